This design comes from an exercise in tuning for small area, a short achievable clock period and few clock cycles per item on the open sky130 flow, not from production work. At most, simulation tests tie the RTL to the original design; equivalence was not proved. The runs stand in the order in which they began. Some may have run side by side, so a run need not build on the results above it, and the first need not be the original design. Not every run is shown, and edits may drop behaviour that the tests do not exercise. The RTL of runs 12 and 13 was laid out without a check of its function. Power and IR drop assume default switching activity.

$ cat flow/config.mk
export PLATFORM = sky130hd
export DESIGN_NAME = DES_ECB
export DESIGN_NICKNAME = DES_ECB
export VERILOG_FILES = /design/flow/design.v
export SDC_FILE = /design/flow/constraint.sdc
export NUM_CORES = 4
export LEC_CHECK = 0
export CAP_MARGIN = 20
export CORE_MARGIN = 2
export CORE_UTILIZATION = 40
export SLEW_MARGIN = 20
$ cat flow/constraint.sdc
create_clock -name core_clock -period 6.0 [get_ports {Clk}]
set_input_delay 1.2000 -clock core_clock [delete_from_list [all_inputs] [get_ports {Clk}]]
set_output_delay 1.2000 -clock core_clock [all_outputs]
set_load 0.01 [all_outputs]
$ cat flow/design.v
module DES_ECB (Clk, Reset, Start, X, KEY, OUT, RDY);
   parameter	 dummy = 1;
   input	 Clk;
   input	 Reset;
   input	 Start;
   input [63:0]	 X, KEY;
   output [63:0] OUT;
   output	 RDY;
   reg [5:0]	 i;
   reg [47:0]	 ikey;
   reg [63:0]	 temp;
   reg [63:0]	 OUT;
   assign RDY = (i==16);
   always @(posedge Clk)
      begin
	 if (Reset)
	    i = 16;
	 else if (Start)
	    begin
	       i = 0;
 	       temp = IP(X);
	    end
	 else if (i != 16)
	    begin
	       ikey = gen_key (KEY,i);
	       temp = DES_ECB_KERN(temp, ikey);
	       i = i + 1;
	    end
	 OUT = IIP({temp[31:0],temp[63:32]});
      end
   function [63:0] IP;
      input [63:0] X;
      reg [31:0]   L, R;
   begin
      L = {X[64-58], X[64-50], X[64-42], X[64-34],
	   X[64-26], X[64-18], X[64-10], X[64-2],
	   X[64-60], X[64-52], X[64-44], X[64-36],
	   X[64-28], X[64-20], X[64-12], X[64-4],
	   X[64-62], X[64-54], X[64-46], X[64-38],
	   X[64-30], X[64-22], X[64-14], X[64-6],
	   X[64-64], X[64-56], X[64-48], X[64-40],
	   X[64-32], X[64-24], X[64-16], X[64-8]};
      R = {X[64-57], X[64-49], X[64-41], X[64-33],
	   X[64-25], X[64-17], X[64-9], X[64-1],
	   X[64-59], X[64-51], X[64-43], X[64-35],
	   X[64-27], X[64-19], X[64-11], X[64-3],
	   X[64-61], X[64-53], X[64-45], X[64-37],
	   X[64-29], X[64-21], X[64-13], X[64-5],
	   X[64-63], X[64-55], X[64-47], X[64-39],
	   X[64-31], X[64-23], X[64-15], X[64-7]};
      IP = {L,R};
   end
   endfunction
   function [63:0] IIP;
      input [63:0] LR;
   begin
      IIP = { LR[64-40],LR[64-8],LR[64-48],LR[64-16],LR[64-56],LR[64-24],LR[64-64],LR[64-32],
	      LR[64-39],LR[64-7],LR[64-47],LR[64-15],LR[64-55],LR[64-23],LR[64-63],LR[64-31],
	      LR[64-38],LR[64-6],LR[64-46],LR[64-14],LR[64-54],LR[64-22],LR[64-62],LR[64-30],
	      LR[64-37],LR[64-5],LR[64-45],LR[64-13],LR[64-53],LR[64-21],LR[64-61],LR[64-29],
	      LR[64-36],LR[64-4],LR[64-44],LR[64-12],LR[64-52],LR[64-20],LR[64-60],LR[64-28],
	      LR[64-35],LR[64-3],LR[64-43],LR[64-11],LR[64-51],LR[64-19],LR[64-59],LR[64-27],
	      LR[64-34],LR[64-2],LR[64-42],LR[64-10],LR[64-50],LR[64-18],LR[64-58],LR[64-26],
	      LR[64-33],LR[64-1],LR[64-41],LR[64-9],LR[64-49],LR[64-17],LR[64-57],LR[64-25] };
   end
   endfunction
   function [63:0] DES_ECB_KERN;
      input [63:0] LR;
      input [47:0] KEY;
      reg [31:0]   L, Li, R, Ri;
      reg [47:0]   e, tau;
      reg [3:0]	   so1, so2, so3, so4, so5, so6, so7, so8;
      reg [31:0]   tp, t;
   begin
      L = LR [63:32];
      R = LR [31:0];
      e = {   R[32-32],R[32-1], R[32-2], R[32-3], R[32-4], R[32-5],
	      R[32-4], R[32-5], R[32-6], R[32-7], R[32-8], R[32-9],
	      R[32-8], R[32-9], R[32-10],R[32-11],R[32-12],R[32-13],
	      R[32-12],R[32-13],R[32-14],R[32-15],R[32-16],R[32-17],
	      R[32-16],R[32-17],R[32-18],R[32-19],R[32-20],R[32-21],
	      R[32-20],R[32-21],R[32-22],R[32-23],R[32-24],R[32-25],
	      R[32-24],R[32-25],R[32-26],R[32-27],R[32-28],R[32-29],
	      R[32-28],R[32-29],R[32-30],R[32-31],R[32-32],R[32-1] };
      tau = e ^ KEY;
      so1 = S1(tau[47:42]);
      so2 = S2(tau[41:36]);
      so3 = S3(tau[35:30]);
      so4 = S4(tau[29:24]);
      so5 = S5(tau[23:18]);
      so6 = S6(tau[17:12]);
      so7 = S7(tau[11:6]);
      so8 = S8(tau[5:0]);
      t = {so1, so2, so3, so4, so5, so6, so7, so8};
      tp = PermP(t);
      Ri = L ^ tp;
      Li = R;
      DES_ECB_KERN = {Li,Ri};
   end
   endfunction
   function [47:0] gen_key;
      input [63:0] KEY;
      input [3:0]  SEQ;
   begin
      case (SEQ)
	0: gen_key = {KEY[64-10], KEY[64-51], KEY[64-34], KEY[64-60], 
		      KEY[64-49], KEY[64-17], KEY[64-33], KEY[64-57], 
		      KEY[64-2], KEY[64-9], KEY[64-19], KEY[64-42],
		      KEY[64-3], KEY[64-35], KEY[64-26], KEY[64-25], 
		      KEY[64-44], KEY[64-58], KEY[64-59], KEY[64-1], 
		      KEY[64-36], KEY[64-27], KEY[64-18], KEY[64-41],
		      KEY[64-22], KEY[64-28], KEY[64-39], KEY[64-54], 
		      KEY[64-37], KEY[64-4], KEY[64-47], KEY[64-30], 
		      KEY[64-5], KEY[64-53], KEY[64-23], KEY[64-29],
		      KEY[64-61], KEY[64-21], KEY[64-38], KEY[64-63], 
		      KEY[64-15], KEY[64-20], KEY[64-45], KEY[64-14], 
		      KEY[64-13], KEY[64-62], KEY[64-55], KEY[64-31]};
	1: gen_key = {KEY[64-2], KEY[64-43], KEY[64-26], KEY[64-52], 
		      KEY[64-41], KEY[64-9], KEY[64-25], KEY[64-49], 
		      KEY[64-59], KEY[64-1], KEY[64-11], KEY[64-34],
		      KEY[64-60], KEY[64-27], KEY[64-18], KEY[64-17],
		      KEY[64-36], KEY[64-50], KEY[64-51], KEY[64-58], 
		      KEY[64-57], KEY[64-19], KEY[64-10], KEY[64-33],
		      KEY[64-14], KEY[64-20], KEY[64-31], KEY[64-46],
		      KEY[64-29], KEY[64-63], KEY[64-39], KEY[64-22], 
		      KEY[64-28], KEY[64-45], KEY[64-15], KEY[64-21],
		      KEY[64-53], KEY[64-13], KEY[64-30], KEY[64-55],
		      KEY[64-7], KEY[64-12], KEY[64-37], KEY[64-6], 
		      KEY[64-5], KEY[64-54], KEY[64-47], KEY[64-23]};
	2: gen_key = {KEY[64-51], KEY[64-27], KEY[64-10], KEY[64-36], 
		      KEY[64-25], KEY[64-58], KEY[64-9], KEY[64-33], 
		      KEY[64-43], KEY[64-50], KEY[64-60], KEY[64-18],
		      KEY[64-44], KEY[64-11], KEY[64-2], KEY[64-1],
		      KEY[64-49], KEY[64-34], KEY[64-35], KEY[64-42], 
		      KEY[64-41], KEY[64-3], KEY[64-59], KEY[64-17],
		      KEY[64-61], KEY[64-4], KEY[64-15], KEY[64-30],
		      KEY[64-13], KEY[64-47], KEY[64-23], KEY[64-6], 
		      KEY[64-12], KEY[64-29], KEY[64-62], KEY[64-5],
		      KEY[64-37], KEY[64-28], KEY[64-14], KEY[64-39],
		      KEY[64-54], KEY[64-63], KEY[64-21], KEY[64-53], 
		      KEY[64-20], KEY[64-38], KEY[64-31], KEY[64-7]};
	3: gen_key = {KEY[64-35], KEY[64-11], KEY[64-59], KEY[64-49], 
		      KEY[64-9], KEY[64-42], KEY[64-58], KEY[64-17], 
		      KEY[64-27], KEY[64-34], KEY[64-44], KEY[64-2],
		      KEY[64-57], KEY[64-60], KEY[64-51], KEY[64-50],
		      KEY[64-33], KEY[64-18], KEY[64-19], KEY[64-26], 
		      KEY[64-25], KEY[64-52], KEY[64-43], KEY[64-1],
		      KEY[64-45], KEY[64-55], KEY[64-62], KEY[64-14],
		      KEY[64-28], KEY[64-31], KEY[64-7], KEY[64-53], 
		      KEY[64-63], KEY[64-13], KEY[64-46], KEY[64-20],
		      KEY[64-21], KEY[64-12], KEY[64-61], KEY[64-23],
		      KEY[64-38], KEY[64-47], KEY[64-5], KEY[64-37], 
		      KEY[64-4], KEY[64-22], KEY[64-15], KEY[64-54]};
	4: gen_key = {KEY[64-19], KEY[64-60], KEY[64-43], KEY[64-33], 
		      KEY[64-58], KEY[64-26], KEY[64-42], KEY[64-1], 
		      KEY[64-11], KEY[64-18], KEY[64-57], KEY[64-51],
		      KEY[64-41], KEY[64-44], KEY[64-35], KEY[64-34],
		      KEY[64-17], KEY[64-2], KEY[64-3], KEY[64-10], 
		      KEY[64-9], KEY[64-36], KEY[64-27], KEY[64-50],
		      KEY[64-29], KEY[64-39], KEY[64-46], KEY[64-61],
		      KEY[64-12], KEY[64-15], KEY[64-54], KEY[64-37], 
		      KEY[64-47], KEY[64-28], KEY[64-30], KEY[64-4],
		      KEY[64-5], KEY[64-63], KEY[64-45], KEY[64-7],
		      KEY[64-22], KEY[64-31], KEY[64-20], KEY[64-21], 
		      KEY[64-55], KEY[64-6], KEY[64-62], KEY[64-38]};
	5: gen_key = {KEY[64-3], KEY[64-44], KEY[64-27], KEY[64-17], 
		      KEY[64-42], KEY[64-10], KEY[64-26], KEY[64-50], 
		      KEY[64-60], KEY[64-2], KEY[64-41], KEY[64-35],
		      KEY[64-25], KEY[64-57], KEY[64-19], KEY[64-18],
		      KEY[64-1], KEY[64-51], KEY[64-52], KEY[64-59], 
		      KEY[64-58], KEY[64-49], KEY[64-11], KEY[64-34],
		      KEY[64-13], KEY[64-23], KEY[64-30], KEY[64-45],
		      KEY[64-63], KEY[64-62], KEY[64-38], KEY[64-21], 
		      KEY[64-31], KEY[64-12], KEY[64-14], KEY[64-55],
		      KEY[64-20], KEY[64-47], KEY[64-29], KEY[64-54],
		      KEY[64-6], KEY[64-15], KEY[64-4], KEY[64-5], 
		      KEY[64-39], KEY[64-53], KEY[64-46], KEY[64-22]};
	6: gen_key = {KEY[64-52], KEY[64-57], KEY[64-11], KEY[64-1], 
		      KEY[64-26], KEY[64-59], KEY[64-10], KEY[64-34], 
		      KEY[64-44], KEY[64-51], KEY[64-25], KEY[64-19],
		      KEY[64-9], KEY[64-41], KEY[64-3], KEY[64-2],
		      KEY[64-50], KEY[64-35], KEY[64-36], KEY[64-43], 
		      KEY[64-42], KEY[64-33], KEY[64-60], KEY[64-18],
		      KEY[64-28], KEY[64-7], KEY[64-14], KEY[64-29],
		      KEY[64-47], KEY[64-46], KEY[64-22], KEY[64-5], 
		      KEY[64-15], KEY[64-63], KEY[64-61], KEY[64-39],
		      KEY[64-4], KEY[64-31], KEY[64-13], KEY[64-38],
		      KEY[64-53], KEY[64-62], KEY[64-55], KEY[64-20], 
		      KEY[64-23], KEY[64-37], KEY[64-30], KEY[64-6]};
	7: gen_key = {KEY[64-36], KEY[64-41], KEY[64-60], KEY[64-50], 
		      KEY[64-10], KEY[64-43], KEY[64-59], KEY[64-18], 
		      KEY[64-57], KEY[64-35], KEY[64-9], KEY[64-3],
		      KEY[64-58], KEY[64-25], KEY[64-52], KEY[64-51],
		      KEY[64-34], KEY[64-19], KEY[64-49], KEY[64-27], 
		      KEY[64-26], KEY[64-17], KEY[64-44], KEY[64-2],
		      KEY[64-12], KEY[64-54], KEY[64-61], KEY[64-13],
		      KEY[64-31], KEY[64-30], KEY[64-6], KEY[64-20], 
		      KEY[64-62], KEY[64-47], KEY[64-45], KEY[64-23],
		      KEY[64-55], KEY[64-15], KEY[64-28], KEY[64-22],
		      KEY[64-37], KEY[64-46], KEY[64-39], KEY[64-4], 
		      KEY[64-7], KEY[64-21], KEY[64-14], KEY[64-53]};
	8: gen_key = {KEY[64-57], KEY[64-33], KEY[64-52], KEY[64-42], 
		      KEY[64-2], KEY[64-35], KEY[64-51], KEY[64-10], 
		      KEY[64-49], KEY[64-27], KEY[64-1], KEY[64-60],
		      KEY[64-50], KEY[64-17], KEY[64-44], KEY[64-43],
		      KEY[64-26], KEY[64-11], KEY[64-41], KEY[64-19], 
		      KEY[64-18], KEY[64-9], KEY[64-36], KEY[64-59],
		      KEY[64-4], KEY[64-46], KEY[64-53], KEY[64-5],
		      KEY[64-23], KEY[64-22], KEY[64-61], KEY[64-12], 
		      KEY[64-54], KEY[64-39], KEY[64-37], KEY[64-15],
		      KEY[64-47], KEY[64-7], KEY[64-20], KEY[64-14],
		      KEY[64-29], KEY[64-38], KEY[64-31], KEY[64-63], 
		      KEY[64-62], KEY[64-13], KEY[64-6], KEY[64-45]};
	9: gen_key = {KEY[64-41], KEY[64-17], KEY[64-36], KEY[64-26], 
		      KEY[64-51], KEY[64-19], KEY[64-35], KEY[64-59], 
		      KEY[64-33], KEY[64-11], KEY[64-50], KEY[64-44],
		      KEY[64-34], KEY[64-1], KEY[64-57], KEY[64-27],
		      KEY[64-10], KEY[64-60], KEY[64-25], KEY[64-3], 
		      KEY[64-2], KEY[64-58], KEY[64-49], KEY[64-43],
		      KEY[64-55], KEY[64-30], KEY[64-37], KEY[64-20],
		      KEY[64-7], KEY[64-6], KEY[64-45], KEY[64-63], 
		      KEY[64-38], KEY[64-23], KEY[64-21], KEY[64-62],
		      KEY[64-31], KEY[64-54], KEY[64-4], KEY[64-61],
		      KEY[64-13], KEY[64-22], KEY[64-15], KEY[64-47], 
		      KEY[64-46], KEY[64-28], KEY[64-53], KEY[64-29]};
	10: gen_key = {KEY[64-25], KEY[64-1], KEY[64-49], KEY[64-10], 
		       KEY[64-35], KEY[64-3], KEY[64-19], KEY[64-43], 
		       KEY[64-17], KEY[64-60], KEY[64-34], KEY[64-57],
		       KEY[64-18], KEY[64-50], KEY[64-41], KEY[64-11],
		       KEY[64-59], KEY[64-44], KEY[64-9], KEY[64-52], 
		       KEY[64-51], KEY[64-42], KEY[64-33], KEY[64-27],
		       KEY[64-39], KEY[64-14], KEY[64-21], KEY[64-4],
		       KEY[64-54], KEY[64-53], KEY[64-29], KEY[64-47], 
		       KEY[64-22], KEY[64-7], KEY[64-5], KEY[64-46],
		       KEY[64-15], KEY[64-38], KEY[64-55], KEY[64-45],
		       KEY[64-28], KEY[64-6], KEY[64-62], KEY[64-31], 
		       KEY[64-30], KEY[64-12], KEY[64-37], KEY[64-13]};
	11: gen_key = {KEY[64-9], KEY[64-50], KEY[64-33], KEY[64-59], 
		       KEY[64-19], KEY[64-52], KEY[64-3], KEY[64-27], 
		       KEY[64-1], KEY[64-44], KEY[64-18], KEY[64-41],
		       KEY[64-2], KEY[64-34], KEY[64-25], KEY[64-60],
		       KEY[64-43], KEY[64-57], KEY[64-58], KEY[64-36], 
		       KEY[64-35], KEY[64-26], KEY[64-17], KEY[64-11],
		       KEY[64-23], KEY[64-61], KEY[64-5], KEY[64-55],
		       KEY[64-38], KEY[64-37], KEY[64-13], KEY[64-31], 
		       KEY[64-6], KEY[64-54], KEY[64-20], KEY[64-30],
		       KEY[64-62], KEY[64-22], KEY[64-39], KEY[64-29],
		       KEY[64-12], KEY[64-53], KEY[64-46], KEY[64-15], 
		       KEY[64-14], KEY[64-63], KEY[64-21], KEY[64-28]};
	12: gen_key = {KEY[64-58], KEY[64-34], KEY[64-17], KEY[64-43], 
		       KEY[64-3], KEY[64-36], KEY[64-52], KEY[64-11], 
		       KEY[64-50], KEY[64-57], KEY[64-2], KEY[64-25],
		       KEY[64-51], KEY[64-18], KEY[64-9], KEY[64-44],
		       KEY[64-27], KEY[64-41], KEY[64-42], KEY[64-49], 
		       KEY[64-19], KEY[64-10], KEY[64-1], KEY[64-60],
		       KEY[64-7], KEY[64-45], KEY[64-20], KEY[64-39],
		       KEY[64-22], KEY[64-21], KEY[64-28], KEY[64-15], 
		       KEY[64-53], KEY[64-38], KEY[64-4], KEY[64-14],
		       KEY[64-46], KEY[64-6], KEY[64-23], KEY[64-13],
		       KEY[64-63], KEY[64-37], KEY[64-30], KEY[64-62], 
		       KEY[64-61], KEY[64-47], KEY[64-5], KEY[64-12]};
	13: gen_key = {KEY[64-42], KEY[64-18], KEY[64-1], KEY[64-27], 
		       KEY[64-52], KEY[64-49], KEY[64-36], KEY[64-60], 
		       KEY[64-34], KEY[64-41], KEY[64-51], KEY[64-9],
		       KEY[64-35], KEY[64-2], KEY[64-58], KEY[64-57],
		       KEY[64-11], KEY[64-25], KEY[64-26], KEY[64-33], 
		       KEY[64-3], KEY[64-59], KEY[64-50], KEY[64-44],
		       KEY[64-54], KEY[64-29], KEY[64-4], KEY[64-23],
		       KEY[64-6], KEY[64-5], KEY[64-12], KEY[64-62], 
		       KEY[64-37], KEY[64-22], KEY[64-55], KEY[64-61],
		       KEY[64-30], KEY[64-53], KEY[64-7], KEY[64-28],
		       KEY[64-47], KEY[64-21], KEY[64-14], KEY[64-46], 
		       KEY[64-45], KEY[64-31], KEY[64-20], KEY[64-63]};
	14: gen_key = {KEY[64-26], KEY[64-2], KEY[64-50], KEY[64-11], 
		       KEY[64-36], KEY[64-33], KEY[64-49], KEY[64-44], 
		       KEY[64-18], KEY[64-25], KEY[64-35], KEY[64-58],
		       KEY[64-19], KEY[64-51], KEY[64-42], KEY[64-41],
		       KEY[64-60], KEY[64-9], KEY[64-10], KEY[64-17], 
		       KEY[64-52], KEY[64-43], KEY[64-34], KEY[64-57],
		       KEY[64-38], KEY[64-13], KEY[64-55], KEY[64-7],
		       KEY[64-53], KEY[64-20], KEY[64-63], KEY[64-46], 
		       KEY[64-21], KEY[64-6], KEY[64-39], KEY[64-45],
		       KEY[64-14], KEY[64-37], KEY[64-54], KEY[64-12],
		       KEY[64-31], KEY[64-5], KEY[64-61], KEY[64-30], 
		       KEY[64-29], KEY[64-15], KEY[64-4], KEY[64-47]};
	15: gen_key = {KEY[64-18], KEY[64-59], KEY[64-42], KEY[64-3], 
		       KEY[64-57], KEY[64-25], KEY[64-41], KEY[64-36], 
		       KEY[64-10], KEY[64-17], KEY[64-27], KEY[64-50],
		       KEY[64-11], KEY[64-43], KEY[64-34], KEY[64-33],
		       KEY[64-52], KEY[64-1], KEY[64-2], KEY[64-9], 
		       KEY[64-44], KEY[64-35], KEY[64-26], KEY[64-49],
		       KEY[64-30], KEY[64-5], KEY[64-47], KEY[64-62],
		       KEY[64-45], KEY[64-12], KEY[64-55], KEY[64-38], 
		       KEY[64-13], KEY[64-61], KEY[64-31], KEY[64-37],
		       KEY[64-6], KEY[64-29], KEY[64-46], KEY[64-4],
		       KEY[64-23], KEY[64-28], KEY[64-53], KEY[64-22], 
		       KEY[64-21], KEY[64-7], KEY[64-63], KEY[64-39]};
      endcase
   end
   endfunction
   function [31:0] PermP;
      input [31:0] IN;
   PermP= { IN[32-16], IN[32-7],  IN[32-20], IN[32-21], 
	    IN[32-29], IN[32-12], IN[32-28], IN[32-17],
	    IN[32-1],  IN[32-15], IN[32-23], IN[32-26], 
	    IN[32-5],  IN[32-18], IN[32-31], IN[32-10],
	    IN[32-2],  IN[32-8],  IN[32-24], IN[32-14], 
	    IN[32-32], IN[32-27], IN[32-3],  IN[32-9],
	    IN[32-19], IN[32-13], IN[32-30], IN[32-6],  
	    IN[32-22], IN[32-11], IN[32-4],  IN[32-25]
	    };
   endfunction
   function [3:0] S1;
      input [5:0] A;
      reg [3:0]	  OUT;
   begin
      case ({A[5], A[0], A[4], A[3], A[2], A[1]})
	6'd0:	OUT = 4'd14;
	6'd1:	OUT = 4'd4;
	6'd2:	OUT = 4'd13;
	6'd3:	OUT = 4'd1;
	6'd4:	OUT = 4'd2;
	6'd5:	OUT = 4'd15;
	6'd6:	OUT = 4'd11;
	6'd7:	OUT = 4'd8;
	6'd8:	OUT = 4'd3;
	6'd9:	OUT = 4'd10;
	6'd10:	OUT = 4'd6;
	6'd11:	OUT = 4'd12;
	6'd12:	OUT = 4'd5;
	6'd13:	OUT = 4'd9;
	6'd14:	OUT = 4'd0;
	6'd15:	OUT = 4'd7;
	6'd16:	OUT = 4'd0;
	6'd17:	OUT = 4'd15;
	6'd18:	OUT = 4'd7;
	6'd19:	OUT = 4'd4;
	6'd20:	OUT = 4'd14;
	6'd21:	OUT = 4'd2;
	6'd22:	OUT = 4'd13;
	6'd23:	OUT = 4'd1;
	6'd24:	OUT = 4'd10;
	6'd25:	OUT = 4'd6;
	6'd26:	OUT = 4'd12;
	6'd27:	OUT = 4'd11;
	6'd28:	OUT = 4'd9;
	6'd29:	OUT = 4'd5;
	6'd30:	OUT = 4'd3;
	6'd31:	OUT = 4'd8;
	6'd32:	OUT = 4'd4;
	6'd33:	OUT = 4'd1;
	6'd34:	OUT = 4'd14;
	6'd35:	OUT = 4'd8;
	6'd36:	OUT = 4'd13;
	6'd37:	OUT = 4'd6;
	6'd38:	OUT = 4'd2;
	6'd39:	OUT = 4'd11;
	6'd40:	OUT = 4'd15;
	6'd41:	OUT = 4'd12;
	6'd42:	OUT = 4'd9;
	6'd43:	OUT = 4'd7;
	6'd44:	OUT = 4'd3;
	6'd45:	OUT = 4'd10;
	6'd46:	OUT = 4'd5;
	6'd47:	OUT = 4'd0;
	6'd48:	OUT = 4'd15;
	6'd49:	OUT = 4'd12;
	6'd50:	OUT = 4'd8;
	6'd51:	OUT = 4'd2;
	6'd52:	OUT = 4'd4;
	6'd53:	OUT = 4'd9;
	6'd54:	OUT = 4'd1;
	6'd55:	OUT = 4'd7;
	6'd56:	OUT = 4'd5;
	6'd57:	OUT = 4'd11;
	6'd58:	OUT = 4'd3;
	6'd59:	OUT = 4'd14;
	6'd60:	OUT = 4'd10;
	6'd61:	OUT = 4'd0;
	6'd62:	OUT = 4'd6;
	6'd63:	OUT = 4'd13;
      endcase
      S1 = OUT;
   end
endfunction
function [3:0] S2;
   input [5:0] A;
   reg [3:0] OUT;
   begin
      case ({A[5], A[0], A[4], A[3], A[2], A[1]})
	6'd0:	OUT = 4'd15;
	6'd1:	OUT = 4'd1;
	6'd2:	OUT = 4'd8;
	6'd3:	OUT = 4'd14;
	6'd4:	OUT = 4'd6;
	6'd5:	OUT = 4'd11;
	6'd6:	OUT = 4'd3;
	6'd7:	OUT = 4'd4;
	6'd8:	OUT = 4'd9;
	6'd9:	OUT = 4'd7;
	6'd10:	OUT = 4'd2;
	6'd11:	OUT = 4'd13;
	6'd12:	OUT = 4'd12;
	6'd13:	OUT = 4'd0;
	6'd14:	OUT = 4'd5;
	6'd15:	OUT = 4'd10;
	6'd16:	OUT = 4'd3;
	6'd17:	OUT = 4'd13;
	6'd18:	OUT = 4'd4;
	6'd19:	OUT = 4'd7;
	6'd20:	OUT = 4'd15;
	6'd21:	OUT = 4'd2;
	6'd22:	OUT = 4'd8;
	6'd23:	OUT = 4'd14;
	6'd24:	OUT = 4'd12;
	6'd25:	OUT = 4'd0;
	6'd26:	OUT = 4'd1;
	6'd27:	OUT = 4'd10;
	6'd28:	OUT = 4'd6;
	6'd29:	OUT = 4'd9;
	6'd30:	OUT = 4'd11;
	6'd31:	OUT = 4'd5;
	6'd32:	OUT = 4'd0;
	6'd33:	OUT = 4'd14;
	6'd34:	OUT = 4'd7;
	6'd35:	OUT = 4'd11;
	6'd36:	OUT = 4'd10;
	6'd37:	OUT = 4'd4;
	6'd38:	OUT = 4'd13;
	6'd39:	OUT = 4'd1;
	6'd40:	OUT = 4'd5;
	6'd41:	OUT = 4'd8;
	6'd42:	OUT = 4'd12;
	6'd43:	OUT = 4'd6;
	6'd44:	OUT = 4'd9;
	6'd45:	OUT = 4'd3;
	6'd46:	OUT = 4'd2;
	6'd47:	OUT = 4'd15;
	6'd48:	OUT = 4'd13;
	6'd49:	OUT = 4'd8;
	6'd50:	OUT = 4'd10;
	6'd51:	OUT = 4'd1;
	6'd52:	OUT = 4'd3;
	6'd53:	OUT = 4'd15;
	6'd54:	OUT = 4'd4;
	6'd55:	OUT = 4'd2;
	6'd56:	OUT = 4'd11;
	6'd57:	OUT = 4'd6;
	6'd58:	OUT = 4'd7;
	6'd59:	OUT = 4'd12;
	6'd60:	OUT = 4'd0;
	6'd61:	OUT = 4'd5;
	6'd62:	OUT = 4'd14;
	6'd63:	OUT = 4'd9;
      endcase
      S2 = OUT;
   end
   endfunction
   function [3:0] S3;
      input [5:0] A;
      reg [3:0]	  OUT;
   begin
      case ({A[5], A[0], A[4], A[3], A[2], A[1]})
	6'd0:	OUT = 4'd10;
	6'd1:	OUT = 4'd0;
	6'd2:	OUT = 4'd9;
	6'd3:	OUT = 4'd14;
	6'd4:	OUT = 4'd6;
	6'd5:	OUT = 4'd3;
	6'd6:	OUT = 4'd15;
	6'd7:	OUT = 4'd5;
	6'd8:	OUT = 4'd1;
	6'd9:	OUT = 4'd13;
	6'd10:	OUT = 4'd12;
	6'd11:	OUT = 4'd7;
	6'd12:	OUT = 4'd11;
	6'd13:	OUT = 4'd4;
	6'd14:	OUT = 4'd2;
	6'd15:	OUT = 4'd8;
	6'd16:	OUT = 4'd13;
	6'd17:	OUT = 4'd7;
	6'd18:	OUT = 4'd0;
	6'd19:	OUT = 4'd9;
	6'd20:	OUT = 4'd3;
	6'd21:	OUT = 4'd4;
	6'd22:	OUT = 4'd6;
	6'd23:	OUT = 4'd10;
	6'd24:	OUT = 4'd2;
	6'd25:	OUT = 4'd8;
	6'd26:	OUT = 4'd5;
	6'd27:	OUT = 4'd14;
	6'd28:	OUT = 4'd12;
	6'd29:	OUT = 4'd11;
	6'd30:	OUT = 4'd15;
	6'd31:	OUT = 4'd1;
	6'd32:	OUT = 4'd13;
	6'd33:	OUT = 4'd6;
	6'd34:	OUT = 4'd4;
	6'd35:	OUT = 4'd9;
	6'd36:	OUT = 4'd8;
	6'd37:	OUT = 4'd15;
	6'd38:	OUT = 4'd3;
	6'd39:	OUT = 4'd0;
	6'd40:	OUT = 4'd11;
	6'd41:	OUT = 4'd1;
	6'd42:	OUT = 4'd2;
	6'd43:	OUT = 4'd12;
	6'd44:	OUT = 4'd5;
	6'd45:	OUT = 4'd10;
	6'd46:	OUT = 4'd14;
	6'd47:	OUT = 4'd7;
	6'd48:	OUT = 4'd1;
	6'd49:	OUT = 4'd10;
	6'd50:	OUT = 4'd13;
	6'd51:	OUT = 4'd0;
	6'd52:	OUT = 4'd6;
	6'd53:	OUT = 4'd9;
	6'd54:	OUT = 4'd8;
	6'd55:	OUT = 4'd7;
	6'd56:	OUT = 4'd4;
	6'd57:	OUT = 4'd15;
	6'd58:	OUT = 4'd14;
	6'd59:	OUT = 4'd3;
	6'd60:	OUT = 4'd11;
	6'd61:	OUT = 4'd5;
	6'd62:	OUT = 4'd2;
	6'd63:	OUT = 4'd12;
      endcase
      S3 = OUT;
   end
   endfunction
   function [3:0] S4;
      input [5:0] A;
      reg [3:0]	  OUT;
   begin
      case ({A[5], A[0], A[4], A[3], A[2], A[1]})
	6'd0:	OUT = 4'd7;
	6'd1:	OUT = 4'd13;
	6'd2:	OUT = 4'd14;
	6'd3:	OUT = 4'd3;
	6'd4:	OUT = 4'd0;
	6'd5:	OUT = 4'd6;
	6'd6:	OUT = 4'd9;
	6'd7:	OUT = 4'd10;
	6'd8:	OUT = 4'd1;
	6'd9:	OUT = 4'd2;
	6'd10:	OUT = 4'd8;
	6'd11:	OUT = 4'd5;
	6'd12:	OUT = 4'd11;
	6'd13:	OUT = 4'd12;
	6'd14:	OUT = 4'd4;
	6'd15:	OUT = 4'd15;
	6'd16:	OUT = 4'd13;
	6'd17:	OUT = 4'd8;
	6'd18:	OUT = 4'd11;
	6'd19:	OUT = 4'd5;
	6'd20:	OUT = 4'd6;
	6'd21:	OUT = 4'd15;
	6'd22:	OUT = 4'd0;
	6'd23:	OUT = 4'd3;
	6'd24:	OUT = 4'd4;
	6'd25:	OUT = 4'd7;
	6'd26:	OUT = 4'd2;
	6'd27:	OUT = 4'd12;
	6'd28:	OUT = 4'd1;
	6'd29:	OUT = 4'd10;
	6'd30:	OUT = 4'd14;
	6'd31:	OUT = 4'd9;
	6'd32:	OUT = 4'd10;
	6'd33:	OUT = 4'd6;
	6'd34:	OUT = 4'd9;
	6'd35:	OUT = 4'd0;
	6'd36:	OUT = 4'd12;
	6'd37:	OUT = 4'd11;
	6'd38:	OUT = 4'd7;
	6'd39:	OUT = 4'd13;
	6'd40:	OUT = 4'd15;
	6'd41:	OUT = 4'd1;
	6'd42:	OUT = 4'd3;
	6'd43:	OUT = 4'd14;
	6'd44:	OUT = 4'd5;
	6'd45:	OUT = 4'd2;
	6'd46:	OUT = 4'd8;
	6'd47:	OUT = 4'd4;
	6'd48:	OUT = 4'd3;
	6'd49:	OUT = 4'd15;
	6'd50:	OUT = 4'd0;
	6'd51:	OUT = 4'd6;
	6'd52:	OUT = 4'd10;
	6'd53:	OUT = 4'd1;
	6'd54:	OUT = 4'd13;
	6'd55:	OUT = 4'd8;
	6'd56:	OUT = 4'd9;
	6'd57:	OUT = 4'd4;
	6'd58:	OUT = 4'd5;
	6'd59:	OUT = 4'd11;
	6'd60:	OUT = 4'd12;
	6'd61:	OUT = 4'd7;
	6'd62:	OUT = 4'd2;
	6'd63:	OUT = 4'd14;
      endcase
      S4 = OUT;
   end
   endfunction
   function [3:0] S5;
      input [5:0] A;
      reg [3:0]	  OUT;
   begin
      case ({A[5], A[0], A[4], A[3], A[2], A[1]})
	6'd0:	OUT = 4'd2;
	6'd1:	OUT = 4'd12;
	6'd2:	OUT = 4'd4;
	6'd3:	OUT = 4'd1;
	6'd4:	OUT = 4'd7;
	6'd5:	OUT = 4'd10;
	6'd6:	OUT = 4'd11;
	6'd7:	OUT = 4'd6;
	6'd8:	OUT = 4'd8;
	6'd9:	OUT = 4'd5;
	6'd10:	OUT = 4'd3;
	6'd11:	OUT = 4'd15;
	6'd12:	OUT = 4'd13;
	6'd13:	OUT = 4'd0;
	6'd14:	OUT = 4'd14;
	6'd15:	OUT = 4'd9;
	6'd16:	OUT = 4'd14;
	6'd17:	OUT = 4'd11;
	6'd18:	OUT = 4'd2;
	6'd19:	OUT = 4'd12;
	6'd20:	OUT = 4'd4;
	6'd21:	OUT = 4'd7;
	6'd22:	OUT = 4'd13;
	6'd23:	OUT = 4'd1;
	6'd24:	OUT = 4'd5;
	6'd25:	OUT = 4'd0;
	6'd26:	OUT = 4'd15;
	6'd27:	OUT = 4'd10;
	6'd28:	OUT = 4'd3;
	6'd29:	OUT = 4'd9;
	6'd30:	OUT = 4'd8;
	6'd31:	OUT = 4'd6;
	6'd32:	OUT = 4'd4;
	6'd33:	OUT = 4'd2;
	6'd34:	OUT = 4'd1;
	6'd35:	OUT = 4'd11;
	6'd36:	OUT = 4'd10;
	6'd37:	OUT = 4'd13;
	6'd38:	OUT = 4'd7;
	6'd39:	OUT = 4'd8;
	6'd40:	OUT = 4'd15;
	6'd41:	OUT = 4'd9;
	6'd42:	OUT = 4'd12;
	6'd43:	OUT = 4'd5;
	6'd44:	OUT = 4'd6;
	6'd45:	OUT = 4'd3;
	6'd46:	OUT = 4'd0;
	6'd47:	OUT = 4'd14;
	6'd48:	OUT = 4'd11;
	6'd49:	OUT = 4'd8;
	6'd50:	OUT = 4'd12;
	6'd51:	OUT = 4'd7;
	6'd52:	OUT = 4'd1;
	6'd53:	OUT = 4'd14;
	6'd54:	OUT = 4'd2;
	6'd55:	OUT = 4'd13;
	6'd56:	OUT = 4'd6;
	6'd57:	OUT = 4'd15;
	6'd58:	OUT = 4'd0;
	6'd59:	OUT = 4'd9;
	6'd60:	OUT = 4'd10;
	6'd61:	OUT = 4'd4;
	6'd62:	OUT = 4'd5;
	6'd63:	OUT = 4'd3;
      endcase
      S5 = OUT;
   end
   endfunction
   function [3:0] S6;
      input [5:0] A;
      reg [3:0]	  OUT;
   begin
      case ({A[5], A[0], A[4], A[3], A[2], A[1]})
	6'd0:	OUT = 4'd12;
	6'd1:	OUT = 4'd1;
	6'd2:	OUT = 4'd10;
	6'd3:	OUT = 4'd15;
	6'd4:	OUT = 4'd9;
	6'd5:	OUT = 4'd2;
	6'd6:	OUT = 4'd6;
	6'd7:	OUT = 4'd8;
	6'd8:	OUT = 4'd0;
	6'd9:	OUT = 4'd13;
	6'd10:	OUT = 4'd3;
	6'd11:	OUT = 4'd4;
	6'd12:	OUT = 4'd14;
	6'd13:	OUT = 4'd7;
	6'd14:	OUT = 4'd5;
	6'd15:	OUT = 4'd11;
	6'd16:	OUT = 4'd10;
	6'd17:	OUT = 4'd15;
	6'd18:	OUT = 4'd4;
	6'd19:	OUT = 4'd2;
	6'd20:	OUT = 4'd7;
	6'd21:	OUT = 4'd12;
	6'd22:	OUT = 4'd9;
	6'd23:	OUT = 4'd5;
	6'd24:	OUT = 4'd6;
	6'd25:	OUT = 4'd1;
	6'd26:	OUT = 4'd13;
	6'd27:	OUT = 4'd14;
	6'd28:	OUT = 4'd0;
	6'd29:	OUT = 4'd11;
	6'd30:	OUT = 4'd3;
	6'd31:	OUT = 4'd8;
	6'd32:	OUT = 4'd9;
	6'd33:	OUT = 4'd14;
	6'd34:	OUT = 4'd15;
	6'd35:	OUT = 4'd5;
	6'd36:	OUT = 4'd2;
	6'd37:	OUT = 4'd8;
	6'd38:	OUT = 4'd12;
	6'd39:	OUT = 4'd3;
	6'd40:	OUT = 4'd7;
	6'd41:	OUT = 4'd0;
	6'd42:	OUT = 4'd4;
	6'd43:	OUT = 4'd10;
	6'd44:	OUT = 4'd1;
	6'd45:	OUT = 4'd13;
	6'd46:	OUT = 4'd11;
	6'd47:	OUT = 4'd6;
	6'd48:	OUT = 4'd4;
	6'd49:	OUT = 4'd3;
	6'd50:	OUT = 4'd2;
	6'd51:	OUT = 4'd12;
	6'd52:	OUT = 4'd9;
	6'd53:	OUT = 4'd5;
	6'd54:	OUT = 4'd15;
	6'd55:	OUT = 4'd10;
	6'd56:	OUT = 4'd11;
	6'd57:	OUT = 4'd14;
	6'd58:	OUT = 4'd1;
	6'd59:	OUT = 4'd7;
	6'd60:	OUT = 4'd6;
	6'd61:	OUT = 4'd0;
	6'd62:	OUT = 4'd8;
	6'd63:	OUT = 4'd13;
      endcase
      S6 = OUT;
   end
   endfunction
   function [3:0] S7;
      input [5:0] A;
      reg [3:0]	  OUT;
   begin
      case ({A[5], A[0], A[4], A[3], A[2], A[1]})
	6'd0:	OUT = 4'd4;
	6'd1:	OUT = 4'd11;
	6'd2:	OUT = 4'd2;
	6'd3:	OUT = 4'd14;
	6'd4:	OUT = 4'd15;
	6'd5:	OUT = 4'd0;
	6'd6:	OUT = 4'd8;
	6'd7:	OUT = 4'd13;
	6'd8:	OUT = 4'd3;
	6'd9:	OUT = 4'd12;
	6'd10:	OUT = 4'd9;
	6'd11:	OUT = 4'd7;
	6'd12:	OUT = 4'd5;
	6'd13:	OUT = 4'd10;
	6'd14:	OUT = 4'd6;
	6'd15:	OUT = 4'd1;
	6'd16:	OUT = 4'd13;
	6'd17:	OUT = 4'd0;
	6'd18:	OUT = 4'd11;
	6'd19:	OUT = 4'd7;
	6'd20:	OUT = 4'd4;
	6'd21:	OUT = 4'd9;
	6'd22:	OUT = 4'd1;
	6'd23:	OUT = 4'd10;
	6'd24:	OUT = 4'd14;
	6'd25:	OUT = 4'd3;
	6'd26:	OUT = 4'd5;
	6'd27:	OUT = 4'd12;
	6'd28:	OUT = 4'd2;
	6'd29:	OUT = 4'd15;
	6'd30:	OUT = 4'd8;
	6'd31:	OUT = 4'd6;
	6'd32:	OUT = 4'd1;
	6'd33:	OUT = 4'd4;
	6'd34:	OUT = 4'd11;
	6'd35:	OUT = 4'd13;
	6'd36:	OUT = 4'd12;
	6'd37:	OUT = 4'd3;
	6'd38:	OUT = 4'd7;
	6'd39:	OUT = 4'd14;
	6'd40:	OUT = 4'd10;
	6'd41:	OUT = 4'd15;
	6'd42:	OUT = 4'd6;
	6'd43:	OUT = 4'd8;
	6'd44:	OUT = 4'd0;
	6'd45:	OUT = 4'd5;
	6'd46:	OUT = 4'd9;
	6'd47:	OUT = 4'd2;
	6'd48:	OUT = 4'd6;
	6'd49:	OUT = 4'd11;
	6'd50:	OUT = 4'd13;
	6'd51:	OUT = 4'd8;
	6'd52:	OUT = 4'd1;
	6'd53:	OUT = 4'd4;
	6'd54:	OUT = 4'd10;
	6'd55:	OUT = 4'd7;
	6'd56:	OUT = 4'd9;
	6'd57:	OUT = 4'd5;
	6'd58:	OUT = 4'd0;
	6'd59:	OUT = 4'd15;
	6'd60:	OUT = 4'd14;
	6'd61:	OUT = 4'd2;
	6'd62:	OUT = 4'd3;
	6'd63:	OUT = 4'd12;
      endcase
      S7 = OUT;
   end
   endfunction
   function [3:0] S8;
      input [5:0] A;
      reg [3:0]	  OUT;
   begin
      case ({A[5], A[0], A[4], A[3], A[2], A[1]})
	6'd0:	OUT = 4'd13;
	6'd1:	OUT = 4'd2;
	6'd2:	OUT = 4'd8;
	6'd3:	OUT = 4'd4;
	6'd4:	OUT = 4'd6;
	6'd5:	OUT = 4'd15;
	6'd6:	OUT = 4'd11;
	6'd7:	OUT = 4'd1;
	6'd8:	OUT = 4'd10;
	6'd9:	OUT = 4'd9;
	6'd10:	OUT = 4'd3;
	6'd11:	OUT = 4'd14;
	6'd12:	OUT = 4'd5;
	6'd13:	OUT = 4'd0;
	6'd14:	OUT = 4'd12;
	6'd15:	OUT = 4'd7;
	6'd16:	OUT = 4'd1;
	6'd17:	OUT = 4'd15;
	6'd18:	OUT = 4'd13;
	6'd19:	OUT = 4'd8;
	6'd20:	OUT = 4'd10;
	6'd21:	OUT = 4'd3;
	6'd22:	OUT = 4'd7;
	6'd23:	OUT = 4'd4;
	6'd24:	OUT = 4'd12;
	6'd25:	OUT = 4'd5;
	6'd26:	OUT = 4'd6;
	6'd27:	OUT = 4'd11;
	6'd28:	OUT = 4'd0;
	6'd29:	OUT = 4'd14;
	6'd30:	OUT = 4'd9;
	6'd31:	OUT = 4'd2;
	6'd32:	OUT = 4'd7;
	6'd33:	OUT = 4'd11;
	6'd34:	OUT = 4'd4;
	6'd35:	OUT = 4'd1;
	6'd36:	OUT = 4'd9;
	6'd37:	OUT = 4'd12;
	6'd38:	OUT = 4'd14;
	6'd39:	OUT = 4'd2;
	6'd40:	OUT = 4'd0;
	6'd41:	OUT = 4'd6;
	6'd42:	OUT = 4'd10;
	6'd43:	OUT = 4'd13;
	6'd44:	OUT = 4'd15;
	6'd45:	OUT = 4'd3;
	6'd46:	OUT = 4'd5;
	6'd47:	OUT = 4'd8;
	6'd48:	OUT = 4'd2;
	6'd49:	OUT = 4'd1;
	6'd50:	OUT = 4'd14;
	6'd51:	OUT = 4'd7;
	6'd52:	OUT = 4'd4;
	6'd53:	OUT = 4'd10;
	6'd54:	OUT = 4'd8;
	6'd55:	OUT = 4'd13;
	6'd56:	OUT = 4'd15;
	6'd57:	OUT = 4'd12;
	6'd58:	OUT = 4'd9;
	6'd59:	OUT = 4'd0;
	6'd60:	OUT = 4'd3;
	6'd61:	OUT = 4'd5;
	6'd62:	OUT = 4'd6;
	6'd63:	OUT = 4'd11;
      endcase
      S8 = OUT;
   end
   endfunction
endmodule
$ cat flow/run.sh
#!/bin/bash
# synth_recipe.tcl (not shown) runs the flow's synth.tcl, then flattens the netlist and writes it again
# the make line also repeats each setting of config.mk as NAME=value (left out here)
make -C /OpenROAD-flow-scripts/flow DESIGN_CONFIG=/design/flow/config.mk WORK_HOME=/design/flow/orfs CLKGATE_MAP_FILE= SYNTH_SCRIPT=/design/flow/synth_recipe.tcl finish
==> metrics.md, run 1 <==
| Metric | Value |
|---|---|
| Outcome | `no timing/DRC/antenna violations` |
| Ys Warns | `1` |
| Req. time, crit path | `6.09 ns` |
| Pre-CTS setup slack | `0.355 ns` |
| Hold WC Path Type | `reg2reg` |
| DR vias/cell | `7.03` |
| CTS H-tree lvls | `3` |
| Synth Area in Compound Gates | `38.6%` |
| Async set-reset flop share out of synthesis | `0%` |
| Cts hold-fix bufs | `0` |
| Top-Level Pins | `196` |
| Fraction of layout cells with a size suffix above 1 | `11.0%` |
| Switching share of power | `48.1%` |
| Largest family of logic cells by synthesized area | `compound AO/OA/AOI/OAI gates` |
| Die W | `201 um` |
| Pins Over Slew Limit | `0` |
| Worst-path clk slew | `0.06 ns` |
| Starting DRT DRC Count | `3,041` |
| Clock Root Buffer | `clkbuf_16` |
| Critical path class | `in2reg` |
| Starting Density | `40.3%` |
| Cts bufs inserted | `9` |
| Post-Synthesis Cells | `2,123` |
| Site Rows | `72` |
| Worst Setup End Kind | `flop` |
| Post-synth cell types | `91` |
| Synth Area per Inst | `7.30 um^2` |
| Worst clock skew | `0.0150 ns` |
| Clk buf depth | `2` |
| Per-cell routed wire length | `26.2 um` |
| Relative slew slack | `23.2%` |
| First-pass GRT wire length | `109 mm` |
| # fillers | `3,853` |
| Most used flip-flop cell after synthesis | `edfxtp_1` |
| Post-Synth Adder-Cell Area | `5.33%` |
| Simple-gate portion of the synthesized area | `20.9%` |
| Setup_tns | `0 ns` |
| Die area | `0.0403 mm^2` |
| Routed WL | `71.8 mm` |
| Net Count, Synth | `2,320` |
| Power Density | `201 mW/mm^2` |
| Vias in the first global route | `17,600` |
| Actual slew at the worst max-slew pin | `1.15 ns` |
| Post-route setup slack | `0.631 ns` |
| Largest net degree at the start of global routing | `126` |
| XOR/XNOR Fraction of Synth Area | `4.63%` |
| P&R area growth vs syn | `18.3%` |
| Remaining routing DRC violations | `0` |
| Seq cells post-synth | `70` |
| Initial antenna violation count | `0` |
| Total global routing overflow | `0` |
| Sequential area share after synthesis | `13.2%` |
| Leak | `6.42 nW` |
| Hold Fails Final Rpt | `0` |
| CTS tree | `done` |
| Worst-skew pair later-pin latency | `0.35 ns` |
| Clock power frac | `14.8%` |
| Worst Path Max Fanout | `12` |
| Final setup viols | `0` |
| RR Startpoint | `i[0]` |
| Net Switching | `1.77 mW` |
| Reg2Reg Setup Slack | `0.63 ns` |
| Worst Setup EP | `temp[4]` |
| Overall Global Routing Usage | `34.2%` |
| Crit start category | `primary input` |
| CTS Sinks | `70` |
| Worst vdd ir | `0.163 mV` |
| Worst R2R End | `temp[4]` |
| Fmax | `186 MHz` |
| CP startpoint | `KEY[30]` |
| Die Span Y | `201 um` |
| Final Net Count | `2,412` |
| Final period util | `89.5%` |
| P_int | `1.91 mW` |
| Fin crit period | `5.37 ns` |
| EDFF count, synth | `64` |
| Mapped Area | `0.0155 mm^2` |
| Initial DRT Pass Iterations | `8` |
| DP HPWL | `51.1 mm` |
| Unrepaired setup endpoints after global routing | `no` |
| Maxcap violations | `0` |
| Post-CTS Resized | `0` |
| WP data arrival | `5.46 ns` |
| Final GP Congestion | `1.00` |
| Register-to-Register Path Depth | `18` |
| Routed via count | `19,300` |
| Post-synthesis mux area share | `8.57%` |
| Core Area | `0.0385 mm^2` |
| Sequential share of power | `18.4%` |
| Postcts setup bufs | `0` |
| Port Buf Inserts | `187` |
| Routed Antenna Nets | `0` |
| Combinational fraction of design power | `66.7%` |
[synthesized netlist by cell type, drive strengths merged, types with 13 or more instances]
library cell / instances / share of area, %
nand3: 80 / 2.6
o22ai: 32 / 1.3
mux2: 15 / 1.1
a222oi: 25 / 1.6
o31ai: 17 / 0.82
edfxtp: 64 / 12
a22o: 13 / 0.73
buf: 115 / 4.3
nand2: 253 / 6.1
ha: 66 / 5.3
a211o: 18 / 1.0
mux2i: 91 / 5.9
xor2: 22 / 1.4
a22oi: 90 / 4.4
xnor2: 53 / 3.2
a221oi: 38 / 2.1
clkbuf: 135 / 3.3
nand3b: 15 / 0.73
inv: 48 / 1.2
o21ai: 110 / 3.6
a21oi: 131 / 4.2
a31oi: 31 / 1.3
a2111oi: 21 / 1.3
nor4: 22 / 0.97
nand4: 17 / 0.69
a32oi: 17 / 0.96
nand2b: 13 / 0.52
o211ai: 45 / 2.2
a211oi: 47 / 2.4
nor2: 110 / 2.7
nor3: 69 / 2.3
or3: 22 / 0.89
a311oi: 24 / 1.4
or4: 15 / 0.75
a21boi: 15 / 0.73
and3: 16 / 0.68
[power groups by stage]
stage                     Clock (mW)  Combinational (mW)  Sequential (mW)
final                          0.547                2.46            0.679
after global routing           0.572                2.66            0.683
after CTS                      0.560                2.40            0.678
after detailed placement           0                2.38            0.688
after global placement             0                2.37            0.686
after floorplan                    0                1.59            0.654
[state kept, by name (all words and copies together), names as in the netlist]
signal and cells:
i 6, OUT 1, temp 63
[placed cells by master (no fill, tap or decap), drive strengths merged, types with 16 or more instances in the layout]
cell / netlist / routed
a221oi: 38 / 38
clkdlybuf4s50: 0 / 186
a2111oi: 21 / 21
a31oi: 31 / 31
xnor2: 53 / 53
o31ai: 17 / 17
or3: 22 / 22
o21ai: 110 / 110
a21oi: 131 / 131
nor4: 22 / 22
mux2i: 91 / 91
buf: 115 / 145
and3: 16 / 16
nand2: 253 / 253
nand3: 80 / 80
a32oi: 17 / 17
nor2: 110 / 110
o211ai: 45 / 45
a311oi: 24 / 24
edfxtp: 64 / 64
ha: 66 / 66
xor2: 22 / 22
nor3: 69 / 69
o22ai: 32 / 32
a211oi: 47 / 47
nand4: 17 / 17
inv: 48 / 49
a22oi: 90 / 90
a211o: 18 / 18
a222oi: 25 / 25
[cells by family (layout without fill, tap and decap cells)]
| family | Yosys count | after routing |
|---|---|---|
| DFF | 70 | 70 |
| muxes | 117 | 117 |
| adders and majority gates | 66 | 66 |
| and+or+nand+nor | 674 | 674 |
| xor gates and xnor gates | 75 | 75 |
| buffers and inverters | 301 | 397 |
| other | 0 | 1 |
| AOI/OAI and AO/OA | 820 | 820 |
[cell type report]
cell class,instances,area [um^2],share of cell area (%)
Clock inverter,5,60.1,0.328
Tap cell,518,648,3.54
Multi-Input combinational cell,1752,12200,66.3
Inverter,51,191,1.04
Timing Repair Buffer,331,2990,16.3
Clock buffer,10,229,1.25
Sequential cell,70,2050,11.2
Antenna cell,1,2.50,0.0137
[worst min path at each step]
stage,from,endpoint,depth (start not counted),slack [ns]
global placement,i[5],i[5],2,0.54
floorplan,i[5],i[5],2,0.52
detailed placement,i[5],i[5],2,0.54
CTS,i[5],i[5],2,0.56
finish,i[5],i[5],2,0.56
global route,i[5],i[5],2,0.60
[stage by stage]
stage                     cells  util, %  total power, mW  area, um^2  hold slack [ns]
after floorplan            2123        -             2.25       15500            0.521
after global placement     2722     46.9             3.05       18000            0.543
after detailed placement   2722     46.9             3.07       18000            0.542
after CTS                  2737     47.6             3.64       18300            0.560
after global routing       2737     47.6             3.91       18300            0.597
final                      2738     47.6             3.68       18300            0.561
[worst max-delay path, stage by stage]
cell and delay (ns):
clkdlybuf4s50_1 0.84, a221oi_1 0.18, or4bb_1 0.53, a41oi_1 0.26, a211o_1 0.19, inv_1 0.08
ha_1 0.40, nand2b_1 0.11, o311ai_0 0.35, nor3_1 0.17, nand2b_1 0.17, o2111a_1 0.15
nor4_2 0.40, buf_4 0.20, xor2_1 0.15, o21ai_1 0.07
[layer usage]
| metal | part of all wire, % | wire (um) | GRT usage, % | vias to the layer above |
|---|---|---|---|---|
| li1 | - | - | - | 8482 |
| met1 | 42 | 29900 | 49.1 | 9146 |
| met2 | 41 | 29600 | 49.5 | 1405 |
| met3 | 13 | 9520 | 8.57 | 222 |
| met4 | 3.8 | 2740 | 11.9 | 0 |
| met5 | 0 | 0 | 0 | - |
Testbench counts, summed over its fixed seeds: cycles 8,704, items 512.
==> run 2: changes to the inputs <==
==> flow/design.v (replaced) <==
module DES_ECB (Clk, Reset, Start, X, KEY, OUT, RDY);
   input         Clk;
   input         Reset;
   input         Start;
   input  [63:0] X, KEY;
   output [63:0] OUT;
   output        RDY;
   reg [31:0] L, R;
   reg [55:0] CD;
   reg [3:0] cnt;
   reg        busy;
   assign RDY = ~busy;
   wire [63:0] LR_out = {R, L};
   assign OUT = {LR_out[24], LR_out[56], LR_out[16], LR_out[48], LR_out[8], LR_out[40], LR_out[0], LR_out[32], LR_out[25], LR_out[57], LR_out[17], LR_out[49], LR_out[9], LR_out[41], LR_out[1], LR_out[33], LR_out[26], LR_out[58], LR_out[18], LR_out[50], LR_out[10], LR_out[42], LR_out[2], LR_out[34], LR_out[27], LR_out[59], LR_out[19], LR_out[51], LR_out[11], LR_out[43], LR_out[3], LR_out[35], LR_out[28], LR_out[60], LR_out[20], LR_out[52], LR_out[12], LR_out[44], LR_out[4], LR_out[36], LR_out[29], LR_out[61], LR_out[21], LR_out[53], LR_out[13], LR_out[45], LR_out[5], LR_out[37], LR_out[30], LR_out[62], LR_out[22], LR_out[54], LR_out[14], LR_out[46], LR_out[6], LR_out[38], LR_out[31], LR_out[63], LR_out[23], LR_out[55], LR_out[15], LR_out[47], LR_out[7], LR_out[39]};
   wire [63:0] ipx = {X[6], X[14], X[22], X[30], X[38], X[46], X[54], X[62], X[4], X[12], X[20], X[28], X[36], X[44], X[52], X[60], X[2], X[10], X[18], X[26], X[34], X[42], X[50], X[58], X[0], X[8], X[16], X[24], X[32], X[40], X[48], X[56], X[7], X[15], X[23], X[31], X[39], X[47], X[55], X[63], X[5], X[13], X[21], X[29], X[37], X[45], X[53], X[61], X[3], X[11], X[19], X[27], X[35], X[43], X[51], X[59], X[1], X[9], X[17], X[25], X[33], X[41], X[49], X[57]};
   wire [55:0] pc1 = {KEY[7], KEY[15], KEY[23], KEY[31], KEY[39], KEY[47], KEY[55], KEY[63], KEY[6], KEY[14], KEY[22], KEY[30], KEY[38], KEY[46], KEY[54], KEY[62], KEY[5], KEY[13], KEY[21], KEY[29], KEY[37], KEY[45], KEY[53], KEY[61], KEY[4], KEY[12], KEY[20], KEY[28], KEY[1], KEY[9], KEY[17], KEY[25], KEY[33], KEY[41], KEY[49], KEY[57], KEY[2], KEY[10], KEY[18], KEY[26], KEY[34], KEY[42], KEY[50], KEY[58], KEY[3], KEY[11], KEY[19], KEY[27], KEY[35], KEY[43], KEY[51], KEY[59], KEY[36], KEY[44], KEY[52], KEY[60]};
   wire [55:0] cd0 = {pc1[54], pc1[53], pc1[52], pc1[51], pc1[50], pc1[49], pc1[48], pc1[47], pc1[46], pc1[45], pc1[44], pc1[43], pc1[42], pc1[41], pc1[40], pc1[39], pc1[38], pc1[37], pc1[36], pc1[35], pc1[34], pc1[33], pc1[32], pc1[31], pc1[30], pc1[29], pc1[28], pc1[55], pc1[26], pc1[25], pc1[24], pc1[23], pc1[22], pc1[21], pc1[20], pc1[19], pc1[18], pc1[17], pc1[16], pc1[15], pc1[14], pc1[13], pc1[12], pc1[11], pc1[10], pc1[9], pc1[8], pc1[7], pc1[6], pc1[5], pc1[4], pc1[3], pc1[2], pc1[1], pc1[0], pc1[27]};
   function [3:0] S1;
      input [5:0] a;
      begin
         case (a)
           6'd0: S1 = 4'd14;
           6'd1: S1 = 4'd0;
           6'd2: S1 = 4'd4;
           6'd3: S1 = 4'd15;
           6'd4: S1 = 4'd13;
           6'd5: S1 = 4'd7;
           6'd6: S1 = 4'd1;
           6'd7: S1 = 4'd4;
           6'd8: S1 = 4'd2;
           6'd9: S1 = 4'd14;
           6'd10: S1 = 4'd15;
           6'd11: S1 = 4'd2;
           6'd12: S1 = 4'd11;
           6'd13: S1 = 4'd13;
           6'd14: S1 = 4'd8;
           6'd15: S1 = 4'd1;
           6'd16: S1 = 4'd3;
           6'd17: S1 = 4'd10;
           6'd18: S1 = 4'd10;
           6'd19: S1 = 4'd6;
           6'd20: S1 = 4'd6;
           6'd21: S1 = 4'd12;
           6'd22: S1 = 4'd12;
           6'd23: S1 = 4'd11;
           6'd24: S1 = 4'd5;
           6'd25: S1 = 4'd9;
           6'd26: S1 = 4'd9;
           6'd27: S1 = 4'd5;
           6'd28: S1 = 4'd0;
           6'd29: S1 = 4'd3;
           6'd30: S1 = 4'd7;
           6'd31: S1 = 4'd8;
           6'd32: S1 = 4'd4;
           6'd33: S1 = 4'd15;
           6'd34: S1 = 4'd1;
           6'd35: S1 = 4'd12;
           6'd36: S1 = 4'd14;
           6'd37: S1 = 4'd8;
           6'd38: S1 = 4'd8;
           6'd39: S1 = 4'd2;
           6'd40: S1 = 4'd13;
           6'd41: S1 = 4'd4;
           6'd42: S1 = 4'd6;
           6'd43: S1 = 4'd9;
           6'd44: S1 = 4'd2;
           6'd45: S1 = 4'd1;
           6'd46: S1 = 4'd11;
           6'd47: S1 = 4'd7;
           6'd48: S1 = 4'd15;
           6'd49: S1 = 4'd5;
           6'd50: S1 = 4'd12;
           6'd51: S1 = 4'd11;
           6'd52: S1 = 4'd9;
           6'd53: S1 = 4'd3;
           6'd54: S1 = 4'd7;
           6'd55: S1 = 4'd14;
           6'd56: S1 = 4'd3;
           6'd57: S1 = 4'd10;
           6'd58: S1 = 4'd10;
           6'd59: S1 = 4'd0;
           6'd60: S1 = 4'd5;
           6'd61: S1 = 4'd6;
           6'd62: S1 = 4'd0;
           6'd63: S1 = 4'd13;
         endcase
      end
   endfunction
   function [3:0] S2;
      input [5:0] a;
      begin
         case (a)
           6'd0: S2 = 4'd15;
           6'd1: S2 = 4'd3;
           6'd2: S2 = 4'd1;
           6'd3: S2 = 4'd13;
           6'd4: S2 = 4'd8;
           6'd5: S2 = 4'd4;
           6'd6: S2 = 4'd14;
           6'd7: S2 = 4'd7;
           6'd8: S2 = 4'd6;
           6'd9: S2 = 4'd15;
           6'd10: S2 = 4'd11;
           6'd11: S2 = 4'd2;
           6'd12: S2 = 4'd3;
           6'd13: S2 = 4'd8;
           6'd14: S2 = 4'd4;
           6'd15: S2 = 4'd14;
           6'd16: S2 = 4'd9;
           6'd17: S2 = 4'd12;
           6'd18: S2 = 4'd7;
           6'd19: S2 = 4'd0;
           6'd20: S2 = 4'd2;
           6'd21: S2 = 4'd1;
           6'd22: S2 = 4'd13;
           6'd23: S2 = 4'd10;
           6'd24: S2 = 4'd12;
           6'd25: S2 = 4'd6;
           6'd26: S2 = 4'd0;
           6'd27: S2 = 4'd9;
           6'd28: S2 = 4'd5;
           6'd29: S2 = 4'd11;
           6'd30: S2 = 4'd10;
           6'd31: S2 = 4'd5;
           6'd32: S2 = 4'd0;
           6'd33: S2 = 4'd13;
           6'd34: S2 = 4'd14;
           6'd35: S2 = 4'd8;
           6'd36: S2 = 4'd7;
           6'd37: S2 = 4'd10;
           6'd38: S2 = 4'd11;
           6'd39: S2 = 4'd1;
           6'd40: S2 = 4'd10;
           6'd41: S2 = 4'd3;
           6'd42: S2 = 4'd4;
           6'd43: S2 = 4'd15;
           6'd44: S2 = 4'd13;
           6'd45: S2 = 4'd4;
           6'd46: S2 = 4'd1;
           6'd47: S2 = 4'd2;
           6'd48: S2 = 4'd5;
           6'd49: S2 = 4'd11;
           6'd50: S2 = 4'd8;
           6'd51: S2 = 4'd6;
           6'd52: S2 = 4'd12;
           6'd53: S2 = 4'd7;
           6'd54: S2 = 4'd6;
           6'd55: S2 = 4'd12;
           6'd56: S2 = 4'd9;
           6'd57: S2 = 4'd0;
           6'd58: S2 = 4'd3;
           6'd59: S2 = 4'd5;
           6'd60: S2 = 4'd2;
           6'd61: S2 = 4'd14;
           6'd62: S2 = 4'd15;
           6'd63: S2 = 4'd9;
         endcase
      end
   endfunction
   function [3:0] S3;
      input [5:0] a;
      begin
         case (a)
           6'd0: S3 = 4'd10;
           6'd1: S3 = 4'd13;
           6'd2: S3 = 4'd0;
           6'd3: S3 = 4'd7;
           6'd4: S3 = 4'd9;
           6'd5: S3 = 4'd0;
           6'd6: S3 = 4'd14;
           6'd7: S3 = 4'd9;
           6'd8: S3 = 4'd6;
           6'd9: S3 = 4'd3;
           6'd10: S3 = 4'd3;
           6'd11: S3 = 4'd4;
           6'd12: S3 = 4'd15;
           6'd13: S3 = 4'd6;
           6'd14: S3 = 4'd5;
           6'd15: S3 = 4'd10;
           6'd16: S3 = 4'd1;
           6'd17: S3 = 4'd2;
           6'd18: S3 = 4'd13;
           6'd19: S3 = 4'd8;
           6'd20: S3 = 4'd12;
           6'd21: S3 = 4'd5;
           6'd22: S3 = 4'd7;
           6'd23: S3 = 4'd14;
           6'd24: S3 = 4'd11;
           6'd25: S3 = 4'd12;
           6'd26: S3 = 4'd4;
           6'd27: S3 = 4'd11;
           6'd28: S3 = 4'd2;
           6'd29: S3 = 4'd15;
           6'd30: S3 = 4'd8;
           6'd31: S3 = 4'd1;
           6'd32: S3 = 4'd13;
           6'd33: S3 = 4'd1;
           6'd34: S3 = 4'd6;
           6'd35: S3 = 4'd10;
           6'd36: S3 = 4'd4;
           6'd37: S3 = 4'd13;
           6'd38: S3 = 4'd9;
           6'd39: S3 = 4'd0;
           6'd40: S3 = 4'd8;
           6'd41: S3 = 4'd6;
           6'd42: S3 = 4'd15;
           6'd43: S3 = 4'd9;
           6'd44: S3 = 4'd3;
           6'd45: S3 = 4'd8;
           6'd46: S3 = 4'd0;
           6'd47: S3 = 4'd7;
           6'd48: S3 = 4'd11;
           6'd49: S3 = 4'd4;
           6'd50: S3 = 4'd1;
           6'd51: S3 = 4'd15;
           6'd52: S3 = 4'd2;
           6'd53: S3 = 4'd14;
           6'd54: S3 = 4'd12;
           6'd55: S3 = 4'd3;
           6'd56: S3 = 4'd5;
           6'd57: S3 = 4'd11;
           6'd58: S3 = 4'd10;
           6'd59: S3 = 4'd5;
           6'd60: S3 = 4'd14;
           6'd61: S3 = 4'd2;
           6'd62: S3 = 4'd7;
           6'd63: S3 = 4'd12;
         endcase
      end
   endfunction
   function [3:0] S4;
      input [5:0] a;
      begin
         case (a)
           6'd0: S4 = 4'd7;
           6'd1: S4 = 4'd13;
           6'd2: S4 = 4'd13;
           6'd3: S4 = 4'd8;
           6'd4: S4 = 4'd14;
           6'd5: S4 = 4'd11;
           6'd6: S4 = 4'd3;
           6'd7: S4 = 4'd5;
           6'd8: S4 = 4'd0;
           6'd9: S4 = 4'd6;
           6'd10: S4 = 4'd6;
           6'd11: S4 = 4'd15;
           6'd12: S4 = 4'd9;
           6'd13: S4 = 4'd0;
           6'd14: S4 = 4'd10;
           6'd15: S4 = 4'd3;
           6'd16: S4 = 4'd1;
           6'd17: S4 = 4'd4;
           6'd18: S4 = 4'd2;
           6'd19: S4 = 4'd7;
           6'd20: S4 = 4'd8;
           6'd21: S4 = 4'd2;
           6'd22: S4 = 4'd5;
           6'd23: S4 = 4'd12;
           6'd24: S4 = 4'd11;
           6'd25: S4 = 4'd1;
           6'd26: S4 = 4'd12;
           6'd27: S4 = 4'd10;
           6'd28: S4 = 4'd4;
           6'd29: S4 = 4'd14;
           6'd30: S4 = 4'd15;
           6'd31: S4 = 4'd9;
           6'd32: S4 = 4'd10;
           6'd33: S4 = 4'd3;
           6'd34: S4 = 4'd6;
           6'd35: S4 = 4'd15;
           6'd36: S4 = 4'd9;
           6'd37: S4 = 4'd0;
           6'd38: S4 = 4'd0;
           6'd39: S4 = 4'd6;
           6'd40: S4 = 4'd12;
           6'd41: S4 = 4'd10;
           6'd42: S4 = 4'd11;
           6'd43: S4 = 4'd1;
           6'd44: S4 = 4'd7;
           6'd45: S4 = 4'd13;
           6'd46: S4 = 4'd13;
           6'd47: S4 = 4'd8;
           6'd48: S4 = 4'd15;
           6'd49: S4 = 4'd9;
           6'd50: S4 = 4'd1;
           6'd51: S4 = 4'd4;
           6'd52: S4 = 4'd3;
           6'd53: S4 = 4'd5;
           6'd54: S4 = 4'd14;
           6'd55: S4 = 4'd11;
           6'd56: S4 = 4'd5;
           6'd57: S4 = 4'd12;
           6'd58: S4 = 4'd2;
           6'd59: S4 = 4'd7;
           6'd60: S4 = 4'd8;
           6'd61: S4 = 4'd2;
           6'd62: S4 = 4'd4;
           6'd63: S4 = 4'd14;
         endcase
      end
   endfunction
   function [3:0] S5;
      input [5:0] a;
      begin
         case (a)
           6'd0: S5 = 4'd2;
           6'd1: S5 = 4'd14;
           6'd2: S5 = 4'd12;
           6'd3: S5 = 4'd11;
           6'd4: S5 = 4'd4;
           6'd5: S5 = 4'd2;
           6'd6: S5 = 4'd1;
           6'd7: S5 = 4'd12;
           6'd8: S5 = 4'd7;
           6'd9: S5 = 4'd4;
           6'd10: S5 = 4'd10;
           6'd11: S5 = 4'd7;
           6'd12: S5 = 4'd11;
           6'd13: S5 = 4'd13;
           6'd14: S5 = 4'd6;
           6'd15: S5 = 4'd1;
           6'd16: S5 = 4'd8;
           6'd17: S5 = 4'd5;
           6'd18: S5 = 4'd5;
           6'd19: S5 = 4'd0;
           6'd20: S5 = 4'd3;
           6'd21: S5 = 4'd15;
           6'd22: S5 = 4'd15;
           6'd23: S5 = 4'd10;
           6'd24: S5 = 4'd13;
           6'd25: S5 = 4'd3;
           6'd26: S5 = 4'd0;
           6'd27: S5 = 4'd9;
           6'd28: S5 = 4'd14;
           6'd29: S5 = 4'd8;
           6'd30: S5 = 4'd9;
           6'd31: S5 = 4'd6;
           6'd32: S5 = 4'd4;
           6'd33: S5 = 4'd11;
           6'd34: S5 = 4'd2;
           6'd35: S5 = 4'd8;
           6'd36: S5 = 4'd1;
           6'd37: S5 = 4'd12;
           6'd38: S5 = 4'd11;
           6'd39: S5 = 4'd7;
           6'd40: S5 = 4'd10;
           6'd41: S5 = 4'd1;
           6'd42: S5 = 4'd13;
           6'd43: S5 = 4'd14;
           6'd44: S5 = 4'd7;
           6'd45: S5 = 4'd2;
           6'd46: S5 = 4'd8;
           6'd47: S5 = 4'd13;
           6'd48: S5 = 4'd15;
           6'd49: S5 = 4'd6;
           6'd50: S5 = 4'd9;
           6'd51: S5 = 4'd15;
           6'd52: S5 = 4'd12;
           6'd53: S5 = 4'd0;
           6'd54: S5 = 4'd5;
           6'd55: S5 = 4'd9;
           6'd56: S5 = 4'd6;
           6'd57: S5 = 4'd10;
           6'd58: S5 = 4'd3;
           6'd59: S5 = 4'd4;
           6'd60: S5 = 4'd0;
           6'd61: S5 = 4'd5;
           6'd62: S5 = 4'd14;
           6'd63: S5 = 4'd3;
         endcase
      end
   endfunction
   function [3:0] S6;
      input [5:0] a;
      begin
         case (a)
           6'd0: S6 = 4'd12;
           6'd1: S6 = 4'd10;
           6'd2: S6 = 4'd1;
           6'd3: S6 = 4'd15;
           6'd4: S6 = 4'd10;
           6'd5: S6 = 4'd4;
           6'd6: S6 = 4'd15;
           6'd7: S6 = 4'd2;
           6'd8: S6 = 4'd9;
           6'd9: S6 = 4'd7;
           6'd10: S6 = 4'd2;
           6'd11: S6 = 4'd12;
           6'd12: S6 = 4'd6;
           6'd13: S6 = 4'd9;
           6'd14: S6 = 4'd8;
           6'd15: S6 = 4'd5;
           6'd16: S6 = 4'd0;
           6'd17: S6 = 4'd6;
           6'd18: S6 = 4'd13;
           6'd19: S6 = 4'd1;
           6'd20: S6 = 4'd3;
           6'd21: S6 = 4'd13;
           6'd22: S6 = 4'd4;
           6'd23: S6 = 4'd14;
           6'd24: S6 = 4'd14;
           6'd25: S6 = 4'd0;
           6'd26: S6 = 4'd7;
           6'd27: S6 = 4'd11;
           6'd28: S6 = 4'd5;
           6'd29: S6 = 4'd3;
           6'd30: S6 = 4'd11;
           6'd31: S6 = 4'd8;
           6'd32: S6 = 4'd9;
           6'd33: S6 = 4'd4;
           6'd34: S6 = 4'd14;
           6'd35: S6 = 4'd3;
           6'd36: S6 = 4'd15;
           6'd37: S6 = 4'd2;
           6'd38: S6 = 4'd5;
           6'd39: S6 = 4'd12;
           6'd40: S6 = 4'd2;
           6'd41: S6 = 4'd9;
           6'd42: S6 = 4'd8;
           6'd43: S6 = 4'd5;
           6'd44: S6 = 4'd12;
           6'd45: S6 = 4'd15;
           6'd46: S6 = 4'd3;
           6'd47: S6 = 4'd10;
           6'd48: S6 = 4'd7;
           6'd49: S6 = 4'd11;
           6'd50: S6 = 4'd0;
           6'd51: S6 = 4'd14;
           6'd52: S6 = 4'd4;
           6'd53: S6 = 4'd1;
           6'd54: S6 = 4'd10;
           6'd55: S6 = 4'd7;
           6'd56: S6 = 4'd1;
           6'd57: S6 = 4'd6;
           6'd58: S6 = 4'd13;
           6'd59: S6 = 4'd0;
           6'd60: S6 = 4'd11;
           6'd61: S6 = 4'd8;
           6'd62: S6 = 4'd6;
           6'd63: S6 = 4'd13;
         endcase
      end
   endfunction
   function [3:0] S7;
      input [5:0] a;
      begin
         case (a)
           6'd0: S7 = 4'd4;
           6'd1: S7 = 4'd13;
           6'd2: S7 = 4'd11;
           6'd3: S7 = 4'd0;
           6'd4: S7 = 4'd2;
           6'd5: S7 = 4'd11;
           6'd6: S7 = 4'd14;
           6'd7: S7 = 4'd7;
           6'd8: S7 = 4'd15;
           6'd9: S7 = 4'd4;
           6'd10: S7 = 4'd0;
           6'd11: S7 = 4'd9;
           6'd12: S7 = 4'd8;
           6'd13: S7 = 4'd1;
           6'd14: S7 = 4'd13;
           6'd15: S7 = 4'd10;
           6'd16: S7 = 4'd3;
           6'd17: S7 = 4'd14;
           6'd18: S7 = 4'd12;
           6'd19: S7 = 4'd3;
           6'd20: S7 = 4'd9;
           6'd21: S7 = 4'd5;
           6'd22: S7 = 4'd7;
           6'd23: S7 = 4'd12;
           6'd24: S7 = 4'd5;
           6'd25: S7 = 4'd2;
           6'd26: S7 = 4'd10;
           6'd27: S7 = 4'd15;
           6'd28: S7 = 4'd6;
           6'd29: S7 = 4'd8;
           6'd30: S7 = 4'd1;
           6'd31: S7 = 4'd6;
           6'd32: S7 = 4'd1;
           6'd33: S7 = 4'd6;
           6'd34: S7 = 4'd4;
           6'd35: S7 = 4'd11;
           6'd36: S7 = 4'd11;
           6'd37: S7 = 4'd13;
           6'd38: S7 = 4'd13;
           6'd39: S7 = 4'd8;
           6'd40: S7 = 4'd12;
           6'd41: S7 = 4'd1;
           6'd42: S7 = 4'd3;
           6'd43: S7 = 4'd4;
           6'd44: S7 = 4'd7;
           6'd45: S7 = 4'd10;
           6'd46: S7 = 4'd14;
           6'd47: S7 = 4'd7;
           6'd48: S7 = 4'd10;
           6'd49: S7 = 4'd9;
           6'd50: S7 = 4'd15;
           6'd51: S7 = 4'd5;
           6'd52: S7 = 4'd6;
           6'd53: S7 = 4'd0;
           6'd54: S7 = 4'd8;
           6'd55: S7 = 4'd15;
           6'd56: S7 = 4'd0;
           6'd57: S7 = 4'd14;
           6'd58: S7 = 4'd5;
           6'd59: S7 = 4'd2;
           6'd60: S7 = 4'd9;
           6'd61: S7 = 4'd3;
           6'd62: S7 = 4'd2;
           6'd63: S7 = 4'd12;
         endcase
      end
   endfunction
   function [3:0] S8;
      input [5:0] a;
      begin
         case (a)
           6'd0: S8 = 4'd13;
           6'd1: S8 = 4'd1;
           6'd2: S8 = 4'd2;
           6'd3: S8 = 4'd15;
           6'd4: S8 = 4'd8;
           6'd5: S8 = 4'd13;
           6'd6: S8 = 4'd4;
           6'd7: S8 = 4'd8;
           6'd8: S8 = 4'd6;
           6'd9: S8 = 4'd10;
           6'd10: S8 = 4'd15;
           6'd11: S8 = 4'd3;
           6'd12: S8 = 4'd11;
           6'd13: S8 = 4'd7;
           6'd14: S8 = 4'd1;
           6'd15: S8 = 4'd4;
           6'd16: S8 = 4'd10;
           6'd17: S8 = 4'd12;
           6'd18: S8 = 4'd9;
           6'd19: S8 = 4'd5;
           6'd20: S8 = 4'd3;
           6'd21: S8 = 4'd6;
           6'd22: S8 = 4'd14;
           6'd23: S8 = 4'd11;
           6'd24: S8 = 4'd5;
           6'd25: S8 = 4'd0;
           6'd26: S8 = 4'd0;
           6'd27: S8 = 4'd14;
           6'd28: S8 = 4'd12;
           6'd29: S8 = 4'd9;
           6'd30: S8 = 4'd7;
           6'd31: S8 = 4'd2;
           6'd32: S8 = 4'd7;
           6'd33: S8 = 4'd2;
           6'd34: S8 = 4'd11;
           6'd35: S8 = 4'd1;
           6'd36: S8 = 4'd4;
           6'd37: S8 = 4'd14;
           6'd38: S8 = 4'd1;
           6'd39: S8 = 4'd7;
           6'd40: S8 = 4'd9;
           6'd41: S8 = 4'd4;
           6'd42: S8 = 4'd12;
           6'd43: S8 = 4'd10;
           6'd44: S8 = 4'd14;
           6'd45: S8 = 4'd8;
           6'd46: S8 = 4'd2;
           6'd47: S8 = 4'd13;
           6'd48: S8 = 4'd0;
           6'd49: S8 = 4'd15;
           6'd50: S8 = 4'd6;
           6'd51: S8 = 4'd12;
           6'd52: S8 = 4'd10;
           6'd53: S8 = 4'd9;
           6'd54: S8 = 4'd13;
           6'd55: S8 = 4'd0;
           6'd56: S8 = 4'd15;
           6'd57: S8 = 4'd3;
           6'd58: S8 = 4'd3;
           6'd59: S8 = 4'd5;
           6'd60: S8 = 4'd5;
           6'd61: S8 = 4'd6;
           6'd62: S8 = 4'd8;
           6'd63: S8 = 4'd11;
         endcase
      end
   endfunction
   function [31:0] F;
      input [31:0] r;
      input [47:0] k;
      reg [47:0] t;
      reg [31:0] s;
      begin
         t = {r[0], r[31], r[30], r[29], r[28], r[27], r[28], r[27], r[26], r[25], r[24], r[23], r[24], r[23], r[22], r[21], r[20], r[19], r[20], r[19], r[18], r[17], r[16], r[15], r[16], r[15], r[14], r[13], r[12], r[11], r[12], r[11], r[10], r[9], r[8], r[7], r[8], r[7], r[6], r[5], r[4], r[3], r[4], r[3], r[2], r[1], r[0], r[31]} ^ k;
         s = {S1(t[47:42]), S2(t[41:36]), S3(t[35:30]), S4(t[29:24]),
              S5(t[23:18]), S6(t[17:12]), S7(t[11:6]), S8(t[5:0])};
         F = {s[16], s[25], s[12], s[11], s[3], s[20], s[4], s[15], s[31], s[17], s[9], s[6], s[27], s[14], s[1], s[22], s[30], s[24], s[8], s[18], s[0], s[5], s[29], s[23], s[13], s[19], s[2], s[26], s[10], s[21], s[28], s[7]};
      end
   endfunction
   wire [31:0] l0 = L, r0 = R;
   reg [55:0] kcd0;
   always @* begin
      kcd0 = {CD[55], CD[54], CD[53], CD[52], CD[51], CD[50], CD[49], CD[48], CD[47], CD[46], CD[45], CD[44], CD[43], CD[42], CD[41], CD[40], CD[39], CD[38], CD[37], CD[36], CD[35], CD[34], CD[33], CD[32], CD[31], CD[30], CD[29], CD[28], CD[27], CD[26], CD[25], CD[24], CD[23], CD[22], CD[21], CD[20], CD[19], CD[18], CD[17], CD[16], CD[15], CD[14], CD[13], CD[12], CD[11], CD[10], CD[9], CD[8], CD[7], CD[6], CD[5], CD[4], CD[3], CD[2], CD[1], CD[0]};
   end
   wire [47:0] k0 = {kcd0[42], kcd0[39], kcd0[45], kcd0[32], kcd0[55], kcd0[51], kcd0[53], kcd0[28], kcd0[41], kcd0[50], kcd0[35], kcd0[46], kcd0[33], kcd0[37], kcd0[44], kcd0[52], kcd0[30], kcd0[48], kcd0[40], kcd0[49], kcd0[29], kcd0[36], kcd0[43], kcd0[54], kcd0[15], kcd0[4], kcd0[25], kcd0[19], kcd0[9], kcd0[1], kcd0[26], kcd0[16], kcd0[5], kcd0[11], kcd0[23], kcd0[8], kcd0[12], kcd0[7], kcd0[17], kcd0[0], kcd0[22], kcd0[3], kcd0[10], kcd0[14], kcd0[6], kcd0[20], kcd0[27], kcd0[24]};
   wire [31:0] l1 = r0;
   wire [31:0] r1 = l0 ^ F(r0, k0);
   reg [55:0] cd_next;
   always @* begin
      case (cnt)
        0: cd_next = {CD[54], CD[53], CD[52], CD[51], CD[50], CD[49], CD[48], CD[47], CD[46], CD[45], CD[44], CD[43], CD[42], CD[41], CD[40], CD[39], CD[38], CD[37], CD[36], CD[35], CD[34], CD[33], CD[32], CD[31], CD[30], CD[29], CD[28], CD[55], CD[26], CD[25], CD[24], CD[23], CD[22], CD[21], CD[20], CD[19], CD[18], CD[17], CD[16], CD[15], CD[14], CD[13], CD[12], CD[11], CD[10], CD[9], CD[8], CD[7], CD[6], CD[5], CD[4], CD[3], CD[2], CD[1], CD[0], CD[27]};
        7: cd_next = {CD[54], CD[53], CD[52], CD[51], CD[50], CD[49], CD[48], CD[47], CD[46], CD[45], CD[44], CD[43], CD[42], CD[41], CD[40], CD[39], CD[38], CD[37], CD[36], CD[35], CD[34], CD[33], CD[32], CD[31], CD[30], CD[29], CD[28], CD[55], CD[26], CD[25], CD[24], CD[23], CD[22], CD[21], CD[20], CD[19], CD[18], CD[17], CD[16], CD[15], CD[14], CD[13], CD[12], CD[11], CD[10], CD[9], CD[8], CD[7], CD[6], CD[5], CD[4], CD[3], CD[2], CD[1], CD[0], CD[27]};
        14: cd_next = {CD[54], CD[53], CD[52], CD[51], CD[50], CD[49], CD[48], CD[47], CD[46], CD[45], CD[44], CD[43], CD[42], CD[41], CD[40], CD[39], CD[38], CD[37], CD[36], CD[35], CD[34], CD[33], CD[32], CD[31], CD[30], CD[29], CD[28], CD[55], CD[26], CD[25], CD[24], CD[23], CD[22], CD[21], CD[20], CD[19], CD[18], CD[17], CD[16], CD[15], CD[14], CD[13], CD[12], CD[11], CD[10], CD[9], CD[8], CD[7], CD[6], CD[5], CD[4], CD[3], CD[2], CD[1], CD[0], CD[27]};
        default: cd_next = {CD[53], CD[52], CD[51], CD[50], CD[49], CD[48], CD[47], CD[46], CD[45], CD[44], CD[43], CD[42], CD[41], CD[40], CD[39], CD[38], CD[37], CD[36], CD[35], CD[34], CD[33], CD[32], CD[31], CD[30], CD[29], CD[28], CD[55], CD[54], CD[25], CD[24], CD[23], CD[22], CD[21], CD[20], CD[19], CD[18], CD[17], CD[16], CD[15], CD[14], CD[13], CD[12], CD[11], CD[10], CD[9], CD[8], CD[7], CD[6], CD[5], CD[4], CD[3], CD[2], CD[1], CD[0], CD[27], CD[26]};
      endcase
   end
   always @(posedge Clk) begin
      if (Reset)
         busy <= 1'b0;
      else if (Start)
         busy <= 1'b1;
      else if (cnt == 4'd15)
         busy <= 1'b0;
      if (Start)
         cnt <= 4'd0;
      else
         cnt <= cnt + 1'b1;
      if (Start)
         CD <= cd0;
      else
         CD <= cd_next;
      if (Start)
         {L, R} <= ipx;
      else if (busy)
         {L, R} <= {l1, r1};
   end
endmodule
==> run 2 against run 1 <==
Net effect: core utilization rose by 2.8 points; fmax grew 53%; cell area decreased by 24%; worst hold slack got worse by 0.096 ns; synthesized cell count decreased by 44%; critical path type is now reg2reg; largest cell class unchanged; highest routed layer unchanged.
==> metrics.md, run 2 <==
| Metric | Value |
|---|---|
| Relative slew slack | `26.9%` |
| Final Util | `50.4%` |
| P_int | `4.67 mW` |
| Largest net degree at the start of global routing | `90` |
| Post-synthesis mux area share | `21.2%` |
| Hold depth | `1` |
| Total global routing overflow | `0` |
| Vias in the first global route | `9,247` |
| Count leader, synth | `nand2_1` |
| Routed via count | `9,910` |
| Post-Synth Adder-Cell Area | `6.87%` |
| Synth top area share | `17.0%` |
| Die W | `172 um` |
| EDFF count, synth | `64` |
| Seq cells post-synth | `125` |
| Port Buf Inserts | `187` |
| Worst-skew pair later-pin latency | `0.44 ns` |
| Worst-path clk slew | `0.06 ns` |
| Net Count, Synth | `1,388` |
| Ys Warns | `1` |
| Net Switching | `4.26 mW` |
| Leak | `5.42 nW` |
| Total power | `8.94 mW` |
| Initial antenna violation count | `0` |
| Worst Setup End Kind | `flop` |
| Hold WC Path Type | `reg2reg` |
| Final Net Count | `1,536` |
| Worst clock skew | `0.0104 ns` |
| First-pass GRT wire length | `52.0 mm` |
| DR vias/cell | `5.72` |
| Clock Root Buffer | `clkbuf_16` |
| Async set-reset flop share out of synthesis | `0%` |
| Mapped Area | `0.0113 mm^2` |
| XOR/XNOR Fraction of Synth Area | `10.3%` |
| Highest Signal Layer | `met4` |
| Crit start category | `flop` |
| Clock power frac | `11.8%` |
| Ant. Diodes | `0` |
| Most frequent cells in the layout | `clkdlybuf4s50_1 (186), nand2_1 (132), mux2i_1 (111)` |
| RR Startpoint | `R[19]` |
| Die area | `0.0296 mm^2` |
| Post-CTS Resized | `0` |
| Initial DRT Pass Iterations | `5` |
| Remaining routing DRC violations | `0` |
| Fraction of layout cells with a size suffix above 1 | `11.8%` |
| Core Area | `0.0278 mm^2` |
| Layout Cells excl Fill | `1,734` |
| Post-Synthesis Cells | `1,195` |
| Most used flip-flop cell after synthesis | `edfxtp_1` |
| Sequential area share after synthesis | `27.8%` |
| Pins Over Slew Limit | `0` |
| Critical path class | `reg2reg` |
| Largest family of logic cells by synthesized area | `multiplexers` |
| Postcts setup bufs | `0` |
| Final period util | `58.5%` |
| Combinational fraction of design power | `69.7%` |
| Worst Path Max Fanout | `14` |
| Worst R2R End | `R[2]` |
| Final GP Congestion | `0.925` |
| Req. time, crit path | `6.17 ns` |
| Simple-gate portion of the synthesized area | `11.9%` |
| Routed Antenna Nets | `0` |
| Outcome | `no timing/DRC/antenna violations` |
| Power Density | `638 mW/mm^2` |
| Worst vdd ir | `0.257 mV` |
| Overall Global Routing Usage | `22.8%` |
| Fmax | `285 MHz` |
| Routed WL | `33.8 mm` |
| Cts bufs inserted | `17` |
| Fin crit period | `3.51 ns` |
| Clk buf depth | `2` |
| Die Span Y | `172 um` |
| Min-Delay Startpoint | `cnt[0]` |
| Actual slew at the worst max-slew pin | `1.09 ns` |
| Starting DRT DRC Count | `926` |
| Cts hold-fix bufs | `0` |
| Wl on met1 | `15.2 mm` |
| CTS Sinks | `125` |
| Routed wl met3 | `2.14 mm` |
| Maxcap violations | `0` |
| Largest area contributor in the synthesized netlist | `edfxtp_1` |
| WP data arrival | `3.69 ns` |
| DP Cell Count | `1,702` |
| Met2 wire len | `16.0 mm` |
| Top-Level Pins | `196` |
| Reg2Reg Setup Slack | `2.49 ns` |
| Hold Fails Final Rpt | `0` |
| Starting Density | `40.6%` |
| Setup_tns | `0 ns` |
| Site Rows | `61` |
| Synth cell count leaders | `nand2_1 (133), mux2i_1 (111), o21ai_0 (91), edfxtp_1 (64), ha_1 (62)` |
| Worst Hold Path EP | `cnt[0]` |
| CTS tree | `done` |
| Sequential share of power | `18.5%` |
| Unrepaired setup endpoints after global routing | `no` |
| CTS H-tree lvls | `4` |
| Per-cell routed wire length | `19.5 um` |
| Area contributors post-synth | `edfxtp_1 (17%), dfxtp_1 (11%), mux2i_1 (9.8%), ha_1 (6.9%), mux4_2 (6.6%)` |
| Final setup viols | `0` |
| Max reg flops | `56` |
| Synth Area in Compound Gates | `16.8%` |
| Register-to-Register Path Depth | `8` |
| Synth Area per Inst | `9.45 um^2` |
| Switching share of power | `47.7%` |
| P&R area growth vs syn | `24.1%` |
| Commonest non-fill, non-tap cell in the layout | `clkdlybuf4s50_1` |
| Post-synth cell types | `75` |
| DP HPWL | `24.4 mm` |
| CP startpoint | `R[19]` |
[run 2: cells by family after synthesis]
logic type      after synthesis
simple gates                301
compound gates              279
mux                         189
buf+inv                     125
flops                       125
xor+xnor                    114
fa+ha+maj                    62
[run 2: power groups by stage]
stage               Combinational (mW)  Clock, mW  Sequential [mW]
global route                      6.81       1.10             1.69
CTS                               6.17       1.07             1.67
detailed placement                6.13          0             1.68
finish                            6.23       1.06             1.65
floorplan                         4.65          0             1.55
global placement                  6.06          0             1.68
[run 2: stage by stage]
stage | hold slack [ns] | setup WS (ns) | instance area (um^2)
after floorplan | 0.414 | 2.20 | 11300
after global placement | 0.431 | 2.50 | 13400
after detailed placement | 0.441 | 2.48 | 13400
after CTS | 0.463 | 2.47 | 14000
after global routing | 0.499 | 2.24 | 14000
final | 0.465 | 2.49 | 14000
[run 2: layout make-up]
type,count,area [um^2]
flip-flops and latches,125,3140
fillers,2597,13800
clock buffers,20,468
inverters,51,199
multi-input cells,945,7620
well taps,378,473
clock inverters,12,106
repair buffers,203,1990
[run 2: critical path, cell delays in order (launching register included)]
cell	delay (ns)
edfxtp_1	0.51
xor2_1	0.71
ha_1	0.45
inv_1	0.36
mux2i_1	0.13
mux4_2	0.48
o32ai_1	0.34
xnor2_1	0.19
o21ai_1	0.07
[run 2: worst max path at each step]
| stage | endpoint | slack (ns) | cells past startpoint |
|---|---|---|---|
| global placement | R[2] | 2.50 | 8 |
| CTS | R[2] | 2.47 | 8 |
| floorplan | L[0] | 2.20 | 5 |
| detailed placement | R[2] | 2.48 | 8 |
| global route | R[2] | 2.24 | 8 |
| finish | R[2] | 2.49 | 8 |
[run 2: layer usage]
metal | vias to the layer above | GRT usage [%]
li1 | 4755 | -
met1 | 4763 | 31.2
met2 | 355 | 37.6
met3 | 37 | 3.62
met4 | 0 | 6.07
met5 | - | 0
Testbench counts for the RTL of run 2, summed over its fixed seeds: cycles 8,704, items 512.
==> run 3: changes to the inputs <==
--- a/flow/config.mk
+++ b/flow/config.mk
@@ -10,2 +10,3 @@
 export CORE_UTILIZATION = 40
+export SETUP_SLACK_MARGIN = 2
 export SLEW_MARGIN = 20
==> run 3 against run 2 <==
Net effect: critical path depth unchanged; area after synthesis unchanged; synthesized cell count unchanged; register-to-register slack about the same; combinational power about the same; global-route usage unchanged; worst hold slack unchanged; clock skew unchanged; clock power about the same; fmax unchanged.
==> metrics.md, run 3 <==
| Metric | Value |
|---|---|
| Commonest non-fill, non-tap cell in the layout | `clkdlybuf4s50_1` |
| Setup_tns | `0 ns` |
| CTS Sinks | `125` |
| Hold slack | `0.465 ns` |
| Core Area | `0.0278 mm^2` |
| Synth cell count leaders | `nand2_1 (133), mux2i_1 (111), o21ai_0 (91), edfxtp_1 (64), ha_1 (62)` |
| Sequential area share after synthesis | `27.8%` |
| WP buf/inv | `1` |
| Req. time, crit path | `6.17 ns` |
| Actual slew at the worst max-slew pin | `1.09 ns` |
| Worst Setup End Kind | `flop` |
| Per-cell routed wire length | `19.5 um` |
| Vias in the first global route | `9,247` |
| Worst clock skew | `0.0104 ns` |
| CTS tree | `done` |
| P&R area growth vs syn | `24.1%` |
| Async set-reset flop share out of synthesis | `0%` |
| Area contributors post-synth | `edfxtp_1 (17%), dfxtp_1 (11%), mux2i_1 (9.8%), ha_1 (6.9%), mux4_2 (6.6%)` |
| Most frequent cells in the layout | `clkdlybuf4s50_1 (186), nand2_1 (132), mux2i_1 (111)` |
| Ant. Diodes | `0` |
| Site Rows | `61` |
| Fraction of layout cells with a size suffix above 1 | `11.8%` |
| DR vias/cell | `5.72` |
| Top delay family on crit path | `XOR/XNOR gates` |
| Most used flip-flop cell after synthesis | `edfxtp_1` |
| Clk buf depth | `2` |
| Unrepaired setup endpoints after global routing | `no` |
| CP max-delay cell | `xor2_1` |
| Outcome | `no timing/DRC/antenna violations` |
| Routed Antenna Nets | `0` |
| Hold Fails Final Rpt | `0` |
| Initial antenna violation count | `0` |
| Fmax | `285 MHz` |
| Largest net degree at the start of global routing | `90` |
| Routed WL | `33.8 mm` |
| Final Net Count | `1,536` |
| Total global routing overflow | `0` |
| Seq cells post-synth | `125` |
| Crit start category | `flop` |
| Slowest stage delay, CP | `0.71 ns` |
| Worst Path Max Fanout | `14` |
| First-pass GRT wire length | `52.0 mm` |
| Max reg flops | `56` |
| Cts bufs inserted | `17` |
| Die area | `0.0296 mm^2` |
| Synth top area share | `17.0%` |
| Relative slew slack | `26.9%` |
| EDFF count, synth | `64` |
| Die W | `172 um` |
| Final setup viols | `0` |
| WP data arrival | `3.69 ns` |
| Remaining routing DRC violations | `0` |
| Final period util | `58.5%` |
| Pins Over Slew Limit | `0` |
| Critical-path cell list | `xor2_1 -> ha_1 -> inv_1 -> mux2i_1 -> mux4_2 -> o32ai_1 -> xnor2_1 -> o21ai_1` |
| Hold WC Path Type | `reg2reg` |
| Routed via count | `9,910` |
| Count leader, synth | `nand2_1` |
| DP HPWL | `24.4 mm` |
| Ys Warns | `1` |
| Largest area contributor in the synthesized netlist | `edfxtp_1` |
| Total power | `8.94 mW` |
| Starting Density | `40.6%` |
| Final GP Congestion | `0.925` |
| Postcts setup bufs | `0` |
| Post-synth cell types | `75` |
| Starting DRT DRC Count | `926` |
| Leak | `5.42 nW` |
| Worst vdd ir | `0.257 mV` |
| Mapped Area | `0.0113 mm^2` |
| Die Span Y | `172 um` |
| Synth Area per Inst | `9.45 um^2` |
| Post-Synthesis Cells | `1,195` |
| Critical path class | `reg2reg` |
| Worst-skew pair later-pin latency | `0.44 ns` |
| Post-CTS Resized | `0` |
| Worst-path clk slew | `0.06 ns` |
| Overall Global Routing Usage | `22.8%` |
| Initial DRT Pass Iterations | `5` |
| Clock Root Buffer | `clkbuf_16` |
| Maxcap violations | `0` |
| # fillers | `2,597` |
| Port Buf Inserts | `187` |
| Net Count, Synth | `1,388` |
| Power Density | `638 mW/mm^2` |
| CTS H-tree lvls | `4` |
| Cts hold-fix bufs | `0` |
| Top-Level Pins | `196` |
| Fin crit period | `3.51 ns` |
run 3: cell counts in the layout (fill, tap and decap cells not counted):
Identical to the previous run, type by type.
run 3: final cells by class:
type	instances	area (um^2)	share of cell area (%)
clock buffer	20	468	3.34
clock inverter	12	106	0.759
inverter	51	199	1.42
multi-input combinational	945	7620	54.4
sequential	125	3140	22.4
tap	378	473	3.38
timing repair buffer	203	1990	14.2
run 3: path summary, 6_finish.rpt:
path	from	slack [ns]	to	depth (start not counted)
max	R[19]	2.49	R[2]	8
min reg2reg	cnt[0]	0.46	cnt[0]	1
min	cnt[0]	0.46	cnt[0]	1
max reg2reg	R[19]	2.49	R[2]	8
run 3: where the power goes:
group	switching [mW]	internal, mW
Sequential	0.446	1.21
Combinational	3.37	2.86
Clock	0.446	0.609
Total	4.26	4.67
run 3: logic make-up (layout without fill, tap and decap cells):
logic type | after synthesis | after routing | share of synthesized area, %
adders and majority gates | 62 | 62 | 6.87
buffers and inverters | 125 | 286 | 5.04
xor gates and xnor gates | 114 | 114 | 10.3
AOI/OAI and AO/OA | 279 | 279 | 16.8
muxes | 189 | 189 | 21.2
and+or+nand+nor | 301 | 301 | 11.9
DFF | 125 | 125 | 27.8
run 3: routing by layer:
| metal | GRT usage, % | share of wire [%] |
|---|---|---|
| met2 | 37.6 | 47 |
| met3 | 3.62 | 6.3 |
| met4 | 6.07 | 1.6 |
| met5 | 0 | 0 |
| met1 | 31.2 | 45 |
run 3: metrics by stage:
stage                     std cells  cell area, um^2  utilization (%)  setup slack, ns
after floorplan                1195            11300                -             2.20
after global placement         1702            13400             48.2             2.50
after detailed placement       1702            13400             48.2             2.48
after CTS                      1734            14000             50.3             2.47
after global routing           1734            14000             50.4             2.24
final                          1734            14000             50.4             2.49
run 3: worst register-to-register path, delay by kind of cell, from the launching register on:
kind	cells	cell delay, ns
flops	1	0.51
mux	2	0.61
buf+inv	1	0.36
compound gates	2	0.41
fa+ha+maj	1	0.45
xor+xnor	2	0.91
==> run 4: changes to the inputs <==
--- a/flow/config.mk
+++ b/flow/config.mk
@@ -10,3 +10,3 @@
 export CORE_UTILIZATION = 40
-export SETUP_SLACK_MARGIN = 2
+export SETUP_SLACK_MARGIN = 3
 export SLEW_MARGIN = 20
==> run 4 against run 3 <==
Net effect: flip-flop and latch count is the same; critical path depth shrank 7; worst hold slack lost 0.011 ns; fmax grew 17%; routed wire length grew 3.2%; global-route usage grew 0.55 points; area after synthesis is the same; count of clock-buffer cells in the layout grew 1; synthesized cell count is the same; register-to-register slack gained 0.60 ns; highest routed layer unchanged.
==> metrics.md, run 4 <==
| Metric | Value |
|---|---|
| First-pass GRT wire length | `53.5 mm` |
| Final GP Congestion | `0.913` |
| Seq cells post-synth | `125` |
| Sequential area share after synthesis | `27.8%` |
| Clock Root Buffer | `clkbuf_16` |
| Worst-path clk slew | `0.06 ns` |
| Routed WL | `34.9 mm` |
| Hold depth | `1` |
| DP HPWL | `24.8 mm` |
| P&R area growth vs syn | `29.0%` |
| CTS tree | `done` |
| WP data arrival | `1.81 ns` |
| EDFF count, synth | `64` |
| Post-route setup slack | `2.99 ns` |
| Critical path class | `reg2out` |
| Power Density | `644 mW/mm^2` |
| XOR/XNOR Fraction of Synth Area | `10.3%` |
| Remaining routing DRC violations | `0` |
| Most frequent cells in the layout | `clkdlybuf4s50_1 (186), nand2_1 (132), mux2i_1 (111)` |
| Most used flip-flop cell after synthesis | `edfxtp_1` |
| Core Area | `0.0278 mm^2` |
| Worst Path Max Fanout | `5` |
| Fmax | `333 MHz` |
| Site Rows | `61` |
| Vias in the first global route | `9,484` |
| CP max-delay cell | `edfxtp_1` |
| Initial antenna violation count | `0` |
| Setup_tns | `0 ns` |
| Worst clock skew | `0.0107 ns` |
| Worst R2R End | `R[0]` |
| Reg2Reg Setup Slack | `3.09 ns` |
| Synth Area in Compound Gates | `16.8%` |
| RR Startpoint | `R[4]` |
| Synth cell count leaders | `nand2_1 (133), mux2i_1 (111), o21ai_0 (91), edfxtp_1 (64), ha_1 (62)` |
| Largest net degree at the start of global routing | `94` |
| Pre-CTS setup slack | `2.63 ns` |
| Hold Fails Final Rpt | `0` |
| Slowest stage delay, CP | `0.69 ns` |
| Ant. Diodes | `0` |
| Synth Area per Inst | `9.45 um^2` |
| Per-cell routed wire length | `19.8 um` |
| Req. time, crit path | `4.80 ns` |
| DR vias/cell | `5.76` |
| Die W | `172 um` |
| Register-to-Register Path Depth | `10` |
| Critical-path cell list | `clkdlybuf4s50_1` |
| Design area | `0.0146 mm^2` |
| Initial DRT Pass Iterations | `5` |
| Leak | `5.62 nW` |
| Die Span Y | `172 um` |
| Fraction of layout cells with a size suffix above 1 | `15.2%` |
| Starting Density | `40.6%` |
| Max reg flops | `56` |
| Total power | `9.37 mW` |
| Net Count, Synth | `1,388` |
| Top delay family on crit path | `flip-flops` |
| Count leader, synth | `nand2_1` |
| Cts bufs inserted | `17` |
| Async set-reset flop share out of synthesis | `0%` |
| Die area | `0.0296 mm^2` |
| Fin crit period | `3.01 ns` |
| Relative slew slack | `29.3%` |
| Post-Synthesis Cells | `1,195` |
| Cts hold-fix bufs | `0` |
| Top-Level Pins | `196` |
| Largest area contributor in the synthesized netlist | `edfxtp_1` |
| WP buf/inv | `1` |
| CTS Sinks | `125` |
| Final period util | `50.1%` |
| Post-synthesis mux area share | `21.2%` |
| Routed via count | `10,100` |
| Actual slew at the worst max-slew pin | `1.06 ns` |
| Clk buf depth | `2` |
| DP Cell Count | `1,703` |
| Simple-gate portion of the synthesized area | `11.9%` |
| Post-DP Area | `0.0134 mm^2` |
| Hold WC Path Type | `reg2reg` |
| Routed Antenna Nets | `0` |
| Min-Delay Startpoint | `cnt[0]` |
| Starting DRT DRC Count | `815` |
| Crit start category | `flop` |
| # fillers | `2,583` |
| CTS H-tree lvls | `4` |
| Overall Global Routing Usage | `23.4%` |
| Post-synth cell types | `75` |
| Unrepaired setup endpoints after global routing | `yes` |
| Worst-skew pair later-pin latency | `0.44 ns` |
| Post-Synth Adder-Cell Area | `6.87%` |
| Outcome | `no timing/DRC/antenna violations` |
| Port Buf Inserts | `187` |
| Mapped Area | `0.0113 mm^2` |
| Maxcap violations | `0` |
| Largest family of logic cells by synthesized area | `multiplexers` |
| Worst vdd ir | `0.206 mV` |
| Ys Warns | `1` |
| Synth top area share | `17.0%` |
| Area contributors post-synth | `edfxtp_1 (17%), dfxtp_1 (11%), mux2i_1 (9.8%), ha_1 (6.9%), mux4_2 (6.6%)` |
| Worst Setup End Kind | `primary output` |
| Layout Cells excl Fill | `1,762` |
| Final setup viols | `0` |
| Commonest non-fill, non-tap cell in the layout | `clkdlybuf4s50_1` |
| Final Net Count | `1,564` |
| Total global routing overflow | `0` |
| Pins Over Slew Limit | `0` |
| Worst Hold Path EP | `cnt[0]` |
-- run 4: cell counts after synthesis --
Identical to the previous run, type by type.
-- run 4: layout make-up --
cell class / count / area, um^2 / area share, %
Sequential cell: 125 / 3140 / 21.6
Tap cell: 378 / 473 / 3.25
Clock buffer: 21 / 504 / 3.46
Timing Repair Buffer: 231 / 2240 / 15.4
Inverter: 51 / 203 / 1.39
Clock inverter: 11 / 75.1 / 0.516
Multi-Input combinational cell: 945 / 7920 / 54.4
-- run 4: stage by stage --
step	hold WS (ns)	utilization, %
detailed placement	0.442	48.3
global placement	0.431	48.3
floorplan	0.414	-
CTS	0.456	51.5
global route	0.490	52.4
finish	0.454	52.4
-- run 4: power by group --
group | switching (mW) | internal, mW | total [mW] | leakage (nW)
registers | 0.433 | 1.21 | 1.64 | 1.16
clock network | 0.449 | 0.605 | 1.05 | 0.294
logic | 3.53 | 3.15 | 6.68 | 4.16
total | 4.41 | 4.96 | 9.37 | 5.62
-- run 4: worst max path at each step --
stage,start,end,cells after the start
6_report,R[12],OUT[26],1
5_1_grt,R[15],R[31],8
4_1_cts,R[19],R[2],8
3_5_place_dp,R[19],R[2],8
3_3_place_gp,R[19],R[2],8
2_1_floorplan,R[3],R[0],9
-- run 4: layer usage --
metal	global-route usage, %	routed length (um)
met1	32.4	16100
met2	38.0	16500
met3	3.62	1830
met4	6.28	538
met5	0	0
-- run 4: cells by family (layout without fill, tap and decap cells) --
family,Yosys count,count (layout)
flops,125,125
xor+xnor,114,114
fa+ha+maj,62,62
simple gates,301,301
mux,189,189
compound gates,279,279
buf+inv,125,314
-- run 4: repair_timing --
| action | in CTS | in global routing |
|---|---|---|
| setup endpoints to repair | 23 | 20 |
| setup buffers | 12 | 15 |
| hold endpoints to repair | 0 | 0 |
| pin swaps | 1 | 3 |
| resized for setup | 24 | 14 |
==> run 5: changes to the inputs <==
--- a/flow/config.mk
+++ b/flow/config.mk
@@ -10,3 +10,3 @@
 export CORE_UTILIZATION = 40
-export SETUP_SLACK_MARGIN = 3
+export SETUP_SLACK_MARGIN = 4
 export SLEW_MARGIN = 20
==> run 5 against run 4 <==
Net effect: fmax is 8.9% higher; non-clock buffer count is 215 higher; flip-flop and latch count stayed put; worst setup slack better by 0.25 ns; clock skew is 0.00073 ns higher; worst hold slack better by 0.0041 ns; largest cell class unchanged; highest routed layer unchanged.
==> metrics.md, run 5 <==
| Metric | Value |
|---|---|
| EDFF count, synth | `64` |
| Async set-reset flop share out of synthesis | `0%` |
| DR vias/cell | `5.68` |
| Relative slew slack | `34.0%` |
| Final setup viols | `0` |
| CTS Sinks | `125` |
| Overall Global Routing Usage | `26.1%` |
| Worst-path clk slew | `0.06 ns` |
| Final period util | `46.0%` |
| CTS H-tree lvls | `4` |
| Most frequent cells in the layout | `buf_4 (174), nand2_1 (130), clkdlybuf4s50_1 (121)` |
| Clock Root Buffer | `clkbuf_16` |
| FF+latch area | `0.00314 mm^2` |
| Final Util | `64.1%` |
| Fraction of layout cells with a size suffix above 1 | `40.3%` |
| Core Area | `0.0278 mm^2` |
| Port Buf Inserts | `187` |
| Pins Over Slew Limit | `0` |
| Count leader, synth | `nand2_1` |
| Starting DRT DRC Count | `952` |
| Hold Fails Final Rpt | `0` |
| Sequential share of power | `12.0%` |
| Slowest stage delay, CP | `0.54 ns` |
| Mapped Area | `0.0113 mm^2` |
| Top-Level Pins | `196` |
| Max reg flops | `56` |
| Maxcap violations | `0` |
| Routed Antenna Nets | `0` |
| Post-Synthesis Cells | `1,195` |
| Most used flip-flop cell after synthesis | `edfxtp_1` |
| Starting Density | `40.6%` |
| Combinational fraction of design power | `79.2%` |
| Actual slew at the worst max-slew pin | `0.983 ns` |
| P_int | `6.67 mW` |
| Final Net Count | `1,784` |
| Critical path class | `reg2reg` |
| Worst clock skew | `0.0114 ns` |
| CP max-delay cell | `mux4_2` |
| Area contributors post-synth | `edfxtp_1 (17%), dfxtp_1 (11%), mux2i_1 (9.8%), ha_1 (6.9%), mux4_2 (6.6%)` |
| Power Density | `682 mW/mm^2` |
| Synth top area share | `17.0%` |
| Commonest non-fill, non-tap cell in the layout | `buf_4` |
| Per-cell routed wire length | `20.6 um` |
| Final GP Congestion | `0.911` |
| Crit start category | `flop` |
| P&R area growth vs syn | `57.7%` |
| Ys Warns | `1` |
| DP HPWL | `25.2 mm` |
| Fin crit period | `2.76 ns` |
| Cts bufs inserted | `17` |
| Initial antenna violation count | `0` |
| Worst vdd ir | `0.293 mV` |
| Die area | `0.0296 mm^2` |
| CTS tree | `done` |
| Clock power frac | `8.8%` |
| First-pass GRT wire length | `59.0 mm` |
| WP buf/inv | `1` |
| Worst Path Max Fanout | `4` |
| Post-synth cell types | `75` |
| Critical-path cell list | `xor2_4 -> inv_4 -> ha_4 -> mux4_2 -> mux4_2 -> xnor2_1 -> mux2_4` |
| Total global routing overflow | `0` |
| Worst-skew pair later-pin latency | `0.43 ns` |
| Seq cells post-synth | `125` |
| Largest net degree at the start of global routing | `69` |
| Clk buf depth | `2` |
| Die W | `172 um` |
| Switching share of power | `45.1%` |
| Net Switching | `5.48 mW` |
| Remaining routing DRC violations | `0` |
| Hold WC Path Type | `reg2reg` |
| Reg2Reg Setup Slack | `3.24 ns` |
| Routed via count | `11,300` |
| Worst Setup End Kind | `flop` |
| Die Span Y | `172 um` |
| Top delay family on crit path | `multiplexers` |
| WP data arrival | `2.94 ns` |
| Leak | `7.06 nW` |
| Largest area contributor in the synthesized netlist | `edfxtp_1` |
| Vias in the first global route | `10,600` |
| Fmax | `362 MHz` |
| Area of the multi-input gates | `0.00922 mm^2` |
| Req. time, crit path | `6.17 ns` |
| Synth Area per Inst | `9.45 um^2` |
| Outcome | `no timing/DRC/antenna violations` |
| Net Count, Synth | `1,388` |
| Routed WL | `40.8 mm` |
| Sequential area share after synthesis | `27.8%` |
| Synth cell count leaders | `nand2_1 (133), mux2i_1 (111), o21ai_0 (91), edfxtp_1 (64), ha_1 (62)` |
| Setup_tns | `0 ns` |
| Crit-path most repeated cell | `mux4_2` |
| Unrepaired setup endpoints after global routing | `yes` |
| Total power | `12.1 mW` |
| # fillers | `2,277` |
| Site Rows | `61` |
| Ant. Diodes | `0` |
| Hold slack | `0.458 ns` |
| Initial DRT Pass Iterations | `6` |
-- run 5: cell counts after synthesis --
Identical to the previous run, type by type.
-- run 5: timing repair --
item                       4_1_cts  5_1_grt
buffers inserted               182       62
pin swaps                       39       64
hold buffers                     0        0
cloned                           4        3
resized for setup              436      139
setup endpoints to repair      247      169
-- run 5: layer usage --
layer	track usage [%]	vias up	wire (um)
met3	5.10	59	2510
li1	-	5261	-
met5	0	-	0
met4	10.1	0	1190
met2	43.8	414	19900
met1	33.0	5521	17200
-- run 5: power by group through the flow --
stage                     registers (mW)  clock network (mW)  logic, mW
after global placement              1.74                   0       6.46
after floorplan                     1.60                   0       5.16
after CTS                           1.44                1.08       8.56
final                               1.46                1.06       9.62
after detailed placement            1.74                   0       6.54
after global routing                1.49                1.11       10.3
-- run 5: worst register-to-register path, delay by kind of cell (launching register included) --
family	cells	cell delay, ns
xor+xnor	2	0.45
fa+ha+maj	1	0.18
buf+inv	1	0.09
flops	1	0.52
mux	3	1.28
-- run 5: worst paths after layout --
| kind | depth (start not counted) | from | to |
|---|---|---|---|
| max | 7 | R[27] | R[1] |
| min | 1 | cnt[0] | cnt[0] |
| max reg2reg | 7 | R[27] | R[1] |
| min reg2reg | 1 | cnt[0] | cnt[0] |
-- run 5: through the flow --
step | instances | worst slack [ns] | cell area (um^2)
final | 1982 | 3.24 | 17800
after global placement | 1699 | 2.72 | 13900
after detailed placement | 1699 | 2.72 | 13900
after floorplan | 1195 | 3.22 | 12200
after global routing | 1982 | 3.18 | 17800
after CTS | 1917 | 3.19 | 16700
-- run 5: logic make-up (layout without fill, tap and decap cells) --
| logic type | Yosys count | count (layout) | synth area share (%) |
|---|---|---|---|
| mux | 189 | 189 | 21.2 |
| buf+inv | 125 | 530 | 5.04 |
| simple gates | 301 | 302 | 11.9 |
| fa+ha+maj | 62 | 62 | 6.87 |
| xor+xnor | 114 | 115 | 10.3 |
| flops | 125 | 125 | 27.8 |
| compound gates | 279 | 281 | 16.8 |
-- run 5: final cells by class --
cell class                 instances  share of cell area (%)
multi-input combinational        949                    51.8
timing repair buffer             446                    23.1
sequential                       125                    17.7
tap                              378                    2.66
clock buffer                      18                    2.41
inverter                          51                    1.55
clock inverter                    14                   0.871
timing repair inverter             1                  0.0351
==> run 6: changes to the inputs <==
--- a/flow/design.v
+++ b/flow/design.v
@@ -7,12 +7,15 @@
    output        RDY;
-   reg [31:0] L, R;
-   reg [55:0] CD;
-   reg [3:0] cnt;
+   reg [31:0] L, R;       
+   reg [55:0] CD;         
+   reg [3:0]  cnt;        
    reg        busy;
    assign RDY = ~busy;
-   wire [63:0] LR_out = {R, L};
-   assign OUT = {LR_out[24], LR_out[56], LR_out[16], LR_out[48], LR_out[8], LR_out[40], LR_out[0], LR_out[32], LR_out[25], LR_out[57], LR_out[17], LR_out[49], LR_out[9], LR_out[41], LR_out[1], LR_out[33], LR_out[26], LR_out[58], LR_out[18], LR_out[50], LR_out[10], LR_out[42], LR_out[2], LR_out[34], LR_out[27], LR_out[59], LR_out[19], LR_out[51], LR_out[11], LR_out[43], LR_out[3], LR_out[35], LR_out[28], LR_out[60], LR_out[20], LR_out[52], LR_out[12], LR_out[44], LR_out[4], LR_out[36], LR_out[29], LR_out[61], LR_out[21], LR_out[53], LR_out[13], LR_out[45], LR_out[5], LR_out[37], LR_out[30], LR_out[62], LR_out[22], LR_out[54], LR_out[14], LR_out[46], LR_out[6], LR_out[38], LR_out[31], LR_out[63], LR_out[23], LR_out[55], LR_out[15], LR_out[47], LR_out[7], LR_out[39]};
+   wire [63:0] RL = {R, L};
+   assign OUT = {RL[24], RL[56], RL[16], RL[48], RL[8], RL[40], RL[0], RL[32], RL[25], RL[57], RL[17], RL[49], RL[9], RL[41], RL[1], RL[33], RL[26], RL[58], RL[18], RL[50], RL[10], RL[42], RL[2], RL[34], RL[27], RL[59], RL[19], RL[51], RL[11], RL[43], RL[3], RL[35], RL[28], RL[60], RL[20], RL[52], RL[12], RL[44], RL[4], RL[36], RL[29], RL[61], RL[21], RL[53], RL[13], RL[45], RL[5], RL[37], RL[30], RL[62], RL[22], RL[54], RL[14], RL[46], RL[6], RL[38], RL[31], RL[63], RL[23], RL[55], RL[15], RL[47], RL[7], RL[39]};
    wire [63:0] ipx = {X[6], X[14], X[22], X[30], X[38], X[46], X[54], X[62], X[4], X[12], X[20], X[28], X[36], X[44], X[52], X[60], X[2], X[10], X[18], X[26], X[34], X[42], X[50], X[58], X[0], X[8], X[16], X[24], X[32], X[40], X[48], X[56], X[7], X[15], X[23], X[31], X[39], X[47], X[55], X[63], X[5], X[13], X[21], X[29], X[37], X[45], X[53], X[61], X[3], X[11], X[19], X[27], X[35], X[43], X[51], X[59], X[1], X[9], X[17], X[25], X[33], X[41], X[49], X[57]};
    wire [55:0] pc1 = {KEY[7], KEY[15], KEY[23], KEY[31], KEY[39], KEY[47], KEY[55], KEY[63], KEY[6], KEY[14], KEY[22], KEY[30], KEY[38], KEY[46], KEY[54], KEY[62], KEY[5], KEY[13], KEY[21], KEY[29], KEY[37], KEY[45], KEY[53], KEY[61], KEY[4], KEY[12], KEY[20], KEY[28], KEY[1], KEY[9], KEY[17], KEY[25], KEY[33], KEY[41], KEY[49], KEY[57], KEY[2], KEY[10], KEY[18], KEY[26], KEY[34], KEY[42], KEY[50], KEY[58], KEY[3], KEY[11], KEY[19], KEY[27], KEY[35], KEY[43], KEY[51], KEY[59], KEY[36], KEY[44], KEY[52], KEY[60]};
-   wire [55:0] cd0 = {pc1[54], pc1[53], pc1[52], pc1[51], pc1[50], pc1[49], pc1[48], pc1[47], pc1[46], pc1[45], pc1[44], pc1[43], pc1[42], pc1[41], pc1[40], pc1[39], pc1[38], pc1[37], pc1[36], pc1[35], pc1[34], pc1[33], pc1[32], pc1[31], pc1[30], pc1[29], pc1[28], pc1[55], pc1[26], pc1[25], pc1[24], pc1[23], pc1[22], pc1[21], pc1[20], pc1[19], pc1[18], pc1[17], pc1[16], pc1[15], pc1[14], pc1[13], pc1[12], pc1[11], pc1[10], pc1[9], pc1[8], pc1[7], pc1[6], pc1[5], pc1[4], pc1[3], pc1[2], pc1[1], pc1[0], pc1[27]};
+   wire [55:0] cd0 = {pc1[54], pc1[53], pc1[52], pc1[51], pc1[50], pc1[49], pc1[48], pc1[47], pc1[46], pc1[45], pc1[44], pc1[43], pc1[42], pc1[41], pc1[40], pc1[39], pc1[38], pc1[37], pc1[36], pc1[35], pc1[34], pc1[33], pc1[32], pc1[31], pc1[30], pc1[29], pc1[28], pc1[55], pc1[26], pc1[25], pc1[24], pc1[23], pc1[22], pc1[21], pc1[20], pc1[19], pc1[18], pc1[17], pc1[16], pc1[15], pc1[14], pc1[13], pc1[12], pc1[11], pc1[10], pc1[9], pc1[8], pc1[7], pc1[6], pc1[5], pc1[4], pc1[3], pc1[2], pc1[1], pc1[0], pc1[27]};   
+   wire [47:0] rk = {CD[42], CD[39], CD[45], CD[32], CD[55], CD[51], CD[53], CD[28], CD[41], CD[50], CD[35], CD[46], CD[33], CD[37], CD[44], CD[52], CD[30], CD[48], CD[40], CD[49], CD[29], CD[36], CD[43], CD[54], CD[15], CD[4], CD[25], CD[19], CD[9], CD[1], CD[26], CD[16], CD[5], CD[11], CD[23], CD[8], CD[12], CD[7], CD[17], CD[0], CD[22], CD[3], CD[10], CD[14], CD[6], CD[20], CD[27], CD[24]};   
+   wire [47:0] t = {R[0], R[31], R[30], R[29], R[28], R[27], R[28], R[27], R[26], R[25], R[24], R[23], R[24], R[23], R[22], R[21], R[20], R[19], R[20], R[19], R[18], R[17], R[16], R[15], R[16], R[15], R[14], R[13], R[12], R[11], R[12], R[11], R[10], R[9], R[8], R[7], R[8], R[7], R[6], R[5], R[4], R[3], R[4], R[3], R[2], R[1], R[0], R[31]} ^ rk;
+   wire [31:0] s;
    function [3:0] S1;
@@ -585,31 +588,8 @@
    endfunction
-   function [31:0] F;
-      input [31:0] r;
-      input [47:0] k;
-      reg [47:0] t;
-      reg [31:0] s;
-      begin
-         t = {r[0], r[31], r[30], r[29], r[28], r[27], r[28], r[27], r[26], r[25], r[24], r[23], r[24], r[23], r[22], r[21], r[20], r[19], r[20], r[19], r[18], r[17], r[16], r[15], r[16], r[15], r[14], r[13], r[12], r[11], r[12], r[11], r[10], r[9], r[8], r[7], r[8], r[7], r[6], r[5], r[4], r[3], r[4], r[3], r[2], r[1], r[0], r[31]} ^ k;
-         s = {S1(t[47:42]), S2(t[41:36]), S3(t[35:30]), S4(t[29:24]),
-              S5(t[23:18]), S6(t[17:12]), S7(t[11:6]), S8(t[5:0])};
-         F = {s[16], s[25], s[12], s[11], s[3], s[20], s[4], s[15], s[31], s[17], s[9], s[6], s[27], s[14], s[1], s[22], s[30], s[24], s[8], s[18], s[0], s[5], s[29], s[23], s[13], s[19], s[2], s[26], s[10], s[21], s[28], s[7]};
-      end
-   endfunction
-   wire [31:0] l0 = L, r0 = R;
-   reg [55:0] kcd0;
-   always @* begin
-      kcd0 = {CD[55], CD[54], CD[53], CD[52], CD[51], CD[50], CD[49], CD[48], CD[47], CD[46], CD[45], CD[44], CD[43], CD[42], CD[41], CD[40], CD[39], CD[38], CD[37], CD[36], CD[35], CD[34], CD[33], CD[32], CD[31], CD[30], CD[29], CD[28], CD[27], CD[26], CD[25], CD[24], CD[23], CD[22], CD[21], CD[20], CD[19], CD[18], CD[17], CD[16], CD[15], CD[14], CD[13], CD[12], CD[11], CD[10], CD[9], CD[8], CD[7], CD[6], CD[5], CD[4], CD[3], CD[2], CD[1], CD[0]};
-   end
-   wire [47:0] k0 = {kcd0[42], kcd0[39], kcd0[45], kcd0[32], kcd0[55], kcd0[51], kcd0[53], kcd0[28], kcd0[41], kcd0[50], kcd0[35], kcd0[46], kcd0[33], kcd0[37], kcd0[44], kcd0[52], kcd0[30], kcd0[48], kcd0[40], kcd0[49], kcd0[29], kcd0[36], kcd0[43], kcd0[54], kcd0[15], kcd0[4], kcd0[25], kcd0[19], kcd0[9], kcd0[1], kcd0[26], kcd0[16], kcd0[5], kcd0[11], kcd0[23], kcd0[8], kcd0[12], kcd0[7], kcd0[17], kcd0[0], kcd0[22], kcd0[3], kcd0[10], kcd0[14], kcd0[6], kcd0[20], kcd0[27], kcd0[24]};
-   wire [31:0] l1 = r0;
-   wire [31:0] r1 = l0 ^ F(r0, k0);
-   reg [55:0] cd_next;
-   always @* begin
-      case (cnt)
-        0: cd_next = {CD[54], CD[53], CD[52], CD[51], CD[50], CD[49], CD[48], CD[47], CD[46], CD[45], CD[44], CD[43], CD[42], CD[41], CD[40], CD[39], CD[38], CD[37], CD[36], CD[35], CD[34], CD[33], CD[32], CD[31], CD[30], CD[29], CD[28], CD[55], CD[26], CD[25], CD[24], CD[23], CD[22], CD[21], CD[20], CD[19], CD[18], CD[17], CD[16], CD[15], CD[14], CD[13], CD[12], CD[11], CD[10], CD[9], CD[8], CD[7], CD[6], CD[5], CD[4], CD[3], CD[2], CD[1], CD[0], CD[27]};
-        7: cd_next = {CD[54], CD[53], CD[52], CD[51], CD[50], CD[49], CD[48], CD[47], CD[46], CD[45], CD[44], CD[43], CD[42], CD[41], CD[40], CD[39], CD[38], CD[37], CD[36], CD[35], CD[34], CD[33], CD[32], CD[31], CD[30], CD[29], CD[28], CD[55], CD[26], CD[25], CD[24], CD[23], CD[22], CD[21], CD[20], CD[19], CD[18], CD[17], CD[16], CD[15], CD[14], CD[13], CD[12], CD[11], CD[10], CD[9], CD[8], CD[7], CD[6], CD[5], CD[4], CD[3], CD[2], CD[1], CD[0], CD[27]};
-        14: cd_next = {CD[54], CD[53], CD[52], CD[51], CD[50], CD[49], CD[48], CD[47], CD[46], CD[45], CD[44], CD[43], CD[42], CD[41], CD[40], CD[39], CD[38], CD[37], CD[36], CD[35], CD[34], CD[33], CD[32], CD[31], CD[30], CD[29], CD[28], CD[55], CD[26], CD[25], CD[24], CD[23], CD[22], CD[21], CD[20], CD[19], CD[18], CD[17], CD[16], CD[15], CD[14], CD[13], CD[12], CD[11], CD[10], CD[9], CD[8], CD[7], CD[6], CD[5], CD[4], CD[3], CD[2], CD[1], CD[0], CD[27]};
-        default: cd_next = {CD[53], CD[52], CD[51], CD[50], CD[49], CD[48], CD[47], CD[46], CD[45], CD[44], CD[43], CD[42], CD[41], CD[40], CD[39], CD[38], CD[37], CD[36], CD[35], CD[34], CD[33], CD[32], CD[31], CD[30], CD[29], CD[28], CD[55], CD[54], CD[25], CD[24], CD[23], CD[22], CD[21], CD[20], CD[19], CD[18], CD[17], CD[16], CD[15], CD[14], CD[13], CD[12], CD[11], CD[10], CD[9], CD[8], CD[7], CD[6], CD[5], CD[4], CD[3], CD[2], CD[1], CD[0], CD[27], CD[26]};
-      endcase
-   end
+   assign s = {S1(t[47:42]), S2(t[41:36]), S3(t[35:30]), S4(t[29:24]),
+               S5(t[23:18]), S6(t[17:12]), S7(t[11:6]), S8(t[5:0])};
+   wire [31:0] f = {s[16], s[25], s[12], s[11], s[3], s[20], s[4], s[15], s[31], s[17], s[9], s[6], s[27], s[14], s[1], s[22], s[30], s[24], s[8], s[18], s[0], s[5], s[29], s[23], s[13], s[19], s[2], s[26], s[10], s[21], s[28], s[7]};   
+   wire rot1 = (cnt == 4'd0) | (cnt == 4'd7) | (cnt == 4'd14);
+   wire [55:0] cd_r1 = {CD[54], CD[53], CD[52], CD[51], CD[50], CD[49], CD[48], CD[47], CD[46], CD[45], CD[44], CD[43], CD[42], CD[41], CD[40], CD[39], CD[38], CD[37], CD[36], CD[35], CD[34], CD[33], CD[32], CD[31], CD[30], CD[29], CD[28], CD[55], CD[26], CD[25], CD[24], CD[23], CD[22], CD[21], CD[20], CD[19], CD[18], CD[17], CD[16], CD[15], CD[14], CD[13], CD[12], CD[11], CD[10], CD[9], CD[8], CD[7], CD[6], CD[5], CD[4], CD[3], CD[2], CD[1], CD[0], CD[27]};
+   wire [55:0] cd_r2 = {CD[53], CD[52], CD[51], CD[50], CD[49], CD[48], CD[47], CD[46], CD[45], CD[44], CD[43], CD[42], CD[41], CD[40], CD[39], CD[38], CD[37], CD[36], CD[35], CD[34], CD[33], CD[32], CD[31], CD[30], CD[29], CD[28], CD[55], CD[54], CD[25], CD[24], CD[23], CD[22], CD[21], CD[20], CD[19], CD[18], CD[17], CD[16], CD[15], CD[14], CD[13], CD[12], CD[11], CD[10], CD[9], CD[8], CD[7], CD[6], CD[5], CD[4], CD[3], CD[2], CD[1], CD[0], CD[27], CD[26]};
    always @(posedge Clk) begin
@@ -624,3 +604,3 @@
       else
-         cnt <= cnt + 1'b1;
+         cnt <= cnt + 4'd1;
       if (Start)
@@ -628,3 +608,3 @@
       else
-         CD <= cd_next;
+         CD <= rot1 ? cd_r1 : cd_r2;
       if (Start)
@@ -632,3 +612,3 @@
       else if (busy)
-         {L, R} <= {l1, r1};
+         {L, R} <= {R, L ^ f};
    end
==> flow/flow/run.sh (new file) <==
#!/bin/bash
# Own layout flow: the standard synthesis, then the combinational logic is
# re-mapped with an area-oriented ABC script (flip-flops and their names are kept),
# then the standard layout from floorplan to finish on the re-mapped netlist.
set -uo pipefail
W=$(pwd)
F=$W/flow
LIB=$FLOW_HOME/platforms/$FLOW_PLATFORM/lib/sky130_fd_sc_hd__tt_025C_1v80.lib
R=$W/orfs/results/$FLOW_PLATFORM/DES_ECB/base

bash standard.sh synth > $W/std_synth.log 2>&1 || { echo "standard synth failed"; exit 1; }
cp $R/1_2_yosys.v $W/netlist_std.v

# functional models of the library's combinational cells, for techmap
yosys -p "read_liberty -ignore_miss_func $LIB; delete sky130_fd_sc_hd__*df* sky130_fd_sc_hd__*dl* sky130_fd_sc_hd__lpflow_inputisolatch_1 sky130_fd_sc_hd__*probe*; write_verilog -noattr $W/combcells.v" > $W/combcells.log 2>&1 || { echo "cell models failed"; exit 1; }

REMAP_CELLS=$W/combcells.v REMAP_LIB=$LIB REMAP_IN=$W/netlist_std.v REMAP_TOP=$FLOW_TOP \
REMAP_DONT_USE="$(cat $F/dont_use.txt)" REMAP_ABC=$F/remap.abc REMAP_OUT=$W/netlist_remap.v \
REMAP_STAT=$W/remap_stat.txt yosys -c $F/remap.tcl > $W/remap.log 2>&1 || { echo "remap failed"; exit 1; }

cp $W/netlist_remap.v $R/1_2_yosys.v
rm -f $R/1_synth.odb
bash standard.sh > $W/std_layout.log 2>&1 || { echo "layout failed"; tail -20 $W/std_layout.log; exit 1; }
==> flow/flow/dont_use.txt (new file) <==
 sky130_fd_sc_hd__probe_p_8 sky130_fd_sc_hd__probec_p_8 sky130_fd_sc_hd__lpflow_bleeder_1 sky130_fd_sc_hd__lpflow_clkbufkapwr_1 sky130_fd_sc_hd__lpflow_clkbufkapwr_16 sky130_fd_sc_hd__lpflow_clkbufkapwr_2 sky130_fd_sc_hd__lpflow_clkbufkapwr_4 sky130_fd_sc_hd__lpflow_clkbufkapwr_8 sky130_fd_sc_hd__lpflow_clkinvkapwr_1 sky130_fd_sc_hd__lpflow_clkinvkapwr_16 sky130_fd_sc_hd__lpflow_clkinvkapwr_2 sky130_fd_sc_hd__lpflow_clkinvkapwr_4 sky130_fd_sc_hd__lpflow_clkinvkapwr_8 sky130_fd_sc_hd__lpflow_decapkapwr_12 sky130_fd_sc_hd__lpflow_decapkapwr_3 sky130_fd_sc_hd__lpflow_decapkapwr_4 sky130_fd_sc_hd__lpflow_decapkapwr_6 sky130_fd_sc_hd__lpflow_decapkapwr_8 sky130_fd_sc_hd__lpflow_inputiso0n_1 sky130_fd_sc_hd__lpflow_inputiso0p_1 sky130_fd_sc_hd__lpflow_inputiso1n_1 sky130_fd_sc_hd__lpflow_inputiso1p_1 sky130_fd_sc_hd__lpflow_inputisolatch_1 sky130_fd_sc_hd__lpflow_isobufsrc_1 sky130_fd_sc_hd__lpflow_isobufsrc_16 sky130_fd_sc_hd__lpflow_isobufsrc_2 sky130_fd_sc_hd__lpflow_isobufsrc_4 sky130_fd_sc_hd__lpflow_isobufsrc_8 sky130_fd_sc_hd__lpflow_isobufsrckapwr_16 sky130_fd_sc_hd__lpflow_lsbuf_lh_hl_isowell_tap_1 sky130_fd_sc_hd__lpflow_lsbuf_lh_hl_isowell_tap_2 sky130_fd_sc_hd__lpflow_lsbuf_lh_hl_isowell_tap_4 sky130_fd_sc_hd__lpflow_lsbuf_lh_isowell_4 sky130_fd_sc_hd__lpflow_lsbuf_lh_isowell_tap_1 sky130_fd_sc_hd__lpflow_lsbuf_lh_isowell_tap_2 sky130_fd_sc_hd__lpflow_lsbuf_lh_isowell_tap_4 # 
==> flow/flow/remap.abc (new file) <==
strash
dch -f
map -a
mfs2 -a
strash
dch -f
map -a
mfs2 -a
strash
dch -f
map -a
mfs2 -a
strash
dch -f
map -a
mfs2 -a
strash
dch -f
map -a
mfs2 -a
strash
dch -f
map -a
topo
stime -c
==> flow/flow/remap.tcl (new file) <==
# Re-map the combinational logic of a mapped netlist with an area-oriented ABC script.
# Flip-flops (and their instance names) are kept as they are.
yosys -import
set lib $::env(REMAP_LIB)
read_liberty -lib $lib
read_verilog $::env(REMAP_IN)
hierarchy -top $::env(REMAP_TOP)
techmap -map $::env(REMAP_CELLS)
techmap
opt -fast
opt_clean -purge
set du {}
foreach c $::env(REMAP_DONT_USE) { lappend du -dont_use $c }
abc -script $::env(REMAP_ABC) -liberty $lib {*}$du
opt_clean -purge
hilomap -singleton -hicell sky130_fd_sc_hd__conb_1 HI -locell sky130_fd_sc_hd__conb_1 LO
insbuf -buf sky130_fd_sc_hd__buf_4 A X
splitnets
opt_clean -purge
tee -o $::env(REMAP_STAT) stat -liberty $lib
check -assert -mapped
write_verilog -noattr -nohex -nodec $::env(REMAP_OUT)
==> flow/standard.sh (new file) <==
#!/bin/bash
# synth_recipe.tcl (not shown) runs the flow's synth.tcl, then flattens the netlist and writes it again
# the make line also repeats each setting of config.mk as NAME=value (left out here)
make -C /OpenROAD-flow-scripts/flow DESIGN_CONFIG=/design/flow/config.mk WORK_HOME=/design/flow/orfs CLKGATE_MAP_FILE= SYNTH_SCRIPT=/design/flow/synth_recipe.tcl "${@:-finish}"
--- a/flow/config.mk
+++ b/flow/config.mk
@@ -10,3 +10,3 @@
 export CORE_UTILIZATION = 40
-export SETUP_SLACK_MARGIN = 4
+export SETUP_SLACK_MARGIN = 3
 export SLEW_MARGIN = 20
removed: flow/run.sh
==> run 6 against run 5 <==
Net effect: still clean on timing, DRC and antenna; count of clock-buffer cells in the layout rose by 2; final cell count is 3.7% lower; flip-flop and latch count is the same; sequential share of layout area is 8.0 points higher; die area shrank 19%; area after synthesis decreased by 20%; routed wire length down 24%; critical path depth is 7 higher; critical path type unchanged; largest cell class unchanged; largest power group unchanged.
==> metrics.md, run 6 <==
| Metric | Value |
|---|---|
| Outcome | `no timing/DRC/antenna violations` |
| Final setup viols | `0` |
| Critical-path cell list | `clkinv_1 -> nand2_1 -> nand2_2 -> clkinv_1 -> nor2_4 -> nor2_4 -> nor3_1 -> a21oi_1 -> nand2_1 -> a22oi_1 -> a2111oi_1 -> a31oi_2 -> xor2_1 -> o21ai_0` |
| Pins Over Slew Limit | `0` |
| Largest net degree at the start of global routing | `138` |
| Hold WC Path Type | `reg2reg` |
| Core Area | `0.0224 mm^2` |
| Total global routing overflow | `0` |
| Die W | `154 um` |
| Crit start category | `flop` |
| Routed Antenna Nets | `0` |
| Final GP Congestion | `0.947` |
| Total power | `5.82 mW` |
| Net Switching | `2.72 mW` |
| Met2 wire len | `14.4 mm` |
| Clk buf depth | `2` |
| CTS tree | `done` |
| Port Buf Inserts | `187` |
| Highest Signal Layer | `met4` |
| Cts bufs inserted | `17` |
| Starting Density | `40.4%` |
| Routed WL | `31.1 mm` |
| Min-Delay Startpoint | `cnt[0]` |
| Fraction of layout cells with a size suffix above 1 | `5.80%` |
| Commonest non-fill, non-tap cell in the layout | `nand2_1` |
| Routed wl met3 | `2.18 mm` |
| CP max-delay cell | `edfxtp_1` |
| Actual slew at the worst max-slew pin | `0.965 ns` |
| Worst Hold Path EP | `cnt[0]` |
| Post-Synthesis Cells | `1,384` |
| Worst-path clk slew | `0.06 ns` |
| Register-to-Register Path Depth | `14` |
| P&R area growth vs syn | `35.1%` |
| Synth Area per Inst | `6.54 um^2` |
| Maxcap violations | `0` |
| Die area | `0.0239 mm^2` |
| Most frequent cells in the layout | `nand2_1 (348), o21ai_0 (245), clkdlybuf4s50_1 (186)` |
| CTS Sinks | `125` |
| DR vias/cell | `5.34` |
| Leak | `4.72 nW` |
| Slowest stage delay, CP | `0.46 ns` |
| Routed via count | `10,200` |
| Worst Path Max Fanout | `6` |
| Final period util | `47.4%` |
| Reg2Reg Setup Slack | `3.16 ns` |
| Setup_tns | `0 ns` |
| Power Density | `476 mW/mm^2` |
| Worst R2R End | `R[18]` |
| P_int | `3.10 mW` |
| Worst Setup End Kind | `flop` |
| Remaining routing DRC violations | `0` |
| Hold Fails Final Rpt | `0` |
| Sequential share of power | `22.7%` |
| Overall Global Routing Usage | `25.5%` |
| Fmax | `352 MHz` |
| Switching share of power | `46.7%` |
| Ys Warns | `1` |
| Die Span Y | `154 um` |
| DP HPWL | `23.1 mm` |
| Worst-skew pair later-pin latency | `0.43 ns` |
| RR Startpoint | `R[12]` |
| WP data arrival | `2.99 ns` |
| Vias in the first global route | `9,246` |
| Site Rows | `55` |
| Top-Level Pins | `196` |
| Initial antenna violation count | `1` |
| Wl on met1 | `14.1 mm` |
| Critical path class | `reg2reg` |
| Worst clock skew | `0.0150 ns` |
| CTS H-tree lvls | `4` |
| First-pass GRT wire length | `48.4 mm` |
| Worst vdd ir | `0.199 mV` |
| Hold depth | `1` |
| Cts hold-fix bufs | `0` |
| Req. time, crit path | `6.15 ns` |
| Initial DRT Pass Iterations | `6` |
| Final Net Count | `1,740` |
| Fin crit period | `2.84 ns` |
| Clock Root Buffer | `clkbuf_16` |
| Starting DRT DRC Count | `978` |
| Net Count, Synth | `1,515` |
| Combinational fraction of design power | `57.8%` |
| # fillers | `2,250` |
| Mapped Area | `0.00905 mm^2` |
| Unrepaired setup endpoints after global routing | `no` |
| Max reg flops | `56` |
| Per-cell routed wire length | `16.3 um` |
| Clock power frac | `19.5%` |
| Relative slew slack | `35.6%` |
==> run 6: power by group through the flow <==
| stage | Clock [mW] | Combinational (mW) | Sequential [mW] |
|---|---|---|---|
| 6_report | 1.14 | 3.36 | 1.32 |
| 5_1_grt | 1.18 | 3.76 | 1.35 |
| 4_1_cts | 1.15 | 3.18 | 1.34 |
| 3_5_place_dp | 0 | 3.15 | 1.35 |
| 3_3_place_gp | 0 | 3.18 | 1.35 |
| 2_1_floorplan | 0 | 2.10 | 1.33 |
==> run 6: layer usage <==
metal	up-vias	global-route usage, %
met3	27	5.10
met5	-	0
met4	0	6.61
met2	382	42.0
met1	4571	34.3
li1	5204	-
==> run 6: worst max-delay path by stage <==
stage | start | to | slack (ns) | depth (start not counted)
CTS | R[12] | R[18] | 3.01 | 15
finish | R[12] | R[18] | 3.16 | 14
global route | R[12] | R[18] | 2.97 | 14
floorplan | cnt[0] | CD[13] | 3.32 | 5
detailed placement | Start | R[14] | 2.82 | 6
global placement | Start | R[14] | 2.85 | 6
==> run 6: what timing repair did <==
item | CTS | global route
resized for setup | 3 | 37
setup endpoints to repair | 2 | 16
pin swaps | 0 | 0
buffers inserted | 0 | 15
==> run 6: worst max-delay path: cells and delay by family (launching register included) <==
family,cells,cell delay (ns)
compound gates,5,0.84
xor+xnor,1,0.15
buf+inv,2,0.34
flops,1,0.46
simple gates,6,0.78
==> run 6: cell type report <==
cell class	instances	area [um^2]	share of cell area, %
antenna	1	2.50	0.0205
clock inverter	12	158	1.29
timing repair buffer	208	2040	16.7
multi-input combinational	1079	5340	43.7
clock buffer	20	489	4.00
sequential	125	3140	25.7
inverter	178	692	5.66
tap	285	357	2.92
==> run 6: stage by stage <==
stage	std cells	utilization, %	setup WS (ns)	hold WS [ns]	area, um^2
after floorplan	1384	-	3.32	0.417	9070
after global routing	1907	54.5	2.97	0.474	12200
after CTS	1892	53.5	3.01	0.445	12000
after global placement	1860	50.6	2.85	0.430	11300
final	1908	54.5	3.16	0.441	12200
after detailed placement	1860	50.6	2.82	0.436	11300
Testbench counts for the RTL of run 6, summed over its fixed seeds: cycles 8,704, items 512.
==> run 7: changes to the inputs <==
--- a/flow/flow/run.sh
+++ b/flow/flow/run.sh
@@ -22,2 +22,3 @@
 rm -f $R/1_synth.odb
+export BUFFER_PORTS_ARGS="-buffer_cell sky130_fd_sc_hd__buf_1"
 bash standard.sh > $W/std_layout.log 2>&1 || { echo "layout failed"; tail -20 $W/std_layout.log; exit 1; }
--- a/flow/config.mk
+++ b/flow/config.mk
@@ -10,3 +10,2 @@
 export CORE_UTILIZATION = 40
-export SETUP_SLACK_MARGIN = 3
 export SLEW_MARGIN = 20
==> run 7 against run 6 <==
Net effect: area after synthesis stayed put; critical path type unchanged; critical path depth decreased by 5; cell area down 12%; clock skew is 0.0054 ns lower; register-to-register slack lost 0.73 ns; still clean; critical endpoint is now R[27]; sequential share of layout area rose by 3.5 points; combinational power decreased by 11%; via count up 0.58%; worst setup slack lost 0.73 ns; highest routed layer unchanged; non-clock buffer count is 15 lower.
==> metrics.md, run 7 <==
| Metric | Value |
|---|---|
| Critical path class | `reg2reg` |
| Largest net degree at the start of global routing | `93` |
| Die Span Y | `154 um` |
| Port Buf Inserts | `187` |
| Final Net Count | `1,725` |
| Reg2Reg Setup Slack | `2.43 ns` |
| Worst vdd ir | `0.195 mV` |
| WP data arrival | `3.70 ns` |
| Setup_tns | `0 ns` |
| Cts bufs inserted | `17` |
| Unrepaired setup endpoints after global routing | `no` |
| Total global routing overflow | `0` |
| Leak | `4.11 nW` |
| Most frequent cells in the layout | `nand2_1 (356), o21ai_0 (247), nor2_1 (186), buf_1 (186), clkinv_1 (177)` |
| DP Cell Count | `1,860` |
| Routed Antenna Nets | `0` |
| Die area | `0.0239 mm^2` |
| CTS Sinks | `125` |
| Final setup viols | `0` |
| Commonest non-fill, non-tap cell in the layout | `nand2_1` |
| Maxcap violations | `0` |
| P&R area growth vs syn | `18.9%` |
| Actual slew at the worst max-slew pin | `0.987 ns` |
| Clk buf depth | `2` |
| Core Area | `0.0224 mm^2` |
| Worst-skew pair later-pin latency | `0.43 ns` |
| Area of the multi-input gates | `0.00524 mm^2` |
| Die W | `154 um` |
| DR vias/cell | `5.41` |
| Net Count, Synth | `1,515` |
| Postcts setup bufs | `0` |
| Final Util | `48.0%` |
| Worst-path clk slew | `0.06 ns` |
| Worst Path Max Fanout | `12` |
| Per-cell routed wire length | `16.0 um` |
| FF+latch area | `0.00314 mm^2` |
| # fillers | `2,303` |
| Routed via count | `10,200` |
| Overall Global Routing Usage | `24.9%` |
| Req. time, crit path | `6.14 ns` |
| Hold Fails Final Rpt | `0` |
| Remaining routing DRC violations | `0` |
| Post-CTS Resized | `0` |
| Starting DRT DRC Count | `976` |
| CTS H-tree lvls | `4` |
| Clock Root Buffer | `clkbuf_16` |
| Ant. Diodes | `0` |
| Initial DRT Pass Iterations | `7` |
| Worst R2R End | `R[27]` |
| Pins Over Slew Limit | `0` |
| CP startpoint | `R[1]` |
| Fin crit period | `3.57 ns` |
| Relative slew slack | `33.2%` |
| Min-Delay Startpoint | `cnt[0]` |
| Fraction of layout cells with a size suffix above 1 | `2.86%` |
| Power Density | `500 mW/mm^2` |
| Final period util | `59.5%` |
| Layout Cells excl Fill | `1,892` |
| CTS tree | `done` |
| Ys Warns | `1` |
| Cts hold-fix bufs | `0` |
| Worst Setup End Kind | `flop` |
| Max reg flops | `56` |
| RR Startpoint | `R[1]` |
| Top-Level Pins | `196` |
| DP HPWL | `23.3 mm` |
| Final GP Congestion | `0.934` |
| Synth Area per Inst | `6.54 um^2` |
| Hold WC Path Type | `reg2reg` |
| First-pass GRT wire length | `47.3 mm` |
| Crit start category | `flop` |
| Routed WL | `30.2 mm` |
| Outcome | `no timing/DRC/antenna violations` |
| Starting Density | `40.4%` |
| Post-Synthesis Cells | `1,384` |
| Mapped Area | `0.00905 mm^2` |
| Worst Setup EP | `R[27]` |
| Initial antenna violation count | `0` |
| Vias in the first global route | `9,100` |
| Register-to-Register Path Depth | `9` |
| Fmax | `280 MHz` |
| Site Rows | `55` |
| Worst clock skew | `0.00962 ns` |
[run 7: how the worst min path moves through the flow]
stage | end | slack (ns) | depth (start not counted)
3_3_place_gp | cnt[0] | 0.43 | 1
3_5_place_dp | cnt[0] | 0.44 | 1
5_1_grt | cnt[0] | 0.48 | 1
6_report | cnt[0] | 0.45 | 1
2_1_floorplan | cnt[0] | 0.42 | 1
4_1_cts | cnt[0] | 0.45 | 1
[run 7: worst max-delay path: stages (launching register included)]
cell	delay, ns
edfxtp_1	0.41
clkinv_1	0.11
nor2_1	0.05
nor2_1	0.65
clkinv_1	0.46
nor2_1	0.38
nor3_1	0.08
o311ai_1	0.82
xor2_1	0.19
o21ai_0	0.11
[run 7: metrics by stage]
step                instance area (um^2)  hold slack, ns  worst slack [ns]  total power [mW]
finish                             10800           0.451              2.43              5.38
CTS                                10800           0.451              2.44              5.36
detailed placement                 10200           0.442              2.45              4.29
floorplan                           9060           0.417              2.12              3.43
global placement                   10200           0.429              2.36              4.33
global route                       10800           0.484              2.33              5.83
[run 7: layer usage]
layer	track usage [%]	wire, um
met2	41.1	14000
met4	8.20	700
met5	0	0
met3	4.01	1880
met1	33.5	13600
[run 7: cell type report]
type | instances | area share (%)
Tap cell | 285 | 3.31
Multi-Input combinational cell | 1079 | 48.7
Clock buffer | 20 | 4.55
Timing Repair Buffer | 193 | 6.98
Inverter | 178 | 6.21
Sequential cell | 125 | 29.2
Clock inverter | 12 | 1.02
[run 7: power breakdown]
part / internal (mW) / total, mW / switching [mW] / leakage, nW
Clock: 0.631 / 1.05 / 0.421 / 0.296
Combinational: 0.965 / 3.00 / 2.03 / 2.64
Sequential: 1.13 / 1.33 / 0.197 / 1.17
==> run 8: changes to the inputs <==
--- a/flow/config.mk
+++ b/flow/config.mk
@@ -9,3 +9,5 @@
 export CORE_MARGIN = 2
-export CORE_UTILIZATION = 40
+export CORE_UTILIZATION = 55
+export CTS_BUF_LIST = sky130_fd_sc_hd__clkbuf_4 sky130_fd_sc_hd__clkbuf_8
+export SETUP_SLACK_MARGIN = 3
 export SLEW_MARGIN = 20
==> run 8 against run 7 <==
Net effect: flip-flop and latch count stayed put; via count increased by 1.5%; critical endpoint is now R[12]; still clean; die area down 27%; worst hold slack worse by 0.0011 ns.
==> metrics.md, run 8 <==
| Metric | Value |
|---|---|
| Worst-path clk slew | `0.07 ns` |
| Port Buf Inserts | `187` |
| Leak | `4.08 nW` |
| Net Count, Synth | `1,515` |
| Initial DRT Pass Iterations | `5` |
| Fraction of layout cells with a size suffix above 1 | `5.02%` |
| Worst Setup End Kind | `flop` |
| Fmax | `342 MHz` |
| Die Span Y | `132 um` |
| Hold WC Path Type | `reg2reg` |
| Critical path class | `reg2reg` |
| CTS tree | `done` |
| P&R area growth vs syn | `17.7%` |
| Initial antenna violation count | `1` |
| Clk buf depth | `2` |
| Worst-skew pair later-pin latency | `0.46 ns` |
| Routed Antenna Nets | `0` |
| Largest net degree at the start of global routing | `96` |
| Cts bufs inserted | `17` |
| Actual slew at the worst max-slew pin | `0.969 ns` |
| Power Density | `488 mW/mm^2` |
| Core Area | `0.0160 mm^2` |
| Routed via count | `10,400` |
| Starting Density | `56.6%` |
| Starting DRT DRC Count | `890` |
| Worst clock skew | `0.0116 ns` |
| CTS Sinks | `125` |
| Commonest non-fill, non-tap cell in the layout | `nand2_1` |
| Vias in the first global route | `9,036` |
| Synth Area per Inst | `6.54 um^2` |
| Final period util | `48.7%` |
| WP data arrival | `3.09 ns` |
| Top-Level Pins | `196` |
| Cts hold-fix bufs | `0` |
| Pins Over Slew Limit | `0` |
| Ant. Diodes | `0` |
| DP HPWL | `20.8 mm` |
| Clock Root Buffer | `clkbuf_8` |
| Crit start category | `flop` |
| Outcome | `no timing/DRC/antenna violations` |
| Worst vdd ir | `0.280 mV` |
| Die area | `0.0175 mm^2` |
| # fillers | `1,482` |
| Req. time, crit path | `6.17 ns` |
| Max reg flops | `56` |
| Die W | `132 um` |
| Setup_tns | `0 ns` |
| Hold slack | `0.450 ns` |
| Most frequent cells in the layout | `nand2_1 (352), o21ai_0 (245), buf_1 (186)` |
| Post-Synthesis Cells | `1,384` |
| Mapped Area | `0.00905 mm^2` |
| Overall Global Routing Usage | `31.0%` |
| Final GP Congestion | `0.994` |
| Total global routing overflow | `0` |
| Maxcap violations | `0` |
| Hold Fails Final Rpt | `0` |
| Per-cell routed wire length | `15.3 um` |
| Remaining routing DRC violations | `0` |
| Worst Path Max Fanout | `10` |
| First-pass GRT wire length | `43.7 mm` |
| Relative slew slack | `35.4%` |
| DR vias/cell | `5.68` |
| Total power | `5.20 mW` |
| CTS H-tree lvls | `4` |
| Final setup viols | `0` |
| Unrepaired setup endpoints after global routing | `yes` |
| Final Net Count | `1,733` |
| Fin crit period | `2.92 ns` |
| Site Rows | `46` |
| Routed WL | `28.0 mm` |
| Ys Warns | `1` |
[run 8: area by class of cell]
cell class,instances,area [um^2],area share (%)
repair buffers,201,811,7.61
inverters,178,684,6.43
flip-flops and latches,125,3140,29.5
clock buffers,26,327,3.07
well taps,216,270,2.54
clock inverters,6,108,1.01
multi-input cells,1079,5310,49.8
[run 8: timing repair]
action	CTS	global route
gates resized for setup	2	32
endpoints found under the setup margin	4	10
setup buffers	0	10
[run 8: metrics by stage]
step           worst slack (ns)  instances  cell area [um^2]  utilization [%]
3_5_place_dp               2.67       1789             10100             62.9
5_1_grt                    2.97       1831             10700             66.6
3_3_place_gp               2.63       1789             10100             62.9
2_1_floorplan              3.32       1384              9070                -
4_1_cts                    2.96       1821             10500             65.6
6_report                   3.08       1831             10700             66.6
[run 8: critical path, stage by stage, from the launching register on]
cell      delay, ns
edfxtp_1       0.45
buf_4          0.17
xor2_1         0.48
clkinv_1       0.44
nor2_1         0.24
clkinv_1       0.11
nor2_1         0.09
o21ai_0        0.08
a31oi_1        0.35
xnor2_1        0.16
o21ai_0        0.08
[run 8: path summary, 6_finish.rpt]
kind,start,to,slack (ns),cells after the start
worst min register to register,cnt[0],cnt[0],0.45,1
worst max-delay path,R[19],R[12],3.08,10
worst min-delay path,cnt[0],cnt[0],0.45,1
worst max register to register,R[19],R[12],3.08,10
[run 8: per-layer routing]
layer  global-route usage [%]  part of all wire [%]  up-vias
met2                     49.5                    45      534
met4                     14.6                   4.4        2
met3                     6.27                   8.4       89
met1                     40.4                    42     4585
met5                        0                 0.046        -
li1                         -                     -     5184
[run 8: where the power goes]
| part | switching (mW) | total (mW) | internal (mW) |
|---|---|---|---|
| sequential | 0.188 | 1.32 | 1.13 |
| clock | 0.338 | 0.815 | 0.477 |
| combinational | 2.05 | 3.06 | 1.01 |
==> run 9: changes to the inputs <==
--- a/flow/config.mk
+++ b/flow/config.mk
@@ -9,4 +9,3 @@
 export CORE_MARGIN = 2
-export CORE_UTILIZATION = 55
-export CTS_BUF_LIST = sky130_fd_sc_hd__clkbuf_4 sky130_fd_sc_hd__clkbuf_8
+export CORE_UTILIZATION = 40
 export SETUP_SLACK_MARGIN = 3
==> run 9 against run 8 <==
Net effect: final cell count grew 3.6%; synthesized cell count did not move; worst setup slack improved by 0.0085 ns; core utilization shrank 18 points; register-to-register slack hardly changed; area after synthesis unchanged; via count decreased by 1.5%; highest routed layer is now met4.
==> metrics.md, run 9 <==
| Metric | Value |
|---|---|
| Largest net degree at the start of global routing | `96` |
| Design area | `0.0110 mm^2` |
| Worst R2R End | `R[18]` |
| CP max-delay cell | `edfxtp_1` |
| Net Switching | `2.70 mW` |
| Power Density | `515 mW/mm^2` |
| Pins Over Slew Limit | `0` |
| Worst Path Max Fanout | `6` |
| Clock Root Buffer | `clkbuf_16` |
| Critical path class | `reg2reg` |
| Switching share of power | `47.7%` |
| Core Area | `0.0224 mm^2` |
| Most frequent cells in the layout | `nand2_1 (354), o21ai_0 (243), buf_1 (186)` |
| Vias in the first global route | `9,276` |
| Sequential share of power | `23.4%` |
| DR vias/cell | `5.40` |
| Worst-path clk slew | `0.06 ns` |
| Cts hold-fix bufs | `0` |
| Cts bufs inserted | `17` |
| Worst clock skew | `0.0132 ns` |
| Critical-path cell list | `clkinv_1 -> nand2_1 -> nand2_1 -> clkinv_1 -> nor2_2 -> clkinv_1 -> nor2_1 -> o21ai_0 -> nand3_1 -> o21ai_0 -> inv_2 -> nand4_1 -> a31oi_1 -> xor2_1 -> o21ai_0` |
| Routed WL | `30.4 mm` |
| Hold Fails Final Rpt | `0` |
| Fraction of layout cells with a size suffix above 1 | `4.66%` |
| Leak | `4.18 nW` |
| DP HPWL | `23.0 mm` |
| Clk buf depth | `2` |
| Worst-skew pair later-pin latency | `0.43 ns` |
| Final setup viols | `0` |
| CTS H-tree lvls | `4` |
| Worst vdd ir | `0.202 mV` |
| Commonest non-fill, non-tap cell in the layout | `nand2_1` |
| RR Startpoint | `R[12]` |
| Maxcap violations | `0` |
| Die W | `154 um` |
| Worst Setup End Kind | `flop` |
| Slowest stage delay, CP | `0.47 ns` |
| P&R area growth vs syn | `21.3%` |
| Max reg flops | `56` |
| Crit start category | `flop` |
| Register-to-Register Path Depth | `15` |
| Final GP Congestion | `0.899` |
| Ys Warns | `1` |
| CP startpoint | `R[12]` |
| Overall Global Routing Usage | `25.2%` |
| Synth Area per Inst | `6.54 um^2` |
| Final Net Count | `1,728` |
| Combinational fraction of design power | `54.5%` |
| Worst Setup EP | `R[18]` |
| Relative slew slack | `32.7%` |
| Unrepaired setup endpoints after global routing | `yes` |
| WP buf/inv | `4` |
| Initial DRT Pass Iterations | `5` |
| Remaining routing DRC violations | `0` |
| Fmax | `343 MHz` |
| Die area | `0.0239 mm^2` |
| Top-Level Pins | `196` |
| Initial antenna violation count | `2` |
| Mapped Area | `0.00905 mm^2` |
| Min-Delay Startpoint | `cnt[0]` |
| Die Span Y | `154 um` |
| Routed via count | `10,200` |
| Starting DRT DRC Count | `809` |
| CTS Sinks | `125` |
| Routed Antenna Nets | `0` |
| CTS tree | `done` |
| Hold WC Path Type | `reg2reg` |
| Port Buf Inserts | `187` |
| Net Count, Synth | `1,515` |
| Per-cell routed wire length | `16.0 um` |
| Total global routing overflow | `0` |
| Starting Density | `40.4%` |
| Clock power frac | `22.1%` |
| Req. time, crit path | `6.16 ns` |
| Fin crit period | `2.91 ns` |
| First-pass GRT wire length | `48.3 mm` |
| WP data arrival | `3.07 ns` |
| Outcome | `no timing/DRC/antenna violations` |
| Final Util | `48.9%` |
| Site Rows | `55` |
| Reg2Reg Setup Slack | `3.09 ns` |
| Post-Synthesis Cells | `1,384` |
| Worst path depth | `15` |
| Post-DP Area | `0.0102 mm^2` |
| Setup_tns | `0 ns` |
| P_int | `2.96 mW` |
| Final period util | `48.5%` |
| Actual slew at the worst max-slew pin | `1.01 ns` |
| Top delay family on crit path | `simple AND/OR/NAND/NOR gates` |
[run 9: area by class of cell]
| type | instances | area (um^2) |
|---|---|---|
| clock buffers | 18 | 429 |
| multi-input cells | 1079 | 5320 |
| clock inverters | 14 | 267 |
| fillers | 2347 | 11500 |
| repair buffers | 196 | 773 |
| inverters | 178 | 686 |
| diodes | 2 | 5.00 |
| well taps | 285 | 357 |
| flip-flops and latches | 125 | 3140 |
[run 9: worst min-delay path by stage]
stage | endpoint | slack [ns] | cells past startpoint
after global routing | cnt[0] | 0.48 | 1
after CTS | cnt[0] | 0.45 | 1
after detailed placement | cnt[0] | 0.44 | 1
after global placement | cnt[0] | 0.43 | 1
after floorplan | cnt[0] | 0.42 | 1
final | cnt[0] | 0.45 | 1
[run 9: metrics by stage]
step	cells	hold slack (ns)	setup slack (ns)	power (mW)
6_report	1897	0.446	3.09	5.66
5_1_grt	1895	0.476	2.85	6.13
4_1_cts	1893	0.448	3.01	5.58
3_5_place_dp	1861	0.439	2.76	4.30
3_3_place_gp	1861	0.428	2.74	4.34
2_1_floorplan	1384	0.417	3.32	3.43
[run 9: power by group through the flow]
stage / registers, mW / clock network [mW] / logic [mW]
finish: 1.32 / 1.25 / 3.09
global route: 1.35 / 1.30 / 3.47
CTS: 1.33 / 1.26 / 2.98
detailed placement: 1.34 / 0 / 2.96
global placement: 1.34 / 0 / 2.99
floorplan: 1.33 / 0 / 2.10
[run 9: repair_timing]
item / 4_1_cts / 5_1_grt
endpoints found under the setup margin: 4 / 17
cloned: 0 / 0
gates resized for setup: 4 / 29
setup buffers: 0 / 2
[run 9: metal layers]
metal,GRT usage (%),share of wire (%)
met5,0,0
met4,8.20,2.4
met3,5.49,7.2
met2,39.8,45
met1,34.4,45
[run 9: worst register-to-register path: stages (launching register included)]
cell	delay [ns]
edfxtp_1	0.47
clkinv_1	0.13
nand2_1	0.06
nand2_1	0.19
clkinv_1	0.20
nor2_2	0.19
clkinv_1	0.14
nor2_1	0.22
o21ai_0	0.15
nand3_1	0.10
o21ai_0	0.09
inv_2	0.12
nand4_1	0.08
a31oi_1	0.25
xor2_1	0.17
o21ai_0	0.08
==> run 10: changes to the inputs <==
==> flow/flow/dont_use.txt (replaced) <==
 sky130_fd_sc_hd__probe_p_8 sky130_fd_sc_hd__probec_p_8 sky130_fd_sc_hd__lpflow_bleeder_1 sky130_fd_sc_hd__lpflow_clkbufkapwr_1 sky130_fd_sc_hd__lpflow_clkbufkapwr_16 sky130_fd_sc_hd__lpflow_clkbufkapwr_2 sky130_fd_sc_hd__lpflow_clkbufkapwr_4 sky130_fd_sc_hd__lpflow_clkbufkapwr_8 sky130_fd_sc_hd__lpflow_clkinvkapwr_1 sky130_fd_sc_hd__lpflow_clkinvkapwr_16 sky130_fd_sc_hd__lpflow_clkinvkapwr_2 sky130_fd_sc_hd__lpflow_clkinvkapwr_4 sky130_fd_sc_hd__lpflow_clkinvkapwr_8 sky130_fd_sc_hd__lpflow_decapkapwr_12 sky130_fd_sc_hd__lpflow_decapkapwr_3 sky130_fd_sc_hd__lpflow_decapkapwr_4 sky130_fd_sc_hd__lpflow_decapkapwr_6 sky130_fd_sc_hd__lpflow_decapkapwr_8 sky130_fd_sc_hd__lpflow_inputiso0n_1 sky130_fd_sc_hd__lpflow_inputiso0p_1 sky130_fd_sc_hd__lpflow_inputiso1n_1 sky130_fd_sc_hd__lpflow_inputiso1p_1 sky130_fd_sc_hd__lpflow_inputisolatch_1 sky130_fd_sc_hd__lpflow_isobufsrc_1 sky130_fd_sc_hd__lpflow_isobufsrc_16 sky130_fd_sc_hd__lpflow_isobufsrc_2 sky130_fd_sc_hd__lpflow_isobufsrc_4 sky130_fd_sc_hd__lpflow_isobufsrc_8 sky130_fd_sc_hd__lpflow_isobufsrckapwr_16 sky130_fd_sc_hd__lpflow_lsbuf_lh_hl_isowell_tap_1 sky130_fd_sc_hd__lpflow_lsbuf_lh_hl_isowell_tap_2 sky130_fd_sc_hd__lpflow_lsbuf_lh_hl_isowell_tap_4 sky130_fd_sc_hd__lpflow_lsbuf_lh_isowell_4 sky130_fd_sc_hd__lpflow_lsbuf_lh_isowell_tap_1 sky130_fd_sc_hd__lpflow_lsbuf_lh_isowell_tap_2 sky130_fd_sc_hd__lpflow_lsbuf_lh_isowell_tap_4
--- a/flow/config.mk
+++ b/flow/config.mk
@@ -9,4 +9,5 @@
 export CORE_MARGIN = 2
-export CORE_UTILIZATION = 40
-export SETUP_SLACK_MARGIN = 3
+export CORE_UTILIZATION = 55
+export CTS_BUF_LIST = sky130_fd_sc_hd__clkbuf_4 sky130_fd_sc_hd__clkbuf_8
+export SETUP_SLACK_MARGIN = 3.3
 export SLEW_MARGIN = 20
==> run 10 against run 9 <==
Net effect: fmax grew 12%; worst hold slack better by 0.0038 ns; still clean; clock power shrank 35%; power shrank 3.0%; register-to-register slack better by 0.30 ns; area after synthesis did not move; first-iteration DRC count is 26% higher; clock skew down 0.0020 ns.
==> metrics.md, run 10 <==
| Metric | Value |
|---|---|
| Met2 wire len | `13.3 mm` |
| Final setup viols | `0` |
| Combinational fraction of design power | `61.2%` |
| Hold Fails Final Rpt | `0` |
| Net Count, Synth | `1,515` |
| Core Area | `0.0160 mm^2` |
| Post-Synthesis Cells | `1,384` |
| Commonest non-fill, non-tap cell in the layout | `nand2_1` |
| Crit start category | `flop` |
| Final GP Congestion | `0.994` |
| Top delay family on crit path | `simple AND/OR/NAND/NOR gates` |
| Ant. Diodes | `0` |
| Power Density | `495 mW/mm^2` |
| CTS Sinks | `125` |
| Reg2Reg Setup Slack | `3.39 ns` |
| Hold depth | `1` |
| Sequential share of power | `24.0%` |
| Cts hold-fix bufs | `0` |
| CP max-delay cell | `edfxtp_1` |
| Synth Area per Inst | `6.54 um^2` |
| Clock Root Buffer | `clkbuf_8` |
| Relative slew slack | `31.0%` |
| Cts bufs inserted | `17` |
| Fmax | `383 MHz` |
| Clock power frac | `14.9%` |
| DP Cell Count | `1,789` |
| Most frequent cells in the layout | `nand2_1 (340), o21ai_0 (240), buf_1 (186)` |
| Die Span Y | `132 um` |
| Leak | `4.25 nW` |
| DP HPWL | `20.8 mm` |
| Ys Warns | `1` |
| Largest net degree at the start of global routing | `96` |
| Switching share of power | `49.8%` |
| Worst clock skew | `0.0111 ns` |
| Design area | `0.0111 mm^2` |
| Worst vdd ir | `0.278 mV` |
| Critical path class | `reg2reg` |
| Unrepaired setup endpoints after global routing | `yes` |
| P&R area growth vs syn | `22.4%` |
| Port Buf Inserts | `187` |
| Hold slack | `0.450 ns` |
| Hold WC Path Type | `reg2reg` |
| Highest Signal Layer | `met5` |
| Worst-path clk slew | `0.07 ns` |
| Routed wl met3 | `2.53 mm` |
| Clk buf depth | `2` |
| Setup_tns | `0 ns` |
| Vias in the first global route | `9,140` |
| Wl on met1 | `12.0 mm` |
| Crit-path most repeated cell | `clkinv_1` |
| CTS H-tree lvls | `4` |
| Worst-skew pair later-pin latency | `0.45 ns` |
| Worst path depth | `15` |
| Die area | `0.0175 mm^2` |
| Post-DP Area | `0.0101 mm^2` |
| Starting DRT DRC Count | `1,018` |
| Routed via count | `10,500` |
| Mapped Area | `0.00905 mm^2` |
| Worst R2R End | `R[18]` |
| Maxcap violations | `0` |
| Actual slew at the worst max-slew pin | `1.04 ns` |
| Min-Delay Startpoint | `cnt[0]` |
| Initial DRT Pass Iterations | `6` |
| Fin crit period | `2.61 ns` |
| Max reg flops | `56` |
| Final Util | `69.3%` |
| Final period util | `43.5%` |
| P_int | `2.76 mW` |
| Fraction of layout cells with a size suffix above 1 | `10.5%` |
| First-pass GRT wire length | `44.1 mm` |
| Die W | `132 um` |
| Worst Hold Path EP | `cnt[0]` |
| Starting Density | `56.6%` |
| Total global routing overflow | `0` |
| Outcome | `no timing/DRC/antenna violations` |
| Layout Cells excl Fill | `1,848` |
| WP buf/inv | `4` |
| Remaining routing DRC violations | `0` |
| Slowest stage delay, CP | `0.42 ns` |
| RR Startpoint | `R[11]` |
| Top-Level Pins | `196` |
| Net Switching | `2.73 mW` |
| WP data arrival | `2.80 ns` |
| Per-cell routed wire length | `15.8 um` |
| Routed Antenna Nets | `0` |
| Site Rows | `46` |
| Worst Path Max Fanout | `5` |
| Pins Over Slew Limit | `0` |
| Critical-path cell list | `clkinv_1 -> nand2_1 -> nand2_2 -> clkinvlp_4 -> nor2_4 -> nor2_4 -> clkinv_1 -> nor2_1 -> o21ai_0 -> o21ai_1 -> clkinv_1 -> nand4_1 -> a31oi_2 -> xor2_1 -> o21ai_0` |
| Req. time, crit path | `6.18 ns` |
| Routed WL | `29.1 mm` |
| Register-to-Register Path Depth | `15` |
| DR vias/cell | `5.70` |
| Overall Global Routing Usage | `31.3%` |
| CTS tree | `done` |
| Worst Setup End Kind | `flop` |
| Initial antenna violation count | `1` |
| Final Net Count | `1,750` |
-- run 10: per-stage QoR --
stage          power (mW)  setup WS [ns]
2_1_floorplan        3.43           3.32
3_3_place_gp         4.21           2.63
3_5_place_dp         4.21           2.67
4_1_cts              5.12           3.31
5_1_grt              5.89           3.15
6_report             5.49           3.39
-- run 10: worst max path at each step --
stage	startpoint	endpoint	slack, ns
final	R[11]	R[18]	3.39
after global routing	R[11]	R[18]	3.15
after global placement	R[1]	R[27]	2.63
after floorplan	cnt[0]	CD[13]	3.32
after CTS	R[13]	R[18]	3.31
after detailed placement	R[1]	R[27]	2.67
-- run 10: worst reg2reg max path, stage by stage (launching register included) --
cell	delay (ns)
edfxtp_1	0.42
clkinv_1	0.14
nand2_1	0.09
nand2_2	0.13
clkinvlp_4	0.15
nor2_4	0.05
nor2_4	0.18
clkinv_1	0.11
nor2_1	0.20
o21ai_0	0.13
o21ai_1	0.16
clkinv_1	0.14
nand4_1	0.12
a31oi_2	0.12
xor2_1	0.14
o21ai_0	0.08
-- run 10: what timing repair did --
item                       in CTS  in global routing
pin swaps                       1                 10
cloned                          0                  1
setup buffers                   3                 23
gates resized for setup        38                 98
setup endpoints to repair      65                 75
-- run 10: power by group through the flow --
stage	logic [mW]	clock network [mW]	registers, mW
4_1_cts	2.98	0.825	1.32
6_report	3.36	0.816	1.32
3_3_place_gp	2.87	0	1.34
3_5_place_dp	2.88	0	1.34
5_1_grt	3.70	0.856	1.34
2_1_floorplan	2.10	0	1.33
-- run 10: layout make-up --
cell class | instances | area (um^2)
timing repair inverter | 1 | 5.00
clock buffer | 26 | 327
sequential | 125 | 3150
inverter | 178 | 716
clock inverter | 6 | 108
fill | 1427 | 4920
multi-input combinational | 1079 | 5560
tap | 216 | 270
timing repair buffer | 217 | 955
-- run 10: routing by layer --
| layer | vias up | GRT usage [%] |
|---|---|---|
| met5 | - | 0 |
| li1 | 5218 | - |
| met2 | 557 | 50.5 |
| met1 | 4675 | 40.7 |
| met3 | 82 | 6.23 |
| met4 | 2 | 14.3 |
==> run 11: changes to the inputs <==
--- a/flow/config.mk
+++ b/flow/config.mk
@@ -11,3 +11,3 @@
 export CTS_BUF_LIST = sky130_fd_sc_hd__clkbuf_4 sky130_fd_sc_hd__clkbuf_8
-export SETUP_SLACK_MARGIN = 3.3
+export SETUP_SLACK_MARGIN = 3.6
 export SLEW_MARGIN = 20
==> run 11 against run 10 <==
Net effect: still clean; cell area increased by 12%; first-iteration DRC count increased by 5.4%; combinational power up 27%; sequential power about the same; non-clock buffer count rose by 72; sequential share of layout area down 3.1 points; final cell count is 3.8% higher; power rose by 18%; area after synthesis stayed put; largest cell class unchanged; largest power group unchanged.
==> metrics.md, run 11 <==
| Metric | Value |
|---|---|
| DR vias/cell | `5.82` |
| Worst-path clk slew | `0.08 ns` |
| Final period util | `41.7%` |
| Worst R2R End | `R[2]` |
| Final Net Count | `1,821` |
| Net Count, Synth | `1,515` |
| First-pass GRT wire length | `47.0 mm` |
| RR Startpoint | `R[19]` |
| Ys Warns | `1` |
| Synth Area per Inst | `6.54 um^2` |
| Remaining routing DRC violations | `0` |
| P_int | `3.26 mW` |
| Fmax | `399 MHz` |
| Min-Delay Startpoint | `cnt[0]` |
| Pre-CTS setup slack | `2.78 ns` |
| Worst Path Max Fanout | `3` |
| Worst Setup End Kind | `primary output` |
| Combinational fraction of design power | `66.2%` |
| Final Util | `77.7%` |
| Commonest non-fill, non-tap cell in the layout | `nand2_1` |
| Routed Antenna Nets | `0` |
| Post-route setup slack | `3.50 ns` |
| Routed via count | `11,200` |
| Fraction of layout cells with a size suffix above 1 | `22.7%` |
| Final GP Congestion | `0.988` |
| Cts bufs inserted | `17` |
| Site Rows | `46` |
| CTS tree | `done` |
| Crit start category | `flop` |
| WP data arrival | `1.30 ns` |
| Register-to-Register Path Depth | `15` |
| Switching share of power | `49.6%` |
| Clk buf depth | `2` |
| Per-cell routed wire length | `16.5 um` |
| Initial DRT Pass Iterations | `6` |
| Most frequent cells in the layout | `nand2_1 (312), o21ai_0 (201), buf_1 (178)` |
| Setup_tns | `0 ns` |
| Pins Over Slew Limit | `0` |
| Hold Fails Final Rpt | `0` |
| CTS Sinks | `125` |
| Core Area | `0.0160 mm^2` |
| CTS H-tree lvls | `4` |
| Starting DRT DRC Count | `1,073` |
| Sequential share of power | `20.3%` |
| Post-DP Area | `0.0101 mm^2` |
| Critical path class | `reg2out` |
| Post-Synthesis Cells | `1,384` |
| Largest net degree at the start of global routing | `125` |
| Unrepaired setup endpoints after global routing | `yes` |
| Total global routing overflow | `0` |
| P&R area growth vs syn | `37.3%` |
| Relative slew slack | `41.2%` |
| Initial antenna violation count | `0` |
| Die area | `0.0175 mm^2` |
| Die Span Y | `132 um` |
| Top-Level Pins | `196` |
| Net Switching | `3.21 mW` |
| Maxcap violations | `0` |
| Hold depth | `1` |
| Worst vdd ir | `0.286 mV` |
| Port Buf Inserts | `187` |
| Outcome | `no timing/DRC/antenna violations` |
| Worst-skew pair later-pin latency | `0.47 ns` |
| Leak | `4.88 nW` |
| Vias in the first global route | `9,717` |
| Actual slew at the worst max-slew pin | `0.881 ns` |
| Final setup viols | `0` |
| Clock power frac | `13.5%` |
| Total power | `6.47 mW` |
| Cts hold-fix bufs | `0` |
| Power Density | `520 mW/mm^2` |
| Clock Root Buffer | `clkbuf_8` |
| Ant. Diodes | `0` |
| Max reg flops | `56` |
| Starting Density | `56.6%` |
| Fin crit period | `2.50 ns` |
| Worst Hold Path EP | `cnt[0]` |
| Hold WC Path Type | `reg2reg` |
| DP HPWL | `20.9 mm` |
| Worst clock skew | `0.0188 ns` |
| Routed WL | `31.7 mm` |
| Reg2Reg Setup Slack | `3.52 ns` |
| Overall Global Routing Usage | `32.9%` |
| Die W | `132 um` |
| Mapped Area | `0.00905 mm^2` |
| Req. time, crit path | `4.80 ns` |
| Design area | `0.0124 mm^2` |
run 11: worst max-delay path by stage:
stage,end,startpoint
4_1_cts,R[27],CD[24]
2_1_floorplan,CD[13],cnt[0]
5_1_grt,R[2],R[19]
6_report,OUT[26],R[12]
3_5_place_dp,R[8],Start
3_3_place_gp,R[27],R[1]
run 11: layout make-up:
cell class              instances  area, um^2
flip-flops and latches        125        3150
inverters                     178         786
fillers                      1178        3570
repair buffers                289        1590
multi-input cells            1079        6180
clock buffers                  18         241
well taps                     216         270
clock inverters                14         218
run 11: stage by stage:
step                      std cells  hold WS [ns]
final                          1919         0.461
after CTS                      1860         0.464
after detailed placement       1791         0.444
after floorplan                1384         0.428
after global routing           1919         0.501
after global placement         1791         0.441
run 11: what timing repair did:
action | 4_1_cts | 5_1_grt
endpoints found under the hold margin | 0 | 0
setup buffers | 37 | 59
pin swaps | 18 | 68
setup endpoints to repair | 32 | 42
resized for setup | 152 | 253
run 11: critical path, stage by stage (launching register included):
cell      delay (ns)
edfxtp_1        0.44
buf_4           0.17
buf_6           0.12
buf_6           0.11
run 11: metal layers:
layer	track usage (%)	vias up	part of all wire, %
met3	5.27	109	8.9
li1	-	5361	-
met2	57.3	641	49
met5	0	-	0
met1	41.3	5058	38
met4	11.4	0	4.0
run 11: power by group through the flow:
stage,combinational (mW),clock [mW],sequential [mW]
after floorplan,2.11,0,1.33
after global placement,2.94,0,1.33
after detailed placement,2.93,0,1.33
after CTS,3.39,0.875,1.30
after global routing,4.62,0.911,1.33
final,4.28,0.873,1.31
## Run 12: large edit since run 11, in outline
flow/design.v: 615 -> 9023 lines; modules unchanged: 0
  DES_ECB: edited, 615 -> 53 lines
  des_sb1: new, 1151 lines, not shown
  des_sb2: new, 1079 lines, not shown
  des_sb3: new, 1109 lines, not shown
  des_sb4: new, 1199 lines, shown in part
  des_sb5: new, 1137 lines, not shown
  des_sb6: new, 1103 lines, not shown
  des_sb7: new, 1131 lines, not shown
  des_sb8: new, 1061 lines, not shown
==> module DES_ECB as of run 12 <==
module DES_ECB (Clk, Reset, Start, X, KEY, OUT, RDY);
   input         Clk;
   input         Reset;
   input         Start;
   input  [63:0] X, KEY;
   output [63:0] OUT;
   output        RDY;
   reg [31:0] L, R;       
   reg [55:0] CD;         
   reg [3:0]  cnt;        
   reg        busy;
   assign RDY = ~busy;
   wire [63:0] RL = {R, L};
   assign OUT = {RL[24], RL[56], RL[16], RL[48], RL[8], RL[40], RL[0], RL[32], RL[25], RL[57], RL[17], RL[49], RL[9], RL[41], RL[1], RL[33], RL[26], RL[58], RL[18], RL[50], RL[10], RL[42], RL[2], RL[34], RL[27], RL[59], RL[19], RL[51], RL[11], RL[43], RL[3], RL[35], RL[28], RL[60], RL[20], RL[52], RL[12], RL[44], RL[4], RL[36], RL[29], RL[61], RL[21], RL[53], RL[13], RL[45], RL[5], RL[37], RL[30], RL[62], RL[22], RL[54], RL[14], RL[46], RL[6], RL[38], RL[31], RL[63], RL[23], RL[55], RL[15], RL[47], RL[7], RL[39]};
   wire [63:0] ipx = {X[6], X[14], X[22], X[30], X[38], X[46], X[54], X[62], X[4], X[12], X[20], X[28], X[36], X[44], X[52], X[60], X[2], X[10], X[18], X[26], X[34], X[42], X[50], X[58], X[0], X[8], X[16], X[24], X[32], X[40], X[48], X[56], X[7], X[15], X[23], X[31], X[39], X[47], X[55], X[63], X[5], X[13], X[21], X[29], X[37], X[45], X[53], X[61], X[3], X[11], X[19], X[27], X[35], X[43], X[51], X[59], X[1], X[9], X[17], X[25], X[33], X[41], X[49], X[57]};
   wire [55:0] pc1 = {KEY[7], KEY[15], KEY[23], KEY[31], KEY[39], KEY[47], KEY[55], KEY[63], KEY[6], KEY[14], KEY[22], KEY[30], KEY[38], KEY[46], KEY[54], KEY[62], KEY[5], KEY[13], KEY[21], KEY[29], KEY[37], KEY[45], KEY[53], KEY[61], KEY[4], KEY[12], KEY[20], KEY[28], KEY[1], KEY[9], KEY[17], KEY[25], KEY[33], KEY[41], KEY[49], KEY[57], KEY[2], KEY[10], KEY[18], KEY[26], KEY[34], KEY[42], KEY[50], KEY[58], KEY[3], KEY[11], KEY[19], KEY[27], KEY[35], KEY[43], KEY[51], KEY[59], KEY[36], KEY[44], KEY[52], KEY[60]};
   wire [55:0] cd0 = {pc1[54], pc1[53], pc1[52], pc1[51], pc1[50], pc1[49], pc1[48], pc1[47], pc1[46], pc1[45], pc1[44], pc1[43], pc1[42], pc1[41], pc1[40], pc1[39], pc1[38], pc1[37], pc1[36], pc1[35], pc1[34], pc1[33], pc1[32], pc1[31], pc1[30], pc1[29], pc1[28], pc1[55], pc1[26], pc1[25], pc1[24], pc1[23], pc1[22], pc1[21], pc1[20], pc1[19], pc1[18], pc1[17], pc1[16], pc1[15], pc1[14], pc1[13], pc1[12], pc1[11], pc1[10], pc1[9], pc1[8], pc1[7], pc1[6], pc1[5], pc1[4], pc1[3], pc1[2], pc1[1], pc1[0], pc1[27]};   
   wire [47:0] rk = {CD[42], CD[39], CD[45], CD[32], CD[55], CD[51], CD[53], CD[28], CD[41], CD[50], CD[35], CD[46], CD[33], CD[37], CD[44], CD[52], CD[30], CD[48], CD[40], CD[49], CD[29], CD[36], CD[43], CD[54], CD[15], CD[4], CD[25], CD[19], CD[9], CD[1], CD[26], CD[16], CD[5], CD[11], CD[23], CD[8], CD[12], CD[7], CD[17], CD[0], CD[22], CD[3], CD[10], CD[14], CD[6], CD[20], CD[27], CD[24]};   
   wire [47:0] t = {R[0], R[31], R[30], R[29], R[28], R[27], R[28], R[27], R[26], R[25], R[24], R[23], R[24], R[23], R[22], R[21], R[20], R[19], R[20], R[19], R[18], R[17], R[16], R[15], R[16], R[15], R[14], R[13], R[12], R[11], R[12], R[11], R[10], R[9], R[8], R[7], R[8], R[7], R[6], R[5], R[4], R[3], R[4], R[3], R[2], R[1], R[0], R[31]} ^ rk;
   wire [31:0] s;
   des_sb1 u_sb1 (.a(t[47:42]), .y(s[31:28]));
   des_sb2 u_sb2 (.a(t[41:36]), .y(s[27:24]));
   des_sb3 u_sb3 (.a(t[35:30]), .y(s[23:20]));
   des_sb4 u_sb4 (.a(t[29:24]), .y(s[19:16]));
   des_sb5 u_sb5 (.a(t[23:18]), .y(s[15:12]));
   des_sb6 u_sb6 (.a(t[17:12]), .y(s[11:8]));
   des_sb7 u_sb7 (.a(t[11:6]), .y(s[7:4]));
   des_sb8 u_sb8 (.a(t[5:0]), .y(s[3:0]));
   wire [31:0] f = {s[16], s[25], s[12], s[11], s[3], s[20], s[4], s[15], s[31], s[17], s[9], s[6], s[27], s[14], s[1], s[22], s[30], s[24], s[8], s[18], s[0], s[5], s[29], s[23], s[13], s[19], s[2], s[26], s[10], s[21], s[28], s[7]};   
   wire rot1 = (cnt == 4'd0) | (cnt == 4'd7) | (cnt == 4'd14);
   wire [55:0] cd_r1 = {CD[54], CD[53], CD[52], CD[51], CD[50], CD[49], CD[48], CD[47], CD[46], CD[45], CD[44], CD[43], CD[42], CD[41], CD[40], CD[39], CD[38], CD[37], CD[36], CD[35], CD[34], CD[33], CD[32], CD[31], CD[30], CD[29], CD[28], CD[55], CD[26], CD[25], CD[24], CD[23], CD[22], CD[21], CD[20], CD[19], CD[18], CD[17], CD[16], CD[15], CD[14], CD[13], CD[12], CD[11], CD[10], CD[9], CD[8], CD[7], CD[6], CD[5], CD[4], CD[3], CD[2], CD[1], CD[0], CD[27]};
   wire [55:0] cd_r2 = {CD[53], CD[52], CD[51], CD[50], CD[49], CD[48], CD[47], CD[46], CD[45], CD[44], CD[43], CD[42], CD[41], CD[40], CD[39], CD[38], CD[37], CD[36], CD[35], CD[34], CD[33], CD[32], CD[31], CD[30], CD[29], CD[28], CD[55], CD[54], CD[25], CD[24], CD[23], CD[22], CD[21], CD[20], CD[19], CD[18], CD[17], CD[16], CD[15], CD[14], CD[13], CD[12], CD[11], CD[10], CD[9], CD[8], CD[7], CD[6], CD[5], CD[4], CD[3], CD[2], CD[1], CD[0], CD[27], CD[26]};
   always @(posedge Clk) begin
      if (Reset)
         busy <= 1'b0;
      else if (Start)
         busy <= 1'b1;
      else if (cnt == 4'd15)
         busy <= 1'b0;
      if (Start)
         cnt <= 4'd0;
      else
         cnt <= cnt + 4'd1;
      if (Start)
         CD <= cd0;
      else
         CD <= rot1 ? cd_r1 : cd_r2;
      if (Start)
         {L, R} <= ipx;
      else if (busy)
         {L, R} <= {R, L ^ f};
   end
endmodule
==> module des_sb4 as of run 12, first 127 of 1199 lines <==
module des_sb4(a, y);
  input [5:0] a;
  wire [5:0] a;
  output [3:0] y;
  wire [3:0] y;
  wire _162_;
  wire _163_;
  wire _164_;
  wire _165_;
  wire _166_;
  wire _167_;
  wire _168_;
  wire _169_;
  wire _170_;
  wire _171_;
  wire _172_;
  wire _173_;
  wire _174_;
  wire _175_;
  wire _176_;
  wire _177_;
  wire _178_;
  wire _179_;
  wire _180_;
  wire _181_;
  wire _182_;
  wire _183_;
  wire _184_;
  wire _185_;
  wire _186_;
  wire _187_;
  wire _188_;
  wire _189_;
  wire _190_;
  wire _191_;
  wire _192_;
  wire _193_;
  wire _194_;
  wire _195_;
  wire _196_;
  wire _197_;
  wire _198_;
  wire _199_;
  wire _200_;
  wire _201_;
  wire _202_;
  wire _203_;
  wire _204_;
  wire _205_;
  wire _206_;
  wire _207_;
  wire _208_;
  wire _209_;
  wire _210_;
  wire _211_;
  wire _212_;
  wire _213_;
  wire _214_;
  wire _215_;
  wire _216_;
  wire _217_;
  wire _218_;
  wire _219_;
  wire _220_;
  wire _221_;
  wire _222_;
  wire _223_;
  wire _224_;
  wire _225_;
  wire _226_;
  wire _227_;
  wire _228_;
  wire _229_;
  wire _230_;
  wire _231_;
  wire _232_;
  wire _233_;
  wire _234_;
  wire _235_;
  wire _236_;
  wire _237_;
  wire _238_;
  wire _239_;
  wire _240_;
  wire _241_;
  wire _242_;
  wire _243_;
  wire _244_;
  wire _245_;
  wire _246_;
  wire _247_;
  wire _248_;
  wire _249_;
  wire _250_;
  wire _251_;
  wire _252_;
  wire _253_;
  wire _254_;
  wire _255_;
  wire _256_;
  wire _257_;
  wire _258_;
  wire _259_;
  wire _260_;
  wire _261_;
  wire _262_;
  wire _263_;
  wire _264_;
  wire _265_;
  wire _266_;
  wire _267_;
  wire _268_;
  wire _269_;
  wire _270_;
  wire _271_;
  wire _272_;
  wire _273_;
  wire _274_;
  wire _275_;
  wire _276_;
  wire _277_;
  wire _278_;
  wire _279_;
  wire _280_;
  wire _281_;
  wire _282_;
  wire _283_;
--- a/flow/config.mk
+++ b/flow/config.mk
@@ -11,3 +11,3 @@
 export CTS_BUF_LIST = sky130_fd_sc_hd__clkbuf_4 sky130_fd_sc_hd__clkbuf_8
-export SETUP_SLACK_MARGIN = 3.6
+export SETUP_SLACK_MARGIN = 3
 export SLEW_MARGIN = 20
==> run 12 against run 11 <==
Net effect: still clean; fmax is 14% lower; flip-flop and latch count unchanged; sequential power about the same; clock power fell by 8.7%; core utilization shrank 12 points; final cell count decreased by 7.1%; worst setup slack got worse by 0.41 ns; first-iteration DRC count decreased by 8.9%; worst hold slack improved by 0.00061 ns; critical path type is now reg2reg; largest power group unchanged.
==> metrics.md, run 12 <==
| Metric | Value |
|---|---|
| Combinational fraction of design power | `59.4%` |
| Final period util | `48.5%` |
| Fraction of layout cells with a size suffix above 1 | `3.83%` |
| Hold slack | `0.461 ns` |
| Final Util | `65.2%` |
| Ys Warns | `1` |
| CTS Sinks | `125` |
| Slowest stage delay, CP | `0.52 ns` |
| Pre-CTS setup slack | `2.90 ns` |
| WP data arrival | `3.09 ns` |
| Die area | `0.0172 mm^2` |
| Ant. Diodes | `0` |
| Design area | `0.0104 mm^2` |
| Crit start category | `flop` |
| Site Rows | `46` |
| Postcts setup bufs | `0` |
| Synth Area per Inst | `6.60 um^2` |
| Setup_tns | `0 ns` |
| Final setup viols | `0` |
| Clock Root Buffer | `clkbuf_8` |
| First-pass GRT wire length | `43.7 mm` |
| Layout Cells excl Fill | `1,782` |
| Die W | `131 um` |
| Worst vdd ir | `0.274 mV` |
| Relative slew slack | `39.4%` |
| DP Cell Count | `1,750` |
| Met2 wire len | `12.3 mm` |
| Worst-path clk slew | `0.08 ns` |
| Clk buf depth | `2` |
| Commonest non-fill, non-tap cell in the layout | `nand2_1` |
| Actual slew at the worst max-slew pin | `0.909 ns` |
| Outcome | `no timing/DRC/antenna violations` |
| Clock power frac | `15.1%` |
| Initial antenna violation count | `0` |
| Worst Setup End Kind | `flop` |
| Per-cell routed wire length | `15.4 um` |
| DR vias/cell | `5.65` |
| Final GP Congestion | `0.977` |
| Worst-skew pair later-pin latency | `0.46 ns` |
| Remaining routing DRC violations | `0` |
| CTS H-tree lvls | `4` |
| CP max-delay cell | `edfxtp_1` |
| Net Switching | `2.69 mW` |
| Most frequent cells in the layout | `nand2_1 (356), o21ai_0 (227), buf_1 (186)` |
| Cts bufs inserted | `17` |
| Critical-path cell list | `clkinv_1 -> nand2_1 -> nand2_1 -> clkinv_1 -> nor2_1 -> nor2_1 -> nand2_1 -> o21ai_0 -> o31ai_1 -> o311ai_0 -> xnor2_1 -> o21ai_0` |
| CTS tree | `done` |
| Total power | `5.27 mW` |
| Post-Synthesis Cells | `1,349` |
| Final Net Count | `1,684` |
| Port Buf Inserts | `187` |
| Net Count, Synth | `1,480` |
| Hold Fails Final Rpt | `0` |
| Unrepaired setup endpoints after global routing | `no` |
| Mapped Area | `0.00891 mm^2` |
| Reg2Reg Setup Slack | `3.09 ns` |
| Starting Density | `56.1%` |
| Post-route setup slack | `3.09 ns` |
| Core Area | `0.0159 mm^2` |
| Pins Over Slew Limit | `0` |
| Highest Signal Layer | `met4` |
| Post-DP Area | `0.00988 mm^2` |
| Routed wl met3 | `2.55 mm` |
| Top-Level Pins | `196` |
| Switching share of power | `50.9%` |
| Hold WC Path Type | `reg2reg` |
| Req. time, crit path | `6.18 ns` |
| Routed Antenna Nets | `0` |
| Maxcap violations | `0` |
| Largest net degree at the start of global routing | `110` |
| Vias in the first global route | `9,047` |
| Starting DRT DRC Count | `978` |
| Max reg flops | `56` |
| Worst Path Max Fanout | `4` |
| Leak | `3.96 nW` |
| Power Density | `509 mW/mm^2` |
| P_int | `2.59 mW` |
| P&R area growth vs syn | `16.3%` |
| Fin crit period | `2.91 ns` |
| Routed WL | `27.4 mm` |
| Worst clock skew | `0.0167 ns` |
| Wl on met1 | `11.9 mm` |
| Fmax | `344 MHz` |
| Sequential share of power | `25.5%` |
| Critical path class | `reg2reg` |
| Initial DRT Pass Iterations | `8` |
| Total global routing overflow | `0` |
| Crit-path most repeated cell | `nand2_1` |
| Die Span Y | `131 um` |
| Overall Global Routing Usage | `31.4%` |
| Routed via count | `10,100` |
| DP HPWL | `20.7 mm` |
-- run 12: power by group through the flow --
stage / Clock (mW) / Combinational [mW] / Sequential, mW
final: 0.797 / 3.13 / 1.34
after global routing: 0.839 / 3.49 / 1.37
after CTS: 0.807 / 3.02 / 1.34
after detailed placement: 0 / 3.00 / 1.36
after global placement: 0 / 3.00 / 1.35
after floorplan: 0 / 2.18 / 1.35
-- run 12: final cells by class --
| type | instances | area [um^2] |
|---|---|---|
| Fill cell | 1486 | 5530 |
| Multi-Input combinational cell | 1045 | 5140 |
| Sequential cell | 125 | 3140 |
| Timing Repair Buffer | 191 | 736 |
| Inverter | 173 | 654 |
| Tap cell | 216 | 270 |
| Clock buffer | 18 | 248 |
| Clock inverter | 14 | 168 |
-- run 12: what timing repair did --
item	in CTS	in global routing
hold buffers	0	0
setup endpoints to repair	0	14
resized for setup	0	22
endpoints found under the hold margin	0	0
-- run 12: worst paths after layout --
check,end,startpoint,cells after the start
worst max-delay path,R[22],R[15],12
worst min-delay path,cnt[0],cnt[0],1
worst max register to register,R[22],R[15],12
worst min register to register,cnt[0],cnt[0],1
-- run 12: critical path: cells and delay by family (launching register included) --
| family | cells | cell delay, ns |
|---|---|---|
| and+or+nand+nor | 5 | 0.77 |
| xor gates and xnor gates | 1 | 0.24 |
| DFF | 1 | 0.52 |
| buffers and inverters | 2 | 0.35 |
| AOI/OAI and AO/OA | 4 | 0.76 |
-- run 12: metal layers --
layer	GRT usage, %	up-vias
li1	-	5020
met1	42.5	4492
met2	49.2	494
met3	8.33	57
met4	9.78	0
met5	0	-
==> run 13: changes to the inputs <==
--- a/flow/config.mk
+++ b/flow/config.mk
@@ -11,3 +11,3 @@
 export CTS_BUF_LIST = sky130_fd_sc_hd__clkbuf_4 sky130_fd_sc_hd__clkbuf_8
-export SETUP_SLACK_MARGIN = 3
+export SETUP_SLACK_MARGIN = 3.3
 export SLEW_MARGIN = 20
==> run 13 against run 12 <==
Net effect: still clean; clock skew is essentially flat; worst hold slack gained 0.0011 ns; clock power is essentially flat; critical path type unchanged; largest cell class unchanged; largest power group unchanged.
==> metrics.md, run 13 <==
| Metric | Value |
|---|---|
| Outcome | `no timing/DRC/antenna violations` |
| Die area | `0.0172 mm^2` |
| Reg2Reg Setup Slack | `3.38 ns` |
| Final Net Count | `1,713` |
| Hold WC Path Type | `reg2reg` |
| Per-cell routed wire length | `16.0 um` |
| Area of the multi-input gates | `0.00538 mm^2` |
| Clk buf depth | `2` |
| Critical path class | `reg2reg` |
| Synth Area per Inst | `6.60 um^2` |
| Ant. Diodes | `0` |
| Die Span Y | `131 um` |
| Commonest non-fill, non-tap cell in the layout | `nand2_1` |
| Overall Global Routing Usage | `31.6%` |
| Crit start category | `flop` |
| Initial antenna violation count | `0` |
| Vias in the first global route | `9,177` |
| Cts bufs inserted | `17` |
| Total global routing overflow | `0` |
| Worst Setup End Kind | `flop` |
| P&R area growth vs syn | `21.7%` |
| Post-Synthesis Cells | `1,349` |
| Site Rows | `46` |
| Relative slew slack | `39.7%` |
| Routed via count | `10,400` |
| Final GP Congestion | `0.977` |
| Unrepaired setup endpoints after global routing | `no` |
| Routed WL | `28.9 mm` |
| Net Count, Synth | `1,480` |
| Worst-path clk slew | `0.08 ns` |
| Actual slew at the worst max-slew pin | `0.904 ns` |
| CTS H-tree lvls | `4` |
| Maxcap violations | `0` |
| Final setup viols | `0` |
| Final Util | `68.3%` |
| Routed Antenna Nets | `0` |
| First-pass GRT wire length | `44.1 mm` |
| Mapped Area | `0.00891 mm^2` |
| Port Buf Inserts | `187` |
| Worst Path Max Fanout | `4` |
| Ys Warns | `1` |
| FF+latch area | `0.00315 mm^2` |
| Most frequent cells in the layout | `nand2_1 (335), o21ai_0 (221), buf_1 (186)` |
| Fmax | `381 MHz` |
| Remaining routing DRC violations | `0` |
| Top-Level Pins | `196` |
| Req. time, crit path | `6.18 ns` |
| Worst vdd ir | `0.276 mV` |
| # fillers | `1,431` |
| Largest net degree at the start of global routing | `110` |
| DR vias/cell | `5.74` |
| Setup_tns | `0 ns` |
| Hold Fails Final Rpt | `0` |
| Worst clock skew | `0.0170 ns` |
| Pins Over Slew Limit | `0` |
| Max reg flops | `56` |
| Die W | `131 um` |
| Worst-skew pair later-pin latency | `0.46 ns` |
| Starting Density | `56.1%` |
| Leak | `4.18 nW` |
| DP HPWL | `20.7 mm` |
| WP data arrival | `2.80 ns` |
| Fraction of layout cells with a size suffix above 1 | `10.1%` |
| Initial DRT Pass Iterations | `8` |
| Clock Root Buffer | `clkbuf_8` |
| CTS Sinks | `125` |
| Final period util | `43.7%` |
| Fin crit period | `2.62 ns` |
| Power Density | `515 mW/mm^2` |
| Core Area | `0.0159 mm^2` |
| Starting DRT DRC Count | `1,131` |
| CTS tree | `done` |
-- run 13: area by class of cell --
type / instances / area share [%]
multi-input combinational: 1046 / 49.6
sequential: 125 / 29.0
timing repair buffer: 219 / 8.76
inverter: 173 / 6.27
tap: 216 / 2.49
clock buffer: 18 / 2.28
clock inverter: 14 / 1.55
-- run 13: layer usage --
metal	routed length [um]	vias to the layer above	global-route usage, %
li1	-	5083	-
met3	2630	75	7.87
met1	12300	4678	42.8
met5	0	-	0
met4	750	0	10.6
met2	13200	553	49.6
-- run 13: path summary, 6_finish.rpt --
| path | from | endpoint | cells past startpoint |
|---|---|---|---|
| hold / removal | cnt[0] | cnt[0] | 1 |
| setup / recovery | R[15] | R[22] | 13 |
| hold reg to reg | cnt[0] | cnt[0] | 1 |
| setup reg to reg | R[15] | R[22] | 13 |
-- run 13: through the flow --
step / setup slack, ns / total power, mW / hold slack (ns) / std cells / cell area (um^2)
after floorplan: 3.53 / 3.53 / 0.417 / 1349 / 8920
after global placement: 2.95 / 4.35 / 0.426 / 1750 / 9880
after detailed placement: 2.90 / 4.36 / 0.450 / 1750 / 9880
after CTS: 3.30 / 5.25 / 0.472 / 1791 / 10400
after global routing: 3.25 / 6.00 / 0.475 / 1811 / 10800
final: 3.38 / 5.59 / 0.462 / 1811 / 10800
-- run 13: worst max-delay path, stage by stage (launching register included) --
cell and delay, ns:
edfxtp_1 0.49, clkinv_1 0.20, nand2_1 0.11, nand2_2 0.13
inv_2 0.13, nor2_2 0.06, nor2_1 0.20, nor2_1 0.09
clkinv_1 0.09, nor2_1 0.06, o31ai_1 0.26, o311ai_1 0.21
xnor2_1 0.21, o21ai_0 0.09
-- run 13: report_power, final --
part           leakage [nW]  total [mW]  switching, mW  internal [mW]
clock network         0.209       0.799          0.378          0.422
logic                  2.80        3.46           2.27           1.18
registers              1.17        1.33          0.188           1.14
total                  4.18        5.59           2.84           2.75
-- run 13: repair_timing --
action                                  4_1_cts  5_1_grt
pin swaps                                     0        7
buffers inserted                              9       19
gates cloned                                  0        1
gates resized for setup                      20      104
hold buffers                                  0        0
endpoints found under the setup margin       16       82
==> run 14: changes to the inputs <==
--- a/flow/design.v
+++ b/flow/design.v
@@ -32,2 +32,4 @@
    wire [55:0] cd_r2 = {CD[53], CD[52], CD[51], CD[50], CD[49], CD[48], CD[47], CD[46], CD[45], CD[44], CD[43], CD[42], CD[41], CD[40], CD[39], CD[38], CD[37], CD[36], CD[35], CD[34], CD[33], CD[32], CD[31], CD[30], CD[29], CD[28], CD[55], CD[54], CD[25], CD[24], CD[23], CD[22], CD[21], CD[20], CD[19], CD[18], CD[17], CD[16], CD[15], CD[14], CD[13], CD[12], CD[11], CD[10], CD[9], CD[8], CD[7], CD[6], CD[5], CD[4], CD[3], CD[2], CD[1], CD[0], CD[27], CD[26]};
+   wire [31:0] r_sel = busy ? L : R;
+   wire [31:0] f_g = f & {32{busy}};
    always @(posedge Clk) begin
@@ -48,5 +50,6 @@
       if (Start)
-         {L, R} <= ipx;
+         L <= ipx[63:32];
       else if (busy)
-         {L, R} <= {R, L ^ f};
+         L <= R;
+      R <= Start ? ipx[31:0] : (r_sel ^ f_g);
    end
==> run 14 against run 13 <==
Net effect: still clean; via count hardly changed; worst setup slack worse by 0.093 ns; power is 25% lower; critical path depth is 1 higher; register-to-register slack worse by 0.09 ns; area after synthesis is 2.3% lower; largest cell class unchanged; largest power group unchanged.
==> metrics.md, run 14 <==
| Metric | Value |
|---|---|
| Mapped Area | `0.00870 mm^2` |
| Worst R2R End | `R[1]` |
| Remaining routing DRC violations | `0` |
| Synth Area per Inst | `6.52 um^2` |
| CTS tree | `done` |
| Initial antenna violation count | `1` |
| Unrepaired setup endpoints after global routing | `yes` |
| Total global routing overflow | `0` |
| Worst Setup EP | `R[1]` |
| Pins Over Slew Limit | `0` |
| Vias in the first global route | `9,101` |
| Hold WC Path Type | `reg2reg` |
| Req. time, crit path | `6.36 ns` |
| Leak | `4.00 nW` |
| Fin crit period | `2.71 ns` |
| Critical path class | `reg2reg` |
| Worst vdd ir | `0.246 mV` |
| Crit start category | `flop` |
| CP max-delay cell | `dfxtp_2` |
| Cts bufs inserted | `17` |
| Maxcap violations | `0` |
| Area of the multi-input gates | `0.00547 mm^2` |
| Starting Density | `56.8%` |
| Cts hold-fix bufs | `0` |
| Outcome | `no timing/DRC/antenna violations` |
| DP HPWL | `21.4 mm` |
| P&R area growth vs syn | `19.4%` |
| Routed via count | `10,400` |
| Post-Synthesis Cells | `1,334` |
| Overall Global Routing Usage | `34.0%` |
| Most frequent cells in the layout | `nand2_1 (233), nor2_1 (226), buf_1 (186)` |
| Power Density | `405 mW/mm^2` |
| Ys Warns | `1` |
| Relative slew slack | `42.1%` |
| Starting DRT DRC Count | `872` |
| Actual slew at the worst max-slew pin | `0.868 ns` |
| Final setup viols | `0` |
| Net Count, Synth | `1,465` |
| Fmax | `368 MHz` |
| Site Rows | `45` |
| Critical-path cell list | `clkinv_1 -> nand2_1 -> nand2_1 -> nor2_4 -> nor2_1 -> nor2_2 -> nor2_1 -> o21ai_1 -> a21oi_1 -> a31oi_1 -> clkinv_1 -> a21oi_1 -> o21ai_0 -> a22o_2` |
| Worst Setup End Kind | `flop` |
| Final Net Count | `1,683` |
| Final period util | `45.2%` |
| Clk buf depth | `2` |
| Fraction of layout cells with a size suffix above 1 | `9.20%` |
| FF+latch area | `0.00283 mm^2` |
| Worst-path clk slew | `0.08 ns` |
| Register-to-Register Path Depth | `14` |
| First-pass GRT wire length | `44.7 mm` |
| Commonest non-fill, non-tap cell in the layout | `nand2_1` |
| Total power | `4.21 mW` |
| Clock Root Buffer | `clkbuf_8` |
| DR vias/cell | `5.84` |
| Reg2Reg Setup Slack | `3.29 ns` |
| Initial DRT Pass Iterations | `6` |
| CTS Sinks | `125` |
| Top-Level Pins | `196` |
| Largest net degree at the start of global routing | `82` |
| Die Span Y | `130 um` |
| # fillers | `1,434` |
| Per-cell routed wire length | `16.5 um` |
| Hold Fails Final Rpt | `0` |
| Die W | `130 um` |
| Final GP Congestion | `0.985` |
| WP data arrival | `3.07 ns` |
| Max reg flops | `56` |
| RR Startpoint | `R[28]` |
| Worst Path Max Fanout | `5` |
| Slowest stage delay, CP | `0.39 ns` |
| Worst clock skew | `0.0145 ns` |
| Die area | `0.0168 mm^2` |
| Port Buf Inserts | `187` |
| CTS H-tree lvls | `4` |
| Setup_tns | `0 ns` |
| Routed Antenna Nets | `0` |
| Core Area | `0.0153 mm^2` |
| CP startpoint | `R[28]` |
| Worst-skew pair later-pin latency | `0.46 ns` |
| Routed WL | `29.3 mm` |
run 14: cell count changes in the layout (fill, tap and decap cells not counted), moves of 28 or more:
| cell | previous run | this run |
|---|---|---|
| o21ai_0 | 221 | 134 |
| a21oi_1 | 69 | 97 |
| nor2_1 | 156 | 226 |
| nand2_1 | 335 | 233 |
| edfxtp_1 | 64 | 32 |
run 14: cell type report:
class	count	area share, %
inverters	160	6.12
flip-flops and latches	125	27.3
diodes	1	0.0241
clock inverters	11	0.879
well taps	211	2.54
multi-input cells	1047	52.7
clock buffers	21	2.66
repair buffers	201	7.84
run 14: repair_timing:
action                                  4_1_cts  5_1_grt
pin swaps                                     0        4
endpoints found under the setup margin       24       76
resized for setup                            13       73
buffers inserted                              0        7
run 14: through the flow:
step	area, um^2	setup WS, ns	hold WS [ns]	utilization [%]	instances
5_1_grt	10400	3.12	0.479	67.9	1777
6_report	10400	3.29	0.446	67.9	1777
4_1_cts	10100	3.19	0.448	66.2	1769
3_3_place_gp	9740	2.74	0.431	63.6	1737
3_5_place_dp	9740	2.67	0.437	63.6	1737
2_1_floorplan	8740	2.98	0.411	-	1334
run 14: worst min path at each step:
stage               cells after the start  slack [ns]   start      to
floorplan                               1        0.41  cnt[0]  cnt[0]
global placement                        1        0.43  cnt[0]  cnt[0]
detailed placement                      1        0.44  cnt[0]  cnt[0]
CTS                                     1        0.45  cnt[0]  cnt[0]
global route                            1        0.48  cnt[0]  cnt[0]
finish                                  1        0.45  cnt[0]  cnt[0]
run 14: routing by layer:
layer,wire length (um),vias to the layer above,global-route usage (%)
li1,-,5029,-
met1,12000,4721,44.0
met2,13600,558,56.1
met3,2780,75,6.40
met4,962,0,13.7
met5,0,-,0
run 14: where the power goes:
part           internal, mW  leakage, nW  total (mW)  switching, mW
clock                 0.355        0.190       0.711          0.356
combinational         0.812         2.70        2.32           1.50
sequential             1.01         1.11        1.18          0.167
total                  2.18         4.00        4.21           2.03
run 14: worst max-delay path, delay by kind of cell (launching register included):
kind | cells | cell delay, ns
AOI/OAI and AO/OA | 6 | 1.05
buffers and inverters | 2 | 0.29
DFF | 1 | 0.39
and+or+nand+nor | 6 | 0.87
Testbench counts for the RTL of run 14, summed over its fixed seeds: cycles 8,704, items 512.
==> run 15: changes to the inputs <==
==> flow/flow/remap.abc (replaced) <==
strash
dch -f
map -a
mfs2 -a
strash
dch -f
map -a
mfs2 -a
strash
dch -f
map -a
mfs2 -a
strash
dch -f
map -B 0.2
topo
==> run 15 against run 14 <==
Net effect: fmax up 6.5%; die area up 5.6%; sequential share of layout area decreased by 0.68 points; via count increased by 7.9%.
==> metrics.md, run 15 <==
| Metric | Value |
|---|---|
| Outcome | `no timing/DRC/antenna violations` |
| Worst clock skew | `0.0104 ns` |
| Worst-path clk slew | `0.08 ns` |
| Clk buf depth | `2` |
| Worst Path Max Fanout | `6` |
| Maxcap violations | `0` |
| Die W | `133 um` |
| Hold slack | `0.463 ns` |
| Cts hold-fix bufs | `0` |
| # fillers | `1,615` |
| Hold WC Path Type | `reg2reg` |
| Mapped Area | `0.00920 mm^2` |
| Fmax | `392 MHz` |
| Fin crit period | `2.55 ns` |
| Setup_tns | `0 ns` |
| First-pass GRT wire length | `50.5 mm` |
| Slowest stage delay, CP | `0.44 ns` |
| Worst Setup EP | `RDY` |
| DP HPWL | `23.4 mm` |
| Pins Over Slew Limit | `0` |
| Actual slew at the worst max-slew pin | `1.01 ns` |
| Final period util | `42.5%` |
| Clock Root Buffer | `clkbuf_8` |
| Commonest non-fill, non-tap cell in the layout | `nand2_1` |
| Combinational fraction of design power | `52.2%` |
| Switching share of power | `48.4%` |
| CTS H-tree lvls | `4` |
| Vias in the first global route | `10,000` |
| Worst vdd ir | `0.172 mV` |
| Clock power frac | `18.7%` |
| CTS tree | `done` |
| Total global routing overflow | `0` |
| Port Buf Inserts | `187` |
| Cts bufs inserted | `17` |
| Top-Level Pins | `196` |
| Req. time, crit path | `4.80 ns` |
| Fraction of layout cells with a size suffix above 1 | `3.22%` |
| Power Density | `381 mW/mm^2` |
| Largest net degree at the start of global routing | `88` |
| Crit start category | `flop` |
| Overall Global Routing Usage | `35.5%` |
| Worst Setup End Kind | `primary output` |
| Register-to-Register Path Depth | `8` |
| Relative slew slack | `32.2%` |
| Per-cell routed wire length | `16.8 um` |
| Max reg flops | `56` |
| Most frequent cells in the layout | `nand2_1 (492), buf_1 (186), o21ai_0 (178)` |
| WP data arrival | `1.35 ns` |
| Die Span Y | `133 um` |
| Initial antenna violation count | `0` |
| Starting Density | `55.9%` |
| Hold Fails Final Rpt | `0` |
| Initial DRT Pass Iterations | `6` |
| Worst R2R End | `R[9]` |
| Reg2Reg Setup Slack | `3.52 ns` |
| Site Rows | `47` |
| P_int | `2.09 mW` |
| Final Net Count | `1,797` |
| Die area | `0.0178 mm^2` |
| Remaining routing DRC violations | `0` |
| Routed via count | `11,200` |
| Leak | `4.40 nW` |
| Critical-path cell list | `clkinv_1 -> buf_1` |
| RR Startpoint | `R[31]` |
| Critical path class | `reg2out` |
| Worst-skew pair later-pin latency | `0.46 ns` |
| P&R area growth vs syn | `15.4%` |
| Final GP Congestion | `0.977` |
| Post-Synthesis Cells | `1,458` |
| Routed WL | `31.9 mm` |
| CP max-delay cell | `dfxtp_1` |
| Synth Area per Inst | `6.31 um^2` |
| DR vias/cell | `5.90` |
| Unrepaired setup endpoints after global routing | `no` |
| CP startpoint | `busy` |
| Core Area | `0.0165 mm^2` |
| Net Switching | `1.96 mW` |
| Sequential share of power | `29.1%` |
| Routed Antenna Nets | `0` |
| Ant. Diodes | `0` |
| Final setup viols | `0` |
| Starting DRT DRC Count | `1,274` |
| Net Count, Synth | `1,589` |
| Ys Warns | `1` |
| CTS Sinks | `125` |
[run 15: routing by layer]
layer	wire length [um]	global-route usage (%)	vias up
li1	-	-	5487
met1	12900	45.5	5061
met2	14900	58.4	577
met3	2980	6.85	76
met4	1160	15.6	0
met5	0	0	-
[run 15: worst min path at each step]
stage                 from     end  depth (start not counted)
finish              cnt[0]  cnt[0]                          1
global route        cnt[0]  cnt[0]                          1
CTS                 cnt[0]  cnt[0]                          1
detailed placement  cnt[0]  cnt[0]                          1
global placement    cnt[0]  cnt[0]                          1
floorplan           cnt[0]  cnt[0]                          1
[run 15: power groups by stage]
stage               clock (mW)  sequential, mW  combinational, mW
floorplan                    0            1.16               1.52
global placement             0            1.19               2.05
detailed placement           0            1.19               2.05
CTS                      0.757            1.18               2.06
global route             0.789            1.20               2.36
finish                   0.757            1.18               2.11
[run 15: through the flow]
stage                     power, mW  setup slack (ns)  instance area (um^2)  util (%)  std cells
after floorplan                2.68              3.40                  9210         -       1458
after global placement         3.24              2.42                 10200      62.0       1867
after detailed placement       3.24              2.38                 10200      62.0       1867
after CTS                      3.99              3.31                 10600      64.4       1899
after global routing           4.35              3.32                 10600      64.5       1899
final                          4.05              3.45                 10600      64.5       1899
[run 15: final cells by class]
| type | count | area (um^2) | share of cell area [%] |
|---|---|---|---|
| Tap cell | 220 | 275 | 2.59 |
| Multi-Input combinational cell | 1223 | 5970 | 56.2 |
| Clock buffer | 26 | 333 | 3.13 |
| Inverter | 108 | 414 | 3.90 |
| Sequential cell | 125 | 2820 | 26.6 |
| Timing Repair Buffer | 191 | 743 | 7.00 |
| Clock inverter | 6 | 57.6 | 0.542 |
[run 15: repair_timing]
action,in CTS,in global routing
setup buffers,0,0
pin swaps,0,0
endpoints found under the setup margin,56,46
resized for setup,4,3
[run 15: worst max-delay path: cells and delay by family (launching register included)]
kind                   cells  cell delay (ns)
DFF                        1             0.44
buffers and inverters      2             0.45
==> run 16: changes to the inputs <==
==> flow/flow/remap.abc (replaced) <==
strash
dch -f
map -a
mfs2 -a
strash
dch -f
map -a
mfs2 -a
strash
dch -f
map -a
mfs2 -a
strash
dch -f
map -a
mfs2 -a
strash
dch -f
map -a
mfs2 -a
strash
dch -f
map -a
topo
stime -c
--- a/flow/config.mk
+++ b/flow/config.mk
@@ -11,3 +11,3 @@
 export CTS_BUF_LIST = sky130_fd_sc_hd__clkbuf_4 sky130_fd_sc_hd__clkbuf_8
-export SETUP_SLACK_MARGIN = 3.3
+export SETUP_SLACK_MARGIN = 3.55
 export SLEW_MARGIN = 20
==> run 16 against run 15 <==
Net effect: worst hold slack worse by 0.016 ns; clock skew is 0.0014 ns higher; first-iteration DRC count is 27% lower; via count is 7.3% lower; fmax is 6.5% higher; sequential share of layout area is 0.56 points lower; global-route usage is 2.9 points lower; area after synthesis is 5.4% lower; critical path type is now reg2reg; largest power group unchanged; cell area is 3.3% higher; flip-flop and latch count stayed put; routed wire length is 9.5% lower; clock power is 4.0% lower.
==> metrics.md, run 16 <==
| Metric | Value |
|---|---|
| Fmax | `417 MHz` |
| Max reg flops | `56` |
| Commonest non-fill, non-tap cell in the layout | `nand2_1` |
| RR Startpoint | `R[16]` |
| Per-cell routed wire length | `16.2 um` |
| Site Rows | `45` |
| Sequential share of power | `26.5%` |
| Die Span Y | `130 um` |
| Routed via count | `10,400` |
| Ant. Diodes | `0` |
| Reg2Reg Setup Slack | `3.60 ns` |
| Worst R2R End | `R[22]` |
| P&R area growth vs syn | `26.1%` |
| Worst Setup EP | `R[22]` |
| Hold depth | `1` |
| Synth Area per Inst | `6.52 um^2` |
| CP startpoint | `R[16]` |
| Top-Level Pins | `196` |
| Routed Antenna Nets | `0` |
| Clock power frac | `16.2%` |
| Worst Setup End Kind | `flop` |
| Hold Fails Final Rpt | `0` |
| Post-DP Area | `0.00974 mm^2` |
| Relative slew slack | `45.7%` |
| Largest net degree at the start of global routing | `81` |
| Remaining routing DRC violations | `0` |
| Pins Over Slew Limit | `0` |
| CTS Sinks | `125` |
| Die area | `0.0168 mm^2` |
| Final GP Congestion | `0.996` |
| Starting Density | `56.8%` |
| Critical path class | `reg2reg` |
| Worst Path Max Fanout | `7` |
| Final setup viols | `0` |
| Routed WL | `28.9 mm` |
| CTS tree | `done` |
| Combinational fraction of design power | `57.2%` |
| Clock Root Buffer | `clkbuf_8` |
| Actual slew at the worst max-slew pin | `0.808 ns` |
| Die W | `130 um` |
| Core Area | `0.0153 mm^2` |
| Unrepaired setup endpoints after global routing | `yes` |
| Port Buf Inserts | `187` |
| Worst-skew pair later-pin latency | `0.45 ns` |
| Power Density | `408 mW/mm^2` |
| Cts bufs inserted | `17` |
| Post-route setup slack | `3.60 ns` |
| Maxcap violations | `0` |
| Clk buf depth | `2` |
| Req. time, crit path | `6.32 ns` |
| Leak | `4.20 nW` |
| Min-Delay Startpoint | `cnt[0]` |
| Fin crit period | `2.40 ns` |
| First-pass GRT wire length | `43.3 mm` |
| Fraction of layout cells with a size suffix above 1 | `16.1%` |
| Initial antenna violation count | `0` |
| Net Switching | `2.14 mW` |
| Mapped Area | `0.00870 mm^2` |
| Ys Warns | `1` |
| Switching share of power | `47.8%` |
| Post-Synthesis Cells | `1,334` |
| Initial DRT Pass Iterations | `5` |
| Worst clock skew | `0.0118 ns` |
| DR vias/cell | `5.82` |
| Worst-path clk slew | `0.07 ns` |
| Register-to-Register Path Depth | `12` |
| Starting DRT DRC Count | `934` |
| Worst vdd ir | `0.284 mV` |
| Pre-CTS setup slack | `2.47 ns` |
| Crit start category | `flop` |
| CTS H-tree lvls | `4` |
| WP data arrival | `2.72 ns` |
| Total power | `4.48 mW` |
| DP HPWL | `20.5 mm` |
| Net Count, Synth | `1,465` |
| Final Util | `71.6%` |
| P_int | `2.34 mW` |
| Design area | `0.0110 mm^2` |
| Final period util | `39.9%` |
| Setup_tns | `0 ns` |
| Overall Global Routing Usage | `32.7%` |
| Outcome | `no timing/DRC/antenna violations` |
| Total global routing overflow | `0` |
| Vias in the first global route | `8,756` |
| Most frequent cells in the layout | `nand2_1 (222), nor2_1 (194), buf_1 (186)` |
| Final Net Count | `1,692` |
| Hold WC Path Type | `reg2reg` |
run 16: cell type report:
| cell class | count | area (um^2) |
|---|---|---|
| clock buffers | 25 | 325 |
| clock inverters | 6 | 58.8 |
| fillers | 1340 | 4340 |
| inverters | 160 | 668 |
| multi-input cells | 1047 | 5920 |
| flip-flops and latches | 125 | 2860 |
| well taps | 211 | 264 |
| repair buffers | 210 | 882 |
run 16: metal layers:
metal  GRT usage (%)  share of wire, %
met5               0                 0
met4            12.2               3.6
met3            6.36               9.3
met2            52.6                46
met1            43.6                42
run 16: worst min-delay path by stage:
stage | to | slack, ns
2_1_floorplan | cnt[0] | 0.41
3_5_place_dp | cnt[0] | 0.43
5_1_grt | cnt[0] | 0.46
4_1_cts | cnt[0] | 0.45
3_3_place_gp | cnt[0] | 0.43
6_report | cnt[0] | 0.45
run 16: critical path, stage by stage, from the launching register on:
cell      delay (ns)
dfxtp_4         0.39
or2_2           0.32
nand2_4         0.12
clkinv_2        0.12
nor2_4          0.24
buf_4           0.15
nor3_2          0.05
nor3_2          0.22
nor2_1          0.09
nor4_2          0.18
o22ai_2         0.14
xor2_1          0.17
o22ai_1         0.08
run 16: power by group through the flow:
stage                     logic [mW]  registers [mW]  clock network, mW
after floorplan                 1.59            1.16                  0
after global placement          2.12            1.19                  0
after detailed placement        2.12            1.19                  0
after CTS                       2.22            1.18              0.733
after global routing            2.82            1.20              0.769
final                           2.56            1.19              0.727
run 16: timing repair:
item                                    4_1_cts  5_1_grt
hold buffers                                  0        0
resized for setup                            82      162
setup buffers                                 0       17
cloned                                        0        0
pin swaps                                     5       37
endpoints found under the setup margin       45       31
run 16: stage by stage:
| step | cells | hold slack, ns |
|---|---|---|
| floorplan | 1334 | 0.411 |
| global placement | 1736 | 0.429 |
| detailed placement | 1736 | 0.431 |
| CTS | 1767 | 0.446 |
| global route | 1784 | 0.461 |
| finish | 1784 | 0.447 |
==> run 17: changes to the inputs <==
--- a/flow/config.mk
+++ b/flow/config.mk
@@ -11,3 +11,3 @@
 export CTS_BUF_LIST = sky130_fd_sc_hd__clkbuf_4 sky130_fd_sc_hd__clkbuf_8
-export SETUP_SLACK_MARGIN = 3.55
+export SETUP_SLACK_MARGIN = 3.8
 export SLEW_MARGIN = 20
==> run 17 against run 16 <==
Net effect: worst hold slack got worse by 0.0062 ns; core utilization rose by 16 points; synthesized cell count did not move; still clean on timing, DRC and antenna; first-iteration DRC count rose by 85%; die area did not move.
==> metrics.md, run 17 <==
| Metric | Value |
|---|---|
| Outcome | `no timing/DRC/antenna violations` |
| Overall Global Routing Usage | `36.6%` |
| Fraction of layout cells with a size suffix above 1 | `37.0%` |
| Mapped Area | `0.00870 mm^2` |
| Die Span Y | `130 um` |
| Net Count, Synth | `1,465` |
| Most frequent cells in the layout | `nand2_1 (209), buf_4 (159), nor2_1 (151)` |
| Routed WL | `38.9 mm` |
| Critical path class | `reg2reg` |
| CTS Sinks | `125` |
| Remaining routing DRC violations | `0` |
| Starting Density | `56.8%` |
| Clock power frac | `15.1%` |
| Hold slack | `0.441 ns` |
| Combinational fraction of design power | `63.6%` |
| Routed Antenna Nets | `0` |
| Worst-skew pair later-pin latency | `0.47 ns` |
| Ys Warns | `1` |
| Hold WC Path Type | `reg2reg` |
| Ant. Diodes | `0` |
| Clock Root Buffer | `clkbuf_8` |
| Largest net degree at the start of global routing | `85` |
| Crit start category | `flop` |
| Relative slew slack | `49.0%` |
| Switching share of power | `47.4%` |
| CP max-delay cell | `dfxtp_4` |
| WP data arrival | `2.67 ns` |
| Worst Setup End Kind | `flop` |
| Core Area | `0.0153 mm^2` |
| Sequential share of power | `21.4%` |
| Site Rows | `45` |
| M1 GR Usage | `47.2%` |
| Net Switching | `2.70 mW` |
| Power Density | `425 mW/mm^2` |
| DR vias/cell | `6.39` |
| Clk buf depth | `2` |
| Final setup viols | `0` |
| DP HPWL | `20.5 mm` |
| CTS tree | `done` |
| Initial antenna violation count | `1` |
| Post-Synthesis Cells | `1,334` |
| Commonest non-fill, non-tap cell in the layout | `nand2_1` |
| Vias in the first global route | `9,824` |
| Hold Fails Final Rpt | `0` |
| Initial DRT Pass Iterations | `7` |
| Global route hottest layer | `met2` |
| Die area | `0.0168 mm^2` |
| Max reg flops | `56` |
| Total global routing overflow | `0` |
| Final GP Congestion | `1.01` |
| Leak | `5.47 nW` |
| Met2 Usage GRT | `59.0%` |
| Worst vdd ir | `0.265 mV` |
| Slowest stage delay, CP | `0.37 ns` |
| Worst-path clk slew | `0.09 ns` |
| Top-Level Pins | `196` |
| Routed via count | `12,400` |
| Global routing usage on met3 | `8.32%` |
| P&R area growth vs syn | `54.2%` |
| Final Net Count | `1,845` |
| Fmax | `429 MHz` |
| Worst Path Max Fanout | `5` |
| Cts bufs inserted | `17` |
| First-pass GRT wire length | `48.5 mm` |
| Maxcap violations | `0` |
| Synth Area per Inst | `6.52 um^2` |
| Crit-path most repeated cell | `o22ai_1` |
| Pins Over Slew Limit | `0` |
| CTS H-tree lvls | `4` |
| Worst clock skew | `0.0197 ns` |
| Final period util | `38.9%` |
| Port Buf Inserts | `187` |
| Per-cell routed wire length | `20.1 um` |
| Unrepaired setup endpoints after global routing | `yes` |
| Die W | `130 um` |
| Setup_tns | `0 ns` |
| P_int | `3.00 mW` |
| Starting DRT DRC Count | `1,732` |
| Actual slew at the worst max-slew pin | `0.762 ns` |
| Req. time, crit path | `6.34 ns` |
| Critical-path cell list | `buf_4 -> nand2_4 -> nand2_8 -> nor2_4 -> clkinv_1 -> nor2_2 -> clkinv_2 -> o311ai_0 -> o31ai_1 -> o22ai_1 -> xor2_1 -> o22ai_1` |
| Fin crit period | `2.33 ns` |
==> run 17: cell types whose count changed in the layout (fill, tap and decap cells not counted), moves of 15 or more <==
| cell | before | now |
|---|---|---|
| buf_1 | 186 | 122 |
| buf_2 | 0 | 17 |
| buf_4 | 23 | 159 |
| buf_6 | 1 | 20 |
| clkbuf_2 | 0 | 34 |
| clkinv_1 | 119 | 75 |
| dfxtp_1 | 75 | 38 |
| dfxtp_2 | 14 | 29 |
| dfxtp_4 | 4 | 26 |
| nor2_1 | 194 | 151 |
| nor2_4 | 25 | 62 |
==> run 17: final timing paths <==
check        cells after the start  endpoint  startpoint  slack, ns
min reg2reg                      1    cnt[0]      cnt[0]       0.44
max reg2reg                     12     R[22]       R[16]       3.67
max                             12     R[22]       R[16]       3.67
min                              1    cnt[0]      cnt[0]       0.44
==> run 17: area by class of cell <==
type                    instances  area [um^2]
flip-flops and latches        125         2960
inverters                     160          802
multi-input cells            1048         6620
fillers                       817         1890
well taps                     211          264
clock buffers                  24          299
clock inverters                 8          141
repair buffers                362         2340
==> run 17: critical path, delay by kind of cell, from the launching register on <==
kind            cells  cell delay [ns]
compound gates      4             0.64
simple gates        4             0.56
buf+inv             3             0.38
flops               1             0.37
xor+xnor            1             0.23
==> run 17: layer usage <==
metal | wire [um] | up-vias
li1 | - | 5363
met1 | 13600 | 5560
met2 | 17600 | 1140
met3 | 4960 | 317
met4 | 2700 | 0
met5 | 0 | -
==> run 17: repair_timing <==
action                     4_1_cts  5_1_grt
pin swaps                       66      119
buffers inserted                79       93
gates resized for setup        308      320
cloned                           1        0
setup endpoints to repair      190       91
hold buffers                     0        0
==> run 17: through the flow <==
| step | util [%] | setup WS (ns) | cells | power [mW] | cell area [um^2] |
|---|---|---|---|---|---|
| final | 87.6 | 3.67 | 1938 | 5.70 | 13400 |
| after global routing | 87.6 | 3.51 | 1938 | 5.94 | 13400 |
| after CTS | 76.3 | 3.72 | 1845 | 4.66 | 11700 |
| after detailed placement | 63.7 | 2.57 | 1733 | 3.32 | 9760 |
| after global placement | 63.7 | 2.60 | 1733 | 3.33 | 9760 |
| after floorplan | - | 2.98 | 1334 | 2.77 | 8780 |
==> run 17: power by group through the flow <==
stage	clock network [mW]	logic, mW	registers [mW]
final	0.858	3.62	1.22
after global routing	0.881	3.84	1.23
after CTS	0.844	2.63	1.18
after detailed placement	0	2.13	1.19
after global placement	0	2.14	1.19
after floorplan	0	1.60	1.16
==> run 18: changes to the inputs <==
--- a/flow/config.mk
+++ b/flow/config.mk
@@ -9,5 +9,6 @@
 export CORE_MARGIN = 2
-export CORE_UTILIZATION = 55
+export CORE_UTILIZATION = 68
 export CTS_BUF_LIST = sky130_fd_sc_hd__clkbuf_4 sky130_fd_sc_hd__clkbuf_8
-export SETUP_SLACK_MARGIN = 3.8
+export PLACE_DENSITY = 0.78
+export SETUP_SLACK_MARGIN = 3.55
 export SLEW_MARGIN = 20
==> run 18 against run 17 <==
Net effect: sequential share of layout area is 3.8 points higher; fmax shrank 15%; cell area shrank 17%; via count decreased by 4.5%; combinational power fell by 22%; sequential power about the same; critical path depth unchanged; core utilization grew 0.46 points; final cell count shrank 9.1%; largest power group unchanged.
==> metrics.md, run 18 <==
| Metric | Value |
|---|---|
| Net Count, Synth | `1,465` |
| DP HPWL | `20.4 mm` |
| CTS tree | `done` |
| CTS Sinks | `125` |
| Reg2Reg Setup Slack | `3.25 ns` |
| # fillers | `712` |
| Post-route setup slack | `3.25 ns` |
| Min-Delay Startpoint | `cnt[0]` |
| Worst Path Max Fanout | `10` |
| Outcome | `no timing/DRC/antenna violations` |
| Max reg flops | `56` |
| Total global routing overflow | `0` |
| Req. time, crit path | `6.33 ns` |
| Slowest stage delay, CP | `0.46 ns` |
| Relative slew slack | `25.4%` |
| Commonest non-fill, non-tap cell in the layout | `nand2_1` |
| Core Area | `0.0126 mm^2` |
| Actual slew at the worst max-slew pin | `1.12 ns` |
| Post-DP Area | `0.00968 mm^2` |
| Most frequent cells in the layout | `nand2_1 (224), nor2_1 (196), buf_1 (186)` |
| Sequential share of power | `24.9%` |
| Routed WL | `35.6 mm` |
| RR Startpoint | `R[26]` |
| Die W | `117 um` |
| Worst-skew pair later-pin latency | `0.48 ns` |
| Combinational fraction of design power | `58.0%` |
| Setup_tns | `0 ns` |
| Final setup viols | `0` |
| Initial antenna violation count | `1` |
| Power Density | `438 mW/mm^2` |
| Top delay family on crit path | `compound AO/OA/AOI/OAI gates` |
| Worst Setup End Kind | `flop` |
| Final GP Congestion | `1.01` |
| DR vias/cell | `6.71` |
| Maxcap violations | `0` |
| Post-Synthesis Cells | `1,334` |
| Port Buf Inserts | `187` |
| P&R area growth vs syn | `27.2%` |
| Layout Cells excl Fill | `1,761` |
| Routed Antenna Nets | `0` |
| Clk buf depth | `2` |
| Fraction of layout cells with a size suffix above 1 | `17.2%` |
| Worst Hold Path EP | `cnt[0]` |
| P_int | `2.42 mW` |
| Cts bufs inserted | `17` |
| Top-Level Pins | `196` |
| Leak | `4.28 nW` |
| Hold slack | `0.446 ns` |
| Remaining routing DRC violations | `0` |
| DP Cell Count | `1,695` |
| Final Net Count | `1,707` |
| Total power | `4.85 mW` |
| Starting Density | `69.2%` |
| Fmax | `363 MHz` |
| Final period util | `45.9%` |
| CP max-delay cell | `dfxtp_1` |
| Cts hold-fix bufs | `0` |
| WP buf/inv | `1` |
| Per-cell routed wire length | `20.2 um` |
| Die area | `0.0137 mm^2` |
| Ant. Diodes | `0` |
| Pins Over Slew Limit | `0` |
| Clock Root Buffer | `clkbuf_8` |
| Hold depth | `1` |
| Mapped Area | `0.00870 mm^2` |
| Critical path class | `reg2reg` |
| Starting DRT DRC Count | `2,023` |
| Hold WC Path Type | `reg2reg` |
| Unrepaired setup endpoints after global routing | `yes` |
| WP data arrival | `3.08 ns` |
| Site Rows | `41` |
| Die Span Y | `117 um` |
| Worst vdd ir | `0.355 mV` |
| Crit-path most repeated cell | `nand2_1` |
| Pre-CTS setup slack | `2.69 ns` |
| Net Switching | `2.42 mW` |
| Overall Global Routing Usage | `42.7%` |
| Synth Area per Inst | `6.52 um^2` |
| Crit start category | `flop` |
| Vias in the first global route | `9,435` |
| Design area | `0.0111 mm^2` |
| Fin crit period | `2.75 ns` |
| Worst R2R End | `R[19]` |
| Critical-path cell list | `clkinv_1 -> nor2_1 -> nor2_4 -> a21oi_2 -> nand2_1 -> o311ai_1 -> nand2_1 -> o211ai_1 -> a31oi_2 -> a211oi_4 -> xor2_1 -> o22ai_1` |
| Worst clock skew | `0.0170 ns` |
| Register-to-Register Path Depth | `12` |
| Ys Warns | `1` |
| Worst-path clk slew | `0.08 ns` |
| First-pass GRT wire length | `45.5 mm` |
| Hold Fails Final Rpt | `0` |
| Clock power frac | `17.1%` |
| Routed via count | `11,800` |
| Final Util | `88.1%` |
| Initial DRT Pass Iterations | `12` |
| Largest net degree at the start of global routing | `89` |
| Switching share of power | `50.0%` |
| CTS H-tree lvls | `4` |
run 18: timing repair:
action | in CTS | in global routing
resized for setup | 87 | 161
pin swaps | 6 | 44
cloned | 1 | 0
buffers inserted | 1 | 32
setup endpoints to repair | 69 | 30
run 18: power by group through the flow:
stage	logic (mW)	registers (mW)	clock network, mW
CTS	2.25	1.17	0.803
global route	2.98	1.21	0.855
finish	2.81	1.21	0.829
detailed placement	2.12	1.18	0
global placement	2.07	1.18	0
floorplan	1.59	1.16	0
run 18: how the worst max path moves through the flow:
stage / startpoint / to / slack [ns] / depth (start not counted)
6_report: R[26] / R[19] / 3.25 / 12
2_1_floorplan: cnt[1] / CD[0] / 2.98 / 7
5_1_grt: cnt[1] / CD[30] / 3.15 / 8
3_5_place_dp: Start / R[10] / 2.69 / 5
3_3_place_gp: Start / R[25] / 2.75 / 4
4_1_cts: R[16] / R[6] / 3.49 / 13
run 18: area by class of cell:
class	instances	area (um^2)	share of cell area [%]
timing repair buffer	224	987	8.92
inverter	160	677	6.11
clock inverter	12	160	1.45
multi-input combinational	1048	5900	53.3
clock buffer	20	269	2.43
tap	172	215	1.94
sequential	125	2860	25.9
run 18: layer usage:
metal  GRT usage, %  vias to the layer above  wire, um
met5              0                        -         0
met4           23.0                        0      3010
met3           11.6                      372      5170
met2           68.7                     1170     15600
met1           52.4                     5193     11800
li1               -                     5084         -
==> run 19: changes to the inputs <==
==> flow/flow/remap.abc (replaced) <==
strash
dch -f
map -a
mfs2 -a
strash
dch -f
map -a
mfs2 -a
strash
dch -f
map -a
mfs2 -a
strash
dch -f
map -B 0.2
topo
--- a/flow/config.mk
+++ b/flow/config.mk
@@ -12,3 +12,3 @@
 export PLACE_DENSITY = 0.78
-export SETUP_SLACK_MARGIN = 3.55
+export SETUP_SLACK_MARGIN = 3.7
 export SLEW_MARGIN = 20
==> run 19 against run 18 <==
Net effect: synthesized cell count rose by 9.3%; largest power group unchanged; count of clock-buffer cells in the layout increased by 2; highest routed layer unchanged; register-to-register slack gained 0.53 ns; still clean on timing, DRC and antenna; largest cell class unchanged; via count is 3.1% higher; sequential power about the same; clock skew decreased by 0.0029 ns; combinational power is about 20% lower; worst setup slack better by 0.40 ns.
==> metrics.md, run 19 <==
| Metric | Value |
|---|---|
| Outcome | `no timing/DRC/antenna violations` |
| Worst-path clk slew | `0.08 ns` |
| Synth Area per Inst | `6.31 um^2` |
| Cts bufs inserted | `17` |
| Clock Root Buffer | `clkbuf_8` |
| Vias in the first global route | `10,500` |
| First-pass GRT wire length | `50.5 mm` |
| Fin crit period | `2.36 ns` |
| Routed via count | `12,200` |
| Actual slew at the worst max-slew pin | `1.06 ns` |
| Initial antenna violation count | `0` |
| Pins Over Slew Limit | `0` |
| Min-Delay Startpoint | `cnt[0]` |
| Starting Density | `69.5%` |
| Commonest non-fill, non-tap cell in the layout | `nand2_1` |
| Net Count, Synth | `1,589` |
| Design area | `0.0111 mm^2` |
| Final period util | `39.3%` |
| Layout Cells excl Fill | `1,881` |
| Unrepaired setup endpoints after global routing | `yes` |
| Worst vdd ir | `0.262 mV` |
| Relative slew slack | `28.5%` |
| Core Area | `0.0132 mm^2` |
| Worst Path Max Fanout | `2` |
| Routed wl met3 | `4.42 mm` |
| P&R area growth vs syn | `20.8%` |
| Leak | `4.64 nW` |
| Post-route setup slack | `3.64 ns` |
| Most frequent cells in the layout | `nand2_1 (487), buf_1 (179), o21ai_0 (177)` |
| Highest Signal Layer | `met4` |
| RR Startpoint | `CD[19]` |
| Die W | `120 um` |
| WP data arrival | `1.16 ns` |
| Met2 wire len | `14.8 mm` |
| CTS tree | `done` |
| Post-Synthesis Cells | `1,458` |
| Fraction of layout cells with a size suffix above 1 | `8.45%` |
| DR vias/cell | `6.48` |
| Ys Warns | `1` |
| Total global routing overflow | `0` |
| Post-DP Area | `0.0102 mm^2` |
| Per-cell routed wire length | `17.8 um` |
| DP Cell Count | `1,824` |
| Maxcap violations | `0` |
| Ant. Diodes | `0` |
| DP HPWL | `22.4 mm` |
| Site Rows | `42` |
| Die Span Y | `120 um` |
| Final GP Congestion | `1.12` |
| Initial DRT Pass Iterations | `19` |
| Hold WC Path Type | `reg2reg` |
| Hold Fails Final Rpt | `0` |
| Worst-skew pair later-pin latency | `0.49 ns` |
| Top-Level Pins | `196` |
| Power Density | `379 mW/mm^2` |
| Clk buf depth | `2` |
| Worst clock skew | `0.0141 ns` |
| Wl on met1 | `12.0 mm` |
| CTS Sinks | `125` |
| Setup_tns | `0 ns` |
| Mapped Area | `0.00920 mm^2` |
| Final Net Count | `1,824` |
| Crit start category | `flop` |
| CTS H-tree lvls | `4` |
| Final setup viols | `0` |
| Largest net degree at the start of global routing | `93` |
| Remaining routing DRC violations | `0` |
| Worst Setup End Kind | `primary output` |
| Req. time, crit path | `4.80 ns` |
| Critical path class | `reg2out` |
| # fillers | `937` |
| Die area | `0.0145 mm^2` |
| Pre-CTS setup slack | `2.41 ns` |
| Fmax | `424 MHz` |
| Routed Antenna Nets | `0` |
| Port Buf Inserts | `187` |
| Hold slack | `0.484 ns` |
| CP startpoint | `busy` |
| Max reg flops | `56` |
| Overall Global Routing Usage | `44.4%` |
| Final Util | `83.9%` |
| Starting DRT DRC Count | `1,621` |
| Routed WL | `33.6 mm` |
| Total power | `4.21 mW` |
==> run 19: cell types whose count changed in the layout (fill, tap and decap cells not counted), sizes merged, moves of 16 or more <==
cell    previous run  this run
inv               33         1
clkinv           127       111
o22ai             39        17
nor3              20         3
a21oi             97        77
nor2             248       133
or2               18         1
nand3             42       130
nand2            254       493
==> run 19: what timing repair did <==
item                                    CTS  global route
hold endpoints to repair                  0             0
resized for setup                        53            54
buffers inserted                          8            17
gates cloned                              1             0
hold buffers                              0             0
pin swaps                                 1             1
endpoints found under the setup margin  168            67
==> run 19: where the power goes <==
part	internal (mW)	switching [mW]
Combinational	0.748	1.50
Sequential	1.01	0.192
Clock	0.407	0.345
Total	2.17	2.04
==> run 19: metal layers <==
layer / global-route usage, % / vias to the layer above
met5: 0 / -
met1: 53.5 / 5405
li1: - / 5549
met2: 70.1 / 1010
met4: 27.3 / 0
met3: 12.6 / 225
==> run 19: final cells by class <==
cell class	instances	area [um^2]	area share, %
Multi-Input combinational cell	1224	6140	55.2
Sequential cell	125	2900	26.1
Timing Repair Buffer	217	1000	9.04
Inverter	108	462	4.15
Clock buffer	22	297	2.67
Tap cell	176	220	1.98
Clock inverter	9	91.3	0.822
==> run 19: path summary, 6_finish.rpt <==
path / to / cells after the start / slack, ns
max reg2reg: R[7] / 9 / 3.78
min reg2reg: cnt[0] / 1 / 0.48
max: RDY / 3 / 3.64
min: cnt[0] / 1 / 0.48
==> run 19: worst max-delay path, stage by stage, from the launching register on <==
cell	delay (ns)
dfxtp_4	0.38
clkinv_4	0.06
buf_12	0.12
buf_6	0.11
==> run 20: changes to the inputs <==
--- a/flow/config.mk
+++ b/flow/config.mk
@@ -9,5 +9,4 @@
 export CORE_MARGIN = 2
-export CORE_UTILIZATION = 68
+export CORE_UTILIZATION = 55
 export CTS_BUF_LIST = sky130_fd_sc_hd__clkbuf_4 sky130_fd_sc_hd__clkbuf_8
-export PLACE_DENSITY = 0.78
 export SETUP_SLACK_MARGIN = 3.7
==> run 20 against run 19 <==
Net effect: still clean; flip-flop and latch count did not move; critical path depth did not move; power rose by 0.81%; cell area barely moved; non-clock buffer count fell by 9; area after synthesis did not move; sequential power barely moved; clock power rose by 13%; core utilization fell by 16 points; critical path type unchanged.
==> metrics.md, run 20 <==
| Metric | Value |
|---|---|
| Routed WL | `32.5 mm` |
| Layout Cells excl Fill | `1,917` |
| Initial antenna violation count | `0` |
| Overall Global Routing Usage | `34.7%` |
| Wl on met1 | `13.3 mm` |
| Core Area | `0.0165 mm^2` |
| Fin crit period | `2.34 ns` |
| Critical-path cell list | `inv_4 -> buf_12 -> buf_6` |
| Ant. Diodes | `0` |
| WP data arrival | `1.14 ns` |
| Fmax | `427 MHz` |
| Cts hold-fix bufs | `0` |
| CTS Sinks | `125` |
| Crit start category | `flop` |
| DR vias/cell | `5.96` |
| Worst-path clk slew | `0.08 ns` |
| CP max-delay cell | `dfxtp_4` |
| Per-cell routed wire length | `16.9 um` |
| Largest net degree at the start of global routing | `88` |
| Req. time, crit path | `4.80 ns` |
| Net Count, Synth | `1,589` |
| Slowest stage delay, CP | `0.39 ns` |
| Routed via count | `11,400` |
| Critical path class | `reg2out` |
| Starting Density | `55.9%` |
| CTS tree | `done` |
| First-pass GRT wire length | `49.1 mm` |
| Total global routing overflow | `0` |
| Remaining routing DRC violations | `0` |
| Cts bufs inserted | `17` |
| Worst R2R End | `CD[38]` |
| Final period util | `39.0%` |
| Worst Setup EP | `RDY` |
| Reg2Reg Setup Slack | `3.73 ns` |
| Starting DRT DRC Count | `1,195` |
| Synth Area per Inst | `6.31 um^2` |
| Site Rows | `47` |
| Clk buf depth | `2` |
| Routed Antenna Nets | `0` |
| Ys Warns | `1` |
| Die Span Y | `133 um` |
| Unrepaired setup endpoints after global routing | `yes` |
| Register-to-Register Path Depth | `4` |
| DP HPWL | `23.0 mm` |
| Hold WC Path Type | `reg2reg` |
| Mapped Area | `0.00920 mm^2` |
| Actual slew at the worst max-slew pin | `1.15 ns` |
| Post-Synthesis Cells | `1,458` |
| Pins Over Slew Limit | `0` |
| Port Buf Inserts | `187` |
| Maxcap violations | `0` |
| Die area | `0.0178 mm^2` |
| CP startpoint | `busy` |
| Worst Path Max Fanout | `5` |
| Commonest non-fill, non-tap cell in the layout | `nand2_1` |
| RR Startpoint | `cnt[2]` |
| Setup_tns | `0 ns` |
| Most frequent cells in the layout | `nand2_1 (488), buf_1 (183), o21ai_0 (175)` |
| Final Net Count | `1,815` |
| Outcome | `no timing/DRC/antenna violations` |
| Hold Fails Final Rpt | `0` |
| Final Util | `67.5%` |
| Max reg flops | `56` |
| Worst clock skew | `0.0157 ns` |
| Top-Level Pins | `196` |
| Clock Root Buffer | `clkbuf_8` |
| Final setup viols | `0` |
| Initial DRT Pass Iterations | `6` |
| Vias in the first global route | `9,872` |
| Worst vdd ir | `0.180 mV` |
| CTS H-tree lvls | `4` |
| Met2 wire len | `14.6 mm` |
| Die W | `133 um` |
| DP Cell Count | `1,868` |
| Highest Signal Layer | `met4` |
| Fraction of layout cells with a size suffix above 1 | `7.72%` |
| P&R area growth vs syn | `20.8%` |
| Worst Setup End Kind | `primary output` |
| Relative slew slack | `22.6%` |
| Worst-skew pair later-pin latency | `0.47 ns` |
| Final GP Congestion | `1.03` |
| Leak | `4.58 nW` |
| Power Density | `382 mW/mm^2` |
| Routed wl met3 | `3.47 mm` |
-- run 20: power by group --
group | internal [mW] | switching, mW | total [mW]
clock | 0.488 | 0.360 | 0.848
combinational | 0.735 | 1.46 | 2.19
sequential | 1.01 | 0.196 | 1.20
total | 2.23 | 2.01 | 4.24
-- run 20: worst min-delay path by stage --
stage / startpoint / end / slack (ns) / depth (start not counted)
2_1_floorplan: cnt[0] / cnt[0] / 0.42 / 1
3_3_place_gp: cnt[0] / cnt[0] / 0.44 / 1
3_5_place_dp: cnt[0] / cnt[0] / 0.45 / 1
4_1_cts: cnt[0] / cnt[0] / 0.47 / 1
5_1_grt: cnt[0] / cnt[0] / 0.51 / 1
6_report: cnt[0] / cnt[0] / 0.49 / 1
-- run 20: cell type report --
class                      instances  area [um^2]
timing repair buffer             208          897
multi-input combinational       1224         6160
clock buffer                      21          283
clock inverter                    11          164
sequential                       125         2880
inverter                         108          455
tap                              220          275
fill                            1519         5350
-- run 20: worst max-delay path: cells and delay by family (launching register included) --
kind | cells | cell delay [ns]
buffers and inverters | 3 | 0.28
flip-flops | 1 | 0.39
-- run 20: metrics by stage --
step | power, mW | hold WS [ns] | instance area, um^2 | setup WS (ns)
after floorplan | 2.68 | 0.416 | 9220 | 3.77
after global placement | 3.22 | 0.439 | 10200 | 2.93
after detailed placement | 3.24 | 0.447 | 10200 | 2.91
after CTS | 4.12 | 0.467 | 10800 | 3.47
after global routing | 4.54 | 0.510 | 11100 | 3.56
final | 4.24 | 0.487 | 11100 | 3.66
-- run 20: what timing repair did --
action	4_1_cts	5_1_grt
endpoints found under the hold margin	0	0
resized for setup	46	42
pin swaps	0	1
gates cloned	0	1
setup endpoints to repair	81	76
setup buffers	2	14
-- run 20: routing by layer --
layer / up-vias / track usage [%]
li1: 5539 / -
met1: 5144 / 46.9
met2: 661 / 54.7
met3: 87 / 6.74
met4: 0 / 14.4
met5: - / 0
==> run 21: changes to the inputs <==
--- a/flow/flow/remap.abc
+++ b/flow/flow/remap.abc
@@ -14,3 +14,3 @@
 dch -f
-map -B 0.2
+map -B 0.5
 topo
==> run 21 against run 20 <==
Net effect: fmax increased by 2.1%; die area decreased by 0.67%; flip-flop and latch count unchanged; sequential power increased by 4%; still clean on timing, DRC and antenna; routed wire length decreased by 7.7%; count of clock-buffer cells in the layout unchanged; cell area increased by 1.1%; critical path type unchanged; area after synthesis decreased by 0.69%.
==> metrics.md, run 21 <==
| Metric | Value |
|---|---|
| Worst R2R End | `R[9]` |
| Die area | `0.0177 mm^2` |
| Initial antenna violation count | `0` |
| Port Buf Inserts | `187` |
| Global routing usage on met3 | `6.44%` |
| Met2 Usage GRT | `52.7%` |
| Worst-skew pair later-pin latency | `0.47 ns` |
| Clk buf depth | `2` |
| Most frequent cells in the layout | `nand2_1 (445), buf_1 (179), nand3_1 (153)` |
| Post-Synthesis Cells | `1,394` |
| Cts bufs inserted | `17` |
| Worst Setup End Kind | `primary output` |
| CTS tree | `done` |
| Worst vdd ir | `0.213 mV` |
| CTS Sinks | `125` |
| Net Count, Synth | `1,525` |
| Mapped Area | `0.00914 mm^2` |
| Req. time, crit path | `4.80 ns` |
| Fraction of layout cells with a size suffix above 1 | `9.35%` |
| # fillers | `1,473` |
| Per-cell routed wire length | `16.1 um` |
| Ant. Diodes | `0` |
| Register-to-Register Path Depth | `8` |
| P&R area growth vs syn | `23.0%` |
| WP data arrival | `1.09 ns` |
| Critical-path cell list | `buf_1` |
| Routed Antenna Nets | `0` |
| DP HPWL | `21.7 mm` |
| WP buf/inv | `1` |
| Slowest stage delay, CP | `0.46 ns` |
| Max reg flops | `56` |
| Overall Global Routing Usage | `33.3%` |
| Final GP Congestion | `0.990` |
| Crit start category | `flop` |
| Clock Root Buffer | `clkbuf_8` |
| Fin crit period | `2.29 ns` |
| Post-DP Area | `0.0102 mm^2` |
| Design area | `0.0112 mm^2` |
| Largest net degree at the start of global routing | `80` |
| Setup_tns | `0 ns` |
| Total global routing overflow | `0` |
| Post-route setup slack | `3.71 ns` |
| Worst clock skew | `0.0159 ns` |
| Pins Over Slew Limit | `0` |
| Pre-CTS setup slack | `2.91 ns` |
| CP max-delay cell | `dfxtp_4` |
| Die Span Y | `133 um` |
| Fmax | `436 MHz` |
| Remaining routing DRC violations | `0` |
| RR Startpoint | `CD[39]` |
| DR vias/cell | `5.74` |
| Initial DRT Pass Iterations | `6` |
| Relative slew slack | `41.8%` |
| Commonest non-fill, non-tap cell in the layout | `nand2_1` |
| Routed WL | `30.0 mm` |
| Top delay family on crit path | `flip-flops` |
| Power Density | `407 mW/mm^2` |
| Core Area | `0.0164 mm^2` |
| Unrepaired setup endpoints after global routing | `yes` |
| Final Net Count | `1,754` |
| Final period util | `38.2%` |
| M1 GR Usage | `45.4%` |
| Final setup viols | `0` |
| Worst path depth | `1` |
| Site Rows | `47` |
| Starting DRT DRC Count | `768` |
| Outcome | `no timing/DRC/antenna violations` |
| Worst-path clk slew | `0.08 ns` |
| Global route hottest layer | `met2` |
| Top-Level Pins | `196` |
| Final Util | `68.5%` |
| Leak | `4.75 nW` |
| Routed via count | `10,700` |
| Hold slack | `0.461 ns` |
| CTS H-tree lvls | `4` |
| First-pass GRT wire length | `46.9 mm` |
| Critical path class | `reg2out` |
| Worst Path Max Fanout | `5` |
| Reg2Reg Setup Slack | `3.82 ns` |
| Actual slew at the worst max-slew pin | `0.866 ns` |
| Hold Fails Final Rpt | `0` |
| Worst Setup EP | `OUT[56]` |
| CP startpoint | `R[0]` |
| Hold WC Path Type | `reg2reg` |
| Maxcap violations | `0` |
| Synth Area per Inst | `6.55 um^2` |
| Cts hold-fix bufs | `0` |
| Starting Density | `55.7%` |
| Vias in the first global route | `9,366` |
| Die W | `133 um` |
| Ys Warns | `1` |
[run 21: what timing repair did]
action	CTS	global route
pin swaps	1	4
gates resized for setup	65	54
setup endpoints to repair	118	110
buffers inserted	4	16
[run 21: worst min-delay path by stage]
stage | startpoint | endpoint | slack, ns | depth (start not counted)
3_3_place_gp | cnt[0] | cnt[0] | 0.43 | 1
4_1_cts | cnt[0] | cnt[0] | 0.45 | 1
3_5_place_dp | cnt[0] | cnt[0] | 0.44 | 1
6_report | cnt[0] | cnt[0] | 0.46 | 1
5_1_grt | cnt[0] | cnt[0] | 0.52 | 1
2_1_floorplan | cnt[0] | cnt[0] | 0.42 | 1
[run 21: metrics by stage]
| stage | power, mW | instances |
|---|---|---|
| global route | 4.96 | 1856 |
| global placement | 3.56 | 1804 |
| floorplan | 2.97 | 1394 |
| finish | 4.58 | 1856 |
| detailed placement | 3.57 | 1804 |
| CTS | 4.43 | 1840 |
[run 21: cell type report]
class | instances | area [um^2] | share of cell area, %
inverters | 76 | 327 | 2.91
multi-input cells | 1191 | 6370 | 56.7
clock buffers | 21 | 283 | 2.52
clock inverters | 11 | 140 | 1.25
repair buffers | 212 | 930 | 8.27
well taps | 220 | 275 | 2.45
flip-flops and latches | 125 | 2910 | 25.9
[run 21: per-layer routing]
layer	vias to the layer above	part of all wire (%)
met5	-	0
met3	50	8.9
met2	529	45
li1	5284	-
met4	0	2.6
met1	4795	43
[run 21: report_power, final]
group	internal (mW)	leakage (nW)	switching, mW
clock network	0.446	0.219	0.362
registers	1.02	1.11	0.226
logic	0.888	3.42	1.64
total	2.35	4.75	2.22
==> run 22: changes to the inputs <==
--- a/flow/design.v
+++ b/flow/design.v
@@ -10,4 +10,5 @@
    reg [3:0]  cnt;        
-   reg        busy;
-   assign RDY = ~busy;
+   reg        idle;
+   wire       busy = ~idle;
+   assign RDY = idle;
    wire [63:0] RL = {R, L};
@@ -36,15 +37,15 @@
       if (Reset)
-         busy <= 1'b0;
+         idle <= 1'b1;
       else if (Start)
-         busy <= 1'b1;
+         idle <= 1'b0;
       else if (cnt == 4'd15)
-         busy <= 1'b0;
-      if (Start)
-         cnt <= 4'd0;
-      else
+         idle <= 1'b1;
+      if (busy)
          cnt <= cnt + 4'd1;
-      if (Start)
-         CD <= cd0;
       else
+         cnt <= 4'd0;
+      if (busy)
          CD <= rot1 ? cd_r1 : cd_r2;
+      else
+         CD <= cd0;
       if (Start)
==> run 22 against run 21 <==
Net effect: highest routed layer unchanged; via count hardly changed; sequential power is 5% higher; critical path type unchanged; routed wire length increased by 5.1%; non-clock buffer count increased by 8.
==> metrics.md, run 22 <==
| Metric | Value |
|---|---|
| Outcome | `no timing/DRC/antenna violations` |
| Setup_tns | `0 ns` |
| Fraction of layout cells with a size suffix above 1 | `12.3%` |
| Clk buf depth | `2` |
| Site Rows | `46` |
| Net Count, Synth | `1,435` |
| Die W | `131 um` |
| Clock Root Buffer | `clkbuf_8` |
| CTS tree | `done` |
| Initial antenna violation count | `0` |
| Port Buf Inserts | `187` |
| WP buf/inv | `1` |
| Die area | `0.0171 mm^2` |
| Routed WL | `31.5 mm` |
| Initial DRT Pass Iterations | `7` |
| DP HPWL | `21.6 mm` |
| Starting DRT DRC Count | `950` |
| Top-Level Pins | `196` |
| Maxcap violations | `0` |
| P&R area growth vs syn | `27.6%` |
| Fin crit period | `2.36 ns` |
| Worst Path Max Fanout | `6` |
| Per-cell routed wire length | `17.8 um` |
| Total global routing overflow | `0` |
| CTS Sinks | `125` |
| Die Span Y | `131 um` |
| Fmax | `423 MHz` |
| Worst clock skew | `0.0147 ns` |
| Ant. Diodes | `0` |
| Final setup viols | `0` |
| Starting Density | `56.0%` |
| Routed Antenna Nets | `0` |
| Hold slack | `0.485 ns` |
| Pre-CTS setup slack | `2.64 ns` |
| Cts bufs inserted | `17` |
| Final period util | `39.4%` |
| Worst-skew pair later-pin latency | `0.46 ns` |
| Critical-path cell list | `buf_2` |
| Worst vdd ir | `0.241 mV` |
| Unrepaired setup endpoints after global routing | `yes` |
| Routed via count | `10,700` |
| CP max-delay cell | `dfxtp_2` |
| RR Startpoint | `CD[48]` |
| Mapped Area | `0.00883 mm^2` |
| Ys Warns | `1` |
| First-pass GRT wire length | `47.5 mm` |
| Relative slew slack | `50.9%` |
| Top delay family on crit path | `flip-flops` |
| Synth Area per Inst | `6.78 um^2` |
| Total power | `4.88 mW` |
| Pins Over Slew Limit | `0` |
| Final GP Congestion | `1.05` |
| Vias in the first global route | `9,349` |
| Min-Delay Startpoint | `cnt[0]` |
| Worst-path clk slew | `0.08 ns` |
| Critical path class | `reg2out` |
| Leak | `4.77 nW` |
| Slowest stage delay, CP | `0.50 ns` |
| WP data arrival | `1.16 ns` |
| Cts hold-fix bufs | `0` |
| Core Area | `0.0158 mm^2` |
| CP startpoint | `R[15]` |
| Crit start category | `flop` |
| Hold WC Path Type | `reg2reg` |
| Overall Global Routing Usage | `35.8%` |
| Largest net degree at the start of global routing | `59` |
| CTS H-tree lvls | `4` |
| Worst Setup End Kind | `primary output` |
| Hold Fails Final Rpt | `0` |
| Actual slew at the worst max-slew pin | `0.733 ns` |
| Remaining routing DRC violations | `0` |
| Final Net Count | `1,672` |
| Commonest non-fill, non-tap cell in the layout | `nand2_1` |
| Max reg flops | `56` |
| DR vias/cell | `6.02` |
| Post-route setup slack | `3.64 ns` |
| Most frequent cells in the layout | `nand2_1 (419), buf_1 (178), o21ai_0 (148)` |
| Power Density | `433 mW/mm^2` |
| Final Util | `71.5%` |
| Req. time, crit path | `4.80 ns` |
| Post-Synthesis Cells | `1,304` |
==> run 22: worst paths after layout <==
| path | slack [ns] | cells past startpoint | to |
|---|---|---|---|
| setup / recovery | 3.64 | 1 | OUT[2] |
| hold / removal | 0.48 | 1 | cnt[0] |
| setup reg to reg | 3.81 | 10 | R[26] |
| hold reg to reg | 0.48 | 1 | cnt[0] |
==> run 22: area by class of cell <==
class                   instances  area, um^2
clock inverters                14         144
flip-flops and latches        125        2920
clock buffers                  18         248
repair buffers                220        1070
fillers                      1367        4500
inverters                      80         339
multi-input cells            1097        6280
well taps                     216         270
==> run 22: timing repair <==
| action | 4_1_cts | 5_1_grt |
|---|---|---|
| buffers inserted | 7 | 15 |
| pin swaps | 2 | 0 |
| endpoints found under the setup margin | 119 | 84 |
| gates cloned | 1 | 1 |
| gates resized for setup | 60 | 90 |
| hold endpoints to repair | 0 | 0 |
==> run 22: through the flow <==
stage	instances	area [um^2]
2_1_floorplan	1304	8880
3_3_place_gp	1714	9910
3_5_place_dp	1714	9910
4_1_cts	1754	10600
5_1_grt	1770	11300
6_report	1770	11300
==> run 22: power breakdown <==
group / internal (mW) / total, mW / switching, mW
Sequential: 1.04 / 1.31 / 0.276
Clock: 0.380 / 0.747 / 0.367
Combinational: 1.04 / 2.82 / 1.78
==> run 22: routing by layer <==
| metal | vias up | GRT usage, % | share of wire, % |
|---|---|---|---|
| li1 | 5055 | - | - |
| met5 | - | 0 | 0 |
| met3 | 79 | 6.35 | 9.7 |
| met1 | 4863 | 47.0 | 40 |
| met4 | 0 | 14.5 | 3.0 |
| met2 | 657 | 58.5 | 47 |
Testbench counts for the RTL of run 22, summed over its fixed seeds: cycles 8,704, items 512.
==> run 23: changes to the inputs <==
--- a/flow/config.mk
+++ b/flow/config.mk
@@ -11,3 +11,3 @@
 export CTS_BUF_LIST = sky130_fd_sc_hd__clkbuf_4 sky130_fd_sc_hd__clkbuf_8
-export SETUP_SLACK_MARGIN = 3.7
+export SETUP_SLACK_MARGIN = 3.8
 export SLEW_MARGIN = 20
==> run 23 against run 22 <==
Net effect: final cell count increased by 5.5%; cell area up 11%; largest power group unchanged; still clean; worst setup slack better by 0.092 ns.
==> metrics.md, run 23 <==
| Metric | Value |
|---|---|
| Fraction of layout cells with a size suffix above 1 | `22.6%` |
| Worst-path clk slew | `0.08 ns` |
| Clk buf depth | `2` |
| DP HPWL | `21.6 mm` |
| Sequential share of power | `23.3%` |
| Die Span Y | `131 um` |
| Power Density | `429 mW/mm^2` |
| Combinational fraction of design power | `62.6%` |
| Net Switching | `2.61 mW` |
| Unrepaired setup endpoints after global routing | `yes` |
| Actual slew at the worst max-slew pin | `0.784 ns` |
| Final period util | `37.9%` |
| DR vias/cell | `6.06` |
| Worst Path Max Fanout | `3` |
| Top delay family on crit path | `flip-flops` |
| Fin crit period | `2.27 ns` |
| Critical-path cell list | `buf_12 -> buf_6` |
| Slowest stage delay, CP | `0.38 ns` |
| Total power | `5.38 mW` |
| Leak | `5.51 nW` |
| Routed via count | `11,300` |
| Die W | `131 um` |
| Overall Global Routing Usage | `37.5%` |
| Site Rows | `46` |
| Worst Setup End Kind | `primary output` |
| Ys Warns | `1` |
| Routed wl met3 | `3.57 mm` |
| Ant. Diodes | `0` |
| Highest Signal Layer | `met4` |
| Most frequent cells in the layout | `nand2_1 (411), o21ai_0 (144), buf_1 (127)` |
| Initial DRT Pass Iterations | `6` |
| Outcome | `no timing/DRC/antenna violations` |
| Total global routing overflow | `0` |
| Cts bufs inserted | `17` |
| Post-Synthesis Cells | `1,304` |
| Crit start category | `flop` |
| Starting DRT DRC Count | `1,197` |
| Routed WL | `34.6 mm` |
| Net Count, Synth | `1,435` |
| Switching share of power | `48.6%` |
| Final Net Count | `1,770` |
| Per-cell routed wire length | `18.5 um` |
| Worst vdd ir | `0.276 mV` |
| P_int | `2.77 mW` |
| Top-Level Pins | `196` |
| Wl on met1 | `13.0 mm` |
| Pins Over Slew Limit | `0` |
| CTS tree | `done` |
| Clock power frac | `14.0%` |
| CTS Sinks | `125` |
| Vias in the first global route | `9,910` |
| Routed Antenna Nets | `0` |
| Largest net degree at the start of global routing | `59` |
| Req. time, crit path | `4.80 ns` |
| First-pass GRT wire length | `49.7 mm` |
| Mapped Area | `0.00883 mm^2` |
| WP data arrival | `1.07 ns` |
| Core Area | `0.0158 mm^2` |
| Final setup viols | `0` |
| CTS H-tree lvls | `4` |
| Cts hold-fix bufs | `0` |
| Hold Fails Final Rpt | `0` |
| Port Buf Inserts | `187` |
| Die area | `0.0171 mm^2` |
| Fmax | `440 MHz` |
| Hold WC Path Type | `reg2reg` |
| Clock Root Buffer | `clkbuf_8` |
| Relative slew slack | `47.6%` |
| Met2 wire len | `16.5 mm` |
| Max reg flops | `56` |
| Setup_tns | `0 ns` |
| Commonest non-fill, non-tap cell in the layout | `nand2_1` |
| Critical path class | `reg2out` |
| P&R area growth vs syn | `42.0%` |
| Final GP Congestion | `1.05` |
| Remaining routing DRC violations | `0` |
| WP buf/inv | `2` |
| Initial antenna violation count | `0` |
| Maxcap violations | `0` |
| Worst-skew pair later-pin latency | `0.46 ns` |
| Starting Density | `56.0%` |
| CP max-delay cell | `dfxtp_4` |
| Synth Area per Inst | `6.78 um^2` |
| Worst clock skew | `0.0141 ns` |
[run 23: worst paths after layout]
check / startpoint / end / slack (ns) / depth (start not counted)
worst min register to register: cnt[0] / cnt[0] / 0.48 / 1
worst max-delay path: idle / RDY / 3.73 / 2
worst max register to register: R[8] / R[3] / 3.83 / 11
worst min-delay path: cnt[0] / cnt[0] / 0.48 / 1
[run 23: layer usage]
layer | GRT usage (%) | vias to the layer above
met1 | 48.4 | 5201
met5 | 0 | -
met4 | 19.9 | 0
li1 | - | 5258
met2 | 60.5 | 720
met3 | 6.43 | 137
[run 23: power groups by stage]
stage	logic (mW)	registers [mW]	clock network, mW
after CTS	2.84	1.22	0.753
after global routing	3.67	1.27	0.791
after detailed placement	2.52	1.26	0
after floorplan	1.91	1.21	0
final	3.37	1.25	0.755
after global placement	2.50	1.25	0
[run 23: cell type report]
cell class                      count  area, um^2
Multi-Input combinational cell   1097        6570
Fill cell                        1164        3220
Sequential cell                   125        2960
Timing Repair Buffer              318        2010
Inverter                           80         349
Tap cell                          216         270
Clock buffer                       18         248
Clock inverter                     14         144
[run 23: stage by stage]
step,setup slack (ns),instances,cell area (um^2),hold WS [ns],util [%]
after floorplan,3.12,1304,8880,0.446,-
after global placement,2.64,1714,9910,0.461,62.8
after detailed placement,2.64,1714,9910,0.474,62.8
after CTS,3.57,1811,11400,0.488,72.4
after global routing,3.71,1868,12500,0.527,79.6
final,3.73,1868,12500,0.485,79.6
[run 23: timing repair]
item,CTS,global route
endpoints found under the setup margin,161,86
hold endpoints to repair,0,0
pin swaps,3,11
cloned,1,1
resized for setup,151,140
buffers inserted,64,56
==> run 24: changes to the inputs <==
--- a/flow/design.v
+++ b/flow/design.v
@@ -10,5 +10,4 @@
    reg [3:0]  cnt;        
-   reg        idle;
-   wire       busy = ~idle;
-   assign RDY = idle;
+   reg        busy;
+   assign RDY = ~busy;
    wire [63:0] RL = {R, L};
@@ -37,15 +36,15 @@
       if (Reset)
-         idle <= 1'b1;
+         busy <= 1'b0;
       else if (Start)
-         idle <= 1'b0;
+         busy <= 1'b1;
       else if (cnt == 4'd15)
-         idle <= 1'b1;
-      if (busy)
-         cnt <= cnt + 4'd1;
-      else
+         busy <= 1'b0;
+      if (Start)
          cnt <= 4'd0;
-      if (busy)
-         CD <= rot1 ? cd_r1 : cd_r2;
       else
+         cnt <= cnt + 4'd1;
+      if (Start)
          CD <= cd0;
+      else
+         CD <= rot1 ? cd_r1 : cd_r2;
       if (Start)
--- a/flow/config.mk
+++ b/flow/config.mk
@@ -11,3 +11,3 @@
 export CTS_BUF_LIST = sky130_fd_sc_hd__clkbuf_4 sky130_fd_sc_hd__clkbuf_8
-export SETUP_SLACK_MARGIN = 3.8
+export SETUP_SLACK_MARGIN = 3.76
 export SLEW_MARGIN = 20
==> run 24 against run 23 <==
Net effect: cell area down 6.1%; final cell count up 1.3%; global-route usage down 3.0 points; non-clock buffer count down 72; clock power up 5.2%; power down 12%; core utilization down 7.7 points; critical path type unchanged; largest power group unchanged.
==> metrics.md, run 24 <==
| Metric | Value |
|---|---|
| Outcome | `no timing/DRC/antenna violations` |
| Vias in the first global route | `9,678` |
| Relative slew slack | `36.9%` |
| Post-Synthesis Cells | `1,394` |
| Synth Area per Inst | `6.55 um^2` |
| Worst Setup End Kind | `primary output` |
| CP max-delay cell | `dfxtp_2` |
| Initial DRT Pass Iterations | `5` |
| Initial antenna violation count | `0` |
| Hold WC Path Type | `reg2reg` |
| Post-DP Area | `0.0102 mm^2` |
| Die Span Y | `133 um` |
| Min-Delay Startpoint | `cnt[0]` |
| DP HPWL | `21.8 mm` |
| Fraction of layout cells with a size suffix above 1 | `14.1%` |
| Reg2Reg Setup Slack | `3.78 ns` |
| Final Net Count | `1,790` |
| CTS tree | `done` |
| Top delay family on crit path | `flip-flops` |
| Crit start category | `flop` |
| Final GP Congestion | `0.997` |
| Slowest stage delay, CP | `0.43 ns` |
| Final setup viols | `0` |
| Per-cell routed wire length | `17.0 um` |
| CTS Sinks | `125` |
| Commonest non-fill, non-tap cell in the layout | `nand2_1` |
| P&R area growth vs syn | `29.0%` |
| WP data arrival | `1.05 ns` |
| Register-to-Register Path Depth | `12` |
| Remaining routing DRC violations | `0` |
| Most frequent cells in the layout | `nand2_1 (447), nand3_1 (153), nor2_1 (144)` |
| Clk buf depth | `2` |
| Pins Over Slew Limit | `0` |
| Design area | `0.0118 mm^2` |
| Routed Antenna Nets | `0` |
| Overall Global Routing Usage | `34.6%` |
| Largest net degree at the start of global routing | `102` |
| Port Buf Inserts | `187` |
| Mapped Area | `0.00914 mm^2` |
| Power Density | `402 mW/mm^2` |
| Net Count, Synth | `1,525` |
| Req. time, crit path | `4.80 ns` |
| Worst Path Max Fanout | `4` |
| Ys Warns | `1` |
| Final period util | `37.5%` |
| Routed WL | `32.1 mm` |
| Max reg flops | `56` |
| Die area | `0.0177 mm^2` |
| Worst clock skew | `0.0151 ns` |
| Starting DRT DRC Count | `861` |
| Setup_tns | `0 ns` |
| Clock Root Buffer | `clkbuf_8` |
| Critical path class | `reg2out` |
| Top-Level Pins | `196` |
| First-pass GRT wire length | `48.4 mm` |
| Worst vdd ir | `0.193 mV` |
| Die W | `133 um` |
| Fin crit period | `2.25 ns` |
| Fmax | `445 MHz` |
| Cts hold-fix bufs | `0` |
| Starting Density | `55.7%` |
| DR vias/cell | `5.86` |
| Core Area | `0.0164 mm^2` |
| Hold depth | `1` |
| Worst R2R End | `R[21]` |
| RR Startpoint | `R[11]` |
| Total global routing overflow | `0` |
| CTS H-tree lvls | `4` |
| Hold Fails Final Rpt | `0` |
| Critical-path cell list | `buf_1` |
| WP buf/inv | `1` |
| Worst Hold Path EP | `cnt[0]` |
| Maxcap violations | `0` |
| Worst path depth | `1` |
| Actual slew at the worst max-slew pin | `0.940 ns` |
| Worst-path clk slew | `0.08 ns` |
| Site Rows | `47` |
| Leak | `5.10 nW` |
| Routed via count | `11,100` |
| Ant. Diodes | `0` |
| Unrepaired setup endpoints after global routing | `yes` |
| Cts bufs inserted | `17` |
| Worst-skew pair later-pin latency | `0.46 ns` |
run 24: report_power, final:
part | internal, mW | switching (mW)
clock network | 0.423 | 0.371
logic | 0.990 | 1.74
registers | 1.02 | 0.201
total | 2.43 | 2.31
run 24: worst max path at each step:
stage | slack, ns | endpoint | from
final | 3.75 | OUT[12] | R[22]
after global routing | 3.63 | R[21] | R[11]
after CTS | 3.73 | OUT[46] | R[26]
after detailed placement | 2.49 | R[18] | Start
after global placement | 2.52 | R[18] | Start
after floorplan | 3.77 | CD[0] | cnt[0]
run 24: final cells by class:
| cell class | count | area, um^2 |
|---|---|---|
| clock buffers | 19 | 249 |
| flip-flops and latches | 125 | 2940 |
| inverters | 76 | 322 |
| multi-input cells | 1193 | 6500 |
| clock inverters | 13 | 165 |
| fillers | 1400 | 4620 |
| well taps | 220 | 275 |
| repair buffers | 246 | 1340 |
run 24: layer usage:
metal,up-vias,wire length (um),global-route usage [%]
li1,5355,-,-
met1,5029,13600,46.2
met2,615,14300,53.9
met3,87,2930,6.40
met4,0,1340,16.8
met5,-,0,0
run 24: repair_timing:
item                                    CTS  global route
pin swaps                                 1             2
buffers inserted                         31            24
gates cloned                              1             1
endpoints found under the setup margin  188            82
resized for setup                       100            89
run 24: per-stage QoR:
stage	std cells	total power, mW	util (%)	hold slack [ns]	setup WS (ns)
after floorplan	1394	2.97	-	0.416	3.77
after global placement	1803	3.58	62.0	0.433	2.52
after detailed placement	1803	3.59	62.0	0.453	2.49
final	1892	4.74	71.8	0.497	3.75
after global routing	1892	5.09	71.8	0.522	3.63
after CTS	1867	4.49	67.8	0.473	3.73
Testbench counts for the RTL of run 24, summed over its fixed seeds: cycles 8,704, items 512.
==> run 25: changes to the inputs <==
--- a/flow/config.mk
+++ b/flow/config.mk
@@ -11,3 +11,3 @@
 export CTS_BUF_LIST = sky130_fd_sc_hd__clkbuf_4 sky130_fd_sc_hd__clkbuf_8
-export SETUP_SLACK_MARGIN = 3.76
+export SETUP_SLACK_MARGIN = 3.65
 export SLEW_MARGIN = 20
==> run 25 against run 24 <==
Net effect: first-iteration DRC count down 3.4%; non-clock buffer count down 49; critical path depth unchanged; synthesized cell count unchanged; via count down 4.1%; power down 4.7%; clock skew down 0.0045 ns; area after synthesis unchanged; sequential power about the same; count of clock-buffer cells in the layout up 2; critical path type unchanged; largest power group unchanged; highest routed layer unchanged.
==> metrics.md, run 25 <==
| Metric | Value |
|---|---|
| Worst Path Max Fanout | `5` |
| DR vias/cell | `5.77` |
| Vias in the first global route | `9,367` |
| Clk buf depth | `2` |
| FF+latch area | `0.00287 mm^2` |
| Commonest non-fill, non-tap cell in the layout | `nand2_1` |
| CP max-delay cell | `dfxtp_1` |
| Total power | `4.52 mW` |
| Routed WL | `29.8 mm` |
| Actual slew at the worst max-slew pin | `0.898 ns` |
| Worst vdd ir | `0.215 mV` |
| Clock Root Buffer | `clkbuf_8` |
| Per-cell routed wire length | `16.2 um` |
| Fmax | `417 MHz` |
| Crit start category | `flop` |
| Ant. Diodes | `0` |
| # fillers | `1,492` |
| Initial DRT Pass Iterations | `5` |
| Total global routing overflow | `0` |
| Leak | `4.63 nW` |
| CTS tree | `done` |
| Routed Antenna Nets | `0` |
| Worst-path clk slew | `0.07 ns` |
| Die area | `0.0177 mm^2` |
| Worst-skew pair later-pin latency | `0.47 ns` |
| Most frequent cells in the layout | `nand2_1 (446), buf_1 (184), nand3_1 (153)` |
| Initial antenna violation count | `0` |
| Hold WC Path Type | `reg2reg` |
| Mapped Area | `0.00914 mm^2` |
| Worst Setup End Kind | `primary output` |
| Critical-path cell list | `buf_1` |
| Port Buf Inserts | `187` |
| Maxcap violations | `0` |
| WP data arrival | `1.20 ns` |
| Unrepaired setup endpoints after global routing | `yes` |
| Final period util | `40.0%` |
| CTS Sinks | `125` |
| Fin crit period | `2.40 ns` |
| Critical path class | `reg2out` |
| Overall Global Routing Usage | `33.3%` |
| Slowest stage delay, CP | `0.54 ns` |
| Hold Fails Final Rpt | `0` |
| Fraction of layout cells with a size suffix above 1 | `7.34%` |
| Remaining routing DRC violations | `0` |
| Die Span Y | `133 um` |
| DP HPWL | `21.7 mm` |
| WP buf/inv | `1` |
| Synth Area per Inst | `6.55 um^2` |
| Die W | `133 um` |
| P&R area growth vs syn | `20.5%` |
| First-pass GRT wire length | `46.9 mm` |
| Max reg flops | `56` |
| Final Net Count | `1,739` |
| Starting DRT DRC Count | `832` |
| Site Rows | `47` |
| Pins Over Slew Limit | `0` |
| Starting Density | `55.7%` |
| CTS H-tree lvls | `4` |
| Cts hold-fix bufs | `0` |
| Largest net degree at the start of global routing | `80` |
| Power Density | `410 mW/mm^2` |
| Area of the multi-input gates | `0.00632 mm^2` |
| Cts bufs inserted | `17` |
| Worst clock skew | `0.0106 ns` |
| Net Count, Synth | `1,525` |
| Ys Warns | `1` |
| Core Area | `0.0164 mm^2` |
| Outcome | `no timing/DRC/antenna violations` |
| Top delay family on crit path | `flip-flops` |
| Post-Synthesis Cells | `1,394` |
| Req. time, crit path | `4.80 ns` |
| Relative slew slack | `39.7%` |
| Final setup viols | `0` |
| Final GP Congestion | `0.990` |
| Top-Level Pins | `196` |
| Setup_tns | `0 ns` |
| Routed via count | `10,600` |
==> run 25: layout make-up <==
type,instances,share of cell area (%)
Clock buffer,21,2.57
Clock inverter,11,1.27
Inverter,76,2.97
Multi-Input combinational cell,1191,57.4
Sequential cell,125,26.1
Tap cell,220,2.50
Timing Repair Buffer,197,7.22
==> run 25: worst paths after layout <==
| path | startpoint | end | slack [ns] | depth (start not counted) |
|---|---|---|---|---|
| worst max-delay path | R[19] | OUT[36] | 3.60 | 1 |
| worst min-delay path | cnt[0] | cnt[0] | 0.46 | 1 |
| worst max register to register | R[26] | R[19] | 3.80 | 10 |
| worst min register to register | cnt[0] | cnt[0] | 0.46 | 1 |
==> run 25: timing repair <==
action | in CTS | in global routing
pin swaps | 0 | 2
setup endpoints to repair | 84 | 106
setup buffers | 0 | 5
resized for setup | 37 | 46
==> run 25: metal layers <==
metal | share of wire (%) | global-route usage [%] | wire [um]
met5 | 0 | 0 | 0
met4 | 2.9 | 11.9 | 852
met3 | 9.7 | 6.51 | 2890
met2 | 45 | 52.6 | 13300
met1 | 43 | 45.5 | 12700
==> run 25: per-stage QoR <==
stage               hold slack (ns)  setup WS, ns  util [%]  cell area (um^2)  cells
floorplan                     0.416          3.72         -              9160   1394
global placement              0.427          2.94      61.9             10200   1804
detailed placement            0.435          2.91      61.9             10200   1804
CTS                           0.453          3.63      65.4             10700   1836
global route                  0.525          3.52      67.1             11000   1841
finish                        0.461          3.60      67.1             11000   1841
==> run 25: power by group <==
| group | switching, mW | internal, mW |
|---|---|---|
| Sequential | 0.230 | 1.01 |
| Clock | 0.361 | 0.446 |
| Combinational | 1.61 | 0.854 |
| Total | 2.21 | 2.31 |
==> run 26: changes to the inputs <==
--- a/flow/design.v
+++ b/flow/design.v
@@ -10,4 +10,5 @@
    reg [3:0]  cnt;        
-   reg        busy;
-   assign RDY = ~busy;
+   reg        idle;
+   wire       busy = ~idle;
+   assign RDY = idle;
    wire [63:0] RL = {R, L};
@@ -36,15 +37,15 @@
       if (Reset)
-         busy <= 1'b0;
+         idle <= 1'b1;
       else if (Start)
-         busy <= 1'b1;
+         idle <= 1'b0;
       else if (cnt == 4'd15)
-         busy <= 1'b0;
-      if (Start)
-         cnt <= 4'd0;
-      else
+         idle <= 1'b1;
+      if (busy)
          cnt <= cnt + 4'd1;
-      if (Start)
-         CD <= cd0;
       else
+         cnt <= 4'd0;
+      if (busy)
          CD <= rot1 ? cd_r1 : cd_r2;
+      else
+         CD <= cd0;
       if (Start)
==> run 26 against run 25 <==
Net effect: critical path type unchanged; area after synthesis down 3.3%; non-clock buffer count grew 9; core utilization increased by 2.5 points; largest cell class unchanged.
==> metrics.md, run 26 <==
| Metric | Value |
|---|---|
| Outcome | `no timing/DRC/antenna violations` |
| Net Count, Synth | `1,435` |
| CTS Sinks | `125` |
| Worst clock skew | `0.0148 ns` |
| Maxcap violations | `0` |
| Vias in the first global route | `9,270` |
| Post-Synthesis Cells | `1,304` |
| Most frequent cells in the layout | `nand2_1 (421), buf_1 (184), o21ai_0 (148)` |
| Die W | `131 um` |
| Remaining routing DRC violations | `0` |
| Worst Path Max Fanout | `6` |
| Met2 Usage GRT | `58.0%` |
| Die Span Y | `131 um` |
| Fmax | `427 MHz` |
| Unrepaired setup endpoints after global routing | `yes` |
| Power Density | `435 mW/mm^2` |
| Final GP Congestion | `1.05` |
| Register-to-Register Path Depth | `10` |
| Routed WL | `30.9 mm` |
| Core Area | `0.0158 mm^2` |
| Hold depth | `1` |
| Worst path depth | `1` |
| CP max-delay cell | `dfxtp_2` |
| Die area | `0.0171 mm^2` |
| Hold slack | `0.485 ns` |
| M1 GR Usage | `47.1%` |
| Global route hottest layer | `met2` |
| Area of the multi-input gates | `0.00618 mm^2` |
| Final setup viols | `0` |
| Routed via count | `10,500` |
| CTS tree | `done` |
| CTS H-tree lvls | `4` |
| FF+latch area | `0.00288 mm^2` |
| Synth Area per Inst | `6.78 um^2` |
| Leak | `4.65 nW` |
| Hold Fails Final Rpt | `0` |
| Routed Antenna Nets | `0` |
| Final Net Count | `1,658` |
| Ys Warns | `1` |
| Global routing usage on met3 | `5.58%` |
| # fillers | `1,418` |
| Min-Delay Startpoint | `cnt[0]` |
| Worst-path clk slew | `0.08 ns` |
| P&R area growth vs syn | `24.3%` |
| DR vias/cell | `5.98` |
| Commonest non-fill, non-tap cell in the layout | `nand2_1` |
| Setup_tns | `0 ns` |
| First-pass GRT wire length | `47.2 mm` |
| Critical-path cell list | `buf_1` |
| Port Buf Inserts | `187` |
| Worst-skew pair later-pin latency | `0.46 ns` |
| Actual slew at the worst max-slew pin | `0.757 ns` |
| Max reg flops | `56` |
| Worst Setup End Kind | `primary output` |
| Pins Over Slew Limit | `0` |
| Initial antenna violation count | `0` |
| Fin crit period | `2.34 ns` |
| Critical path class | `reg2out` |
| Worst Setup EP | `OUT[36]` |
| Starting DRT DRC Count | `996` |
| Cts bufs inserted | `17` |
| Site Rows | `46` |
| Clk buf depth | `2` |
| WP buf/inv | `1` |
| Top delay family on crit path | `flip-flops` |
| Cts hold-fix bufs | `0` |
| Hold WC Path Type | `reg2reg` |
| Fraction of layout cells with a size suffix above 1 | `10.3%` |
| WP data arrival | `1.14 ns` |
| Final period util | `39.0%` |
| Total global routing overflow | `0` |
| Relative slew slack | `49.4%` |
| DP HPWL | `21.6 mm` |
| Initial DRT Pass Iterations | `5` |
| RR Startpoint | `R[19]` |
| Reg2Reg Setup Slack | `3.75 ns` |
| Worst R2R End | `R[26]` |
| Starting Density | `56.0%` |
| Overall Global Routing Usage | `35.5%` |
| Worst vdd ir | `0.240 mV` |
| CP startpoint | `R[19]` |
| Ant. Diodes | `0` |
| Per-cell routed wire length | `17.6 um` |
| Clock Root Buffer | `clkbuf_8` |
| Req. time, crit path | `4.80 ns` |
| Total power | `4.78 mW` |
| Mapped Area | `0.00883 mm^2` |
| Slowest stage delay, CP | `0.49 ns` |
| Crit start category | `flop` |
| Top-Level Pins | `196` |
| Largest net degree at the start of global routing | `60` |
[run 26: final cells by class]
type	instances	share of cell area, %
flip-flops and latches	125	26.3
clock inverters	14	1.31
well taps	216	2.46
clock buffers	18	2.26
inverters	80	3.02
multi-input cells	1097	56.2
repair buffers	206	8.44
[run 26: per-layer routing]
| metal | vias up | share of wire, % |
|---|---|---|
| met5 | - | 0 |
| met4 | 0 | 3.3 |
| met3 | 81 | 9.5 |
| met2 | 624 | 47 |
| met1 | 4762 | 40 |
| li1 | 5035 | - |
[run 26: what timing repair did]
item / 4_1_cts / 5_1_grt
resized for setup: 41 / 71
gates cloned: 0 / 2
setup buffers: 6 / 2
endpoints found under the setup margin: 108 / 80
pin swaps: 1 / 0
[run 26: worst min-delay path by stage]
stage	slack (ns)	to
floorplan	0.45	cnt[0]
global placement	0.46	cnt[0]
detailed placement	0.47	cnt[0]
CTS	0.49	cnt[0]
global route	0.53	cnt[0]
finish	0.48	cnt[0]
[run 26: report_power, final]
part | switching [mW] | total, mW | internal, mW | leakage [nW]
Combinational | 1.75 | 2.73 | 0.988 | 3.33
Sequential | 0.274 | 1.30 | 1.03 | 1.11
Clock | 0.366 | 0.746 | 0.380 | 0.207
[run 26: through the flow]
step                worst slack (ns)  util [%]  std cells  area, um^2
floorplan                       3.12         -       1304        8880
global placement                2.64      62.8       1714        9910
detailed placement              2.64      62.8       1714        9910
CTS                             3.51      66.8       1752       10500
global route                    3.52      69.6       1756       11000
finish                          3.66      69.6       1756       11000
Testbench counts for the RTL of run 26, summed over its fixed seeds: cycles 8,704, items 512.

separate check: timing with driven ports:
In the flow no input, the clock included, has a driving cell. The finished layouts below were timed again as built, in two steps. Step 1 (the two cells are an assumption about what drives the block):
set clk [get_ports {Clk}]
set_driving_cell -lib_cell sky130_fd_sc_hd__clkbuf_16 $clk
set_driving_cell -lib_cell sky130_fd_sc_hd__buf_2 [delete_from_list [all_inputs] $clk]
Step 2 adds t to the input delays and takes it off the output delays; t is the mean of the earliest and latest rising clock arrival at the registers after step 1. Input paths then give back, and output paths get back, about the clock's delay inside the block. a / b / c = ideal ports / drivers / drivers and shift; a / b = the first two.
run	shift t [ns]	setup slack, ns	worst hold slack (ns)	worst setup path at the end	worst data-port slew with drivers (ns)
run 1	0.386	0.631 / 0.632 / 0.250	0.561 / 0.561 / 0.561	input to register	0.06
run 2	0.478	2.488 / 2.488 / 2.488	0.465 / 0.465 / 0.465	register to register	0.05
run 3	0.478	2.488 / 2.488 / 2.488	0.465 / 0.465 / 0.465	register to register	0.05
run 4	0.476	2.993 / 2.948 / 2.777	0.454 / 0.454 / 0.454	input to register	0.06
run 5	0.472	3.239 / 3.239 / 3.239	0.458 / 0.458 / 0.458	register to register	0.13
run 6	0.464	3.157 / 3.157 / 2.733	0.441 / 0.441 / 0.441	input to register	0.07
run 7	0.467	2.431 / 2.431 / 2.431	0.451 / 0.451 / 0.451	register to register	0.07
run 8	0.494	3.080 / 3.080 / 2.734	0.450 / 0.450 / 0.450	input to register	0.06
run 9	0.467	3.088 / 3.088 / 2.803	0.446 / 0.446 / 0.446	input to register	0.07
run 10	0.491	3.389 / 3.389 / 2.918	0.450 / 0.450 / 0.450	input to register	0.06
run 11	0.507	3.496 / 3.454 / 3.153	0.461 / 0.461 / 0.461	input to register	0.06
run 12	0.488	3.090 / 3.090 / 2.929	0.461 / 0.461 / 0.461	input to register	0.05
run 13	0.492	3.378 / 3.378 / 3.029	0.462 / 0.462 / 0.462	input to register	0.05
run 14	0.490	3.285 / 3.285 / 2.997	0.446 / 0.446 / 0.446	input to register	0.08
run 15	0.494	3.450 / 3.409 / 3.136	0.463 / 0.463 / 0.463	input to register	0.05
run 16	0.484	3.605 / 3.594 / 3.202	0.447 / 0.447 / 0.447	input to register	0.06
run 17	0.507	3.666 / 3.643 / 3.320	0.441 / 0.441 / 0.441	input to register	0.06
run 18	0.513	3.245 / 3.245 / 3.109	0.446 / 0.446 / 0.446	input to register	0.06
run 19	0.528	3.640 / 3.600 / 3.251	0.484 / 0.484 / 0.484	input to register	0.04
run 20	0.503	3.658 / 3.616 / 3.287	0.487 / 0.487 / 0.487	input to register	0.04
run 21	0.501	3.707 / 3.665 / 3.354	0.461 / 0.461 / 0.461	input to register	0.04
run 22	0.495	3.636 / 3.597 / 3.348	0.485 / 0.485 / 0.485	input to register	0.05
run 23	0.493	3.729 / 3.691 / 3.405	0.485 / 0.485 / 0.485	input to register	0.05
run 24	0.497	3.752 / 3.708 / 3.378	0.497 / 0.497 / 0.497	input to register	0.05
run 25	0.501	3.600 / 3.558 / 3.314	0.461 / 0.461 / 0.461	input to register	0.04
run 26	0.494	3.658 / 3.619 / 3.308	0.485 / 0.485 / 0.485	input to register	0.05
After both steps setup and hold are still met in every run listed. For run 10, which loses most, drivers alone change the setup slack by 0.000 ns; drivers and shift together by -0.471 ns.
